Source: an optimization exercise on an open RTL-to-GDS flow (aim: small area). Production flows keep margins and buffers that such runs may drop.
At most, simulation tests tie the RTL to the original design; equivalence was not proved.
The runs stand in the order in which they began. Some may have run side by side, so a run need not build on the results above it, and the first need not be the original design.
The series may have gaps, and a smaller design here may also do less where the tests do not look.
Function not checked in run 1: the RTL went through the layout flow alone.
Power and IR drop assume default switching activity.

File: flow/config.mk
export PLATFORM = sky130hd
export DESIGN_NAME = race_controller
export DESIGN_NICKNAME = race_controller
export VERILOG_FILES = /design/flow/design.v
export SDC_FILE = /design/flow/constraint.sdc
export NUM_CORES = 4
export LEC_CHECK = 0
export CAP_MARGIN = 20
export CORE_MARGIN = 2
export CORE_UTILIZATION = 40
export PLACE_DENSITY = 0.6
export SLEW_MARGIN = 20
File: flow/constraint.sdc
create_clock -name core_clock -period 12.0 [get_ports {clk}]
set_input_delay 2.4000 -clock core_clock [delete_from_list [all_inputs] [get_ports {clk}]]
set_output_delay 2.4000 -clock core_clock [all_outputs]
set_load 0.01 [all_outputs]
File: flow/design.v
`timescale 1ns / 1ps
module collision_detect #(parameter WIDTH = 20, parameter HEIGHT = 20)
    (input [20:0] object, input active, input [9:0] car_x, input [8:0] car_y,
    output collided);
  wire object_present = object[20];
  wire [9:0] obj_x = object[19:10];
  wire [8:0] obj_y = object[8:0];
  wire [9:0] ul_x = car_x - 10;
  wire [8:0] ul_y = car_y - 10;
  wire ul_in = (ul_x >= obj_x) && (ul_x < obj_x + WIDTH) &&
               (ul_y >= obj_y) && (ul_y < obj_y + HEIGHT);
  wire [9:0] ur_x = car_x + 10;
  wire [8:0] ur_y = car_y - 10;
  wire ur_in = (ur_x >= obj_x) && (ur_x < obj_x + WIDTH) &&
               (ur_y >= obj_y) && (ur_y < obj_y + HEIGHT);
  wire [9:0] bl_x = car_x - 10;
  wire [8:0] bl_y = car_y + 10;
  wire bl_in = (bl_x >= obj_x) && (bl_x < obj_x + WIDTH) &&
               (bl_y >= obj_y) && (bl_y < obj_y + HEIGHT);
  wire [9:0] br_x = car_x + 10;
  wire [8:0] br_y = car_y + 10;
  wire br_in = (br_x >= obj_x) && (br_x < obj_x + WIDTH) &&
               (br_y >= obj_y) && (br_y < obj_y + HEIGHT);
  assign collided = active && object_present && (ul_in || ur_in || bl_in || br_in);
endmodule
`timescale 1ns / 1ps
module buff_item_manager(input clk_100mhz, input rst,
    input item_box_hit,
    input banana_hit,
    input lightning_hit,
    input Z,
    output reg [1:0] owned_item,
    output reg picking_item,
    output has_banana_buff,
    output has_lightning_buff,
    output has_mushroom_buff,
    output reg place_banana,
    output reg use_lightning,
    output reg use_mushroom
    );
  reg [2:0] item_pick_counter;
  reg [14-1:0] item_pick_clk_counter;
  reg [14-1:0] item_rotation_clk_counter;
  reg [2:0] mushroom_counter;
  reg [14-1:0] mushroom_clk_counter;
  reg [2:0] banana_counter;
  reg [14-1:0] banana_clk_counter;
  reg [2:0] lightning_counter;
  reg [14-1:0] lightning_clk_counter;
  assign has_banana_buff = banana_counter > 0;
  assign has_mushroom_buff = mushroom_counter > 0;
  assign has_lightning_buff = lightning_counter > 0;
  always @(posedge clk_100mhz) begin
    if(rst == 1) begin
      owned_item <= 0;
      picking_item <= 0;
      item_pick_counter <= 0;
      item_pick_clk_counter <= 0;
      item_rotation_clk_counter <= 0;
      place_banana <= 0;
      use_lightning <= 0;
      use_mushroom <= 0;
      mushroom_counter <= 0;
      mushroom_clk_counter <= 0;
      banana_counter <= 0;
      banana_clk_counter <= 0;
      lightning_counter <= 0;
      lightning_clk_counter <= 0;
    end
    else begin
      if(item_box_hit) begin
        picking_item <= 1;
      end
      if(lightning_hit) begin
        lightning_counter <= 3;
      end
      if(banana_hit) begin
        banana_counter <= 1;
      end
      if(picking_item == 1) begin
        if(item_pick_clk_counter < 10000) begin
          item_pick_clk_counter <= item_pick_clk_counter + 1;
        end
        else begin
          item_pick_clk_counter <= 0;
          if(item_pick_counter < 2) begin
            item_pick_counter <= item_pick_counter + 1;
          end
          else begin
            picking_item <= 0;
            item_pick_counter <= 0;
          end
        end
        if(item_rotation_clk_counter < 1200) begin
          item_rotation_clk_counter <= item_rotation_clk_counter + 1;
        end
        else begin
          item_rotation_clk_counter <= 0;
          if(owned_item == 3) begin
            owned_item <= 1;
          end
          else begin
            owned_item <= owned_item + 1;
          end
        end
      end
      else if(owned_item != 0) begin
        if(Z == 1) begin
          case(owned_item)
            1: begin
              place_banana <= 1;
              owned_item <= 0;
            end
            2: begin
              mushroom_counter <= 1;
              use_mushroom <= 1;
              owned_item <= 0;
            end
            3: begin
              use_lightning <= 1;
              owned_item <= 0;
            end
          endcase
        end
      end
      else begin
        place_banana <= 0;
        use_lightning <= 0;
        use_mushroom <= 0;
      end
      if(has_banana_buff) begin
        if(banana_clk_counter < 10000) begin
          banana_clk_counter <= banana_clk_counter + 1;
        end
        else begin
          banana_clk_counter <= 0;
          banana_counter <= banana_counter - 1;
        end
      end
      if(has_mushroom_buff) begin
        if(mushroom_clk_counter < 10000) begin
          mushroom_clk_counter <= mushroom_clk_counter + 1;
        end
        else begin
          mushroom_clk_counter <= 0;
          mushroom_counter <= mushroom_counter - 1;
        end
      end
      if(has_lightning_buff) begin
        if(lightning_clk_counter < 10000) begin
          lightning_clk_counter <= lightning_clk_counter + 1;
        end
        else begin
          lightning_clk_counter <= 0;
          lightning_counter <= lightning_counter - 1;
        end
      end
    end
  end
endmodule
`timescale 1ns / 1ps
module physics_logic (input clk_100mhz, input rst,
    input [2:0] phase,
    input [2:0] selected_character1, input [2:0] selected_character2,
    input race_begin,
    input [9:0] car1_x,
    input [8:0] car1_y,
    output reg lap_completed1,
    output reg correct_direction1,
    input [9:0] car2_x,
    input [8:0] car2_y,
    output reg lap_completed2,
    output reg correct_direction2,
    input car1_banana_buff,
    input car1_mushroom_buff,
    input car1_lightning_buff,
    input car2_banana_buff,
    input car2_mushroom_buff,
    input car2_lightning_buff,
    input A1,
    input B1,
    input stickLeft1,
    input stickRight1,
    input A2,
    input B2,
    input stickLeft2,
    input stickRight2,
    input [1:0] map_type,
    output reg [9:0] imap_x,
    output reg [8:0] imap_y,
    input [20:0] item_box1,
    input [20:0] item_box2,
    input [20:0] item_box3,
    input [20:0] item_box4,
    input [20:0] item_box5,
    input [20:0] item_box6,
    input [20:0] item_box7,
    input [20:0] item_box8,
    input [20:0] banana1,
    input [20:0] banana2,
    input [20:0] banana3,
    input [20:0] banana4,
    input [20:0] banana5,
    input [20:0] banana6,
    input [20:0] banana7,
    input [20:0] banana8,
    output item_box_hit1,
    output item_box_hit2,
    output item_box1_hit,
    output item_box2_hit,
    output item_box3_hit,
    output item_box4_hit,
    output item_box5_hit,
    output item_box6_hit,
    output item_box7_hit,
    output item_box8_hit,
    output banana_hit1,
    output banana_hit2,
    output banana1_hit,
    output banana2_hit,
    output banana3_hit,
    output banana4_hit,
    output banana5_hit,
    output banana6_hit,
    output banana7_hit,
    output banana8_hit,
    input banana1_active,
    input banana2_active,
    input banana3_active,
    input banana4_active,
    input banana5_active,
    input banana6_active,
    input banana7_active,
    input banana8_active,
    output forward1,
    output backward1,
    output turn_left1,
    output turn_right1, 
    output [1:0] speed1,
    output forward2,
    output backward2,
    output turn_left2,
    output turn_right2, 
    output [1:0] speed2
    );
    reg [6-1:0] counter_deltas;
    reg clk_update_deltas;
    always @(posedge clk_100mhz) begin
        if(rst == 1) begin
            counter_deltas <= 0;
            clk_update_deltas <= 1;
        end
        else if(counter_deltas == 50) begin
            counter_deltas <= 0;
            clk_update_deltas <= ~clk_update_deltas;
        end
        else begin
            counter_deltas <= counter_deltas + 1;
        end
    end
    wire update_deltas = (counter_deltas == 50) && (clk_update_deltas == 0);
    reg [9:0] car1_previous_x;
    reg [9:0] car1_previous_y;
    wire signed [10:0] car1_delta_x = $signed({1'b0, car1_x}) - $signed({1'b0, car1_previous_x});
    wire signed [9:0] car1_delta_y = $signed({1'b0, car1_y}) - $signed({1'b0, car1_previous_y});
    reg signed [10:0] car1_forward_delta_x;
    reg signed [9:0] car1_forward_delta_y;
    reg signed [10:0] car1_backward_delta_x;
    reg signed [9:0] car1_backward_delta_y;
    reg signed [10:0] car1_turn_left_delta_x;
    reg signed [9:0] car1_turn_left_delta_y;
    reg signed [10:0] car1_turn_right_delta_x;
    reg signed [9:0] car1_turn_right_delta_y;
    always @(posedge clk_100mhz) begin
        if(rst == 1) begin
            car1_previous_x <= car1_x;
            car1_previous_y <= car1_y;
            car1_forward_delta_x <= 0;
            car1_forward_delta_y <= 0;
            car1_backward_delta_x <= 0;
            car1_backward_delta_y <= 0;
            car1_turn_left_delta_x <= 0;
            car1_turn_left_delta_y <= 0;
            car1_turn_right_delta_x <= 0;
            car1_turn_right_delta_y <= 0;
        end
        else if(update_deltas) begin
            car1_previous_x <= car1_x;
            car1_previous_y <= car1_y;
            if(forward1 == 1) begin
                if(car1_delta_x != 0) begin
                    car1_forward_delta_x <= car1_delta_x;
                end
                if(car1_delta_y != 0) begin
                    car1_forward_delta_y <= car1_delta_y;
                end
            end
            if(backward1 == 1) begin
                if(car1_delta_x != 0) begin
                    car1_backward_delta_x <= car1_delta_x;
                end
                if(car1_delta_y != 0) begin
                    car1_backward_delta_y <= car1_delta_y;
                end
            end
            if(turn_left1 == 1) begin
                if(car1_delta_x != 0) begin
                    car1_turn_left_delta_x <= car1_delta_x;
                end
                if(car1_delta_y != 0) begin
                    car1_turn_left_delta_y <= car1_delta_y;
                end
            end
            if(turn_right1 == 1) begin
                if(car1_delta_x != 0) begin
                    car1_turn_right_delta_x <= car1_delta_x;
                end
                if(car1_delta_y != 0) begin
                    car1_turn_right_delta_y <= car1_delta_y;
                end
            end
        end
    end
    reg [9:0] car2_previous_x;
    reg [9:0] car2_previous_y;
    wire signed [10:0] car2_delta_x = $signed({1'b0, car2_x}) - $signed({1'b0, car2_previous_x});
    wire signed [9:0] car2_delta_y = $signed({1'b0, car2_y}) - $signed({1'b0, car2_previous_y});
    reg signed [10:0] car2_forward_delta_x;
    reg signed [9:0] car2_forward_delta_y;
    reg signed [10:0] car2_backward_delta_x;
    reg signed [9:0] car2_backward_delta_y;
    reg signed [10:0] car2_turn_left_delta_x;
    reg signed [9:0] car2_turn_left_delta_y;
    reg signed [10:0] car2_turn_right_delta_x;
    reg signed [9:0] car2_turn_right_delta_y;
    always @(posedge clk_100mhz) begin
        if(rst == 1) begin
            car2_previous_x <= car2_x;
            car2_previous_y <= car2_y;
            car2_forward_delta_x <= 0;
            car2_forward_delta_y <= 0;
            car2_backward_delta_x <= 0;
            car2_backward_delta_y <= 0;
            car2_turn_left_delta_x <= 0;
            car2_turn_left_delta_y <= 0;
            car2_turn_right_delta_x <= 0;
            car2_turn_right_delta_y <= 0;
        end
        else if(update_deltas) begin
            car2_previous_x <= car2_x;
            car2_previous_y <= car2_y;
            if(forward2 == 1) begin
                if(car2_delta_x != 0) begin
                    car2_forward_delta_x <= car2_delta_x;
                end
                if(car2_delta_y != 0) begin
                    car2_forward_delta_y <= car2_delta_y;
                end
            end
            if(backward2 == 1) begin
                if(car2_delta_x != 0) begin
                    car2_backward_delta_x <= car2_delta_x;
                end
                if(car2_delta_y != 0) begin
                    car2_backward_delta_y <= car2_delta_y;
                end
            end
            if(turn_left2 == 1) begin
                if(car2_delta_x != 0) begin
                    car2_turn_left_delta_x <= car2_delta_x;
                end
                if(car2_delta_y != 0) begin
                    car2_turn_left_delta_y <= car2_delta_y;
                end
            end
            if(turn_right2 == 1) begin
                if(car2_delta_x != 0) begin
                    car2_turn_right_delta_x <= car2_delta_x;
                end
                if(car2_delta_y != 0) begin
                    car2_turn_right_delta_y <= car2_delta_y;
                end
            end
        end
    end
    reg [1:0] car1_previous_map_type;
    reg [1:0] car1_current_map_type;
    wire signed [10:0] scar1_forward_x = $signed({1'b0, car1_x}) + car1_forward_delta_x;
    wire signed [9:0] scar1_forward_y = $signed({1'b0, car1_y}) + car1_forward_delta_y;
    wire [9:0] car1_forward_x = scar1_forward_x;
    wire [8:0] car1_forward_y = scar1_forward_y;
    reg [1:0] car1_forward_map_type;
    wire signed [10:0] scar1_backward_x = $signed({1'b0, car1_x}) + car1_backward_delta_x;
    wire signed [9:0] scar1_backward_y = $signed({1'b0, car1_y}) + car1_backward_delta_y;
    wire [9:0] car1_backward_x = scar1_backward_x;
    wire [8:0] car1_backward_y = scar1_backward_y;
    reg [1:0] car1_backward_map_type;
    wire signed [10:0] scar1_turn_left_x = $signed({1'b0, car1_x}) + car1_turn_left_delta_x;
    wire signed [9:0] scar1_turn_left_y = $signed({1'b0, car1_y}) + car1_turn_left_delta_y;
    wire [9:0] car1_turn_left_x = scar1_turn_left_x;
    wire [8:0] car1_turn_left_y = scar1_turn_left_y;
    reg [1:0] car1_turn_left_map_type;
    wire signed [10:0] scar1_turn_right_x = $signed({1'b0, car1_x}) + car1_turn_right_delta_x;
    wire signed [9:0] scar1_turn_right_y = $signed({1'b0, car1_y}) + car1_turn_right_delta_y;
    wire [9:0] car1_turn_right_x = scar1_turn_right_x;
    wire [8:0] car1_turn_right_y = scar1_turn_right_y;
    reg [1:0] car1_turn_right_map_type;
    reg [1:0] car2_previous_map_type;
    reg [1:0] car2_current_map_type;
    wire signed [10:0] scar2_forward_x = $signed({1'b0, car2_x}) + car2_forward_delta_x;
    wire signed [9:0] scar2_forward_y = $signed({1'b0, car2_y}) + car2_forward_delta_y;
    wire [9:0] car2_forward_x = scar2_forward_x;
    wire [8:0] car2_forward_y = scar2_forward_y;
    reg [1:0] car2_forward_map_type;
    wire signed [10:0] scar2_backward_x = $signed({1'b0, car2_x}) + car2_backward_delta_x;
    wire signed [9:0] scar2_backward_y = $signed({1'b0, car2_y}) + car2_backward_delta_y;
    wire [9:0] car2_backward_x = scar2_backward_x;
    wire [8:0] car2_backward_y = scar2_backward_y;
    reg [1:0] car2_backward_map_type;
    wire signed [10:0] scar2_turn_left_x = $signed({1'b0, car2_x}) + car2_turn_left_delta_x;
    wire signed [9:0] scar2_turn_left_y = $signed({1'b0, car2_y}) + car2_turn_left_delta_y;
    wire [9:0] car2_turn_left_x = scar2_turn_left_x;
    wire [8:0] car2_turn_left_y = scar2_turn_left_y;
    reg [1:0] car2_turn_left_map_type;
    wire signed [10:0] scar2_turn_right_x = $signed({1'b0, car2_x}) + car2_turn_right_delta_x;
    wire signed [9:0] scar2_turn_right_y = $signed({1'b0, car2_y}) + car2_turn_right_delta_y;
    wire [9:0] car2_turn_right_x = scar2_turn_right_x;
    wire [8:0] car2_turn_right_y = scar2_turn_right_y;
    reg [1:0] car2_turn_right_map_type;
    reg [4:0] imap_counter;
    always @(posedge clk_100mhz) begin
        if(rst == 1) begin
            imap_counter <= 0;
            imap_x <= 0;
            imap_y <= 0;
            car1_previous_map_type <= 0;
            car1_current_map_type <= 0;
            car1_current_map_type <= 0;
            car1_forward_map_type <= 0;
            car1_backward_map_type <= 0;
            car1_turn_left_map_type <= 0;
            car1_turn_right_map_type <= 0;
            car2_previous_map_type <= 0;
            car2_current_map_type <= 0;
            car2_current_map_type <= 0;
            car2_forward_map_type <= 0;
            car2_backward_map_type <= 0;
            car2_turn_left_map_type <= 0;
            car2_turn_right_map_type <= 0;
        end
        else begin
            imap_counter <= imap_counter + 1;
            case(imap_counter)
                0: begin
                    imap_x <= car1_x;
                    imap_y <= car1_y;
                end
                2: begin
                    car1_previous_map_type <= car1_current_map_type;
                    car1_current_map_type <= map_type;
                    imap_x <= car1_forward_x;
                    imap_y <= car1_forward_y;
                end
                4: begin
                    car1_forward_map_type <= map_type;
                    imap_x <= car1_backward_x;
                    imap_y <= car1_backward_y;
                end
                6: begin
                    car1_backward_map_type <= map_type;
                    imap_x <= car1_turn_left_x;
                    imap_y <= car1_turn_left_y;
                end
                8: begin
                    car1_turn_left_map_type <= map_type;
                    imap_x <= car1_turn_right_x;
                    imap_y <= car1_turn_right_y;
                end
                10: begin
                    car1_turn_right_map_type <= map_type;
                    imap_x <= car2_x;
                    imap_y <= car2_y;
                end
                12: begin
                    car2_previous_map_type <= car2_current_map_type;
                    car2_current_map_type <= map_type;
                    imap_x <= car2_forward_x;
                    imap_y <= car2_forward_y;
                end
                14: begin
                    car2_forward_map_type <= map_type;
                    imap_x <= car2_backward_x;
                    imap_y <= car2_backward_y;
                end
                16: begin
                    car2_backward_map_type <= map_type;
                    imap_x <= car2_turn_left_x;
                    imap_y <= car2_turn_left_y;
                end
                18: begin
                    car2_turn_left_map_type <= map_type;
                    imap_x <= car2_turn_right_x;
                    imap_y <= car2_turn_right_y;
                end
                20: begin
                    car2_turn_right_map_type <= map_type;
                end
            endcase
        end
    end
    wire finish_entered1 = (car1_previous_map_type != 3) &&
            (car1_current_map_type == 3);
    wire finish_exited1 = (car1_previous_map_type == 3) &&
            (car1_current_map_type != 3);
    always @(posedge clk_100mhz) begin
        if(rst == 1) begin
            correct_direction1 <= 1;
            lap_completed1 <= 0;
        end
        else begin
            if(finish_entered1) begin
                if(car1_delta_x > 0) begin
                    if(correct_direction1 == 1) begin
                        lap_completed1 <= 1;
                    end
                end
            end
            if(finish_exited1) begin
                if(car1_delta_x >= 0) begin
                    lap_completed1 <= 0;
                    correct_direction1 <= 1;
                end
                else begin
                    correct_direction1 <= 0;
                end
            end
        end
    end
    wire finish_entered2 = (car2_previous_map_type != 3) &&
            (car2_current_map_type == 3);
    wire finish_exited2 = (car2_previous_map_type == 3) &&
            (car2_current_map_type != 3);
    always @(posedge clk_100mhz) begin
        if(rst == 1) begin
            correct_direction2 <= 1;
            lap_completed2 <= 0;
        end
        else begin
            if(finish_entered2) begin
                if(car2_delta_x > 0) begin
                    if(correct_direction2 == 1) begin
                        lap_completed2 <= 1;
                    end
                end
            end
            if(finish_exited2) begin
                if(car2_delta_x >= 0) begin
                    lap_completed2 <= 0;
                    correct_direction2 <= 1;
                end
                else begin
                    correct_direction2 <= 0;
                end
            end
        end
    end
    wire [1:0] road_speed1 = (car1_mushroom_buff ? 3 :
            (car1_lightning_buff ? 1 : 2));
    wire [1:0] wall_speed1 = 1;
    wire [1:0] grass_speed1 = (car1_mushroom_buff ? 2 : 1);
    wire [1:0] finish_speed1 = road_speed1;
    assign speed1 = (car1_current_map_type == 0 ? road_speed1 : 
      (car1_current_map_type == 3 ? finish_speed1 :
      (car1_current_map_type == 1 ? grass_speed1 :
      (car1_current_map_type == 2 ? wall_speed1 : 0))));
    wire [1:0] road_speed2 = (car2_mushroom_buff ? 3 :
            (car2_lightning_buff ? 1 : 2));
    wire [1:0] wall_speed2 = 1;
    wire [1:0] grass_speed2 = (car2_mushroom_buff ? 2 : 1);
    wire [1:0] finish_speed2 = road_speed2;
    assign speed2 = (car2_current_map_type == 0 ? road_speed2 : 
      (car2_current_map_type == 3 ? finish_speed2 :
      (car2_current_map_type == 1 ? grass_speed2 :
      (car2_current_map_type == 2 ? wall_speed2 : 0))));
    wire wall_forward1 = (car1_forward_map_type == 2) ||
            (car1_forward_x >= 640 || car1_forward_y >= 480 || car1_forward_y == 0);
    wire wall_backward1 = (car1_backward_map_type == 2) ||
            (car1_backward_x >= 640 || car1_backward_y >= 480 || car1_backward_y == 0);
    wire wall_turn_left1 = (car1_turn_left_map_type == 2) ||
            (car1_turn_left_x >= 640 || car1_turn_left_y >= 480 || car1_turn_left_y == 0);
    wire wall_turn_right1 = (car1_turn_right_map_type == 2) ||
            (car1_turn_right_x >= 640 || car1_turn_right_y >= 480 || car1_turn_right_y == 0);
    assign forward1 = A1 && (~wall_forward1 || (wall_forward1 && wall_backward1)) && race_begin;
    assign backward1 = B1 && (~wall_backward1 || (wall_forward1 && wall_backward1)) && race_begin;
    assign turn_left1 = (car1_banana_buff || car1_lightning_buff ? stickRight1 : stickLeft1) && (~wall_turn_left1 || (wall_turn_left1 && wall_turn_right1)) && race_begin;
    assign turn_right1 = (car1_banana_buff || car1_lightning_buff ? stickLeft1 : stickRight1) && (~wall_turn_right1 || (wall_turn_left1 && wall_turn_right1)) && race_begin;
    wire wall_forward2 = (car2_forward_map_type == 2) ||
            (car2_forward_x >= 640 || car2_forward_y >= 480 || car2_forward_y == 0);
    wire wall_backward2 = (car2_backward_map_type == 2) ||
            (car2_backward_x >= 640 || car2_backward_y >= 480 || car2_backward_y == 0);
    wire wall_turn_left2 = (car2_turn_left_map_type == 2) ||
            (car2_turn_left_x >= 640 || car2_turn_left_y >= 480 || car2_turn_left_y == 0);
    wire wall_turn_right2 = (car2_turn_right_map_type == 2) ||
            (car2_turn_right_x >= 640 || car2_turn_right_y >= 480 || car2_turn_right_y == 0);
    assign forward2 = A2 && (~wall_forward2 || (wall_forward2 && wall_backward2)) && race_begin;
    assign backward2 = B2 && (~wall_backward2 || (wall_forward2 && wall_backward2)) && race_begin;
    assign turn_left2 = (car2_banana_buff || car2_lightning_buff ? stickRight2 : stickLeft2) && (~wall_turn_left2 || (wall_turn_left2 && wall_turn_right2)) && race_begin;
    assign turn_right2 = (car2_banana_buff || car2_lightning_buff ? stickLeft2 : stickRight2) && (~wall_turn_right2 || (wall_turn_left2 && wall_turn_right2)) && race_begin;
    wire car1_item_box1;
    wire car1_item_box2;
    wire car1_item_box3;
    wire car1_item_box4;
    wire car1_item_box5;
    wire car1_item_box6;
    wire car1_item_box7;
    wire car1_item_box8;
    collision_detect c1ib1(.object(item_box1), .active(1), .collided(car1_item_box1), .car_x(car1_x), .car_y(car1_y));
    collision_detect c1ib2(.object(item_box2), .active(1), .collided(car1_item_box2), .car_x(car1_x), .car_y(car1_y));
    collision_detect c1ib3(.object(item_box3), .active(1), .collided(car1_item_box3), .car_x(car1_x), .car_y(car1_y));
    collision_detect c1ib4(.object(item_box4), .active(1), .collided(car1_item_box4), .car_x(car1_x), .car_y(car1_y));
    collision_detect c1ib5(.object(item_box5), .active(1), .collided(car1_item_box5), .car_x(car1_x), .car_y(car1_y));
    collision_detect c1ib6(.object(item_box6), .active(1), .collided(car1_item_box6), .car_x(car1_x), .car_y(car1_y));
    collision_detect c1ib7(.object(item_box7), .active(1), .collided(car1_item_box7), .car_x(car1_x), .car_y(car1_y));
    collision_detect c1ib8(.object(item_box8), .active(1), .collided(car1_item_box8), .car_x(car1_x), .car_y(car1_y));
    wire car2_item_box1;
    wire car2_item_box2;
    wire car2_item_box3;
    wire car2_item_box4;
    wire car2_item_box5;
    wire car2_item_box6;
    wire car2_item_box7;
    wire car2_item_box8;
    collision_detect c2ib1(.object(item_box1), .active(1), .collided(car2_item_box1), .car_x(car2_x), .car_y(car2_y));
    collision_detect c2ib2(.object(item_box2), .active(1), .collided(car2_item_box2), .car_x(car2_x), .car_y(car2_y));
    collision_detect c2ib3(.object(item_box3), .active(1), .collided(car2_item_box3), .car_x(car2_x), .car_y(car2_y));
    collision_detect c2ib4(.object(item_box4), .active(1), .collided(car2_item_box4), .car_x(car2_x), .car_y(car2_y));
    collision_detect c2ib5(.object(item_box5), .active(1), .collided(car2_item_box5), .car_x(car2_x), .car_y(car2_y));
    collision_detect c2ib6(.object(item_box6), .active(1), .collided(car2_item_box6), .car_x(car2_x), .car_y(car2_y));
    collision_detect c2ib7(.object(item_box7), .active(1), .collided(car2_item_box7), .car_x(car2_x), .car_y(car2_y));
    collision_detect c2ib8(.object(item_box8), .active(1), .collided(car2_item_box8), .car_x(car2_x), .car_y(car2_y));
    assign item_box_hit1 = car1_item_box1 || car1_item_box2 ||
                          car1_item_box3 || car1_item_box4 ||
                          car1_item_box5 || car1_item_box6 ||
                          car1_item_box7 || car1_item_box8;
    assign item_box_hit2 = car2_item_box1 || car2_item_box2 ||
                          car2_item_box3 || car2_item_box4 ||
                          car2_item_box5 || car2_item_box6 ||
                          car2_item_box7 || car2_item_box8;
    assign item_box1_hit = car1_item_box1 || car2_item_box1;
    assign item_box2_hit = car1_item_box2 || car2_item_box2;
    assign item_box3_hit = car1_item_box3 || car2_item_box3;
    assign item_box4_hit = car1_item_box4 || car2_item_box4;
    assign item_box5_hit = car1_item_box5 || car2_item_box5;
    assign item_box6_hit = car1_item_box6 || car2_item_box6;
    assign item_box7_hit = car1_item_box7 || car2_item_box7;
    assign item_box8_hit = car1_item_box8 || car2_item_box8;
    wire car1_banana1;
    wire car1_banana2;
    wire car1_banana3;
    wire car1_banana4;
    wire car1_banana5;
    wire car1_banana6;
    wire car1_banana7;
    wire car1_banana8;
    collision_detect c1ban1(.object(banana1), .active(banana1_active), .collided(car1_banana1), .car_x(car1_x), .car_y(car1_y));
    collision_detect c1ban2(.object(banana2), .active(banana2_active), .collided(car1_banana2), .car_x(car1_x), .car_y(car1_y));
    collision_detect c1ban3(.object(banana3), .active(banana3_active), .collided(car1_banana3), .car_x(car1_x), .car_y(car1_y));
    collision_detect c1ban4(.object(banana4), .active(banana4_active), .collided(car1_banana4), .car_x(car1_x), .car_y(car1_y));
    collision_detect c1ban5(.object(banana5), .active(banana5_active), .collided(car1_banana5), .car_x(car1_x), .car_y(car1_y));
    collision_detect c1ban6(.object(banana6), .active(banana6_active), .collided(car1_banana6), .car_x(car1_x), .car_y(car1_y));
    collision_detect c1ban7(.object(banana7), .active(banana7_active), .collided(car1_banana7), .car_x(car1_x), .car_y(car1_y));
    collision_detect c1ban8(.object(banana8), .active(banana8_active), .collided(car1_banana8), .car_x(car1_x), .car_y(car1_y));
    wire car2_banana1;
    wire car2_banana2;
    wire car2_banana3;
    wire car2_banana4;
    wire car2_banana5;
    wire car2_banana6;
    wire car2_banana7;
    wire car2_banana8;
    collision_detect c2ban1(.object(banana1), .active(banana1_active), .collided(car2_banana1), .car_x(car2_x), .car_y(car2_y));
    collision_detect c2ban2(.object(banana2), .active(banana2_active), .collided(car2_banana2), .car_x(car2_x), .car_y(car2_y));
    collision_detect c2ban3(.object(banana3), .active(banana3_active), .collided(car2_banana3), .car_x(car2_x), .car_y(car2_y));
    collision_detect c2ban4(.object(banana4), .active(banana4_active), .collided(car2_banana4), .car_x(car2_x), .car_y(car2_y));
    collision_detect c2ban5(.object(banana5), .active(banana5_active), .collided(car2_banana5), .car_x(car2_x), .car_y(car2_y));
    collision_detect c2ban6(.object(banana6), .active(banana6_active), .collided(car2_banana6), .car_x(car2_x), .car_y(car2_y));
    collision_detect c2ban7(.object(banana7), .active(banana7_active), .collided(car2_banana7), .car_x(car2_x), .car_y(car2_y));
    collision_detect c2ban8(.object(banana8), .active(banana8_active), .collided(car2_banana8), .car_x(car2_x), .car_y(car2_y));
    assign banana_hit1 = car1_banana1 || car1_banana2 ||
                          car1_banana3 || car1_banana4 ||
                          car1_banana5 || car1_banana6 ||
                          car1_banana7 || car1_banana8;
    assign banana_hit2 = car2_banana1 || car2_banana2 ||
                          car2_banana3 || car2_banana4 ||
                          car2_banana5 || car2_banana6 ||
                          car2_banana7 || car2_banana8;
    assign banana1_hit = car1_banana1 || car2_banana1;
    assign banana2_hit = car1_banana2 || car2_banana2;
    assign banana3_hit = car1_banana3 || car2_banana3;
    assign banana4_hit = car1_banana4 || car2_banana4;
    assign banana5_hit = car1_banana5 || car2_banana5;
    assign banana6_hit = car1_banana6 || car2_banana6;
    assign banana7_hit = car1_banana7 || car2_banana7;
    assign banana8_hit = car1_banana8 || car2_banana8;
endmodule    
`timescale 1ns / 1ps
module game_logic(input clk_100mhz, input rst,
		input A1, B1, start1, Z1, R1, L1, dU1, dD1, dL1, dR1, cU1, cD1, cL1, cR1,
		input stickUp1, stickDown1, stickLeft1, stickRight1,
		input [7:0] stickX1, input [7:0] stickY1,
		input A2, B2, start2, Z2, R2, L2, dU2, dD2, dL2, dR2, cU2, cD2, cL2, cR2,
		input stickUp2, stickDown2, stickLeft2, stickRight2,
		input [7:0] stickX2, input [7:0] stickY2,
		input phase_loaded,
		output in_loading_phase,
		output reg [2:0] phase,
		output reg [2:0] selected_character1,
		output reg [2:0] selected_character2,
		output reg character_selected1,
		output reg character_selected2,
		output reg ready_for_race,
		output reg [1:0] laps_completed1,
		output reg [1:0] laps_completed2,
		input lap_completed1,
		input lap_completed2,
		output reg race_begin,
		output reg [1:0] oym_counter,
		output reg [1:0] finish_place1,
		output reg [1:0] finish_place2,
		output reg [3:0] fmin_tens1,
		output reg [3:0] fmin_ones1,
		output reg [3:0] fsec_tens1,
		output reg [3:0] fsec_ones1,
		output reg [3:0] fms_tens1,
		output reg [3:0] fms_ones1,
		output reg [3:0] fmin_tens2,
		output reg [3:0] fmin_ones2,
		output reg [3:0] fsec_tens2,
		output reg [3:0] fsec_ones2,
		output reg [3:0] fms_tens2,
		output reg [3:0] fms_ones2,
		input [3:0] min_tens,
		input [3:0] min_ones,
		input [3:0] sec_tens,
		input [3:0] sec_ones,
		input [3:0] ms_tens,
		input [3:0] ms_ones,
		output [1:0] owned_item1,
		output [1:0] owned_item2,
		output picking_item1,
		output picking_item2,
		output car1_banana_buff,
		output car1_mushroom_buff,
		output car1_lightning_buff,
		output car2_banana_buff,
		output car2_mushroom_buff,
		output car2_lightning_buff,
	    input [20:0] imap_item_box1,
	    input [20:0] imap_item_box2,
	    input [20:0] imap_item_box3,
	    input [20:0] imap_item_box4,
	    input [20:0] imap_item_box5,
	    input [20:0] imap_item_box6,
	    input [20:0] imap_item_box7,
	    input [20:0] imap_item_box8,
		output [20:0] item_box1,
		output [20:0] item_box2,
		output [20:0] item_box3,
		output [20:0] item_box4,
		output [20:0] item_box5,
		output [20:0] item_box6,
		output [20:0] item_box7,
		output [20:0] item_box8,
		input item_box_hit1,
		input item_box_hit2,
	    input item_box1_hit,
	    input item_box2_hit,
	    input item_box3_hit,
	    input item_box4_hit,
	    input item_box5_hit,
	    input item_box6_hit,
	    input item_box7_hit,
	    input item_box8_hit,
		input banana_hit1,
		input banana_hit2,
	    input banana1_hit,
	    input banana2_hit,
	    input banana3_hit,
	    input banana4_hit,
	    input banana5_hit,
	    input banana6_hit,
	    input banana7_hit,
	    input banana8_hit,
	    input [9:0] car1_x, input [8:0] car1_y,
	    input [9:0] car2_x, input [8:0] car2_y,
	    output reg [20:0] banana1,
	    output reg [20:0] banana2,
	    output reg [20:0] banana3,
	    output reg [20:0] banana4,
	    output reg [20:0] banana5,
	    output reg [20:0] banana6,
	    output reg [20:0] banana7,
	    output reg [20:0] banana8,
	    output banana1_active,
	    output banana2_active,
	    output banana3_active,
	    output banana4_active,
	    output banana5_active,
	    output banana6_active,
	    output banana7_active,
	    output banana8_active,
	    output lightning_used,
	    output banana_placed,
	    output mushroom_used
	);
	assign in_loading_phase = (phase == 3 ||
		                    phase == 4 ||
		                    phase == 5 ||
		                    phase == 6);
	reg prev_lap_completed1;
	reg prev_lap_completed2;
	reg [19:0] item_box1_pos;
	assign item_box1[19:0] = item_box1_pos;
	reg [19:0] item_box2_pos;
	assign item_box2[19:0] = item_box2_pos;
	reg [19:0] item_box3_pos;
	assign item_box3[19:0] = item_box3_pos;
	reg [19:0] item_box4_pos;
	assign item_box4[19:0] = item_box4_pos;
	reg [19:0] item_box5_pos;
	assign item_box5[19:0] = item_box5_pos;
	reg [19:0] item_box6_pos;
	assign item_box6[19:0] = item_box6_pos;
	reg [19:0] item_box7_pos;
	assign item_box7[19:0] = item_box7_pos;
	reg [19:0] item_box8_pos;
	assign item_box8[19:0] = item_box8_pos;
	always @(posedge clk_100mhz) begin
		if(rst == 1) begin
			phase <= 3;
			selected_character1 <= 0;
			selected_character2 <= 1;
			character_selected1 <= 0;
			character_selected2 <= 0;
			ready_for_race <= 0;
			laps_completed1 <= 0;
			laps_completed2 <= 0;
			finish_place1 <= 0;
			finish_place2 <= 0;
      item_box1_pos <= 0;
      item_box2_pos <= 0;
      item_box3_pos <= 0;
      item_box4_pos <= 0;
      item_box5_pos <= 0;
      item_box6_pos <= 0;
      item_box7_pos <= 0;
      item_box8_pos <= 0;
      fmin_tens1 <= 0;
      fmin_ones1 <= 0;
      fsec_tens1 <= 0;
      fsec_ones1 <= 0;
      fms_tens1 <= 0;
      fms_ones1 <= 0;
      fmin_tens2 <= 0;
      fmin_ones2 <= 0;
      fsec_tens2 <= 0;
      fsec_ones2 <= 0;
      fms_tens2 <= 0;
      fms_ones2 <= 0;
      prev_lap_completed1 <= 0;
      prev_lap_completed2 <= 0;
		end
		else begin
			prev_lap_completed1 <= lap_completed1;
			prev_lap_completed2 <= lap_completed2;
			case(phase)
				3: begin
					if(phase_loaded == 1) begin
						phase <= 0;
					end
				end
				0: begin
					if(A1 == 1 || start1 == 1 || A2 == 1 || start2 == 1) begin
						phase <= 4;
					end
				end
				4: begin
					if(phase_loaded == 1) begin
						phase <= 1;
					end
					selected_character1 <= 0;
					selected_character2 <= 1;
					ready_for_race <= 0;
					character_selected1 <= 0;
					character_selected2 <= 0;
				end
				1: begin
					if(character_selected1 == 1 && character_selected2 == 1) begin
						ready_for_race <= 1;
					end 
					else begin
						ready_for_race <= 0;
					end
					if(ready_for_race && (start1 || start2)) begin
						phase <= 5;
						item_box1_pos <= imap_item_box1;
						item_box2_pos <= imap_item_box2;
						item_box3_pos <= imap_item_box3;
						item_box4_pos <= imap_item_box4;
						item_box5_pos <= imap_item_box5;
						item_box6_pos <= imap_item_box6;
						item_box7_pos <= imap_item_box7;
						item_box8_pos <= imap_item_box8;
					end
					if(~character_selected1) begin
						if(stickLeft1 == 1) begin
							if(selected_character1[1:0] != 2'b00 && 
								selected_character1 - 1 != selected_character2) begin
								selected_character1 <= selected_character1 - 1;
							end
						end
						if(stickRight1 == 1) begin
							if(selected_character1[1:0] != 2'b11 && 
								selected_character1 + 1 != selected_character2) begin
								selected_character1 <= selected_character1 + 1;
							end
						end
						if(stickDown1 == 1) begin
							if(selected_character1[2] != 1'b1 && 
								selected_character1 + 3'b100 != selected_character2) begin
								selected_character1 <= selected_character1 + 3'b100;
							end
						end
						if(stickUp1 == 1) begin
							if(selected_character1[2] != 1'b0 && 
								selected_character1 - 3'b100 != selected_character2) begin
								selected_character1 <= selected_character1 - 3'b100;
							end
						end
						if(A1 == 1) begin
							character_selected1 <= 1;
						end
					end
					else begin
						if(B1 == 1) begin
							character_selected1 <= 0;
						end
					end
					if(~character_selected2) begin
						if(stickLeft2 == 1) begin
							if(selected_character2[1:0] != 2'b00 && 
								selected_character2 - 1 != selected_character1) begin
								selected_character2 <= selected_character2 - 1;
							end
						end
						if(stickRight2 == 1) begin
							if(selected_character2[1:0] != 2'b11 && 
								selected_character2 + 1 != selected_character1) begin
								selected_character2 <= selected_character2 + 1;
							end
						end
						if(stickDown2 == 1) begin
							if(selected_character2[2] != 1'b1 && 
								selected_character2 + 3'b100 != selected_character1) begin
								selected_character2 <= selected_character2 + 3'b100;
							end
						end
						if(stickUp2 == 1) begin
							if(selected_character2[2] != 1'b0 && 
								selected_character2 - 3'b100 != selected_character1) begin
								selected_character2 <= selected_character2 - 3'b100;
							end
						end
						if(A2 == 1) begin
							character_selected2 <= 1;
						end
					end
					else begin
						if(B2 == 1) begin
							character_selected2 <= 0;
						end
					end
				end
				5: begin
					if(phase_loaded == 1) begin
						phase <= 2;
					end
					laps_completed1 <= 0;
					laps_completed2 <= 0;
					finish_place1 <= 0;
					finish_place2 <= 0;
					fmin_tens1 <= 0;
					fmin_ones1 <= 0;
					fsec_tens1 <= 0;
					fsec_ones1 <= 0;
					fms_tens1 <= 0;
					fms_ones1 <= 0;
					fmin_tens2 <= 0;
					fmin_ones2 <= 0;
					fsec_tens2 <= 0;
					fsec_ones2 <= 0;
					fms_tens2 <= 0;
					fms_ones2 <= 0;
				end
				2: begin
					if(prev_lap_completed1 == 0 && lap_completed1 == 1) begin
						if(laps_completed1 == 2) begin
							finish_place1 <= finish_place2 == 0 ? 1 : 2;
							laps_completed1 <= 3;
							if(finish_place2 == 0) begin
								fmin_tens1 <= min_tens;
								fmin_ones1 <= min_ones;
								fsec_tens1 <= sec_tens;
								fsec_ones1 <= sec_ones;
								fms_tens1 <= ms_tens;
								fms_ones1 <= ms_ones;
							end
							else begin
								fmin_tens2 <= min_tens;
								fmin_ones2 <= min_ones;
								fsec_tens2 <= sec_tens;
								fsec_ones2 <= sec_ones;
								fms_tens2 <= ms_tens;
								fms_ones2 <= ms_ones;
							end
						end
						else if(laps_completed1 < 2) begin
							laps_completed1 <= laps_completed1 + 1;
						end
					end
					if(prev_lap_completed2 == 0 && lap_completed2 == 1) begin
						if(laps_completed2 == 2) begin
							finish_place2 <= finish_place1 == 0 ? 1 : 2;
							laps_completed2 <= 3;
							if(finish_place1 == 0) begin
								fmin_tens1 <= min_tens;
								fmin_ones1 <= min_ones;
								fsec_tens1 <= sec_tens;
								fsec_ones1 <= sec_ones;
								fms_tens1 <= ms_tens;
								fms_ones1 <= ms_ones;
							end
							else begin
								fmin_tens2 <= min_tens;
								fmin_ones2 <= min_ones;
								fsec_tens2 <= sec_tens;
								fsec_ones2 <= sec_ones;
								fms_tens2 <= ms_tens;
								fms_ones2 <= ms_ones;
							end
						end
						else if(laps_completed2 < 2) begin
							laps_completed2 <= laps_completed2 + 1;
						end
					end
					if(finish_place1 != 0 && finish_place2 != 0) begin
						phase <= 6;
					end
				end
				6: begin
					if(phase_loaded == 1) begin
						phase <= 7;
					end
				end
				7: begin
					if(start1 || start2) begin
						phase <= 4;
					end
				end
				default: begin
					phase <= 0;
				end
			endcase
		end
	end
	reg [14-1:0] counter;
	always @(posedge clk_100mhz) begin
		if(rst == 1 || phase == 5) begin
			race_begin <= 0;
			oym_counter <= 0;
			counter <= 0;
		end
		else begin
			if(phase == 2) begin
				if(race_begin == 0) begin
					if(counter == 10000) begin
						counter <= 0;
						if(oym_counter == 2) begin
							race_begin <= 1;
						end
						else begin
							oym_counter <= oym_counter + 1;
						end
					end
					else begin
						counter <= counter + 1;
					end
				end
			end
		end
	end
	reg [3:0] item_box1_timer;
	reg [3:0] item_box2_timer;
	reg [3:0] item_box3_timer;
	reg [3:0] item_box4_timer;
	reg [3:0] item_box5_timer;
	reg [3:0] item_box6_timer;
	reg [3:0] item_box7_timer;
	reg [3:0] item_box8_timer;
	reg [14-1:0] second_counter;
	always @(posedge clk_100mhz) begin
		if(rst == 1) begin
			second_counter <= 0;
			item_box1_timer <= 5;
			item_box2_timer <= 5;
			item_box3_timer <= 5;
			item_box4_timer <= 5;
			item_box5_timer <= 5;
			item_box6_timer <= 5;
			item_box7_timer <= 5;
			item_box8_timer <= 5;
		end
		else begin
			if(second_counter == 10000) begin
				second_counter <= 0;
				item_box1_timer <= item_box1_timer + ((item_box1_timer == 5) ? 0 : 1);
				item_box2_timer <= item_box2_timer + ((item_box2_timer == 5) ? 0 : 1);
				item_box3_timer <= item_box3_timer + ((item_box3_timer == 5) ? 0 : 1);
				item_box4_timer <= item_box4_timer + ((item_box4_timer == 5) ? 0 : 1);
				item_box5_timer <= item_box5_timer + ((item_box5_timer == 5) ? 0 : 1);
				item_box6_timer <= item_box6_timer + ((item_box6_timer == 5) ? 0 : 1);
				item_box7_timer <= item_box7_timer + ((item_box7_timer == 5) ? 0 : 1);
				item_box8_timer <= item_box8_timer + ((item_box8_timer == 5) ? 0 : 1);
			end
			else begin
				second_counter <= second_counter + 1;
			end
			if(item_box1_hit) item_box1_timer <= 0;
			if(item_box2_hit) item_box2_timer <= 0;
			if(item_box3_hit) item_box3_timer <= 0;
			if(item_box4_hit) item_box4_timer <= 0;
			if(item_box5_hit) item_box5_timer <= 0;
			if(item_box6_hit) item_box6_timer <= 0;
			if(item_box7_hit) item_box7_timer <= 0;
			if(item_box8_hit) item_box8_timer <= 0;
		end
	end
	assign item_box1[20] = (item_box1_timer == 5) && imap_item_box1[20];
	assign item_box2[20] = (item_box2_timer == 5) && imap_item_box2[20];
	assign item_box3[20] = (item_box3_timer == 5) && imap_item_box3[20];
	assign item_box4[20] = (item_box4_timer == 5) && imap_item_box4[20];
	assign item_box5[20] = (item_box5_timer == 5) && imap_item_box5[20];
	assign item_box6[20] = (item_box6_timer == 5) && imap_item_box6[20];
	assign item_box7[20] = (item_box7_timer == 5) && imap_item_box7[20];
	assign item_box8[20] = (item_box8_timer == 5) && imap_item_box8[20];
	wire car1_place_banana;
	wire car2_place_banana;
	wire car1_use_lightning;
	wire car2_use_lightning;
	wire car1_use_mushroom;
	wire car2_use_mushroom;
	assign lightning_used = car1_use_lightning || car2_use_lightning;
	assign banana_placed = car1_place_banana || car2_place_banana;
	assign mushroom_used = car1_use_mushroom || car2_use_mushroom;
	buff_item_manager car1_buffs(.clk_100mhz(clk_100mhz), .rst(rst || phase == 5),
			.item_box_hit(item_box_hit1), 
			.banana_hit(banana_hit1),
			.lightning_hit(car2_use_lightning),
			.Z(Z1), .owned_item(owned_item1),
			.picking_item(picking_item1), 
			.has_banana_buff(car1_banana_buff),
			.has_mushroom_buff(car1_mushroom_buff),
			.has_lightning_buff(car1_lightning_buff),
			.place_banana(car1_place_banana),
			.use_lightning(car1_use_lightning),
			.use_mushroom(car1_use_mushroom));
	buff_item_manager car2_buffs(.clk_100mhz(clk_100mhz), .rst(rst || phase == 5),
			.item_box_hit(item_box_hit2), 
			.banana_hit(banana_hit2),
			.lightning_hit(car1_use_lightning),
			.Z(Z2), .owned_item(owned_item2),
			.picking_item(picking_item2), 
			.has_banana_buff(car2_banana_buff),
			.has_mushroom_buff(car2_mushroom_buff),
			.has_lightning_buff(car2_lightning_buff),
			.place_banana(car2_place_banana),
			.use_lightning(car2_use_lightning),
			.use_mushroom(car2_use_mushroom));
	wire [4:0] next_free_banana_slot = 
			(banana1[20] == 0 ? 1 :
			(banana2[20] == 0 ? 2 :
			(banana3[20] == 0 ? 3 :
			(banana4[20] == 0 ? 4 :
			(banana5[20] == 0 ? 5 :
			(banana6[20] == 0 ? 6 :
			(banana7[20] == 0 ? 7 :
			(banana8[20] == 0 ? 8 : 1))))))));
	reg [13-1:0] banana1_clock;
	reg [13-1:0] banana2_clock;
	reg [13-1:0] banana3_clock;
	reg [13-1:0] banana4_clock;
	reg [13-1:0] banana5_clock;
	reg [13-1:0] banana6_clock;
	reg [13-1:0] banana7_clock;
	reg [13-1:0] banana8_clock;
	assign banana1_active = banana1_clock == 0;
	assign banana2_active = banana2_clock == 0;
	assign banana3_active = banana3_clock == 0;
	assign banana4_active = banana4_clock == 0;
	assign banana5_active = banana5_clock == 0;
	assign banana6_active = banana6_clock == 0;
	assign banana7_active = banana7_clock == 0;
	assign banana8_active = banana8_clock == 0;
	always @(posedge clk_100mhz) begin
		if(rst == 1) begin
			banana1 <= 0;
			banana2 <= 0;
			banana3 <= 0;
			banana4 <= 0;
			banana5 <= 0;
			banana6 <= 0;
			banana7 <= 0;
			banana8 <= 0;
			banana1_clock <= 0;
			banana2_clock <= 0;
			banana3_clock <= 0;
			banana4_clock <= 0;
			banana5_clock <= 0;
			banana6_clock <= 0;
			banana7_clock <= 0;
			banana8_clock <= 0;
		end
		else begin
			if(car1_place_banana) begin
				case(next_free_banana_slot)
					1: banana1 <= {1'b1, car1_x, 1'b0, car1_y};
					2: banana2 <= {1'b1, car1_x, 1'b0, car1_y};
					3: banana3 <= {1'b1, car1_x, 1'b0, car1_y};
					4: banana4 <= {1'b1, car1_x, 1'b0, car1_y};
					5: banana5 <= {1'b1, car1_x, 1'b0, car1_y};
					6: banana6 <= {1'b1, car1_x, 1'b0, car1_y};
					7: banana7 <= {1'b1, car1_x, 1'b0, car1_y};
					8: banana8 <= {1'b1, car1_x, 1'b0, car1_y};
				endcase
				case(next_free_banana_slot)
					1: banana1_clock <= 5000;
					2: banana2_clock <= 5000;
					3: banana3_clock <= 5000;
					4: banana4_clock <= 5000;
					5: banana5_clock <= 5000;
					6: banana6_clock <= 5000;
					7: banana7_clock <= 5000;
					8: banana8_clock <= 5000;
				endcase
			end
			if(car2_place_banana) begin
				case(next_free_banana_slot)
					1: banana1 <= {1'b1, car2_x, 1'b0, car2_y};
					2: banana2 <= {1'b1, car2_x, 1'b0, car2_y};
					3: banana3 <= {1'b1, car2_x, 1'b0, car2_y};
					4: banana4 <= {1'b1, car2_x, 1'b0, car2_y};
					5: banana5 <= {1'b1, car2_x, 1'b0, car2_y};
					6: banana6 <= {1'b1, car2_x, 1'b0, car2_y};
					7: banana7 <= {1'b1, car2_x, 1'b0, car2_y};
					8: banana8 <= {1'b1, car2_x, 1'b0, car2_y};
				endcase
				case(next_free_banana_slot)
					1: banana1_clock <= 5000;
					2: banana2_clock <= 5000;
					3: banana3_clock <= 5000;
					4: banana4_clock <= 5000;
					5: banana5_clock <= 5000;
					6: banana6_clock <= 5000;
					7: banana7_clock <= 5000;
					8: banana8_clock <= 5000;
				endcase
			end
			if(banana1_hit && banana1_clock == 0) banana1 <= 0;
			if(banana2_hit && banana2_clock == 0) banana2 <= 0;
			if(banana3_hit && banana3_clock == 0) banana3 <= 0;
			if(banana4_hit && banana4_clock == 0) banana4 <= 0;
			if(banana5_hit && banana5_clock == 0) banana5 <= 0;
			if(banana6_hit && banana6_clock == 0) banana6 <= 0;
			if(banana7_hit && banana7_clock == 0) banana7 <= 0;
			if(banana8_hit && banana8_clock == 0) banana8 <= 0;
			if(banana1_clock > 0) banana1_clock <= banana1_clock - 1;
			if(banana2_clock > 0) banana2_clock <= banana2_clock - 1;
			if(banana3_clock > 0) banana3_clock <= banana3_clock - 1;
			if(banana4_clock > 0) banana4_clock <= banana4_clock - 1;
			if(banana5_clock > 0) banana5_clock <= banana5_clock - 1;
			if(banana6_clock > 0) banana6_clock <= banana6_clock - 1;
			if(banana7_clock > 0) banana7_clock <= banana7_clock - 1;
			if(banana8_clock > 0) banana8_clock <= banana8_clock - 1;
		end
	end
endmodule
`timescale 1ns / 1ps
module race_controller (
    input clk,
    input rst,
    input A1, B1, start1, Z1, up1, down1, left1, right1, steer_left1, steer_right1,
    input A2, B2, start2, Z2, up2, down2, left2, right2, steer_left2, steer_right2,
    input phase_loaded,
    input [20:0] imap_item_box1,
    input [20:0] imap_item_box2,
    input [20:0] imap_item_box3,
    input [20:0] imap_item_box4,
    input [20:0] imap_item_box5,
    input [20:0] imap_item_box6,
    input [20:0] imap_item_box7,
    input [20:0] imap_item_box8,
    input [1:0] map_type,
    input [3:0] min_tens, input [3:0] min_ones,
    input [3:0] sec_tens, input [3:0] sec_ones,
    input [3:0] ms_tens, input [3:0] ms_ones,
    input [9:0] car1_x, input [8:0] car1_y,
    input [9:0] car2_x, input [8:0] car2_y,
    output [2:0] phase,
    output in_loading_phase,
    output [2:0] selected_character1, output [2:0] selected_character2,
    output character_selected1, output character_selected2,
    output ready_for_race,
    output [1:0] laps_completed1, output [1:0] laps_completed2,
    output race_begin,
    output [1:0] oym_counter,
    output [1:0] finish_place1, output [1:0] finish_place2,
    output [3:0] fmin_tens1, output [3:0] fmin_ones1, output [3:0] fsec_tens1,
    output [3:0] fsec_ones1, output [3:0] fms_tens1, output [3:0] fms_ones1,
    output [3:0] fmin_tens2, output [3:0] fmin_ones2, output [3:0] fsec_tens2,
    output [3:0] fsec_ones2, output [3:0] fms_tens2, output [3:0] fms_ones2,
    output [1:0] owned_item1, output [1:0] owned_item2,
    output picking_item1, output picking_item2,
    output car1_banana_buff, output car1_mushroom_buff, output car1_lightning_buff,
    output car2_banana_buff, output car2_mushroom_buff, output car2_lightning_buff,
    output lightning_used, output banana_placed, output mushroom_used,
    output [20:0] item_box1,
    output [20:0] item_box2,
    output [20:0] item_box3,
    output [20:0] item_box4,
    output [20:0] item_box5,
    output [20:0] item_box6,
    output [20:0] item_box7,
    output [20:0] item_box8,
    output [20:0] banana1,
    output [20:0] banana2,
    output [20:0] banana3,
    output [20:0] banana4,
    output [20:0] banana5,
    output [20:0] banana6,
    output [20:0] banana7,
    output [20:0] banana8,
    output lap_completed1, output correct_direction1,
    output lap_completed2, output correct_direction2,
    output [9:0] imap_x, output [8:0] imap_y,
    output forward1, output backward1, output turn_left1, output turn_right1,
    output [1:0] speed1,
    output forward2, output backward2, output turn_left2, output turn_right2,
    output [1:0] speed2
    );
  wire item_box_hit1;
  wire item_box_hit2;
  wire banana_hit1;
  wire banana_hit2;
  wire item_box1_hit;
  wire item_box2_hit;
  wire item_box3_hit;
  wire item_box4_hit;
  wire item_box5_hit;
  wire item_box6_hit;
  wire item_box7_hit;
  wire item_box8_hit;
  wire banana1_hit;
  wire banana2_hit;
  wire banana3_hit;
  wire banana4_hit;
  wire banana5_hit;
  wire banana6_hit;
  wire banana7_hit;
  wire banana8_hit;
  wire banana1_active;
  wire banana2_active;
  wire banana3_active;
  wire banana4_active;
  wire banana5_active;
  wire banana6_active;
  wire banana7_active;
  wire banana8_active;
  game_logic gl(.clk_100mhz(clk), .rst(rst),
      .A1(A1), .B1(B1), .start1(start1), .Z1(Z1), .R1(1'b0), .L1(1'b0),
      .dU1(1'b0), .dD1(1'b0), .dL1(1'b0), .dR1(1'b0), .cU1(1'b0), .cD1(1'b0), .cL1(1'b0), .cR1(1'b0),
      .stickUp1(up1), .stickDown1(down1), .stickLeft1(left1), .stickRight1(right1),
      .stickX1(8'd0), .stickY1(8'd0),
      .A2(A2), .B2(B2), .start2(start2), .Z2(Z2), .R2(1'b0), .L2(1'b0),
      .dU2(1'b0), .dD2(1'b0), .dL2(1'b0), .dR2(1'b0), .cU2(1'b0), .cD2(1'b0), .cL2(1'b0), .cR2(1'b0),
      .stickUp2(up2), .stickDown2(down2), .stickLeft2(left2), .stickRight2(right2),
      .stickX2(8'd0), .stickY2(8'd0),
      .phase_loaded(phase_loaded),
      .in_loading_phase(in_loading_phase),
      .phase(phase),
      .selected_character1(selected_character1),
      .selected_character2(selected_character2),
      .character_selected1(character_selected1),
      .character_selected2(character_selected2),
      .ready_for_race(ready_for_race),
      .laps_completed1(laps_completed1),
      .laps_completed2(laps_completed2),
      .lap_completed1(lap_completed1),
      .lap_completed2(lap_completed2),
      .race_begin(race_begin),
      .oym_counter(oym_counter),
      .finish_place1(finish_place1),
      .finish_place2(finish_place2),
      .fmin_tens1(fmin_tens1),
      .fmin_ones1(fmin_ones1),
      .fsec_tens1(fsec_tens1),
      .fsec_ones1(fsec_ones1),
      .fms_tens1(fms_tens1),
      .fms_ones1(fms_ones1),
      .fmin_tens2(fmin_tens2),
      .fmin_ones2(fmin_ones2),
      .fsec_tens2(fsec_tens2),
      .fsec_ones2(fsec_ones2),
      .fms_tens2(fms_tens2),
      .fms_ones2(fms_ones2),
      .min_tens(min_tens),
      .min_ones(min_ones),
      .sec_tens(sec_tens),
      .sec_ones(sec_ones),
      .ms_tens(ms_tens),
      .ms_ones(ms_ones),
      .owned_item1(owned_item1),
      .owned_item2(owned_item2),
      .picking_item1(picking_item1),
      .picking_item2(picking_item2),
      .car1_banana_buff(car1_banana_buff),
      .car1_mushroom_buff(car1_mushroom_buff),
      .car1_lightning_buff(car1_lightning_buff),
      .car2_banana_buff(car2_banana_buff),
      .car2_mushroom_buff(car2_mushroom_buff),
      .car2_lightning_buff(car2_lightning_buff),
      .imap_item_box1(imap_item_box1),
      .imap_item_box2(imap_item_box2),
      .imap_item_box3(imap_item_box3),
      .imap_item_box4(imap_item_box4),
      .imap_item_box5(imap_item_box5),
      .imap_item_box6(imap_item_box6),
      .imap_item_box7(imap_item_box7),
      .imap_item_box8(imap_item_box8),
      .item_box1(item_box1),
      .item_box2(item_box2),
      .item_box3(item_box3),
      .item_box4(item_box4),
      .item_box5(item_box5),
      .item_box6(item_box6),
      .item_box7(item_box7),
      .item_box8(item_box8),
      .item_box_hit1(item_box_hit1),
      .item_box_hit2(item_box_hit2),
      .item_box1_hit(item_box1_hit),
      .item_box2_hit(item_box2_hit),
      .item_box3_hit(item_box3_hit),
      .item_box4_hit(item_box4_hit),
      .item_box5_hit(item_box5_hit),
      .item_box6_hit(item_box6_hit),
      .item_box7_hit(item_box7_hit),
      .item_box8_hit(item_box8_hit),
      .banana_hit1(banana_hit1),
      .banana_hit2(banana_hit2),
      .banana1_hit(banana1_hit),
      .banana2_hit(banana2_hit),
      .banana3_hit(banana3_hit),
      .banana4_hit(banana4_hit),
      .banana5_hit(banana5_hit),
      .banana6_hit(banana6_hit),
      .banana7_hit(banana7_hit),
      .banana8_hit(banana8_hit),
      .car1_x(car1_x),
      .car1_y(car1_y),
      .car2_x(car2_x),
      .car2_y(car2_y),
      .banana1(banana1),
      .banana2(banana2),
      .banana3(banana3),
      .banana4(banana4),
      .banana5(banana5),
      .banana6(banana6),
      .banana7(banana7),
      .banana8(banana8),
      .banana1_active(banana1_active),
      .banana2_active(banana2_active),
      .banana3_active(banana3_active),
      .banana4_active(banana4_active),
      .banana5_active(banana5_active),
      .banana6_active(banana6_active),
      .banana7_active(banana7_active),
      .banana8_active(banana8_active),
      .lightning_used(lightning_used),
      .banana_placed(banana_placed),
      .mushroom_used(mushroom_used));
  physics_logic pl(.clk_100mhz(clk), .rst(rst),
      .A1(A1), .B1(B1), .stickLeft1(steer_left1), .stickRight1(steer_right1),
      .A2(A2), .B2(B2), .stickLeft2(steer_left2), .stickRight2(steer_right2),
      .phase(phase),
      .selected_character1(selected_character1),
      .selected_character2(selected_character2),
      .race_begin(race_begin),
      .car1_x(car1_x),
      .car1_y(car1_y),
      .lap_completed1(lap_completed1),
      .correct_direction1(correct_direction1),
      .car2_x(car2_x),
      .car2_y(car2_y),
      .lap_completed2(lap_completed2),
      .correct_direction2(correct_direction2),
      .car1_banana_buff(car1_banana_buff),
      .car1_mushroom_buff(car1_mushroom_buff),
      .car1_lightning_buff(car1_lightning_buff),
      .car2_banana_buff(car2_banana_buff),
      .car2_mushroom_buff(car2_mushroom_buff),
      .car2_lightning_buff(car2_lightning_buff),
      .map_type(map_type),
      .imap_x(imap_x),
      .imap_y(imap_y),
      .item_box1(item_box1),
      .item_box2(item_box2),
      .item_box3(item_box3),
      .item_box4(item_box4),
      .item_box5(item_box5),
      .item_box6(item_box6),
      .item_box7(item_box7),
      .item_box8(item_box8),
      .banana1(banana1),
      .banana2(banana2),
      .banana3(banana3),
      .banana4(banana4),
      .banana5(banana5),
      .banana6(banana6),
      .banana7(banana7),
      .banana8(banana8),
      .item_box_hit1(item_box_hit1),
      .item_box_hit2(item_box_hit2),
      .item_box1_hit(item_box1_hit),
      .item_box2_hit(item_box2_hit),
      .item_box3_hit(item_box3_hit),
      .item_box4_hit(item_box4_hit),
      .item_box5_hit(item_box5_hit),
      .item_box6_hit(item_box6_hit),
      .item_box7_hit(item_box7_hit),
      .item_box8_hit(item_box8_hit),
      .banana_hit1(banana_hit1),
      .banana_hit2(banana_hit2),
      .banana1_hit(banana1_hit),
      .banana2_hit(banana2_hit),
      .banana3_hit(banana3_hit),
      .banana4_hit(banana4_hit),
      .banana5_hit(banana5_hit),
      .banana6_hit(banana6_hit),
      .banana7_hit(banana7_hit),
      .banana8_hit(banana8_hit),
      .banana1_active(banana1_active),
      .banana2_active(banana2_active),
      .banana3_active(banana3_active),
      .banana4_active(banana4_active),
      .banana5_active(banana5_active),
      .banana6_active(banana6_active),
      .banana7_active(banana7_active),
      .banana8_active(banana8_active),
      .forward1(forward1),
      .backward1(backward1),
      .turn_left1(turn_left1),
      .turn_right1(turn_right1),
      .speed1(speed1),
      .forward2(forward2),
      .backward2(backward2),
      .turn_left2(turn_left2),
      .turn_right2(turn_right2),
      .speed2(speed2));
endmodule
File: flow/run.sh
#!/bin/bash
# synth_recipe.tcl (not shown) runs the flow's synth.tcl, then flattens the netlist and writes it again
# the make line also repeats each setting of config.mk as NAME=value (left out here)
make -C /OpenROAD-flow-scripts/flow DESIGN_CONFIG=/design/flow/config.mk WORK_HOME=/design/flow/orfs CLKGATE_MAP_FILE= SYNTH_SCRIPT=/design/flow/synth_recipe.tcl finish
==> results of run 1 <==
[through the flow]
stage                     cells  worst slack (ns)
final                     15670             2.432
after global routing      15660             2.310
after floorplan           11650             4.598
after CTS                 15660             2.535
after detailed placement  15440             2.562
after global placement    15440             2.518
[metal layers]
layer  up-vias  global-route usage  routed length (um)
li1      44690                   -                   -
met1     45850              0.4025              170100
met2      3814              0.5036              179600
met3       953             0.05838               33470
met4        12              0.1624               24510
met5         -                   0                  75
[state kept, by name (all words and copies together), names as in the netlist, 21 cells and up]
register,cells
gl.banana1,21
gl.banana2,21
gl.banana3,21
gl.banana4,21
gl.banana5,21
gl.banana6,21
gl.banana7,21
gl.banana8,21
[area by class of cell]
| type | instances | area share |
|---|---|---|
| Antenna cell | 5 | 0.0001102 |
| Clock buffer | 157 | 0.02815 |
| Clock inverter | 58 | 0.006580 |
| Inverter | 602 | 0.01993 |
| Multi-Input combinational cell | 9744 | 0.6572 |
| Sequential cell | 990 | 0.1779 |
| Tap cell | 3202 | 0.03529 |
| Timing Repair Buffer | 907 | 0.07486 |
[cells by family (layout without fill, tap and decap cells)]
| family | after synthesis | after routing | synth area share |
|---|---|---|---|
| XOR/XNOR | 577 | 577 | 0.05181 |
| AND/OR/NAND/NOR | 3271 | 3271 | 0.1576 |
| multiplexers | 238 | 238 | 0.02445 |
| buffers and inverters | 918 | 1724 | 0.03593 |
| flip-flops | 990 | 990 | 0.2071 |
| AO/OA/AOI/OAI | 3284 | 3284 | 0.2173 |
| other | 0 | 5 | 0 |
| adder cells (fa/ha/maj) | 2374 | 2374 | 0.3059 |
[cell usage after synthesis, types with 156 or more instances]
cell type  number
ha_1         2348
a21oi_1       984
nand2_1       959
dfxtp_1       952
nor2_1        944
o21ai_0       683
inv_1         596
xnor2_1       353
a211oi_1      313
clkbuf_1      277
nand3_1       271
nor3_1        259
mux2i_1       236
xor2_1        224
a21o_1        178
o21a_1        167
nand2b_1      156
[worst paths after layout]
| check | from | endpoint |
|---|---|---|
| hold reg to reg | gl.banana8[9] | gl.banana8[9] |
| hold / removal | gl.banana8[9] | gl.banana8[9] |
| setup / recovery | car1_x[0] | turn_right1 |
| setup reg to reg | gl.banana7[12] | gl.banana7[16] |
[cell usage in the layout, fill, tap and decap left out, types with 76 or more instances in the layout]
| cell | Yosys | final |
|---|---|---|
| nor3_1 | 259 | 256 |
| clkdlybuf4s50_1 | 0 | 690 |
| nor2b_1 | 135 | 135 |
| and3_1 | 76 | 76 |
| nand3_1 | 271 | 267 |
| or3_1 | 86 | 86 |
| clkbuf_16 | 0 | 115 |
| nand2_1 | 959 | 953 |
| inv_1 | 596 | 591 |
| xor2_1 | 224 | 200 |
| a21o_1 | 178 | 178 |
| nand2b_1 | 156 | 156 |
| o21ai_0 | 683 | 681 |
| buf_4 | 7 | 193 |
| a21oi_1 | 984 | 983 |
| a22oi_1 | 80 | 80 |
| xnor2_1 | 353 | 323 |
| nor2_1 | 944 | 936 |
| a211oi_1 | 313 | 313 |
| nor4_1 | 80 | 80 |
| mux2i_1 | 236 | 236 |
| o21a_1 | 167 | 167 |
| o211ai_1 | 112 | 112 |
| ha_1 | 2348 | 2344 |
| dfxtp_1 | 952 | 952 |
[power by group]
group / switching, mW / internal [mW]
sequential: 0.215 / 3.51
combinational: 2.48 / 1.54
clock: 1.60 / 2.11
total: 4.30 / 7.17
[worst register-to-register path, stage by stage (launching register included)]
cell and delay [ns]:
dfxtp_1 0.71, a21oi_1 0.21, nor3_1 0.28, xnor2_1 0.30, ha_1 0.34, a211o_1 0.32, nor2_1 0.11, o311ai_0 0.21
a221oi_1 0.37, o22ai_1 0.37, a221oi_1 0.59, a21oi_1 0.11, nand2_1 0.80, a211oi_1 0.12
==> results.yml, run 1 <==
timing:
  fin_crit_ns: 9.568
  fin_setup_tns_ns: 0
  finClkSkew_ns: 0.1209
  fin_crit_sh: 0.7973
  hold_slack_ns: 0.4308
  fmax_mhz: 104.5
  hold_violations: 0
  rsz0062_at_grt: "no"
  finalSetupViolations: 0
  slew_headroom: 0.1487
  worstMarginPinSlew_ns: 1.273
  drv_slew: 0
grt:
  grtUsageTotal: 0.3149
  grt_pass1_wl_mm: 596.2
  grt_max_degree: 93
  antenna_found_initial: 24
  grt-ovfl-total: 0
  grt_pass1_vias: 92250
clock_network:
  hold_buffers: 0
  h-tree-depth: 3
  cts_buffer_depth: 3
  root_buffer: "clkbuf_16"
  cts.sinks: 990
  cts.clk_slew.worst_paths_ns: 0.06
  cts_buffers: 115
  post_cts_buffers: 0
  cts_tree: "yes"
  clk_latency_ns: 0.85
  cts_resized: 0
logic_synthesis:
  synth_ff_type: "dfxtp_1"
  postSynthCellCount: 11650
  synth-seq-cells: 990
  synth_edf_count: 38
  yosysTopAreaCell: "ha_1"
  synth_area_sq_mm: 0.09755
  synthArstFlopShare: 0
  synth_top_area_frac: 0.3012
  synth_cell_type_count: 100
  yosysSeqAreaShare: 0.2071
  synth_area_leaders: "ha_1 30%, dfxtp_1 20%, a21oi_1 5.0%, nand2_1 3.7%, nor2_1 3.6%"
  avgSynthCellArea_sq_um: 8.372
  yosysWarnings: 19
critical_path:
  arrival_ns: 7.17
  cpMaxStageDelayCell: "clkdlybuf4s50_1"
  path_delay_family: "compound AO/OA/AOI/OAI gates"
  r2r_slack_ns: 6.97
  worstPathRequired_ns: 9.60
  critPathBufInv: 2
  crit_type: "in -> out"
  cp-end-kind: "output port"
  crit_fanout: 11
  critPathLaunchType: "primary input"
  r2r_cells: 13
  cp.depth: 12
  max_stage_delay_ns: 0.82
  worstPathCellList: "clkdlybuf4s50_1, ha_1, fa_1, a21o_1, a21oi_1, o211ai_1, a21o_1, xor2_1, or2_2, a2111o_1, a21boi_1, clkdlybuf4s50_1"
detailed_routing:
  first_pass_iters: 8
  post_drt_via_cell_ratio: 6.085
  drt_wl_total_mm: 407.8
  first_iter_violations: 8298
  drc: 0
  routed-via-count: 95320
  avgRoutedWirePerCell_um: 26.03
  drtAntennaViolNets: 0
min_path:
  hold_depth: 2
  hold_class: "reg -> reg"
run:
  drv_cap: 0
placement:
  io_buffers: 712
  place_congestion: 0.9763
  postPlaceCellArea_sq_mm: 0.1095
  dp_hpwl_mm: 300.4
pwr:
  ir_drop_v: 0.0001220
  p_per_area_mw_per_mm2: 101.0
  power.total_mw: 11.46
  power_leakage_nw: 45.85
die:
  dieHeight_um: 497.8
  pin_count: 713
  core_area_sq_mm: 0.2428
  dieArea_sq_mm: 0.2478
  start_util: 0.4018
  die_width_um: 497.8
  num_rows: 181
final_layout:
  fill_cells: 23340
  drive_gt1_frac: 0.04640
  stdcell_area_sq_mm: 0.1135
  fin_util: 0.4676
  final_nets: 14980
  multiInputGateArea_sq_mm: 0.07461
  area.growth.synth_to_final_pct: 16.38
  area.sequential_sq_mm: 0.02020
outcome:
  outcome: "no timing/DRC/antenna violations"
==> run 2: changes to the inputs <==
==> flow/design.v (replaced) <==
`timescale 1ns / 1ps
module axis_hit #(parameter W = 10)
    (input [W-1:0] pr, input pr_lt20, input [W-1:0] o, output hit);
  wire [W:0] u = {1'b0, pr} - {1'b0, o};
  wire low40 = (u[5:0] < 6'd40);
  wire low20 = (u[5:0] >= 6'd20);
  assign hit = (u[W-1:6] == 0) && low40 && (!u[W] || (pr_lt20 && low20));
endmodule
module collision_detect (input [20:0] object, input active,
    input [9:0] prx, input prx_lt20, input [8:0] pry, input pry_lt20,
    output collided);
  wire hx, hy;
  axis_hit #(10) ax(.pr(prx), .pr_lt20(prx_lt20), .o(object[19:10]), .hit(hx));
  axis_hit #(9) ay(.pr(pry), .pr_lt20(pry_lt20), .o(object[8:0]), .hit(hy));
  assign collided = active && object[20] && hx && hy;
endmodule
`timescale 1ns / 1ps
`timescale 1ns / 1ps
`timescale 1ns / 1ps
`timescale 1ns / 1ps
module race_controller (
    input clk,
    input rst,
    input A1, B1, start1, Z1, up1, down1, left1, right1, steer_left1, steer_right1,
    input A2, B2, start2, Z2, up2, down2, left2, right2, steer_left2, steer_right2,
    input phase_loaded,
    input [20:0] imap_item_box1,
    input [20:0] imap_item_box2,
    input [20:0] imap_item_box3,
    input [20:0] imap_item_box4,
    input [20:0] imap_item_box5,
    input [20:0] imap_item_box6,
    input [20:0] imap_item_box7,
    input [20:0] imap_item_box8,
    input [1:0] map_type,
    input [3:0] min_tens, input [3:0] min_ones,
    input [3:0] sec_tens, input [3:0] sec_ones,
    input [3:0] ms_tens, input [3:0] ms_ones,
    input [9:0] car1_x, input [8:0] car1_y,
    input [9:0] car2_x, input [8:0] car2_y,
    output reg [2:0] phase,
    output in_loading_phase,
    output reg [2:0] selected_character1, output reg [2:0] selected_character2,
    output reg character_selected1, output reg character_selected2,
    output reg ready_for_race,
    output reg [1:0] laps_completed1, output reg [1:0] laps_completed2,
    output reg race_begin,
    output reg [1:0] oym_counter,
    output reg [1:0] finish_place1, output reg [1:0] finish_place2,
    output reg [3:0] fmin_tens1, output reg [3:0] fmin_ones1, output reg [3:0] fsec_tens1,
    output reg [3:0] fsec_ones1, output reg [3:0] fms_tens1, output reg [3:0] fms_ones1,
    output reg [3:0] fmin_tens2, output reg [3:0] fmin_ones2, output reg [3:0] fsec_tens2,
    output reg [3:0] fsec_ones2, output reg [3:0] fms_tens2, output reg [3:0] fms_ones2,
    output [1:0] owned_item1, output [1:0] owned_item2,
    output picking_item1, output picking_item2,
    output car1_banana_buff, output car1_mushroom_buff, output car1_lightning_buff,
    output car2_banana_buff, output car2_mushroom_buff, output car2_lightning_buff,
    output lightning_used, output banana_placed, output mushroom_used,
    output [20:0] item_box1,
    output [20:0] item_box2,
    output [20:0] item_box3,
    output [20:0] item_box4,
    output [20:0] item_box5,
    output [20:0] item_box6,
    output [20:0] item_box7,
    output [20:0] item_box8,
    output [20:0] banana1,
    output [20:0] banana2,
    output [20:0] banana3,
    output [20:0] banana4,
    output [20:0] banana5,
    output [20:0] banana6,
    output [20:0] banana7,
    output [20:0] banana8,
    output reg lap_completed1, output reg correct_direction1,
    output reg lap_completed2, output reg correct_direction2,
    output reg [9:0] imap_x, output reg [8:0] imap_y,
    output forward1, output backward1, output turn_left1, output turn_right1,
    output [1:0] speed1,
    output forward2, output backward2, output turn_left2, output turn_right2,
    output [1:0] speed2
    );
  localparam [14-1:0] SEC_END = 10000;
  wire ph_start   = phase == 0;
  wire ph_csel    = phase == 1;
  wire ph_racing  = phase == 2;
  wire ph_ld_race = phase == 5;
  assign in_loading_phase = phase[2] ^ (phase[1] & phase[0]);   
  wire [9:0] c1_prx = car1_x + 10'd10;
  wire [8:0] c1_pry = car1_y + 9'd10;
  wire [9:0] c2_prx = car2_x + 10'd10;
  wire [8:0] c2_pry = car2_y + 9'd10;
  wire c1_prx_lt20 = c1_prx < 10'd20;
  wire c1_pry_lt20 = c1_pry < 9'd20;
  wire c2_prx_lt20 = c2_prx < 10'd20;
  wire c2_pry_lt20 = c2_pry < 9'd20;
  wire [20:0] obj [0:15];
  wire [15:0] obj_active;
  wire [15:0] hit1, hit2;
  genvar gi;
  generate
    for (gi = 0; gi < 16; gi = gi + 1) begin : coll
      collision_detect cd1(.object(obj[gi]), .active(obj_active[gi]),
          .prx(c1_prx), .prx_lt20(c1_prx_lt20), .pry(c1_pry), .pry_lt20(c1_pry_lt20),
          .collided(hit1[gi]));
      collision_detect cd2(.object(obj[gi]), .active(obj_active[gi]),
          .prx(c2_prx), .prx_lt20(c2_prx_lt20), .pry(c2_pry), .pry_lt20(c2_pry_lt20),
          .collided(hit2[gi]));
    end
  endgenerate
  wire item_box_hit1 = |hit1[7:0];
  wire item_box_hit2 = |hit2[7:0];
  wire banana_hit1 = |hit1[15:8];
  wire banana_hit2 = |hit2[15:8];
  wire [7:0] box_hit = hit1[7:0] | hit2[7:0];
  wire [7:0] ban_hit = hit1[15:8] | hit2[15:8];
  reg prev_lap_completed1, prev_lap_completed2;
  reg [19:0] box_pos [0:7];
  wire [20:0] imap_box [0:7];
  assign imap_box[0] = imap_item_box1;
  assign imap_box[1] = imap_item_box2;
  assign imap_box[2] = imap_item_box3;
  assign imap_box[3] = imap_item_box4;
  assign imap_box[4] = imap_item_box5;
  assign imap_box[5] = imap_item_box6;
  assign imap_box[6] = imap_item_box7;
  assign imap_box[7] = imap_item_box8;
  wire go_race = ph_csel && ready_for_race && (start1 || start2);
  wire lap_ev1 = ph_racing && !prev_lap_completed1 && lap_completed1;
  wire lap_ev2 = ph_racing && !prev_lap_completed2 && lap_completed2;
  wire fin1 = lap_ev1 && laps_completed1 == 2'd2;
  wire fin2 = lap_ev2 && laps_completed2 == 2'd2;
  wire fp1_zero = finish_place1 == 2'd0;
  wire fp2_zero = finish_place2 == 2'd0;
  wire set_ft1 = (fin1 && fp2_zero) || (fin2 && fp1_zero);
  wire set_ft2 = (fin1 && !fp2_zero) || (fin2 && !fp1_zero);
  function [2:0] move_sel(input [2:0] s, input [2:0] o, input l, input r, input d, input u);
    begin
      move_sel = s;
      if (l && s[1:0] != 2'b00 && s - 3'd1 != o) move_sel = s - 3'd1;
      if (r && s[1:0] != 2'b11 && s + 3'd1 != o) move_sel = s + 3'd1;
      if (d && !s[2] && s + 3'd4 != o) move_sel = s + 3'd4;
      if (u && s[2] && s - 3'd4 != o) move_sel = s - 3'd4;
    end
  endfunction
  integer k;
  always @(posedge clk) begin
    if (rst) begin
      phase <= 3;
      selected_character1 <= 0;
      selected_character2 <= 1;
      character_selected1 <= 0;
      character_selected2 <= 0;
      ready_for_race <= 0;
      laps_completed1 <= 0;
      laps_completed2 <= 0;
      finish_place1 <= 0;
      finish_place2 <= 0;
      prev_lap_completed1 <= 0;
      prev_lap_completed2 <= 0;
    end
    else begin
      prev_lap_completed1 <= lap_completed1;
      prev_lap_completed2 <= lap_completed2;
      case (phase)
        3: if (phase_loaded) phase <= 0;
        0: if (A1 || start1 || A2 || start2) phase <= 4;
        4: if (phase_loaded) phase <= 1;
        1: if (go_race) phase <= 5;
        5: if (phase_loaded) phase <= 2;
        2: if (!fp1_zero && !fp2_zero) phase <= 6;
        6: if (phase_loaded) phase <= 7;
        default: if (start1 || start2) phase <= 4;
      endcase
      if (phase == 4) begin
        selected_character1 <= 0;
        selected_character2 <= 1;
        ready_for_race <= 0;
        character_selected1 <= 0;
        character_selected2 <= 0;
      end
      if (ph_csel) begin
        ready_for_race <= character_selected1 && character_selected2;
        if (!character_selected1) begin
          selected_character1 <= move_sel(selected_character1, selected_character2, left1, right1, down1, up1);
          if (A1) character_selected1 <= 1;
        end
        else if (B1) character_selected1 <= 0;
        if (!character_selected2) begin
          selected_character2 <= move_sel(selected_character2, selected_character1, left2, right2, down2, up2);
          if (A2) character_selected2 <= 1;
        end
        else if (B2) character_selected2 <= 0;
      end
      if (ph_ld_race) begin
        laps_completed1 <= 0;
        laps_completed2 <= 0;
        finish_place1 <= 0;
        finish_place2 <= 0;
      end
      if (lap_ev1) begin
        if (fin1) begin
          finish_place1 <= fp2_zero ? 2'd1 : 2'd2;
          laps_completed1 <= 2'd3;
        end
        else if (laps_completed1 < 2) laps_completed1 <= laps_completed1 + 2'd1;
      end
      if (lap_ev2) begin
        if (fin2) begin
          finish_place2 <= fp1_zero ? 2'd1 : 2'd2;
          laps_completed2 <= 2'd3;
        end
        else if (laps_completed2 < 2) laps_completed2 <= laps_completed2 + 2'd1;
      end
    end
  end
  always @(posedge clk) begin
    if (rst) begin
      for (k = 0; k < 8; k = k + 1) box_pos[k] <= 0;
    end
    else if (go_race) begin
      for (k = 0; k < 8; k = k + 1) box_pos[k] <= imap_box[k][19:0];
    end
  end
  always @(posedge clk) begin
    if (rst || ph_ld_race) begin
      {fmin_tens1, fmin_ones1, fsec_tens1, fsec_ones1, fms_tens1, fms_ones1} <= 0;
      {fmin_tens2, fmin_ones2, fsec_tens2, fsec_ones2, fms_tens2, fms_ones2} <= 0;
    end
    else begin
      if (set_ft1)
        {fmin_tens1, fmin_ones1, fsec_tens1, fsec_ones1, fms_tens1, fms_ones1} <=
            {min_tens, min_ones, sec_tens, sec_ones, ms_tens, ms_ones};
      if (set_ft2)
        {fmin_tens2, fmin_ones2, fsec_tens2, fsec_ones2, fms_tens2, fms_ones2} <=
            {min_tens, min_ones, sec_tens, sec_ones, ms_tens, ms_ones};
    end
  end
  reg [14-1:0] oym_clk;
  always @(posedge clk) begin
    if (rst || ph_ld_race) begin
      race_begin <= 0;
      oym_counter <= 0;
      oym_clk <= 0;
    end
    else if (ph_racing && !race_begin) begin
      if (oym_clk == SEC_END) begin
        oym_clk <= 0;
        if (oym_counter == 2) race_begin <= 1;
        else oym_counter <= oym_counter + 2'd1;
      end
      else oym_clk <= oym_clk + 1'b1;
    end
  end
  reg [14-1:0] second_counter;
  reg [2:0] box_timer [0:7];
  wire second_tick = second_counter == SEC_END;
  always @(posedge clk) begin
    if (rst) begin
      second_counter <= 0;
      for (k = 0; k < 8; k = k + 1) box_timer[k] <= 5;
    end
    else begin
      second_counter <= second_tick ? {14{1'b0}} : second_counter + 1'b1;
      for (k = 0; k < 8; k = k + 1) begin
        if (box_hit[k]) box_timer[k] <= 0;
        else if (second_tick && box_timer[k] != 5)
          box_timer[k] <= box_timer[k] + 3'd1;
      end
    end
  end
  wire [20:0] box_out [0:7];
  generate
    for (gi = 0; gi < 8; gi = gi + 1) begin : boxo
      assign box_out[gi] = {box_timer[gi] == 5 && imap_box[gi][20], box_pos[gi]};
      assign obj[gi] = box_out[gi];
      assign obj_active[gi] = 1'b1;
    end
  endgenerate
  assign item_box1 = box_out[0];
  assign item_box2 = box_out[1];
  assign item_box3 = box_out[2];
  assign item_box4 = box_out[3];
  assign item_box5 = box_out[4];
  assign item_box6 = box_out[5];
  assign item_box7 = box_out[6];
  assign item_box8 = box_out[7];
  wire brst = rst || ph_ld_race;
  reg [1:0] owned [0:1];
  reg picking [0:1];
  reg [1:0] pick_cnt [0:1];
  reg [14-1:0] pick_clk [0:1];
  reg [10:0] rot_clk [0:1];
  reg place_banana [0:1];
  reg use_lightning [0:1];
  reg use_mushroom [0:1];
  reg ban_buff [0:1];
  reg mush_buff [0:1];
  reg [1:0] light_cnt [0:1];
  reg [14-1:0] ban_clk [0:1];
  reg [14-1:0] mush_clk [0:1];
  reg [14-1:0] light_clk [0:1];
  wire [1:0] bm_box_hit = {item_box_hit2, item_box_hit1};
  wire [1:0] bm_ban_hit = {banana_hit2, banana_hit1};
  wire [1:0] bm_Z = {Z2, Z1};
  wire [1:0] bm_light_hit = {use_lightning[0], use_lightning[1]};
  integer c;
  always @(posedge clk) begin
    for (c = 0; c < 2; c = c + 1) begin
      if (brst) begin
        owned[c] <= 0;
        picking[c] <= 0;
        pick_cnt[c] <= 0;
        pick_clk[c] <= 0;
        rot_clk[c] <= 0;
        place_banana[c] <= 0;
        use_lightning[c] <= 0;
        use_mushroom[c] <= 0;
        ban_buff[c] <= 0;
        mush_buff[c] <= 0;
        light_cnt[c] <= 0;
        ban_clk[c] <= 0;
        mush_clk[c] <= 0;
        light_clk[c] <= 0;
      end
      else begin
        if (bm_box_hit[c]) picking[c] <= 1;
        if (bm_light_hit[c]) light_cnt[c] <= 3;
        if (bm_ban_hit[c]) ban_buff[c] <= 1;
        if (picking[c]) begin
          if (pick_clk[c] != SEC_END) pick_clk[c] <= pick_clk[c] + 1'b1;
          else begin
            pick_clk[c] <= 0;
            if (pick_cnt[c] != 2) pick_cnt[c] <= pick_cnt[c] + 2'd1;
            else begin
              picking[c] <= 0;
              pick_cnt[c] <= 0;
            end
          end
          if (rot_clk[c] != 1200) rot_clk[c] <= rot_clk[c] + 1'b1;
          else begin
            rot_clk[c] <= 0;
            owned[c] <= (owned[c] == 2'd3) ? 2'd1 : owned[c] + 2'd1;
          end
        end
        else if (owned[c] != 0) begin
          if (bm_Z[c]) begin
            owned[c] <= 0;
            case (owned[c])
              1: place_banana[c] <= 1;
              2: begin mush_buff[c] <= 1; use_mushroom[c] <= 1; end
              default: use_lightning[c] <= 1;
            endcase
          end
        end
        else begin
          place_banana[c] <= 0;
          use_lightning[c] <= 0;
          use_mushroom[c] <= 0;
        end
        if (ban_buff[c]) begin
          if (ban_clk[c] != SEC_END) ban_clk[c] <= ban_clk[c] + 1'b1;
          else begin ban_clk[c] <= 0; ban_buff[c] <= 0; end
        end
        if (mush_buff[c]) begin
          if (mush_clk[c] != SEC_END) mush_clk[c] <= mush_clk[c] + 1'b1;
          else begin mush_clk[c] <= 0; mush_buff[c] <= 0; end
        end
        if (light_cnt[c] != 0) begin
          if (light_clk[c] != SEC_END) light_clk[c] <= light_clk[c] + 1'b1;
          else begin light_clk[c] <= 0; light_cnt[c] <= light_cnt[c] - 2'd1; end
        end
      end
    end
  end
  assign owned_item1 = owned[0];
  assign owned_item2 = owned[1];
  assign picking_item1 = picking[0];
  assign picking_item2 = picking[1];
  assign car1_banana_buff = ban_buff[0];
  assign car2_banana_buff = ban_buff[1];
  assign car1_mushroom_buff = mush_buff[0];
  assign car2_mushroom_buff = mush_buff[1];
  assign car1_lightning_buff = light_cnt[0] != 0;
  assign car2_lightning_buff = light_cnt[1] != 0;
  assign lightning_used = use_lightning[0] || use_lightning[1];
  assign banana_placed = place_banana[0] || place_banana[1];
  assign mushroom_used = use_mushroom[0] || use_mushroom[1];
  reg [19:0] ban [0:7];      
  reg [13-1:0] ban_grace [0:7];
  wire [7:0] ban_present;
  wire [7:0] ban_active;
  generate
    for (gi = 0; gi < 8; gi = gi + 1) begin : bano
      assign ban_present[gi] = ban[gi][19];
      assign ban_active[gi] = ban_grace[gi] == 0;
      assign obj[8 + gi] = {ban[gi][19:9], 1'b0, ban[gi][8:0]};
      assign obj_active[8 + gi] = ban_active[gi];
    end
  endgenerate
  assign banana1 = obj[8];
  assign banana2 = obj[9];
  assign banana3 = obj[10];
  assign banana4 = obj[11];
  assign banana5 = obj[12];
  assign banana6 = obj[13];
  assign banana7 = obj[14];
  assign banana8 = obj[15];
  wire [7:0] free_slot;
  assign free_slot[0] = !ban_present[0] || (&ban_present);
  generate
    for (gi = 1; gi < 8; gi = gi + 1) begin : fslot
      assign free_slot[gi] = !ban_present[gi] && (&ban_present[gi-1:0]);
    end
  endgenerate
  wire any_place = place_banana[0] || place_banana[1];
  wire [18:0] place_pos = place_banana[1] ? {car2_x, car2_y} : {car1_x, car1_y};
  always @(posedge clk) begin
    for (k = 0; k < 8; k = k + 1) begin
      if (rst) begin
        ban[k] <= 0;
        ban_grace[k] <= 0;
      end
      else begin
        if (ban_hit[k] && ban_active[k]) ban[k] <= 0;
        else if (any_place && free_slot[k]) ban[k] <= {1'b1, place_pos};
        if (!ban_active[k]) ban_grace[k] <= ban_grace[k] - 1'b1;
        else if (any_place && free_slot[k]) ban_grace[k] <= 5000;
      end
    end
  end
  reg [6:0] delta_cnt;    
  wire update_deltas = delta_cnt == 7'd101;
  always @(posedge clk) begin
    if (rst || update_deltas) delta_cnt <= 0;
    else delta_cnt <= delta_cnt + 1'b1;
  end
  reg [9:0] prev_x [0:1];
  reg [8:0] prev_y [0:1];
  reg [9:0] dlx [0:1][0:3];
  reg [8:0] dly [0:1][0:3];
  wire [9:0] cx [0:1];
  wire [8:0] cy [0:1];
  assign cx[0] = car1_x; assign cy[0] = car1_y;
  assign cx[1] = car2_x; assign cy[1] = car2_y;
  wire [10:0] ddx [0:1];
  wire [9:0] ddy [0:1];
  assign ddx[0] = {1'b0, car1_x} - {1'b0, prev_x[0]};
  assign ddx[1] = {1'b0, car2_x} - {1'b0, prev_x[1]};
  assign ddy[0] = {1'b0, car1_y} - {1'b0, prev_y[0]};
  assign ddy[1] = {1'b0, car2_y} - {1'b0, prev_y[1]};
  wire [1:0] dx_nz = {ddx[1][9:0] != 0, ddx[0][9:0] != 0};
  wire [1:0] dy_nz = {ddy[1][8:0] != 0, ddy[0][8:0] != 0};
  wire [3:0] dir [0:1];
  assign dir[0] = {turn_right1, turn_left1, backward1, forward1};
  assign dir[1] = {turn_right2, turn_left2, backward2, forward2};
  integer d;
  always @(posedge clk) begin
    for (c = 0; c < 2; c = c + 1) begin
      if (rst) begin
        prev_x[c] <= cx[c];
        prev_y[c] <= cy[c];
        for (d = 0; d < 4; d = d + 1) begin
          dlx[c][d] <= 0;
          dly[c][d] <= 0;
        end
      end
      else if (update_deltas) begin
        prev_x[c] <= cx[c];
        prev_y[c] <= cy[c];
        for (d = 0; d < 4; d = d + 1) begin
          if (dir[c][d] && dx_nz[c]) dlx[c][d] <= ddx[c][9:0];
          if (dir[c][d] && dy_nz[c]) dly[c][d] <= ddy[c][8:0];
        end
      end
    end
  end
  wire [9:0] px [0:1][0:3];
  wire [8:0] py [0:1][0:3];
  wire wall_pos [0:1][0:3];
  genvar gc, gd;
  generate
    for (gc = 0; gc < 2; gc = gc + 1) begin : probe_c
      for (gd = 0; gd < 4; gd = gd + 1) begin : probe_d
        assign px[gc][gd] = cx[gc] + dlx[gc][gd];
        assign py[gc][gd] = cy[gc] + dly[gc][gd];
        assign wall_pos[gc][gd] = px[gc][gd] >= 10'd640 || py[gc][gd] >= 9'd480 || py[gc][gd] == 9'd0;
      end
    end
  endgenerate
  reg [4:0] imap_counter;
  reg [1:0] cur_mt [0:1];
  reg prev_fin [0:1];
  reg wall_mt [0:1][0:3];
  always @(posedge clk) begin
    if (rst) begin
      imap_counter <= 0;
      imap_x <= 0;
      imap_y <= 0;
      for (c = 0; c < 2; c = c + 1) begin
        cur_mt[c] <= 0;
        prev_fin[c] <= 0;
        for (d = 0; d < 4; d = d + 1) wall_mt[c][d] <= 0;
      end
    end
    else begin
      imap_counter <= imap_counter + 1'b1;
      case (imap_counter)
        5'd0:  begin imap_x <= car1_x; imap_y <= car1_y; end
        5'd2:  begin prev_fin[0] <= cur_mt[0] == 3; cur_mt[0] <= map_type;
                     imap_x <= px[0][0]; imap_y <= py[0][0]; end
        5'd4:  begin wall_mt[0][0] <= map_type == 2; imap_x <= px[0][1]; imap_y <= py[0][1]; end
        5'd6:  begin wall_mt[0][1] <= map_type == 2; imap_x <= px[0][2]; imap_y <= py[0][2]; end
        5'd8:  begin wall_mt[0][2] <= map_type == 2; imap_x <= px[0][3]; imap_y <= py[0][3]; end
        5'd10: begin wall_mt[0][3] <= map_type == 2; imap_x <= car2_x; imap_y <= car2_y; end
        5'd12: begin prev_fin[1] <= cur_mt[1] == 3; cur_mt[1] <= map_type;
                     imap_x <= px[1][0]; imap_y <= py[1][0]; end
        5'd14: begin wall_mt[1][0] <= map_type == 2; imap_x <= px[1][1]; imap_y <= py[1][1]; end
        5'd16: begin wall_mt[1][1] <= map_type == 2; imap_x <= px[1][2]; imap_y <= py[1][2]; end
        5'd18: begin wall_mt[1][2] <= map_type == 2; imap_x <= px[1][3]; imap_y <= py[1][3]; end
        5'd20: begin wall_mt[1][3] <= map_type == 2; end
        default: ;
      endcase
    end
  end
  wire wall [0:1][0:3];
  generate
    for (gc = 0; gc < 2; gc = gc + 1) begin : wall_c
      for (gd = 0; gd < 4; gd = gd + 1) begin : wall_d
        assign wall[gc][gd] = wall_mt[gc][gd] || wall_pos[gc][gd];
      end
    end
  endgenerate
  wire [1:0] fin_in = {cur_mt[1] == 3, cur_mt[0] == 3};
  wire [1:0] dx_neg = {ddx[1][10], ddx[0][10]};
  always @(posedge clk) begin
    if (rst) begin
      correct_direction1 <= 1;
      lap_completed1 <= 0;
      correct_direction2 <= 1;
      lap_completed2 <= 0;
    end
    else begin
      if (!prev_fin[0] && fin_in[0] && !dx_neg[0] && dx_nz[0] && correct_direction1) lap_completed1 <= 1;
      if (prev_fin[0] && !fin_in[0]) begin
        if (!dx_neg[0]) begin lap_completed1 <= 0; correct_direction1 <= 1; end
        else correct_direction1 <= 0;
      end
      if (!prev_fin[1] && fin_in[1] && !dx_neg[1] && dx_nz[1] && correct_direction2) lap_completed2 <= 1;
      if (prev_fin[1] && !fin_in[1]) begin
        if (!dx_neg[1]) begin lap_completed2 <= 0; correct_direction2 <= 1; end
        else correct_direction2 <= 0;
      end
    end
  end
  function [1:0] speed_of(input [1:0] mt, input mush, input light);
    begin
      case (mt)
        1: speed_of = mush ? 2 : 1;
        2: speed_of = 1;
        default: speed_of = mush ? 3 : (light ? 1 : 2);
      endcase
    end
  endfunction
  assign speed1 = speed_of(cur_mt[0], car1_mushroom_buff, car1_lightning_buff);
  assign speed2 = speed_of(cur_mt[1], car2_mushroom_buff, car2_lightning_buff);
  wire inv1 = car1_banana_buff || car1_lightning_buff;
  wire inv2 = car2_banana_buff || car2_lightning_buff;
  assign forward1 = A1 && (!wall[0][0] || wall[0][1]) && race_begin;
  assign backward1 = B1 && (!wall[0][1] || wall[0][0]) && race_begin;
  assign turn_left1 = (inv1 ? steer_right1 : steer_left1) && (!wall[0][2] || wall[0][3]) && race_begin;
  assign turn_right1 = (inv1 ? steer_left1 : steer_right1) && (!wall[0][3] || wall[0][2]) && race_begin;
  assign forward2 = A2 && (!wall[1][0] || wall[1][1]) && race_begin;
  assign backward2 = B2 && (!wall[1][1] || wall[1][0]) && race_begin;
  assign turn_left2 = (inv2 ? steer_right2 : steer_left2) && (!wall[1][2] || wall[1][3]) && race_begin;
  assign turn_right2 = (inv2 ? steer_left2 : steer_right2) && (!wall[1][3] || wall[1][2]) && race_begin;
endmodule
==> results.yml, run 2 <==
critical_path:
  path_delay_family: "buffers and inverters"
  critPathLaunchType: "primary input"
  cp-end-kind: "output port"
  worstPathCellList: "clkdlybuf4s50_1, ha_1, a21o_1, a21o_1, a2111oi_0, nor3_1, nor3_1, nor3_1, a211o_1, nor2_1, nor2_1, clkdlybuf4s50_1"
  cpMaxStageDelayCell: "clkdlybuf4s50_1"
  crit_type: "in -> out"
  r2r_slack_ns: 7.44
  arrival_ns: 7.24
  worstPathRequired_ns: 9.60
  critPathBufInv: 2
  path_common_cell: "nor3_1"
  crit_fanout: 17
  max_stage_delay_ns: 1.06
timing:
  worstMarginPinSlew_ns: 1.198
  fmax_mhz: 103.7
  fin_crit_sh: 0.8036
  hold_violations: 0
  hold_slack_ns: 0.4513
  finClkSkew_ns: 0.05880
  drv_slew: 0
  fin_crit_ns: 9.643
  slew_headroom: 0.1984
  fin_setup_tns_ns: 0
  finalSetupViolations: 0
  rsz0062_at_grt: "no"
pwr:
  power_switching_share: 0.3493
  power_leakage_nw: 33.07
  power_switching_mw: 3.594
  clkPwrFrac: 0.347
  p_comb_frac: 0.316
  power_frac_seq: 0.337
  p_per_area_mw_per_mm2: 116.1
  ir_drop_v: 0.0001141
  internal_power_mw: 6.696
logic_synthesis:
  yosysTopAreaCell: "dfxtp_1"
  synth_top_area_frac: 0.2446
  synthArstFlopShare: 0
  avgSynthCellArea_sq_um: 7.884
  yosysWarnings: 51
  synth_edf_count: 38
  synth.most_common_cell: "nor2_1"
  synth_common_cells: "1078 x nor2_1, 908 x dfxtp_1, 894 x nand2_1, 859 x ha_1, 804 x a21oi_1"
  synth_cell_type_count: 89
  postSynthCellCount: 9427
  synth_area_leaders: "dfxtp_1 24%, ha_1 14%, nor2_1 5.4%, a21oi_1 5.4%, nand2_1 4.5%"
  yosysSeqAreaShare: 0.2599
  synth_area_sq_mm: 0.07432
  synth-seq-cells: 946
  synth_ff_type: "dfxtp_1"
placement:
  io_buffers: 704
  dp_hpwl_mm: 213.6
  place_congestion: 0.9571
die:
  core_area_sq_mm: 0.1850
  die_width_um: 435.1
  dieHeight_um: 435.1
  num_rows: 158
  start_util: 0.4017
  dieArea_sq_mm: 0.1893
  pin_count: 713
min_path:
  hold_class: "reg -> reg"
clock_network:
  cts.clk_slew.worst_paths_ns: 0.06
  root_buffer: "clkbuf_16"
  cts_buffers: 112
  cts.sinks: 946
  h-tree-depth: 3
  cts_buffer_depth: 3
  hold_buffers: 0
  cts_resized: 0
  clk_latency_ns: 0.80
  post_cts_buffers: 0
  cts_tree: "yes"
grt:
  grt-ovfl-total: 0
  grt_max_degree: 161
  grtUsageTotal: 0.2893
  antenna_found_initial: 34
  grt_pass1_wl_mm: 421.4
  grt_pass1_vias: 68490
outcome:
  outcome: "no timing/DRC/antenna violations"
detailed_routing:
  first_pass_iters: 6
  avgRoutedWirePerCell_um: 22.74
  post_drt_via_cell_ratio: 5.753
  drt_wl_total_mm: 287.7
  drtAntennaViolNets: 0
  drc: 0
  first_iter_violations: 5238
  routed-via-count: 72780
final_layout:
  reg_top3: "ban: 160 flops, box_pos: 160 flops, ban_grace: 104 flops"
  layout_common_cells: "1073 x nor2_1, 907 x dfxtp_1, 892 x nand2_1"
  final_nets: 11270
  area.growth.synth_to_final_pct: 19.27
  final_common_cell: "nor2_1"
  fill_cells: 18030
  drive_gt1_frac: 0.05028
run:
  drv_cap: 0
## run 2: path summary, 6_finish.rpt
path / start / to / cells past startpoint
setup / recovery: car2_x[1] / backward2 / 12
hold / removal: fsec_ones2[3] / fsec_ones2[3] / 2
setup reg to reg: dly[5][0] / dlx[5][3] / 12
hold reg to reg: fsec_ones2[3] / fsec_ones2[3] / 2
## run 2: through the flow
step / std cells / instance area (sq um) / util / power (mW) / setup slack [ns]
after detailed placement: 12440 / 84750 / 0.4580 / 6.711 / 2.560
after floorplan: 9434 / 74350 / - / 5.769 / 4.698
after global placement: 12440 / 84740 / 0.4580 / 6.639 / 2.519
final: 12650 / 88640 / 0.4791 / 10.29 / 2.357
after global routing: 12650 / 88640 / 0.4790 / 10.84 / 2.181
after CTS: 12640 / 88620 / 0.4789 / 10.31 / 2.531
## run 2: kinds of logic after synthesis
family	after synthesis	share of synthesized area
other	1	0.00005045
adder cells (fa/ha/maj)	943	0.1672
AO/OA/AOI/OAI	2609	0.2258
multiplexers	167	0.02266
flip-flops	946	0.2599
AND/OR/NAND/NOR	3220	0.2034
buffers and inverters	910	0.04655
XOR/XNOR	631	0.07436
## run 2: cell type report
cell class | instances | area [sq um] | area share
multi-input cells | 7578 | 52060 | 0.5873
flip-flops and latches | 946 | 19320 | 0.2179
repair buffers | 822 | 7959 | 0.08978
clock buffers | 167 | 3353 | 0.03783
well taps | 2480 | 3103 | 0.03501
inverters | 613 | 2306 | 0.02601
clock inverters | 37 | 515.5 | 0.005815
diodes | 9 | 22.52 | 0.0002541
## run 2: power by group through the flow
stage / Sequential (mW) / Combinational (mW) / Clock [mW]
after floorplan: 3.50 / 2.27 / 0
after global placement: 3.53 / 3.11 / 0
after detailed placement: 3.53 / 3.18 / 0
after CTS: 3.47 / 3.20 / 3.65
after global routing: 3.49 / 3.58 / 3.77
final: 3.47 / 3.25 / 3.57
## run 2: routing by layer
metal | global-route usage | routed length, um
met1 | 0.3471 | 116500
met3 | 0.04077 | 18020
met4 | 0.1896 | 20980
met5 | 0 | 80
met2 | 0.4826 | 132100
## run 2: worst min-delay path: cells and delay by family (launching register included)
family / cells / cell delay [ns]
AOI/OAI and AO/OA: 1 / 0.05
and+or+nand+nor: 1 / 0.05
DFF: 1 / 0.31
==> run 3: changes to the inputs <==
--- a/flow/design.v
+++ b/flow/design.v
@@ -1,18 +1,58 @@
 `timescale 1ns / 1ps
+module cmaj(input a, input b, input c, output y);
+  assign y = (a & b) | (a & c) | (b & c);
+endmodule
+module cblk2(input [1:0] a, input [1:0] b, input c, output y);
+  wire m = (a[0] & b[0]) | (a[0] & c) | (b[0] & c);
+  assign y = (a[1] & b[1]) | (a[1] & m) | (b[1] & m);
+endmodule
+module cchain #(parameter W = 10, parameter GE = 1)
+    (input [W-1:0] o, input [W-1:0] nt, output y);
+  wire [W:0] c;
+  assign c[1] = GE ? (o[0] | nt[0]) : (o[0] & nt[0]);
+  genvar k;
+  generate
+    for (k = 1; k + 1 < W; k = k + 2) begin : b2
+      cblk2 s(.a(o[k+1:k]), .b(nt[k+1:k]), .c(c[k]), .y(c[k+2]));
+    end
+    if ((W - 1) % 2 == 1) begin : b1
+      cmaj s(.a(o[W-1]), .b(nt[W-1]), .c(c[W-1]), .y(c[W]));
+    end
+  endgenerate
+  assign y = c[W];
+endmodule
 module axis_hit #(parameter W = 10)
-    (input [W-1:0] pr, input pr_lt20, input [W-1:0] o, output hit);
-  wire [W:0] u = {1'b0, pr} - {1'b0, o};
-  wire low40 = (u[5:0] < 6'd40);
-  wire low20 = (u[5:0] >= 6'd20);
-  assign hit = (u[W-1:6] == 0) && low40 && (!u[W] || (pr_lt20 && low20));
+    (input [W-1:0] o, input ohz, input [W-1:0] nt1, input [W-1:0] nt2,
+     input [4:0] npr5, input wrap, output hit);
+  wire ge1, gt2, gtp;
+  cchain #(W, 1) c1(.o(o), .nt(nt1), .y(ge1));
+  cchain #(W, 0) c2(.o(o), .nt(nt2), .y(gt2));
+  cchain #(5, 0) c3(.o(o[4:0]), .nt(npr5), .y(gtp));
+  assign hit = (ge1 & ~gt2) | (wrap & ohz & ~gtp);
+endmodule
+module axis_car #(parameter W = 10)
+    (input [W-1:0] c, output [W-1:0] nt1, output [W-1:0] nt2, output [4:0] npr5,
+     output wrap);
+  wire [W-1:0] pr = c + 10;
+  wire [W-1:0] pl = c - 10;
+  wire [W-1:0] prm39 = c - 29;
+  assign wrap = pr < 20;
+  wire clamp = !wrap && pr < 39;
+  assign nt1 = clamp ? {W{1'b1}} : ~prm39;
+  assign nt2 = wrap ? ~pl : ~pr;
+  assign npr5 = ~pr[4:0];
 endmodule
 module collision_detect (input [20:0] object, input active,
-    input [9:0] prx, input prx_lt20, input [8:0] pry, input pry_lt20,
+    input [1:0] ohz,           
+    input [9:0] xnt1, input [9:0] xnt2, input [4:0] xnpr5, input xwrap,
+    input [8:0] ynt1, input [8:0] ynt2, input [4:0] ynpr5, input ywrap,
     output collided);
   wire hx, hy;
-  axis_hit #(10) ax(.pr(prx), .pr_lt20(prx_lt20), .o(object[19:10]), .hit(hx));
-  axis_hit #(9) ay(.pr(pry), .pr_lt20(pry_lt20), .o(object[8:0]), .hit(hy));
-  assign collided = active && object[20] && hx && hy;
+  axis_hit #(10) ax(.o(object[19:10]), .ohz(ohz[0]), .nt1(xnt1), .nt2(xnt2),
+      .npr5(xnpr5), .wrap(xwrap), .hit(hx));
+  axis_hit #(9) ay(.o(object[8:0]), .ohz(ohz[1]), .nt1(ynt1), .nt2(ynt2),
+      .npr5(ynpr5), .wrap(ywrap), .hit(hy));
+  assign collided = active & hx & hy;
 endmodule
 `timescale 1ns / 1ps
 `timescale 1ns / 1ps
@@ -80,31 +120,52 @@
     output forward2, output backward2, output turn_left2, output turn_right2,
     output [1:0] speed2
     );
-  localparam [14-1:0] SEC_END = 10000;
-  wire ph_start   = phase == 0;
+  localparam [13:0] SEC_END   = 14'd6219;    
+  localparam [14:0] PICK_END  = 15'd5426;    
+  localparam [10:0] ROT_END   = 11'd158;     
+  localparam [12:0] GRACE_START = 13'd7972;  
+  localparam [6:0]  DELTA_END = 7'd45;       
+  function [13:0] sec_next(input [13:0] s);
+    sec_next = {s[12:0], ~(s[13] ^ s[12])};
+  endfunction
+  function [14:0] pick_next(input [14:0] s);
+    pick_next = {s[13:0], ~(s[14] ^ s[13])};
+  endfunction
+  function [10:0] rot_next(input [10:0] s);
+    rot_next = {s[9:0], ~(s[10] ^ s[8])};
+  endfunction
+  function [12:0] grace_next(input [12:0] s);
+    grace_next = {s[11:0], ~(s[12] ^ s[3])};
+  endfunction
+  function [6:0] delta_next(input [6:0] s);
+    delta_next = {s[5:0], ~(s[6] ^ s[5])};
+  endfunction
   wire ph_csel    = phase == 1;
   wire ph_racing  = phase == 2;
   wire ph_ld_race = phase == 5;
   assign in_loading_phase = phase[2] ^ (phase[1] & phase[0]);   
-  wire [9:0] c1_prx = car1_x + 10'd10;
-  wire [8:0] c1_pry = car1_y + 9'd10;
-  wire [9:0] c2_prx = car2_x + 10'd10;
-  wire [8:0] c2_pry = car2_y + 9'd10;
-  wire c1_prx_lt20 = c1_prx < 10'd20;
-  wire c1_pry_lt20 = c1_pry < 9'd20;
-  wire c2_prx_lt20 = c2_prx < 10'd20;
-  wire c2_pry_lt20 = c2_pry < 9'd20;
+  wire [9:0] c1_xnt1, c1_xnt2, c2_xnt1, c2_xnt2;
+  wire [8:0] c1_ynt1, c1_ynt2, c2_ynt1, c2_ynt2;
+  wire [4:0] c1_xnpr5, c1_ynpr5, c2_xnpr5, c2_ynpr5;
+  wire c1_xwrap, c1_ywrap, c2_xwrap, c2_ywrap;
+  axis_car #(10) c1x(.c(car1_x), .nt1(c1_xnt1), .nt2(c1_xnt2), .npr5(c1_xnpr5), .wrap(c1_xwrap));
+  axis_car #(9)  c1y(.c(car1_y), .nt1(c1_ynt1), .nt2(c1_ynt2), .npr5(c1_ynpr5), .wrap(c1_ywrap));
+  axis_car #(10) c2x(.c(car2_x), .nt1(c2_xnt1), .nt2(c2_xnt2), .npr5(c2_xnpr5), .wrap(c2_xwrap));
+  axis_car #(9)  c2y(.c(car2_y), .nt1(c2_ynt1), .nt2(c2_ynt2), .npr5(c2_ynpr5), .wrap(c2_ywrap));
   wire [20:0] obj [0:15];
-  wire [15:0] obj_active;
+  wire [15:0] obj_active;       
   wire [15:0] hit1, hit2;
   genvar gi;
   generate
     for (gi = 0; gi < 16; gi = gi + 1) begin : coll
-      collision_detect cd1(.object(obj[gi]), .active(obj_active[gi]),
-          .prx(c1_prx), .prx_lt20(c1_prx_lt20), .pry(c1_pry), .pry_lt20(c1_pry_lt20),
+      wire [1:0] ohz = {obj[gi][8:5] == 4'd0, obj[gi][19:15] == 5'd0};
+      collision_detect cd1(.object(obj[gi]), .active(obj_active[gi]), .ohz(ohz),
+          .xnt1(c1_xnt1), .xnt2(c1_xnt2), .xnpr5(c1_xnpr5), .xwrap(c1_xwrap),
+          .ynt1(c1_ynt1), .ynt2(c1_ynt2), .ynpr5(c1_ynpr5), .ywrap(c1_ywrap),
           .collided(hit1[gi]));
-      collision_detect cd2(.object(obj[gi]), .active(obj_active[gi]),
-          .prx(c2_prx), .prx_lt20(c2_prx_lt20), .pry(c2_pry), .pry_lt20(c2_pry_lt20),
+      collision_detect cd2(.object(obj[gi]), .active(obj_active[gi]), .ohz(ohz),
+          .xnt1(c2_xnt1), .xnt2(c2_xnt2), .xnpr5(c2_xnpr5), .xwrap(c2_xwrap),
+          .ynt1(c2_ynt1), .ynt2(c2_ynt2), .ynpr5(c2_ynpr5), .ywrap(c2_ywrap),
           .collided(hit2[gi]));
     end
   endgenerate
@@ -236,45 +297,38 @@
             {min_tens, min_ones, sec_tens, sec_ones, ms_tens, ms_ones};
     end
   end
-  reg [14-1:0] oym_clk;
+  reg [13:0] oym_clk;
+  wire oym_tick = oym_clk == SEC_END;
+  wire oym_run = ph_racing && !race_begin;
   always @(posedge clk) begin
+    oym_clk <= (oym_run && !oym_tick) ? sec_next(oym_clk) : 14'd0;
     if (rst || ph_ld_race) begin
       race_begin <= 0;
       oym_counter <= 0;
-      oym_clk <= 0;
     end
-    else if (ph_racing && !race_begin) begin
-      if (oym_clk == SEC_END) begin
-        oym_clk <= 0;
-        if (oym_counter == 2) race_begin <= 1;
-        else oym_counter <= oym_counter + 2'd1;
-      end
-      else oym_clk <= oym_clk + 1'b1;
+    else if (oym_run && oym_tick) begin
+      if (oym_counter == 2) race_begin <= 1;
+      else oym_counter <= oym_counter + 2'd1;
     end
   end
-  reg [14-1:0] second_counter;
+  reg [13:0] second_counter;
   reg [2:0] box_timer [0:7];
   wire second_tick = second_counter == SEC_END;
   always @(posedge clk) begin
-    if (rst) begin
-      second_counter <= 0;
-      for (k = 0; k < 8; k = k + 1) box_timer[k] <= 5;
-    end
-    else begin
-      second_counter <= second_tick ? {14{1'b0}} : second_counter + 1'b1;
-      for (k = 0; k < 8; k = k + 1) begin
-        if (box_hit[k]) box_timer[k] <= 0;
-        else if (second_tick && box_timer[k] != 5)
-          box_timer[k] <= box_timer[k] + 3'd1;
-      end
+    second_counter <= (rst || second_tick) ? 14'd0 : sec_next(second_counter);
+    for (k = 0; k < 8; k = k + 1) begin
+      if (rst) box_timer[k] <= 3'b100;
+      else if (box_hit[k]) box_timer[k] <= 3'b000;
+      else if (second_tick && !(box_timer[k][2] && !box_timer[k][1]))
+        box_timer[k] <= {box_timer[k][1:0], ~box_timer[k][2]};
     end
   end
   wire [20:0] box_out [0:7];
   generate
     for (gi = 0; gi < 8; gi = gi + 1) begin : boxo
-      assign box_out[gi] = {box_timer[gi] == 5 && imap_box[gi][20], box_pos[gi]};
+      assign box_out[gi] = {box_timer[gi][2] && !box_timer[gi][1] && imap_box[gi][20], box_pos[gi]};
       assign obj[gi] = box_out[gi];
-      assign obj_active[gi] = 1'b1;
+      assign obj_active[gi] = box_out[gi][20];
     end
   endgenerate
   assign item_box1 = box_out[0];
@@ -288,8 +342,7 @@
   wire brst = rst || ph_ld_race;
   reg [1:0] owned [0:1];
   reg picking [0:1];
-  reg [1:0] pick_cnt [0:1];
-  reg [14-1:0] pick_clk [0:1];
+  reg [14:0] pick_clk [0:1];
   reg [10:0] rot_clk [0:1];
   reg place_banana [0:1];
   reg use_lightning [0:1];
@@ -297,9 +350,9 @@
   reg ban_buff [0:1];
   reg mush_buff [0:1];
   reg [1:0] light_cnt [0:1];
-  reg [14-1:0] ban_clk [0:1];
-  reg [14-1:0] mush_clk [0:1];
-  reg [14-1:0] light_clk [0:1];
+  reg [13:0] ban_clk [0:1];
+  reg [13:0] mush_clk [0:1];
+  reg [13:0] light_clk [0:1];
   wire [1:0] bm_box_hit = {item_box_hit2, item_box_hit1};
   wire [1:0] bm_ban_hit = {banana_hit2, banana_hit1};
   wire [1:0] bm_Z = {Z2, Z1};
@@ -307,11 +360,13 @@
   integer c;
   always @(posedge clk) begin
     for (c = 0; c < 2; c = c + 1) begin
+      pick_clk[c] <= (!brst && picking[c] && pick_clk[c] != PICK_END) ? pick_next(pick_clk[c]) : 15'd0;
+      ban_clk[c] <= (!brst && ban_buff[c] && ban_clk[c] != SEC_END) ? sec_next(ban_clk[c]) : 14'd0;
+      mush_clk[c] <= (!brst && mush_buff[c] && mush_clk[c] != SEC_END) ? sec_next(mush_clk[c]) : 14'd0;
+      light_clk[c] <= (!brst && light_cnt[c] != 0 && light_clk[c] != SEC_END) ? sec_next(light_clk[c]) : 14'd0;
       if (brst) begin
         owned[c] <= 0;
         picking[c] <= 0;
-        pick_cnt[c] <= 0;
-        pick_clk[c] <= 0;
         rot_clk[c] <= 0;
         place_banana[c] <= 0;
         use_lightning[c] <= 0;
@@ -319,25 +374,14 @@
         ban_buff[c] <= 0;
         mush_buff[c] <= 0;
         light_cnt[c] <= 0;
-        ban_clk[c] <= 0;
-        mush_clk[c] <= 0;
-        light_clk[c] <= 0;
       end
       else begin
         if (bm_box_hit[c]) picking[c] <= 1;
         if (bm_light_hit[c]) light_cnt[c] <= 3;
         if (bm_ban_hit[c]) ban_buff[c] <= 1;
         if (picking[c]) begin
-          if (pick_clk[c] != SEC_END) pick_clk[c] <= pick_clk[c] + 1'b1;
-          else begin
-            pick_clk[c] <= 0;
-            if (pick_cnt[c] != 2) pick_cnt[c] <= pick_cnt[c] + 2'd1;
-            else begin
-              picking[c] <= 0;
-              pick_cnt[c] <= 0;
-            end
-          end
-          if (rot_clk[c] != 1200) rot_clk[c] <= rot_clk[c] + 1'b1;
+          if (pick_clk[c] == PICK_END) picking[c] <= 0;
+          if (rot_clk[c] != ROT_END) rot_clk[c] <= rot_next(rot_clk[c]);
           else begin
             rot_clk[c] <= 0;
             owned[c] <= (owned[c] == 2'd3) ? 2'd1 : owned[c] + 2'd1;
@@ -358,18 +402,9 @@
           use_lightning[c] <= 0;
           use_mushroom[c] <= 0;
         end
-        if (ban_buff[c]) begin
-          if (ban_clk[c] != SEC_END) ban_clk[c] <= ban_clk[c] + 1'b1;
-          else begin ban_clk[c] <= 0; ban_buff[c] <= 0; end
-        end
-        if (mush_buff[c]) begin
-          if (mush_clk[c] != SEC_END) mush_clk[c] <= mush_clk[c] + 1'b1;
-          else begin mush_clk[c] <= 0; mush_buff[c] <= 0; end
-        end
-        if (light_cnt[c] != 0) begin
-          if (light_clk[c] != SEC_END) light_clk[c] <= light_clk[c] + 1'b1;
-          else begin light_clk[c] <= 0; light_cnt[c] <= light_cnt[c] - 2'd1; end
-        end
+        if (ban_buff[c] && ban_clk[c] == SEC_END) ban_buff[c] <= 0;
+        if (mush_buff[c] && mush_clk[c] == SEC_END) mush_buff[c] <= 0;
+        if (light_cnt[c] != 0 && light_clk[c] == SEC_END) light_cnt[c] <= light_cnt[c] - 2'd1;
       end
     end
   end
@@ -387,13 +422,15 @@
   assign banana_placed = place_banana[0] || place_banana[1];
   assign mushroom_used = use_mushroom[0] || use_mushroom[1];
   reg [19:0] ban [0:7];      
-  reg [13-1:0] ban_grace [0:7];
+  reg [12:0] ban_grace [0:7];
   wire [7:0] ban_present;
+  wire [7:0] grace_end;
   wire [7:0] ban_active;
   generate
     for (gi = 0; gi < 8; gi = gi + 1) begin : bano
       assign ban_present[gi] = ban[gi][19];
-      assign ban_active[gi] = ban_grace[gi] == 0;
+      assign grace_end[gi] = ban_grace[gi] == 13'd0;
+      assign ban_active[gi] = ban_present[gi] && grace_end[gi];
       assign obj[8 + gi] = {ban[gi][19:9], 1'b0, ban[gi][8:0]};
       assign obj_active[8 + gi] = ban_active[gi];
     end
@@ -417,23 +454,17 @@
   wire [18:0] place_pos = place_banana[1] ? {car2_x, car2_y} : {car1_x, car1_y};
   always @(posedge clk) begin
     for (k = 0; k < 8; k = k + 1) begin
-      if (rst) begin
-        ban[k] <= 0;
-        ban_grace[k] <= 0;
-      end
-      else begin
-        if (ban_hit[k] && ban_active[k]) ban[k] <= 0;
-        else if (any_place && free_slot[k]) ban[k] <= {1'b1, place_pos};
-        if (!ban_active[k]) ban_grace[k] <= ban_grace[k] - 1'b1;
-        else if (any_place && free_slot[k]) ban_grace[k] <= 5000;
-      end
+      if (rst || (ban_hit[k] && ban_active[k])) ban[k] <= 0;
+      else if (any_place && free_slot[k]) ban[k] <= {1'b1, place_pos};
+      if (rst) ban_grace[k] <= 13'd0;
+      else if (!grace_end[k]) ban_grace[k] <= grace_next(ban_grace[k]);
+      else if (any_place && free_slot[k]) ban_grace[k] <= GRACE_START;
     end
   end
-  reg [6:0] delta_cnt;    
-  wire update_deltas = delta_cnt == 7'd101;
+  reg [6:0] delta_cnt;
+  wire update_deltas = delta_cnt == DELTA_END;
   always @(posedge clk) begin
-    if (rst || update_deltas) delta_cnt <= 0;
-    else delta_cnt <= delta_cnt + 1'b1;
+    delta_cnt <= (rst || update_deltas) ? 7'd0 : delta_next(delta_cnt);
   end
   reg [9:0] prev_x [0:1];
   reg [8:0] prev_y [0:1];
--- a/flow/config.mk
+++ b/flow/config.mk
@@ -10,3 +10,5 @@
 export CORE_UTILIZATION = 40
 export PLACE_DENSITY = 0.6
 export SLEW_MARGIN = 20
+export SYNTH_HIERARCHICAL = 1
+export SYNTH_MINIMUM_KEEP_SIZE = 0
==> results.yml, run 3 <==
outcome:
  outcome: "no timing/DRC/antenna violations"
final_layout:
  fill_cells: 15090
  drive_gt1_frac: 0.07093
  final_common_cell: "nand2_1"
  stdcell_area_sq_mm: 0.07574
  final_nets: 9487
  layout_common_cells: "1478 x nand2_1, 1102 x a21oi_1, 905 x dfxtp_1"
  reg_top3: "ban: 160 flops, box_pos: 160 flops, ban_grace: 104 flops"
  area.growth.synth_to_final_pct: 22.03
pwr:
  p_per_area_mw_per_mm2: 108.6
  power.total_mw: 8.222
  ir_drop_v: 0.0001152
  power_leakage_nw: 26.93
clock_network:
  cts.clk_slew.worst_paths_ns: 0.06
  cts_buffers: 109
  cts_tree: "yes"
  cts_buffer_depth: 3
  post_cts_buffers: 0
  cts.sinks: 944
  cts_resized: 0
  hold_buffers: 0
  h-tree-depth: 3
  clk_latency_ns: 0.75
  root_buffer: "clkbuf_16"
detailed_routing:
  avgRoutedWirePerCell_um: 23.95
  first_iter_violations: 6616
  first_pass_iters: 18
  post_drt_via_cell_ratio: 6.100
  drtAntennaViolNets: 0
  routed-via-count: 67910
  drc: 0
  drt_wl_total_mm: 266.6
critical_path:
  cpMaxStageDelayCell: "clkdlybuf4s50_1"
  max_stage_delay_ns: 0.84
  worstPathCellList: "clkdlybuf4s50_1, ha_1, fa_1, a211o_1, a2111oi_2, nor3_1, or4_1, o221ai_1, a31oi_1, o31ai_1, nor3b_1, clkdlybuf4s50_1"
  crit_fanout: 12
  worstPathRequired_ns: 9.60
  path_common_cell: "clkdlybuf4s50_1"
  arrival_ns: 7.27
  critPathLaunchType: "primary input"
  cp-end-kind: "output port"
  crit_type: "in -> out"
logic_synthesis:
  synth_edf_count: 38
  synth_area_sq_mm: 0.06207
  synth_cell_type_count: 121
  postSynthCellCount: 8284
  synthArstFlopShare: 0
  avgSynthCellArea_sq_um: 7.492
  synth-seq-cells: 944
  yosysSeqAreaShare: 0.3106
  synth_area_leaders: "dfxtp_1 29%, nand2_1 9.0%, a21oi_1 8.9%, o22ai_1 6.6%, o21ai_1 5.2%"
  synth_top_area_frac: 0.2922
  yosysTopAreaCell: "dfxtp_1"
  synth.most_common_cell: "nand2_1"
  synth_ff_type: "dfxtp_1"
  synth_common_cells: "1480 x nand2_1, 1109 x a21oi_1, 906 x dfxtp_1, 656 x o22ai_1, 644 x o21ai_1"
  yosysWarnings: 55
timing:
  hold_slack_ns: 0.4056
  rsz0062_at_grt: "no"
  fmax_mhz: 103.4
  worstMarginPinSlew_ns: 1.211
  finalSetupViolations: 0
  fin_crit_sh: 0.8056
  timing.final.ws_setup_ns: 2.332
  hold_violations: 0
  finClkSkew_ns: 0.06093
  slew_headroom: 0.1907
  fin_setup_tns_ns: 0
  drv_slew: 0
  fin_crit_ns: 9.668
grt:
  grt_max_degree: 162
  grtUsageTotal: 0.3204
  antenna_found_initial: 18
  grt_pass1_wl_mm: 390.2
  grt-ovfl-total: 0
  grt_pass1_vias: 61340
die:
  die_width_um: 397.9
  dieArea_sq_mm: 0.1583
  start_util: 0.4029
  core_area_sq_mm: 0.1540
  pin_count: 713
  dieHeight_um: 397.9
  num_rows: 144
min_path:
  hold_class: "reg -> reg"
placement:
  place_ws_ns: 2.472
  dp_hpwl_mm: 192.6
  place_congestion: 0.9529
  postPlaceCellArea_sq_mm: 0.07203
  io_buffers: 704
run:
  drv_cap: 0
-- run 3: changes by cell type after synthesis, moves of 193 or more --
| cell | previous run | this run |
|---|---|---|
| ha_1 | 859 | 223 |
| nand2_1 | 894 | 1480 |
| nor2_1 | 1078 | 424 |
| o21ai_0 | 513 | 115 |
| and2_1 | 25 | 268 |
| o22ai_1 | 44 | 656 |
| a21oi_1 | 804 | 1109 |
| xor2_1 | 331 | 100 |
| inv_1 | 612 | 257 |
| xnor2_1 | 300 | 107 |
| o21ai_1 | 4 | 644 |
-- run 3: path summary, 6_finish.rpt --
check	from	to	cells after the start	slack, ns
setup / recovery	car2_y[0]	turn_right2	12	2.33
hold / removal	pick_clk[0][4]	pick_clk[0][5]	1	0.41
setup reg to reg	prev_y[1][0]	dly[4][7]	11	7.64
hold reg to reg	pick_clk[0][4]	pick_clk[0][5]	1	0.41
-- run 3: through the flow --
stage / util / cells
6_report: 0.4917 / 11130
5_1_grt: 0.4916 / 11130
3_5_place_dp: 0.4676 / 10920
2_1_floorplan: - / 8291
4_1_cts: 0.4914 / 11120
3_3_place_gp: 0.4674 / 10920
-- run 3: per-module statistics from Yosys, one instance, submodules excluded, a selection --
| module | flip-flops and latches | cells | cell area [sq um] | times used |
|---|---|---|---|---|
| cmaj | 0 | 1 | 11.26 | 64 |
| race_controller | 944 | 4842 | 43010 | 1 |
| cblk2 | 0 | 4 | 20.02 | 640 |
| collision_detect | 0 | 1 | 6.256 | 32 |
-- run 3: cell type report --
class                      count  area (sq um)  share of cell area
antenna                        9         22.52           0.0002974
clock buffer                 160          3182             0.04201
clock inverter                41         484.2            0.006393
inverter                     259         977.2             0.01290
multi-input combinational   6815         41000              0.5413
sequential                   944         19280              0.2546
tap                         2044          2557             0.03377
timing repair buffer         860          8235              0.1087
-- run 3: layer usage --
metal / global-route usage / wire [um] / share of wire
met1: 0.4137 / 108900 / 0.41
met2: 0.5107 / 118700 / 0.45
met3: 0.05911 / 24040 / 0.090
met4: 0.1606 / 14810 / 0.056
met5: 0 / 85 / 0.00032
-- run 3: power breakdown --
part           switching [mW]  total (mW)  internal (mW)  leakage, nW
sequential             0.0469        3.25           3.21         7.68
clock                    1.46        3.44           1.97         1.79
combinational            1.03        1.53          0.503         17.5
total                    2.54        8.22           5.69         26.9
-- run 3: cell families after synthesis --
logic type               after synthesis  share of synthesized area
AO/OA/AOI/OAI                       3209                     0.3128
AND/OR/NAND/NOR                     2904                     0.2194
flip-flops                           944                     0.3106
buffers and inverters                532                    0.03530
adder cells (fa/ha/maj)              307                    0.06302
XOR/XNOR                             211                    0.03026
multiplexers                         176                    0.02859
other                                  1                 0.00006042
-- run 3: worst max-delay path, delay by kind of cell --
kind / cells / cell delay, ns
buffers and inverters: 2 / 1.49
AO/OA/AOI/OAI: 5 / 1.24
AND/OR/NAND/NOR: 3 / 1.19
adder cells (fa/ha/maj): 2 / 0.93
==> run 4: changes to the inputs <==
==> flow/flow/run.sh (new file) <==
#!/bin/bash
# The standard layout, with two changes:
#  - the port buffers are sky130_fd_sc_hd__buf_1 (one buffer on every port, as
#    in the standard flow, but the smallest buffer cell);
#  - clock tree synthesis clusters the flip-flops under clkbuf_4 leaf buffers
#    and inserts no dummy loads.
set -euo pipefail
export BUFFER_PORTS_ARGS="-buffer_cell sky130_fd_sc_hd__buf_1"
export CTS_ARGS="-sink_clustering_enable -repair_clock_nets -dont_use_dummy_load -buf_list {sky130_fd_sc_hd__clkbuf_4} -sink_clustering_size 10 -sink_clustering_max_diameter 40"
bash standard.sh > standard_flow.log 2>&1
==> flow/standard.sh (new file) <==
#!/bin/bash
# synth_recipe.tcl (not shown) runs the flow's synth.tcl, then flattens the netlist and writes it again
# the make line also repeats each setting of config.mk as NAME=value (left out here)
make -C /OpenROAD-flow-scripts/flow DESIGN_CONFIG=/design/flow/config.mk WORK_HOME=/design/flow/orfs CLKGATE_MAP_FILE= SYNTH_SCRIPT=/design/flow/synth_recipe.tcl "${@:-finish}"
--- a/flow/config.mk
+++ b/flow/config.mk
@@ -7,8 +7,8 @@
 export LEC_CHECK = 0
 export CAP_MARGIN = 20
 export CORE_MARGIN = 2
-export CORE_UTILIZATION = 40
-export PLACE_DENSITY = 0.6
+export CORE_UTILIZATION = 55
+export PLACE_DENSITY = 0.7
 export SLEW_MARGIN = 20
 export SYNTH_HIERARCHICAL = 1
 export SYNTH_MINIMUM_KEEP_SIZE = 0
removed: flow/run.sh
==> results.yml, run 4 <==
pwr:
  ir_drop_v: 0.00007655
  p_per_area_mw_per_mm2: 92.98
  power_leakage_nw: 24.02
logic_synthesis:
  synth_area_leaders: "dfxtp_1 29%, nand2_1 9.0%, a21oi_1 8.9%, o22ai_1 6.6%, o21ai_1 5.2%"
  yosysTopAreaCell: "dfxtp_1"
  yosysSeqAreaShare: 0.3106
  synthArstFlopShare: 0
  synth_area_sq_mm: 0.06207
  yosysWarnings: 55
  synth_top_area_frac: 0.2922
  avgSynthCellArea_sq_um: 7.492
  synth.most_common_cell: "nand2_1"
  synth_cell_type_count: 121
  synth_common_cells: "1480 x nand2_1, 1109 x a21oi_1, 906 x dfxtp_1, 656 x o22ai_1, 644 x o21ai_1"
  synth_ff_type: "dfxtp_1"
  postSynthCellCount: 8284
  synth_edf_count: 38
  synth-seq-cells: 944
final_layout:
  drive_gt1_frac: 0.06620
  fin_cells: 10520
  reg_top3: "ban: 160 flops, box_pos: 160 flops, ban_grace: 104 flops"
  fill_cells: 10510
  layout_common_cells: "1471 x nand2_1, 1102 x a21oi_1, 906 x dfxtp_1"
  final_nets: 9503
  final_common_cell: "nand2_1"
  area.sequential_sq_mm: 0.01928
  area.growth.synth_to_final_pct: 9.575
  multiInputGateArea_sq_mm: 0.04102
run:
  drv_cap: 0
detailed_routing:
  first_iter_violations: 8317
  drtAntennaViolNets: 0
  routed-via-count: 69000
  drc: 0
  post_drt_via_cell_ratio: 6.560
  first_pass_iters: 15
  avgRoutedWirePerCell_um: 23.72
  drt_wl_total_mm: 249.4
die:
  num_rows: 123
  pin_count: 713
  core_area_sq_mm: 0.1122
  die_width_um: 339.9
  start_util: 0.5532
  dieHeight_um: 339.9
  dieArea_sq_mm: 0.1156
critical_path:
  crit_fanout: 15
  worstPathRequired_ns: 9.60
  crit_type: "in -> out"
  cpMaxStageDelayCell: "or4_1"
  max_stage_delay_ns: 0.55
  arrival_ns: 6.30
  critPathLaunchType: "primary input"
  path_common_cell: "buf_1"
  path_delay_family: "compound AO/OA/AOI/OAI gates"
  worstPathCellList: "buf_1, ha_1, fa_1, a21o_1, a221oi_2, xnor2_1, or4_1, a2111oi_0, or4_4, a41oi_4, and2_2, buf_1"
  critPathBufInv: 2
  cp-end-kind: "output port"
outcome:
  outcome: "no timing/DRC/antenna violations"
placement:
  place_ws_ns: 2.764
  dp_hpwl_mm: 178.9
  io_buffers: 704
  place_congestion: 0.9890
  dp_cells: 10350
timing:
  fin_setup_tns_ns: 0
  worstMarginPinSlew_ns: 1.299
  timing.final.ws_setup_ns: 3.304
  fin_crit_ns: 8.696
  finalSetupViolations: 0
  hold_violations: 0
  slew_headroom: 0.1316
  fmax_mhz: 115.0
  drv_slew: 0
  finClkSkew_ns: 0.1077
  rsz0062_at_grt: "no"
  fin_crit_sh: 0.7247
clock_network:
  post_cts_buffers: 0
  cts.sinks: 944
  cts_buffer_depth: 3
  clk_latency_ns: 1.10
  cts_resized: 0
  cts_buffers: 147
  root_buffer: "clkbuf_4"
  cts.clk_slew.worst_paths_ns: 0.11
  hold_buffers: 0
  h-tree-depth: 4
  cts_tree: "yes"
grt:
  grt_pass1_wl_mm: 369.7
  antenna_found_initial: 11
  grtUsageTotal: 0.4099
  grt_max_degree: 201
  grt_pass1_vias: 61410
  grt-ovfl-total: 0
min_path:
  hold_class: "reg -> reg"
run 4: per-module statistics from Yosys (local to each module, per instance), excerpt:
| module | copies in the design | flip-flops and latches | cells |
|---|---|---|---|
| collision_detect | 32 | 0 | 1 |
| race_controller | 1 | 944 | 4842 |
| cblk2 | 640 | 0 | 4 |
| cmaj | 64 | 0 | 1 |
run 4: cell type report:
class	instances	area share
inverters	259	0.01437
clock buffers	147	0.01623
flip-flops and latches	944	0.2835
well taps	1500	0.02760
multi-input cells	6815	0.6031
repair buffers	838	0.05473
diodes	14	0.0005151
run 4: metal layers:
layer	vias to the layer above	routed length [um]	global-route usage
met5	-	78	0
met4	14	18550	0.2719
met3	1057	30600	0.1185
met2	4002	107400	0.6253
met1	32080	92800	0.5026
li1	31840	-	-
run 4: logic make-up (layout without fill, tap and decap cells):
logic type / after synthesis / after routing / synth area share
compound gates: 3209 / 3209 / 0.3128
simple gates: 2904 / 2904 / 0.2194
other cells: 1 / 22 / 0.00006042
xor+xnor: 211 / 211 / 0.03026
fa+ha+maj: 307 / 307 / 0.06302
mux: 176 / 176 / 0.02859
flops: 944 / 944 / 0.3106
buf+inv: 532 / 1244 / 0.03530
run 4: power breakdown:
part           total [mW]  switching, mW  internal [mW]
Clock                1.66           1.10          0.560
Combinational        1.42          0.999          0.417
Sequential           3.25         0.0460           3.20
run 4: worst paths after layout:
kind                    from            end  slack (ns)  cells past startpoint
setup reg to reg    phase[0]  box_pos[1][0]        7.57                      8
hold / removal    oym_clk[7]     oym_clk[8]        0.41                      1
setup / recovery   car1_y[0]      backward1        3.30                     12
hold reg to reg   oym_clk[7]     oym_clk[8]        0.41                      1
run 4: per-stage QoR:
step / utilization / total power, mW / area [sq um] / hold slack (ns)
final: 0.6062 / 6.324 / 68010 / 0.4120
after floorplan: - / 4.155 / 62090 / 0.4202
after global routing: 0.6061 / 6.568 / 68000 / 0.4352
after detailed placement: 0.5954 / 4.666 / 66800 / 0.4341
after global placement: 0.5949 / 4.637 / 66740 / 0.4301
after CTS: 0.6052 / 6.291 / 67900 / 0.4158
==> run 5: changes to the inputs <==
--- a/flow/design.v
+++ b/flow/design.v
@@ -1,61 +1,151 @@
 `timescale 1ns / 1ps
-module cmaj(input a, input b, input c, output y);
-  assign y = (a & b) | (a & c) | (b & c);
+module carry2(input [1:0] a, input [1:0] b, output y);
+  wire c1 = a[0] | b[0];
+  assign y = (a[1] & b[1]) | (a[1] & c1) | (b[1] & c1);
 endmodule
-module cblk2(input [1:0] a, input [1:0] b, input c, output y);
-  wire m = (a[0] & b[0]) | (a[0] & c) | (b[0] & c);
-  assign y = (a[1] & b[1]) | (a[1] & m) | (b[1] & m);
-endmodule
-module cchain #(parameter W = 10, parameter GE = 1)
-    (input [W-1:0] o, input [W-1:0] nt, output y);
+module axis_hit #(parameter W = 10)
+    (input [W-1:0] o, input [W-1:0] nt1, input wrap, input clamp, output hit);
   wire [W:0] c;
-  assign c[1] = GE ? (o[0] | nt[0]) : (o[0] & nt[0]);
+  wire [W-1:0] d;
+  carry2 c01(.a(o[1:0]), .b(nt1[1:0]), .y(c[2]));
   genvar k;
   generate
-    for (k = 1; k + 1 < W; k = k + 2) begin : b2
-      cblk2 s(.a(o[k+1:k]), .b(nt[k+1:k]), .c(c[k]), .y(c[k+2]));
-    end
-    if ((W - 1) % 2 == 1) begin : b1
-      cmaj s(.a(o[W-1]), .b(nt[W-1]), .c(c[W-1]), .y(c[W]));
+    for (k = 2; k < W; k = k + 1) begin : f
+      fadd u(.a(o[k]), .b(nt1[k]), .c(c[k]), .s(d[k]), .co(c[k+1]));
     end
   endgenerate
-  assign y = c[W];
-endmodule
-module axis_hit #(parameter W = 10)
-    (input [W-1:0] o, input ohz, input [W-1:0] nt1, input [W-1:0] nt2,
-     input [4:0] npr5, input wrap, output hit);
-  wire ge1, gt2, gtp;
-  cchain #(W, 1) c1(.o(o), .nt(nt1), .y(ge1));
-  cchain #(W, 0) c2(.o(o), .nt(nt2), .y(gt2));
-  cchain #(5, 0) c3(.o(o[4:0]), .nt(npr5), .y(gtp));
-  assign hit = (ge1 & ~gt2) | (wrap & ohz & ~gtp);
+  wire lt40 = (d[W-1:6] == 0) && !(d[5] && (d[4] || d[3]));
+  wire ge20 = d[5] || (d[4] && (d[3] || d[2]));
+  assign hit = lt40 && !(o[W-1] && (clamp || (wrap && ge20)));
 endmodule
 module axis_car #(parameter W = 10)
-    (input [W-1:0] c, output [W-1:0] nt1, output [W-1:0] nt2, output [4:0] npr5,
-     output wrap);
-  wire [W-1:0] pr = c + 10;
-  wire [W-1:0] pl = c - 10;
-  wire [W-1:0] prm39 = c - 29;
-  assign wrap = pr < 20;
-  wire clamp = !wrap && pr < 39;
-  assign nt1 = clamp ? {W{1'b1}} : ~prm39;
-  assign nt2 = wrap ? ~pl : ~pr;
-  assign npr5 = ~pr[4:0];
+    (input [W-1:0] c, output [W-1:0] nt1, output wrap, output clamp);
+  localparam [W-1:0] M29 = -29;
+  localparam [W-1:0] TOP10 = -10;
+  wire [W-1:0] t1;
+  add_const #(W, M29) am(.a(c), .s(t1));
+  assign nt1 = ~t1;
+  assign wrap = c >= TOP10 || c < 10;
+  assign clamp = c >= 10 && c < 29;
 endmodule
 module collision_detect (input [20:0] object, input active,
-    input [1:0] ohz,           
-    input [9:0] xnt1, input [9:0] xnt2, input [4:0] xnpr5, input xwrap,
-    input [8:0] ynt1, input [8:0] ynt2, input [4:0] ynpr5, input ywrap,
+    input [9:0] xnt1, input xwrap, input xclamp,
+    input [8:0] ynt1, input ywrap, input yclamp,
     output collided);
   wire hx, hy;
-  axis_hit #(10) ax(.o(object[19:10]), .ohz(ohz[0]), .nt1(xnt1), .nt2(xnt2),
-      .npr5(xnpr5), .wrap(xwrap), .hit(hx));
-  axis_hit #(9) ay(.o(object[8:0]), .ohz(ohz[1]), .nt1(ynt1), .nt2(ynt2),
-      .npr5(ynpr5), .wrap(ywrap), .hit(hy));
+  axis_hit #(10) ax(.o(object[19:10]), .nt1(xnt1), .wrap(xwrap), .clamp(xclamp), .hit(hx));
+  axis_hit #(9) ay(.o(object[8:0]), .nt1(ynt1), .wrap(ywrap), .clamp(yclamp), .hit(hy));
   assign collided = active & hx & hy;
 endmodule
 `timescale 1ns / 1ps
 `timescale 1ns / 1ps
+module fadd(input a, input b, input c, output s, output co);
+  assign {co, s} = a + b + c;
+endmodule
+module hadd(input a, input b, output s, output co);
+  assign {co, s} = a + b;
+endmodule
+module xnor2m(input a, input b, output y);
+  assign y = ~(a ^ b);
+endmodule
+module rca_add #(parameter W = 10) (input [W-1:0] a, input [W-1:0] b, output [W-1:0] s, output co);
+  wire [W:0] c;
+  hadd h0(.a(a[0]), .b(b[0]), .s(s[0]), .co(c[1]));
+  genvar k;
+  generate
+    for (k = 1; k < W; k = k + 1) begin : f
+      fadd u(.a(a[k]), .b(b[k]), .c(c[k]), .s(s[k]), .co(c[k+1]));
+    end
+  endgenerate
+  assign co = c[W];
+endmodule
+module rca_sub #(parameter W = 10) (input [W-1:0] a, input [W-1:0] b, output [W-1:0] d, output borrow);
+  wire [W:0] c;
+  wire [W-1:0] nb = ~b;
+  assign c[0] = 1'b1;
+  genvar k;
+  generate
+    for (k = 0; k < W; k = k + 1) begin : f
+      fadd u(.a(a[k]), .b(nb[k]), .c(c[k]), .s(d[k]), .co(c[k+1]));
+    end
+  endgenerate
+  assign borrow = ~c[W];
+endmodule
+module add_const #(parameter W = 10, parameter [W-1:0] K = 1) (input [W-1:0] a, output [W-1:0] s);
+  function integer lowest_one(input [W-1:0] v);
+    integer i;
+    begin
+      lowest_one = W;
+      for (i = W - 1; i >= 0; i = i - 1) if (v[i]) lowest_one = i;
+    end
+  endfunction
+  localparam integer F = lowest_one(K);
+  wire [W:0] c;
+  genvar k;
+  generate
+    for (k = 0; k < W; k = k + 1) begin : b
+      if (k < F) begin : low
+        assign s[k] = a[k];
+      end
+      else if (k == F) begin : first
+        assign s[k] = ~a[k];
+        assign c[k+1] = a[k];
+      end
+      else if (k == W - 1) begin : top
+        assign s[k] = K[k] ? ~(a[k] ^ c[k]) : (a[k] ^ c[k]);
+      end
+      else if (K[k]) begin : one
+        xnor2m x(.a(a[k]), .b(c[k]), .y(s[k]));
+        assign c[k+1] = a[k] | c[k];
+      end
+      else begin : zero
+        hadd h(.a(a[k]), .b(c[k]), .s(s[k]), .co(c[k+1]));
+      end
+    end
+  endgenerate
+endmodule
+module ldbit(input en, input d, input hold, input q, output y);
+  assign y = (en & d) | (hold & q);
+endmodule
+module ldmux #(parameter W = 1) (input en, input [W-1:0] d, input hold, input [W-1:0] q, output [W-1:0] y);
+  genvar k;
+  generate
+    for (k = 0; k < W; k = k + 1) begin : b
+      ldbit u(.en(en), .d(d[k]), .hold(hold), .q(q[k]), .y(y[k]));
+    end
+  endgenerate
+endmodule
+module ao222n(input [2:0] s, input [2:0] d, output y);
+  assign y = ~|(s & d);
+endmodule
+module nand4m(input [3:0] a, output y);
+  assign y = ~&a;
+endmodule
+module aosel11(input [10:0] s, input [10:0] d, output y);
+  wire [3:0] t;
+  ao222n g0(.s(s[2:0]), .d(d[2:0]), .y(t[0]));
+  ao222n g1(.s(s[5:3]), .d(d[5:3]), .y(t[1]));
+  ao222n g2(.s(s[8:6]), .d(d[8:6]), .y(t[2]));
+  ao222n g3(.s({s[10:9], s[10]}), .d({d[10:9], d[10]}), .y(t[3]));
+  nand4m g4(.a(t), .y(y));
+endmodule
+module lfsr_alt #(parameter N = 14, parameter TAP = 13) (input [N-1:0] p, input cond, output [N-1:0] pn);
+  wire ncond = ~cond;
+  wire top = (N % 2 == 0) ? ~p[N-1] : p[N-1];      
+  wire tap = (TAP % 2 == 0) ? ~p[TAP-1] : p[TAP-1];  
+  assign pn[0] = cond & ~(top ^ tap);
+  genvar k;
+  generate
+    for (k = 1; k < N; k = k + 1) begin : b
+      if (k % 2 == 1) begin : odd
+        assign pn[k] = ~(cond & p[k-1]);
+      end
+      else begin : even
+        assign pn[k] = ~(ncond | p[k-1]);
+      end
+    end
+  endgenerate
+endmodule
 `timescale 1ns / 1ps
 `timescale 1ns / 1ps
 module race_controller (
@@ -125,47 +215,43 @@
   localparam [10:0] ROT_END   = 11'd158;     
   localparam [12:0] GRACE_START = 13'd7972;  
   localparam [6:0]  DELTA_END = 7'd45;       
-  function [13:0] sec_next(input [13:0] s);
-    sec_next = {s[12:0], ~(s[13] ^ s[12])};
-  endfunction
-  function [14:0] pick_next(input [14:0] s);
-    pick_next = {s[13:0], ~(s[14] ^ s[13])};
-  endfunction
+  localparam [13:0] ALT14 = 14'h2AAA;
+  localparam [14:0] ALT15 = 15'h2AAA;
+  localparam [6:0]  ALT7  = 7'h2A;
+  localparam [13:0] SEC_P   = SEC_END ^ ALT14;
+  localparam [14:0] PICK_P  = PICK_END ^ ALT15;
+  localparam [6:0]  DELTA_P = DELTA_END ^ ALT7;
   function [10:0] rot_next(input [10:0] s);
     rot_next = {s[9:0], ~(s[10] ^ s[8])};
   endfunction
   function [12:0] grace_next(input [12:0] s);
     grace_next = {s[11:0], ~(s[12] ^ s[3])};
   endfunction
-  function [6:0] delta_next(input [6:0] s);
-    delta_next = {s[5:0], ~(s[6] ^ s[5])};
-  endfunction
   wire ph_csel    = phase == 1;
   wire ph_racing  = phase == 2;
   wire ph_ld_race = phase == 5;
   assign in_loading_phase = phase[2] ^ (phase[1] & phase[0]);   
-  wire [9:0] c1_xnt1, c1_xnt2, c2_xnt1, c2_xnt2;
-  wire [8:0] c1_ynt1, c1_ynt2, c2_ynt1, c2_ynt2;
-  wire [4:0] c1_xnpr5, c1_ynpr5, c2_xnpr5, c2_ynpr5;
+  wire [9:0] c1_xnt1, c2_xnt1;
+  wire [8:0] c1_ynt1, c2_ynt1;
   wire c1_xwrap, c1_ywrap, c2_xwrap, c2_ywrap;
-  axis_car #(10) c1x(.c(car1_x), .nt1(c1_xnt1), .nt2(c1_xnt2), .npr5(c1_xnpr5), .wrap(c1_xwrap));
-  axis_car #(9)  c1y(.c(car1_y), .nt1(c1_ynt1), .nt2(c1_ynt2), .npr5(c1_ynpr5), .wrap(c1_ywrap));
-  axis_car #(10) c2x(.c(car2_x), .nt1(c2_xnt1), .nt2(c2_xnt2), .npr5(c2_xnpr5), .wrap(c2_xwrap));
-  axis_car #(9)  c2y(.c(car2_y), .nt1(c2_ynt1), .nt2(c2_ynt2), .npr5(c2_ynpr5), .wrap(c2_ywrap));
+  wire c1_xclamp, c1_yclamp, c2_xclamp, c2_yclamp;
+  axis_car #(10) c1x(.c(car1_x), .nt1(c1_xnt1), .wrap(c1_xwrap), .clamp(c1_xclamp));
+  axis_car #(9)  c1y(.c(car1_y), .nt1(c1_ynt1), .wrap(c1_ywrap), .clamp(c1_yclamp));
+  axis_car #(10) c2x(.c(car2_x), .nt1(c2_xnt1), .wrap(c2_xwrap), .clamp(c2_xclamp));
+  axis_car #(9)  c2y(.c(car2_y), .nt1(c2_ynt1), .wrap(c2_ywrap), .clamp(c2_yclamp));
   wire [20:0] obj [0:15];
   wire [15:0] obj_active;       
   wire [15:0] hit1, hit2;
   genvar gi;
   generate
     for (gi = 0; gi < 16; gi = gi + 1) begin : coll
-      wire [1:0] ohz = {obj[gi][8:5] == 4'd0, obj[gi][19:15] == 5'd0};
-      collision_detect cd1(.object(obj[gi]), .active(obj_active[gi]), .ohz(ohz),
-          .xnt1(c1_xnt1), .xnt2(c1_xnt2), .xnpr5(c1_xnpr5), .xwrap(c1_xwrap),
-          .ynt1(c1_ynt1), .ynt2(c1_ynt2), .ynpr5(c1_ynpr5), .ywrap(c1_ywrap),
+      collision_detect cd1(.object(obj[gi]), .active(obj_active[gi]),
+          .xnt1(c1_xnt1), .xwrap(c1_xwrap), .xclamp(c1_xclamp),
+          .ynt1(c1_ynt1), .ywrap(c1_ywrap), .yclamp(c1_yclamp),
           .collided(hit1[gi]));
-      collision_detect cd2(.object(obj[gi]), .active(obj_active[gi]), .ohz(ohz),
-          .xnt1(c2_xnt1), .xnt2(c2_xnt2), .xnpr5(c2_xnpr5), .xwrap(c2_xwrap),
-          .ynt1(c2_ynt1), .ynt2(c2_ynt2), .ynpr5(c2_ynpr5), .ywrap(c2_ywrap),
+      collision_detect cd2(.object(obj[gi]), .active(obj_active[gi]),
+          .xnt1(c2_xnt1), .xwrap(c2_xwrap), .xclamp(c2_xclamp),
+          .ynt1(c2_ynt1), .ywrap(c2_ywrap), .yclamp(c2_yclamp),
           .collided(hit2[gi]));
     end
   endgenerate
@@ -275,33 +361,36 @@
       end
     end
   end
-  always @(posedge clk) begin
-    if (rst) begin
-      for (k = 0; k < 8; k = k + 1) box_pos[k] <= 0;
-    end
-    else if (go_race) begin
-      for (k = 0; k < 8; k = k + 1) box_pos[k] <= imap_box[k][19:0];
+  wire [159:0] box_pos_q, box_pos_d, box_pos_in;
+  generate
+    for (gi = 0; gi < 8; gi = gi + 1) begin : bpos
+      assign box_pos_q[gi*20 +: 20] = box_pos[gi];
+      assign box_pos_in[gi*20 +: 20] = imap_box[gi][19:0];
     end
+  endgenerate
+  ldmux #(160) box_pos_mux(.en(!rst && go_race), .d(box_pos_in), .hold(!rst && !go_race),
+      .q(box_pos_q), .y(box_pos_d));
+  always @(posedge clk) begin
+    for (k = 0; k < 8; k = k + 1) box_pos[k] <= box_pos_d[k*20 +: 20];
   end
+  wire ft_clr = rst || ph_ld_race;
+  wire [23:0] ft_now = {min_tens, min_ones, sec_tens, sec_ones, ms_tens, ms_ones};
+  wire [23:0] ft1_q = {fmin_tens1, fmin_ones1, fsec_tens1, fsec_ones1, fms_tens1, fms_ones1};
+  wire [23:0] ft2_q = {fmin_tens2, fmin_ones2, fsec_tens2, fsec_ones2, fms_tens2, fms_ones2};
+  wire [23:0] ft1_d, ft2_d;
+  ldmux #(24) ft1_mux(.en(!ft_clr && set_ft1), .d(ft_now), .hold(!ft_clr && !set_ft1), .q(ft1_q), .y(ft1_d));
+  ldmux #(24) ft2_mux(.en(!ft_clr && set_ft2), .d(ft_now), .hold(!ft_clr && !set_ft2), .q(ft2_q), .y(ft2_d));
   always @(posedge clk) begin
-    if (rst || ph_ld_race) begin
-      {fmin_tens1, fmin_ones1, fsec_tens1, fsec_ones1, fms_tens1, fms_ones1} <= 0;
-      {fmin_tens2, fmin_ones2, fsec_tens2, fsec_ones2, fms_tens2, fms_ones2} <= 0;
-    end
-    else begin
-      if (set_ft1)
-        {fmin_tens1, fmin_ones1, fsec_tens1, fsec_ones1, fms_tens1, fms_ones1} <=
-            {min_tens, min_ones, sec_tens, sec_ones, ms_tens, ms_ones};
-      if (set_ft2)
-        {fmin_tens2, fmin_ones2, fsec_tens2, fsec_ones2, fms_tens2, fms_ones2} <=
-            {min_tens, min_ones, sec_tens, sec_ones, ms_tens, ms_ones};
-    end
+    {fmin_tens1, fmin_ones1, fsec_tens1, fsec_ones1, fms_tens1, fms_ones1} <= ft1_d;
+    {fmin_tens2, fmin_ones2, fsec_tens2, fsec_ones2, fms_tens2, fms_ones2} <= ft2_d;
   end
   reg [13:0] oym_clk;
-  wire oym_tick = oym_clk == SEC_END;
+  wire oym_tick = oym_clk == SEC_P;
   wire oym_run = ph_racing && !race_begin;
+  wire [13:0] oym_clk_d;
+  lfsr_alt #(14, 13) oym_step(.p(oym_clk), .cond(oym_run && !oym_tick), .pn(oym_clk_d));
   always @(posedge clk) begin
-    oym_clk <= (oym_run && !oym_tick) ? sec_next(oym_clk) : 14'd0;
+    oym_clk <= oym_clk_d;
     if (rst || ph_ld_race) begin
       race_begin <= 0;
       oym_counter <= 0;
@@ -313,9 +402,11 @@
   end
   reg [13:0] second_counter;
   reg [2:0] box_timer [0:7];
-  wire second_tick = second_counter == SEC_END;
+  wire second_tick = second_counter == SEC_P;
+  wire [13:0] second_counter_d;
+  lfsr_alt #(14, 13) sec_step(.p(second_counter), .cond(!rst && !second_tick), .pn(second_counter_d));
   always @(posedge clk) begin
-    second_counter <= (rst || second_tick) ? 14'd0 : sec_next(second_counter);
+    second_counter <= second_counter_d;
     for (k = 0; k < 8; k = k + 1) begin
       if (rst) box_timer[k] <= 3'b100;
       else if (box_hit[k]) box_timer[k] <= 3'b000;
@@ -357,13 +448,30 @@
   wire [1:0] bm_ban_hit = {banana_hit2, banana_hit1};
   wire [1:0] bm_Z = {Z2, Z1};
   wire [1:0] bm_light_hit = {use_lightning[0], use_lightning[1]};
+  wire [1:0] pick_end, ban_end, mush_end, light_end;
+  wire [14:0] pick_clk_d [0:1];
+  wire [13:0] ban_clk_d [0:1];
+  wire [13:0] mush_clk_d [0:1];
+  wire [13:0] light_clk_d [0:1];
+  generate
+    for (gi = 0; gi < 2; gi = gi + 1) begin : bclk
+      assign pick_end[gi] = pick_clk[gi] == PICK_P;
+      assign ban_end[gi] = ban_clk[gi] == SEC_P;
+      assign mush_end[gi] = mush_clk[gi] == SEC_P;
+      assign light_end[gi] = light_clk[gi] == SEC_P;
+      lfsr_alt #(15, 14) ps(.p(pick_clk[gi]), .cond(!brst && picking[gi] && !pick_end[gi]), .pn(pick_clk_d[gi]));
+      lfsr_alt #(14, 13) bs(.p(ban_clk[gi]), .cond(!brst && ban_buff[gi] && !ban_end[gi]), .pn(ban_clk_d[gi]));
+      lfsr_alt #(14, 13) ms(.p(mush_clk[gi]), .cond(!brst && mush_buff[gi] && !mush_end[gi]), .pn(mush_clk_d[gi]));
+      lfsr_alt #(14, 13) ls(.p(light_clk[gi]), .cond(!brst && light_cnt[gi] != 0 && !light_end[gi]), .pn(light_clk_d[gi]));
+    end
+  endgenerate
   integer c;
   always @(posedge clk) begin
     for (c = 0; c < 2; c = c + 1) begin
-      pick_clk[c] <= (!brst && picking[c] && pick_clk[c] != PICK_END) ? pick_next(pick_clk[c]) : 15'd0;
-      ban_clk[c] <= (!brst && ban_buff[c] && ban_clk[c] != SEC_END) ? sec_next(ban_clk[c]) : 14'd0;
-      mush_clk[c] <= (!brst && mush_buff[c] && mush_clk[c] != SEC_END) ? sec_next(mush_clk[c]) : 14'd0;
-      light_clk[c] <= (!brst && light_cnt[c] != 0 && light_clk[c] != SEC_END) ? sec_next(light_clk[c]) : 14'd0;
+      pick_clk[c] <= pick_clk_d[c];
+      ban_clk[c] <= ban_clk_d[c];
+      mush_clk[c] <= mush_clk_d[c];
+      light_clk[c] <= light_clk_d[c];
       if (brst) begin
         owned[c] <= 0;
         picking[c] <= 0;
@@ -380,7 +488,7 @@
         if (bm_light_hit[c]) light_cnt[c] <= 3;
         if (bm_ban_hit[c]) ban_buff[c] <= 1;
         if (picking[c]) begin
-          if (pick_clk[c] == PICK_END) picking[c] <= 0;
+          if (pick_end[c]) picking[c] <= 0;
           if (rot_clk[c] != ROT_END) rot_clk[c] <= rot_next(rot_clk[c]);
           else begin
             rot_clk[c] <= 0;
@@ -402,9 +510,9 @@
           use_lightning[c] <= 0;
           use_mushroom[c] <= 0;
         end
-        if (ban_buff[c] && ban_clk[c] == SEC_END) ban_buff[c] <= 0;
-        if (mush_buff[c] && mush_clk[c] == SEC_END) mush_buff[c] <= 0;
-        if (light_cnt[c] != 0 && light_clk[c] == SEC_END) light_cnt[c] <= light_cnt[c] - 2'd1;
+        if (ban_buff[c] && ban_end[c]) ban_buff[c] <= 0;
+        if (mush_buff[c] && mush_end[c]) mush_buff[c] <= 0;
+        if (light_cnt[c] != 0 && light_end[c]) light_cnt[c] <= light_cnt[c] - 2'd1;
       end
     end
   end
@@ -452,19 +560,28 @@
   endgenerate
   wire any_place = place_banana[0] || place_banana[1];
   wire [18:0] place_pos = place_banana[1] ? {car2_x, car2_y} : {car1_x, car1_y};
+  wire [19:0] ban_d [0:7];
+  generate
+    for (gi = 0; gi < 8; gi = gi + 1) begin : banmux
+      wire clr = rst || (ban_hit[gi] && ban_active[gi]);
+      wire ld = any_place && free_slot[gi];
+      ldmux #(20) m(.en(!clr && ld), .d({1'b1, place_pos}), .hold(!clr && !ld), .q(ban[gi]), .y(ban_d[gi]));
+    end
+  endgenerate
   always @(posedge clk) begin
     for (k = 0; k < 8; k = k + 1) begin
-      if (rst || (ban_hit[k] && ban_active[k])) ban[k] <= 0;
-      else if (any_place && free_slot[k]) ban[k] <= {1'b1, place_pos};
+      ban[k] <= ban_d[k];
       if (rst) ban_grace[k] <= 13'd0;
       else if (!grace_end[k]) ban_grace[k] <= grace_next(ban_grace[k]);
       else if (any_place && free_slot[k]) ban_grace[k] <= GRACE_START;
     end
   end
   reg [6:0] delta_cnt;
-  wire update_deltas = delta_cnt == DELTA_END;
+  wire update_deltas = delta_cnt == DELTA_P;
+  wire [6:0] delta_cnt_d;
+  lfsr_alt #(7, 6) dstep(.p(delta_cnt), .cond(!rst && !update_deltas), .pn(delta_cnt_d));
   always @(posedge clk) begin
-    delta_cnt <= (rst || update_deltas) ? 7'd0 : delta_next(delta_cnt);
+    delta_cnt <= delta_cnt_d;
   end
   reg [9:0] prev_x [0:1];
   reg [8:0] prev_y [0:1];
@@ -476,49 +593,86 @@
   assign cx[1] = car2_x; assign cy[1] = car2_y;
   wire [10:0] ddx [0:1];
   wire [9:0] ddy [0:1];
-  assign ddx[0] = {1'b0, car1_x} - {1'b0, prev_x[0]};
-  assign ddx[1] = {1'b0, car2_x} - {1'b0, prev_x[1]};
-  assign ddy[0] = {1'b0, car1_y} - {1'b0, prev_y[0]};
-  assign ddy[1] = {1'b0, car2_y} - {1'b0, prev_y[1]};
+  rca_sub #(10) sx0(.a(car1_x), .b(prev_x[0]), .d(ddx[0][9:0]), .borrow(ddx[0][10]));
+  rca_sub #(10) sx1(.a(car2_x), .b(prev_x[1]), .d(ddx[1][9:0]), .borrow(ddx[1][10]));
+  rca_sub #(9) sy0(.a(car1_y), .b(prev_y[0]), .d(ddy[0][8:0]), .borrow(ddy[0][9]));
+  rca_sub #(9) sy1(.a(car2_y), .b(prev_y[1]), .d(ddy[1][8:0]), .borrow(ddy[1][9]));
   wire [1:0] dx_nz = {ddx[1][9:0] != 0, ddx[0][9:0] != 0};
   wire [1:0] dy_nz = {ddy[1][8:0] != 0, ddy[0][8:0] != 0};
   wire [3:0] dir [0:1];
   assign dir[0] = {turn_right1, turn_left1, backward1, forward1};
   assign dir[1] = {turn_right2, turn_left2, backward2, forward2};
+  wire prev_ld = rst || update_deltas;
+  wire [18:0] prev_d [0:1];
+  wire [9:0] dlx_d [0:1][0:3];
+  wire [8:0] dly_d [0:1][0:3];
+  genvar gc, gd;
+  generate
+    for (gc = 0; gc < 2; gc = gc + 1) begin : dmux_c
+      ldmux #(19) pm(.en(prev_ld), .d({cx[gc], cy[gc]}), .hold(!prev_ld), .q({prev_x[gc], prev_y[gc]}), .y(prev_d[gc]));
+      for (gd = 0; gd < 4; gd = gd + 1) begin : dmux_d
+        wire ldx = update_deltas && dir[gc][gd] && dx_nz[gc];
+        wire ldy = update_deltas && dir[gc][gd] && dy_nz[gc];
+        ldmux #(10) mx(.en(!rst && ldx), .d(ddx[gc][9:0]), .hold(!rst && !ldx), .q(dlx[gc][gd]), .y(dlx_d[gc][gd]));
+        ldmux #(9) my(.en(!rst && ldy), .d(ddy[gc][8:0]), .hold(!rst && !ldy), .q(dly[gc][gd]), .y(dly_d[gc][gd]));
+      end
+    end
+  endgenerate
   integer d;
   always @(posedge clk) begin
     for (c = 0; c < 2; c = c + 1) begin
-      if (rst) begin
-        prev_x[c] <= cx[c];
-        prev_y[c] <= cy[c];
-        for (d = 0; d < 4; d = d + 1) begin
-          dlx[c][d] <= 0;
-          dly[c][d] <= 0;
-        end
-      end
-      else if (update_deltas) begin
-        prev_x[c] <= cx[c];
-        prev_y[c] <= cy[c];
-        for (d = 0; d < 4; d = d + 1) begin
-          if (dir[c][d] && dx_nz[c]) dlx[c][d] <= ddx[c][9:0];
-          if (dir[c][d] && dy_nz[c]) dly[c][d] <= ddy[c][8:0];
-        end
+      {prev_x[c], prev_y[c]} <= prev_d[c];
+      for (d = 0; d < 4; d = d + 1) begin
+        dlx[c][d] <= dlx_d[c][d];
+        dly[c][d] <= dly_d[c][d];
       end
     end
   end
   wire [9:0] px [0:1][0:3];
   wire [8:0] py [0:1][0:3];
   wire wall_pos [0:1][0:3];
-  genvar gc, gd;
   generate
     for (gc = 0; gc < 2; gc = gc + 1) begin : probe_c
       for (gd = 0; gd < 4; gd = gd + 1) begin : probe_d
-        assign px[gc][gd] = cx[gc] + dlx[gc][gd];
-        assign py[gc][gd] = cy[gc] + dly[gc][gd];
+        wire cox, coy;
+        rca_add #(10) ax(.a(cx[gc]), .b(dlx[gc][gd]), .s(px[gc][gd]), .co(cox));
+        rca_add #(9) ay(.a(cy[gc]), .b(dly[gc][gd]), .s(py[gc][gd]), .co(coy));
         assign wall_pos[gc][gd] = px[gc][gd] >= 10'd640 || py[gc][gd] >= 9'd480 || py[gc][gd] == 9'd0;
       end
     end
   endgenerate
+  wire [10:0] imap_sel;
+  wire imap_ld = !rst && !imap_counter[0] && imap_counter <= 5'd18;
+  generate
+    for (gi = 0; gi < 10; gi = gi + 1) begin : isel
+      assign imap_sel[gi] = imap_ld && imap_counter[4:1] == gi;
+    end
+  endgenerate
+  assign imap_sel[10] = !rst && !imap_ld;
+  wire [18:0] imap_src [0:10];
+  assign imap_src[0] = {car1_x, car1_y};
+  assign imap_src[1] = {px[0][0], py[0][0]};
+  assign imap_src[2] = {px[0][1], py[0][1]};
+  assign imap_src[3] = {px[0][2], py[0][2]};
+  assign imap_src[4] = {px[0][3], py[0][3]};
+  assign imap_src[5] = {car2_x, car2_y};
+  assign imap_src[6] = {px[1][0], py[1][0]};
+  assign imap_src[7] = {px[1][1], py[1][1]};
+  assign imap_src[8] = {px[1][2], py[1][2]};
+  assign imap_src[9] = {px[1][3], py[1][3]};
+  assign imap_src[10] = {imap_x, imap_y};
+  wire [18:0] imap_d;
+  generate
+    for (gi = 0; gi < 19; gi = gi + 1) begin : imux
+      wire [10:0] col;
+      genvar gj;
+      for (gj = 0; gj < 11; gj = gj + 1) begin : src
+        assign col[gj] = imap_src[gj][gi];
+      end
+      aosel11 m(.s(imap_sel), .d(col), .y(imap_d[gi]));
+    end
+  endgenerate
+  always @(posedge clk) {imap_x, imap_y} <= imap_d;
   reg [4:0] imap_counter;
   reg [1:0] cur_mt [0:1];
   reg prev_fin [0:1];
@@ -526,8 +680,6 @@
   always @(posedge clk) begin
     if (rst) begin
       imap_counter <= 0;
-      imap_x <= 0;
-      imap_y <= 0;
       for (c = 0; c < 2; c = c + 1) begin
         cur_mt[c] <= 0;
         prev_fin[c] <= 0;
@@ -537,18 +689,15 @@
     else begin
       imap_counter <= imap_counter + 1'b1;
       case (imap_counter)
-        5'd0:  begin imap_x <= car1_x; imap_y <= car1_y; end
-        5'd2:  begin prev_fin[0] <= cur_mt[0] == 3; cur_mt[0] <= map_type;
-                     imap_x <= px[0][0]; imap_y <= py[0][0]; end
-        5'd4:  begin wall_mt[0][0] <= map_type == 2; imap_x <= px[0][1]; imap_y <= py[0][1]; end
-        5'd6:  begin wall_mt[0][1] <= map_type == 2; imap_x <= px[0][2]; imap_y <= py[0][2]; end
-        5'd8:  begin wall_mt[0][2] <= map_type == 2; imap_x <= px[0][3]; imap_y <= py[0][3]; end
-        5'd10: begin wall_mt[0][3] <= map_type == 2; imap_x <= car2_x; imap_y <= car2_y; end
-        5'd12: begin prev_fin[1] <= cur_mt[1] == 3; cur_mt[1] <= map_type;
-                     imap_x <= px[1][0]; imap_y <= py[1][0]; end
-        5'd14: begin wall_mt[1][0] <= map_type == 2; imap_x <= px[1][1]; imap_y <= py[1][1]; end
-        5'd16: begin wall_mt[1][1] <= map_type == 2; imap_x <= px[1][2]; imap_y <= py[1][2]; end
-        5'd18: begin wall_mt[1][2] <= map_type == 2; imap_x <= px[1][3]; imap_y <= py[1][3]; end
+        5'd2:  begin prev_fin[0] <= cur_mt[0] == 3; cur_mt[0] <= map_type;end
+        5'd4:  begin wall_mt[0][0] <= map_type == 2; end
+        5'd6:  begin wall_mt[0][1] <= map_type == 2; end
+        5'd8:  begin wall_mt[0][2] <= map_type == 2; end
+        5'd10: begin wall_mt[0][3] <= map_type == 2; end
+        5'd12: begin prev_fin[1] <= cur_mt[1] == 3; cur_mt[1] <= map_type;end
+        5'd14: begin wall_mt[1][0] <= map_type == 2; end
+        5'd16: begin wall_mt[1][1] <= map_type == 2; end
+        5'd18: begin wall_mt[1][2] <= map_type == 2; end
         5'd20: begin wall_mt[1][3] <= map_type == 2; end
         default: ;
       endcase
--- a/flow/flow/run.sh
+++ b/flow/flow/run.sh
@@ -6,5 +6,5 @@
 #    and inserts no dummy loads.
 set -euo pipefail
 export BUFFER_PORTS_ARGS="-buffer_cell sky130_fd_sc_hd__buf_1"
-export CTS_ARGS="-sink_clustering_enable -repair_clock_nets -dont_use_dummy_load -buf_list {sky130_fd_sc_hd__clkbuf_4} -sink_clustering_size 10 -sink_clustering_max_diameter 40"
+export CTS_ARGS="-sink_clustering_enable -repair_clock_nets -dont_use_dummy_load -buf_list {sky130_fd_sc_hd__clkbuf_4} -sink_clustering_size 8 -sink_clustering_max_diameter 35"
 bash standard.sh > standard_flow.log 2>&1
--- a/flow/config.mk
+++ b/flow/config.mk
@@ -7,8 +7,8 @@
 export LEC_CHECK = 0
 export CAP_MARGIN = 20
 export CORE_MARGIN = 2
-export CORE_UTILIZATION = 55
-export PLACE_DENSITY = 0.7
+export CORE_UTILIZATION = 60
+export PLACE_DENSITY = 0.72
 export SLEW_MARGIN = 20
 export SYNTH_HIERARCHICAL = 1
 export SYNTH_MINIMUM_KEEP_SIZE = 0
==> results.yml, run 5 <==
critical_path:
  cp-end-kind: "output port"
  critPathLaunchType: "primary input"
  worstPathRequired_ns: 9.60
  arrival_ns: 7.80
  crit_type: "in -> out"
  crit_fanout: 12
  r2r_end: "dlx[3][1]"
  r2r_slack_ns: 5.44
  reg2reg_from: "prev_x[0][0]"
  r2r_cells: 16
timing:
  fin_crit_sh: 0.8498
  hold_violations: 0
  timing.final.ws_setup_ns: 1.802
  fin_crit_ns: 10.20
  slew_headroom: 0.2696
  drv_slew: 0
  worstMarginPinSlew_ns: 1.091
  rsz0062_at_grt: "no"
  finalSetupViolations: 0
  fmax_mhz: 98.06
  finClkSkew_ns: 0.09834
  fin_setup_tns_ns: 0
final_layout:
  layout_common_cells: "944 x dfxtp_1, 702 x buf_1, 654 x fa_1"
  final_common_cell: "dfxtp_1"
  final_nets: 6279
  area.growth.synth_to_final_pct: 11.50
  reg_top3: "ban: 160 flops, box_pos: 160 flops, ban_grace: 104 flops"
  drive_gt1_frac: 0.08354
clock_network:
  cts_buffer_depth: 3
  cts_resized: 0
  clk_latency_ns: 1.11
  cts.clk_slew.worst_paths_ns: 0.08
  post_cts_buffers: 0
  cts_buffers: 167
  cts_tree: "yes"
  h-tree-depth: 4
  hold_buffers: 0
  cts.sinks: 944
  root_buffer: "clkbuf_4"
grt:
  grt_pass1_wl_mm: 241.7
  grtUsageTotal: 0.3729
  grt_pass1_vias: 39680
  antenna_found_initial: 15
  grt_max_degree: 89
  grt-ovfl-total: 0
detailed_routing:
  first_iter_violations: 4398
  routed-via-count: 40560
  first_pass_iters: 9
  drtAntennaViolNets: 0
  drc: 0
  drt_wl_total_mm: 161.6
  post_drt_via_cell_ratio: 6.334
  avgRoutedWirePerCell_um: 25.24
placement:
  dp_hpwl_mm: 118.1
  place_ws_ns: 1.978
  io_buffers: 704
  place_congestion: 0.9213
logic_synthesis:
  avgSynthCellArea_sq_um: 11.46
  yosysWarnings: 55
  synth_area_sq_mm: 0.05050
  postSynthCellCount: 4408
die:
  die_width_um: 294.1
  dieArea_sq_mm: 0.08651
  num_rows: 106
  start_util: 0.6044
  pin_count: 713
  core_area_sq_mm: 0.08356
  dieHeight_um: 294.1
run:
  drv_cap: 0
outcome:
  outcome: "no timing/DRC/antenna violations"
pwr:
  ir_drop_v: 0.0001070
  power_leakage_nw: 22.64
  p_per_area_mw_per_mm2: 108.6
  power.total_mw: 6.115
min_path:
  hold_class: "reg -> reg"
  whs_endpoint: "second_counter[8]"
  min_from: "second_counter[7]"
  hold_depth: 1
[run 5: how the worst max path moves through the flow]
| stage | slack (ns) | start | end |
|---|---|---|---|
| after floorplan | 0.06 | rst | box_pos[0][0] |
| after global placement | 2.08 | car1_x[0] | forward1 |
| after detailed placement | 1.98 | car1_x[0] | forward1 |
| after CTS | 1.93 | car1_x[0] | forward1 |
| after global routing | 1.68 | car2_x[0] | forward2 |
| final | 1.80 | car1_x[0] | forward1 |
[run 5: layout make-up]
| class | count | area [sq um] |
|---|---|---|
| Antenna cell | 9 | 22.52 |
| Clock buffer | 167 | 1254 |
| Tap cell | 1080 | 1351 |
| Fill cell | 6743 | 27240 |
| Multi-Input combinational cell | 3253 | 30860 |
| Timing Repair Buffer | 797 | 3346 |
| Inverter | 154 | 578.1 |
| Sequential cell | 944 | 18900 |
[run 5: per-stage QoR]
| step | cell area, sq um | utilization | hold slack [ns] | cells |
|---|---|---|---|---|
| final | 56310 | 0.6739 | 0.3370 | 6404 |
| after CTS | 56270 | 0.6735 | 0.3265 | 6395 |
| after detailed placement | 55020 | 0.6585 | 0.3660 | 6228 |
| after floorplan | 50560 | - | 0.3530 | 4422 |
| after global routing | 56310 | 0.6739 | 0.3313 | 6402 |
| after global placement | 55000 | 0.6583 | 0.3631 | 6227 |
[run 5: report_power, final]
| part | total, mW | switching [mW] | internal, mW |
|---|---|---|---|
| Sequential | 3.24 | 0.0575 | 3.19 |
| Clock | 1.72 | 1.09 | 0.633 |
| Combinational | 1.15 | 0.751 | 0.398 |
| Total | 6.11 | 1.90 | 4.22 |
[run 5: worst max-delay path, stage by stage]
cell and delay [ns]:
buf_1 0.29, ha_1 0.33, fa_1 0.38, fa_1 0.40, fa_1 0.42, fa_1 0.42
fa_1 0.41, fa_1 0.41, fa_1 0.41, fa_1 0.39, fa_1 0.47, o21ai_0 0.14
nand2_1 0.08, a31oi_1 0.23, o211ai_1 0.16, inv_1 0.16, buf_1 0.29
[run 5: per-layer routing]
| metal | vias to the layer above | share of wire | track usage |
|---|---|---|---|
| met5 | - | 0.00028 | 0 |
| met4 | 8 | 0.042 | 0.1542 |
| met3 | 434 | 0.12 | 0.1158 |
| met2 | 2155 | 0.45 | 0.5611 |
| met1 | 20100 | 0.39 | 0.5018 |
| li1 | 17860 | - | - |
==> run 6: changes to the inputs <==
--- a/flow/design.v
+++ b/flow/design.v
@@ -3,10 +3,9 @@
   wire c1 = a[0] | b[0];
   assign y = (a[1] & b[1]) | (a[1] & c1) | (b[1] & c1);
 endmodule
-module axis_hit #(parameter W = 10)
-    (input [W-1:0] o, input [W-1:0] nt1, input wrap, input clamp, output hit);
+module axis_diff #(parameter W = 10)
+    (input [W-1:0] o, input [W-1:0] nt1, output [W-1:2] d);
   wire [W:0] c;
-  wire [W-1:0] d;
   carry2 c01(.a(o[1:0]), .b(nt1[1:0]), .y(c[2]));
   genvar k;
   generate
@@ -14,9 +13,6 @@
       fadd u(.a(o[k]), .b(nt1[k]), .c(c[k]), .s(d[k]), .co(c[k+1]));
     end
   endgenerate
-  wire lt40 = (d[W-1:6] == 0) && !(d[5] && (d[4] || d[3]));
-  wire ge20 = d[5] || (d[4] && (d[3] || d[2]));
-  assign hit = lt40 && !(o[W-1] && (clamp || (wrap && ge20)));
 endmodule
 module axis_car #(parameter W = 10)
     (input [W-1:0] c, output [W-1:0] nt1, output wrap, output clamp);
@@ -28,15 +24,6 @@
   assign wrap = c >= TOP10 || c < 10;
   assign clamp = c >= 10 && c < 29;
 endmodule
-module collision_detect (input [20:0] object, input active,
-    input [9:0] xnt1, input xwrap, input xclamp,
-    input [8:0] ynt1, input ywrap, input yclamp,
-    output collided);
-  wire hx, hy;
-  axis_hit #(10) ax(.o(object[19:10]), .nt1(xnt1), .wrap(xwrap), .clamp(xclamp), .hit(hx));
-  axis_hit #(9) ay(.o(object[8:0]), .nt1(ynt1), .wrap(ywrap), .clamp(yclamp), .hit(hy));
-  assign collided = active & hx & hy;
-endmodule
 `timescale 1ns / 1ps
 `timescale 1ns / 1ps
 module fadd(input a, input b, input c, output s, output co);
@@ -129,23 +116,6 @@
   ao222n g3(.s({s[10:9], s[10]}), .d({d[10:9], d[10]}), .y(t[3]));
   nand4m g4(.a(t), .y(y));
 endmodule
-module lfsr_alt #(parameter N = 14, parameter TAP = 13) (input [N-1:0] p, input cond, output [N-1:0] pn);
-  wire ncond = ~cond;
-  wire top = (N % 2 == 0) ? ~p[N-1] : p[N-1];      
-  wire tap = (TAP % 2 == 0) ? ~p[TAP-1] : p[TAP-1];  
-  assign pn[0] = cond & ~(top ^ tap);
-  genvar k;
-  generate
-    for (k = 1; k < N; k = k + 1) begin : b
-      if (k % 2 == 1) begin : odd
-        assign pn[k] = ~(cond & p[k-1]);
-      end
-      else begin : even
-        assign pn[k] = ~(ncond | p[k-1]);
-      end
-    end
-  endgenerate
-endmodule
 `timescale 1ns / 1ps
 `timescale 1ns / 1ps
 module race_controller (
@@ -176,7 +146,7 @@
     output reg [1:0] laps_completed1, output reg [1:0] laps_completed2,
     output reg race_begin,
     output reg [1:0] oym_counter,
-    output reg [1:0] finish_place1, output reg [1:0] finish_place2,
+    output [1:0] finish_place1, output [1:0] finish_place2,
     output reg [3:0] fmin_tens1, output reg [3:0] fmin_ones1, output reg [3:0] fsec_tens1,
     output reg [3:0] fsec_ones1, output reg [3:0] fms_tens1, output reg [3:0] fms_ones1,
     output reg [3:0] fmin_tens2, output reg [3:0] fmin_ones2, output reg [3:0] fsec_tens2,
@@ -221,12 +191,39 @@
   localparam [13:0] SEC_P   = SEC_END ^ ALT14;
   localparam [14:0] PICK_P  = PICK_END ^ ALT15;
   localparam [6:0]  DELTA_P = DELTA_END ^ ALT7;
+  localparam [12:0] GRACE_ALT = 13'h0AAA;
+  function [12:0] grace_step(input [12:0] p, input step, input ldz);
+    reg [12:0] s, n;
+    begin
+      s = p ^ GRACE_ALT;
+      n = ({13{step}} & {s[11:0], ~(s[12] ^ s[3])}) | ({13{ldz}} & GRACE_START);
+      grace_step = n ^ GRACE_ALT;
+    end
+  endfunction
+  function [13:0] lfsr14_alt(input [13:0] p, input cond);
+    reg [13:0] s;
+    begin
+      s = p ^ ALT14;
+      lfsr14_alt = ({14{cond}} & {s[12:0], ~(s[13] ^ s[12])}) ^ ALT14;
+    end
+  endfunction
+  function [14:0] lfsr15_alt(input [14:0] p, input cond);
+    reg [14:0] s;
+    begin
+      s = p ^ ALT15;
+      lfsr15_alt = ({15{cond}} & {s[13:0], ~(s[14] ^ s[13])}) ^ ALT15;
+    end
+  endfunction
+  function [6:0] lfsr7_alt(input [6:0] p, input cond);
+    reg [6:0] s;
+    begin
+      s = p ^ ALT7;
+      lfsr7_alt = ({7{cond}} & {s[5:0], ~(s[6] ^ s[5])}) ^ ALT7;
+    end
+  endfunction
   function [10:0] rot_next(input [10:0] s);
     rot_next = {s[9:0], ~(s[10] ^ s[8])};
   endfunction
-  function [12:0] grace_next(input [12:0] s);
-    grace_next = {s[11:0], ~(s[12] ^ s[3])};
-  endfunction
   wire ph_csel    = phase == 1;
   wire ph_racing  = phase == 2;
   wire ph_ld_race = phase == 5;
@@ -239,20 +236,26 @@
   axis_car #(9)  c1y(.c(car1_y), .nt1(c1_ynt1), .wrap(c1_ywrap), .clamp(c1_yclamp));
   axis_car #(10) c2x(.c(car2_x), .nt1(c2_xnt1), .wrap(c2_xwrap), .clamp(c2_xclamp));
   axis_car #(9)  c2y(.c(car2_y), .nt1(c2_ynt1), .wrap(c2_ywrap), .clamp(c2_yclamp));
+  function axis_in(input [9:2] d, input msb, input wrap, input clamp);
+    axis_in = (d[9:6] == 0) && !(d[5] && (d[4] || d[3])) &&
+              !(msb && (clamp || (wrap && (d[5] || (d[4] && (d[3] || d[2]))))));
+  endfunction
   wire [20:0] obj [0:15];
   wire [15:0] obj_active;       
   wire [15:0] hit1, hit2;
   genvar gi;
   generate
     for (gi = 0; gi < 16; gi = gi + 1) begin : coll
-      collision_detect cd1(.object(obj[gi]), .active(obj_active[gi]),
-          .xnt1(c1_xnt1), .xwrap(c1_xwrap), .xclamp(c1_xclamp),
-          .ynt1(c1_ynt1), .ywrap(c1_ywrap), .yclamp(c1_yclamp),
-          .collided(hit1[gi]));
-      collision_detect cd2(.object(obj[gi]), .active(obj_active[gi]),
-          .xnt1(c2_xnt1), .xwrap(c2_xwrap), .xclamp(c2_xclamp),
-          .ynt1(c2_ynt1), .ywrap(c2_ywrap), .yclamp(c2_yclamp),
-          .collided(hit2[gi]));
+      wire [9:2] dx1, dx2;
+      wire [8:2] dy1, dy2;
+      axis_diff #(10) ax1(.o(obj[gi][19:10]), .nt1(c1_xnt1), .d(dx1));
+      axis_diff #(9)  ay1(.o(obj[gi][8:0]), .nt1(c1_ynt1), .d(dy1));
+      axis_diff #(10) ax2(.o(obj[gi][19:10]), .nt1(c2_xnt1), .d(dx2));
+      axis_diff #(9)  ay2(.o(obj[gi][8:0]), .nt1(c2_ynt1), .d(dy2));
+      assign hit1[gi] = obj_active[gi] && axis_in(dx1, obj[gi][19], c1_xwrap, c1_xclamp) &&
+                        axis_in({1'b0, dy1}, obj[gi][8], c1_ywrap, c1_yclamp);
+      assign hit2[gi] = obj_active[gi] && axis_in(dx2, obj[gi][19], c2_xwrap, c2_xclamp) &&
+                        axis_in({1'b0, dy2}, obj[gi][8], c2_ywrap, c2_yclamp);
     end
   endgenerate
   wire item_box_hit1 = |hit1[7:0];
@@ -277,8 +280,11 @@
   wire lap_ev2 = ph_racing && !prev_lap_completed2 && lap_completed2;
   wire fin1 = lap_ev1 && laps_completed1 == 2'd2;
   wire fin2 = lap_ev2 && laps_completed2 == 2'd2;
-  wire fp1_zero = finish_place1 == 2'd0;
-  wire fp2_zero = finish_place2 == 2'd0;
+  reg fsec1, fsec2;
+  wire fp1_zero = laps_completed1 != 2'd3;
+  wire fp2_zero = laps_completed2 != 2'd3;
+  assign finish_place1 = fp1_zero ? 2'd0 : (fsec1 ? 2'd2 : 2'd1);
+  assign finish_place2 = fp2_zero ? 2'd0 : (fsec2 ? 2'd2 : 2'd1);
   wire set_ft1 = (fin1 && fp2_zero) || (fin2 && fp1_zero);
   wire set_ft2 = (fin1 && !fp2_zero) || (fin2 && !fp1_zero);
   function [2:0] move_sel(input [2:0] s, input [2:0] o, input l, input r, input d, input u);
@@ -301,8 +307,6 @@
       ready_for_race <= 0;
       laps_completed1 <= 0;
       laps_completed2 <= 0;
-      finish_place1 <= 0;
-      finish_place2 <= 0;
       prev_lap_completed1 <= 0;
       prev_lap_completed2 <= 0;
     end
@@ -342,19 +346,17 @@
       if (ph_ld_race) begin
         laps_completed1 <= 0;
         laps_completed2 <= 0;
-        finish_place1 <= 0;
-        finish_place2 <= 0;
       end
       if (lap_ev1) begin
         if (fin1) begin
-          finish_place1 <= fp2_zero ? 2'd1 : 2'd2;
+          fsec1 <= !fp2_zero;
           laps_completed1 <= 2'd3;
         end
         else if (laps_completed1 < 2) laps_completed1 <= laps_completed1 + 2'd1;
       end
       if (lap_ev2) begin
         if (fin2) begin
-          finish_place2 <= fp1_zero ? 2'd1 : 2'd2;
+          fsec2 <= !fp1_zero;
           laps_completed2 <= 2'd3;
         end
         else if (laps_completed2 < 2) laps_completed2 <= laps_completed2 + 2'd1;
@@ -388,7 +390,7 @@
   wire oym_tick = oym_clk == SEC_P;
   wire oym_run = ph_racing && !race_begin;
   wire [13:0] oym_clk_d;
-  lfsr_alt #(14, 13) oym_step(.p(oym_clk), .cond(oym_run && !oym_tick), .pn(oym_clk_d));
+  assign oym_clk_d = lfsr14_alt(oym_clk, oym_run && !oym_tick);
   always @(posedge clk) begin
     oym_clk <= oym_clk_d;
     if (rst || ph_ld_race) begin
@@ -404,7 +406,7 @@
   reg [2:0] box_timer [0:7];
   wire second_tick = second_counter == SEC_P;
   wire [13:0] second_counter_d;
-  lfsr_alt #(14, 13) sec_step(.p(second_counter), .cond(!rst && !second_tick), .pn(second_counter_d));
+  assign second_counter_d = lfsr14_alt(second_counter, !rst && !second_tick);
   always @(posedge clk) begin
     second_counter <= second_counter_d;
     for (k = 0; k < 8; k = k + 1) begin
@@ -450,32 +452,37 @@
   wire [1:0] bm_light_hit = {use_lightning[0], use_lightning[1]};
   wire [1:0] pick_end, ban_end, mush_end, light_end;
   wire [14:0] pick_clk_d [0:1];
+  wire [1:0] rot_end;
+  wire [10:0] rot_clk_d [0:1];
   wire [13:0] ban_clk_d [0:1];
   wire [13:0] mush_clk_d [0:1];
   wire [13:0] light_clk_d [0:1];
   generate
     for (gi = 0; gi < 2; gi = gi + 1) begin : bclk
       assign pick_end[gi] = pick_clk[gi] == PICK_P;
+      assign rot_end[gi] = rot_clk[gi] == ROT_END;
+      ldmux #(11) rs(.en(!brst && picking[gi] && !rot_end[gi]), .d(rot_next(rot_clk[gi])),
+          .hold(!brst && !picking[gi]), .q(rot_clk[gi]), .y(rot_clk_d[gi]));
       assign ban_end[gi] = ban_clk[gi] == SEC_P;
       assign mush_end[gi] = mush_clk[gi] == SEC_P;
       assign light_end[gi] = light_clk[gi] == SEC_P;
-      lfsr_alt #(15, 14) ps(.p(pick_clk[gi]), .cond(!brst && picking[gi] && !pick_end[gi]), .pn(pick_clk_d[gi]));
-      lfsr_alt #(14, 13) bs(.p(ban_clk[gi]), .cond(!brst && ban_buff[gi] && !ban_end[gi]), .pn(ban_clk_d[gi]));
-      lfsr_alt #(14, 13) ms(.p(mush_clk[gi]), .cond(!brst && mush_buff[gi] && !mush_end[gi]), .pn(mush_clk_d[gi]));
-      lfsr_alt #(14, 13) ls(.p(light_clk[gi]), .cond(!brst && light_cnt[gi] != 0 && !light_end[gi]), .pn(light_clk_d[gi]));
+      assign pick_clk_d[gi] = lfsr15_alt(pick_clk[gi], !brst && picking[gi] && !pick_end[gi]);
+      assign ban_clk_d[gi] = lfsr14_alt(ban_clk[gi], !brst && ban_buff[gi] && !ban_end[gi]);
+      assign mush_clk_d[gi] = lfsr14_alt(mush_clk[gi], !brst && mush_buff[gi] && !mush_end[gi]);
+      assign light_clk_d[gi] = lfsr14_alt(light_clk[gi], !brst && light_cnt[gi] != 0 && !light_end[gi]);
     end
   endgenerate
   integer c;
   always @(posedge clk) begin
     for (c = 0; c < 2; c = c + 1) begin
       pick_clk[c] <= pick_clk_d[c];
+      rot_clk[c] <= rot_clk_d[c];
       ban_clk[c] <= ban_clk_d[c];
       mush_clk[c] <= mush_clk_d[c];
       light_clk[c] <= light_clk_d[c];
       if (brst) begin
         owned[c] <= 0;
         picking[c] <= 0;
-        rot_clk[c] <= 0;
         place_banana[c] <= 0;
         use_lightning[c] <= 0;
         use_mushroom[c] <= 0;
@@ -489,11 +496,7 @@
         if (bm_ban_hit[c]) ban_buff[c] <= 1;
         if (picking[c]) begin
           if (pick_end[c]) picking[c] <= 0;
-          if (rot_clk[c] != ROT_END) rot_clk[c] <= rot_next(rot_clk[c]);
-          else begin
-            rot_clk[c] <= 0;
-            owned[c] <= (owned[c] == 2'd3) ? 2'd1 : owned[c] + 2'd1;
-          end
+          if (rot_end[c]) owned[c] <= (owned[c] == 2'd3) ? 2'd1 : owned[c] + 2'd1;
         end
         else if (owned[c] != 0) begin
           if (bm_Z[c]) begin
@@ -530,14 +533,17 @@
   assign banana_placed = place_banana[0] || place_banana[1];
   assign mushroom_used = use_mushroom[0] || use_mushroom[1];
   reg [19:0] ban [0:7];      
-  reg [12:0] ban_grace [0:7];
+  reg [12:0] ban_grace [0:7];   
+  wire [12:0] ban_grace_d [0:7];
   wire [7:0] ban_present;
   wire [7:0] grace_end;
   wire [7:0] ban_active;
   generate
     for (gi = 0; gi < 8; gi = gi + 1) begin : bano
       assign ban_present[gi] = ban[gi][19];
-      assign grace_end[gi] = ban_grace[gi] == 13'd0;
+      assign grace_end[gi] = ban_grace[gi] == GRACE_ALT;
+      assign ban_grace_d[gi] = grace_step(ban_grace[gi], !rst && !grace_end[gi],
+          !rst && grace_end[gi] && any_place && free_slot[gi]);
       assign ban_active[gi] = ban_present[gi] && grace_end[gi];
       assign obj[8 + gi] = {ban[gi][19:9], 1'b0, ban[gi][8:0]};
       assign obj_active[8 + gi] = ban_active[gi];
@@ -571,15 +577,13 @@
   always @(posedge clk) begin
     for (k = 0; k < 8; k = k + 1) begin
       ban[k] <= ban_d[k];
-      if (rst) ban_grace[k] <= 13'd0;
-      else if (!grace_end[k]) ban_grace[k] <= grace_next(ban_grace[k]);
-      else if (any_place && free_slot[k]) ban_grace[k] <= GRACE_START;
+      ban_grace[k] <= ban_grace_d[k];
     end
   end
   reg [6:0] delta_cnt;
   wire update_deltas = delta_cnt == DELTA_P;
   wire [6:0] delta_cnt_d;
-  lfsr_alt #(7, 6) dstep(.p(delta_cnt), .cond(!rst && !update_deltas), .pn(delta_cnt_d));
+  assign delta_cnt_d = lfsr7_alt(delta_cnt, !rst && !update_deltas);
   always @(posedge clk) begin
     delta_cnt <= delta_cnt_d;
   end
==> results.yml, run 6 <==
outcome:
  outcome: "no timing/DRC/antenna violations"
timing:
  fmax_mhz: 95.85
  fin_crit_ns: 10.43
  hold_slack_ns: 0.3020
  finClkSkew_ns: 0.1282
  hold_violations: 0
  finalSetupViolations: 0
  fin_crit_sh: 0.8695
  fin_setup_tns_ns: 0
  drv_slew: 0
  worstMarginPinSlew_ns: 1.162
  slew_headroom: 0.2198
  rsz0062_at_grt: "no"
grt:
  grt_max_degree: 90
  grt-ovfl-total: 0
  grt_pass1_vias: 40270
  grtUsageTotal: 0.4158
  grt_pass1_wl_mm: 258.8
  antenna_found_initial: 7
clock_network:
  post_cts_buffers: 0
  hold_buffers: 0
  cts_tree: "yes"
  cts.clk_slew.worst_paths_ns: 0.09
  cts.sinks: 942
  cts_buffer_depth: 3
  cts_resized: 0
  clk_latency_ns: 1.08
  h-tree-depth: 4
  cts_buffers: 168
  root_buffer: "clkbuf_4"
detailed_routing:
  first_pass_iters: 16
  drtAntennaViolNets: 0
  avgRoutedWirePerCell_um: 28.59
  first_iter_violations: 5119
  post_drt_via_cell_ratio: 6.641
  drt_wl_total_mm: 177.9
  routed-via-count: 41320
  drc: 0
final_layout:
  layout_common_cells: "940 x dfxtp_1, 703 x buf_1, 654 x fa_1"
  drive_gt1_frac: 0.07365
  area.growth.synth_to_final_pct: 12.09
  fill_cells: 6543
  final_common_cell: "dfxtp_1"
  final_nets: 6116
  reg_top3: "ban: 160 flops, box_pos: 160 flops, ban_grace: 104 flops"
die:
  core_area_sq_mm: 0.08172
  dieArea_sq_mm: 0.08435
  num_rows: 105
  pin_count: 713
  die_width_um: 290.4
  start_util: 0.6024
  dieHeight_um: 290.4
run:
  drv_cap: 0
logic_synthesis:
  postSynthCellCount: 4226
  avgSynthCellArea_sq_um: 11.65
  synth_area_sq_mm: 0.04923
  yosysWarnings: 55
critical_path:
  worstPathRequired_ns: 9.60
  crit_fanout: 12
  critPathLaunchType: "primary input"
  arrival_ns: 8.03
  cp-end-kind: "output port"
  crit_type: "in -> out"
placement:
  dp_hpwl_mm: 129.7
  io_buffers: 704
  place_congestion: 1.011
pwr:
  power_leakage_nw: 22.45
  ir_drop_v: 0.00009443
  p_per_area_mw_per_mm2: 110.8
min_path:
  hold_class: "reg -> reg"
[run 6: cell count changes in the layout (fill, tap and decap cells not counted), sizes merged, moves of 15 or more]
cell,delta
o21ai,-71
nand2,+37
nor2,-45
o21a,+22
a22o,+23
and3,-27
nor2b,-101
nand4,+15
a21oi,-78
xor2,-20
inv,-20
o311a,+34
nand3,+16
[run 6: per-stage QoR]
step                setup WS [ns]  cells    util  total power [mW]  instance area [sq um]
finish                      1.567   6223  0.6753             6.113                  55180
CTS                         1.670   6215  0.6746             6.096                  55120
global placement            1.778   6046  0.6591             4.382                  53860
detailed placement          1.671   6047  0.6591             4.404                  53860
global route                1.372   6218  0.6751             6.351                  55170
floorplan                   2.272   4240       -             3.942                  49280
[run 6: area by class of cell]
type	instances	area, sq um	area share
Multi-Input combinational cell	3091	29730	0.5388
Antenna cell	7	17.52	0.0003174
Inverter	134	503.0	0.009115
Tap cell	1070	1339	0.02426
Clock buffer	168	1261	0.02286
Timing Repair Buffer	811	3450	0.06251
Sequential cell	942	18880	0.3421
[run 6: final timing paths]
check / cells after the start / start / to / slack, ns
setup / recovery: 17 / car1_x[0] / turn_left1 / 1.57
hold / removal: 1 / ban_grace[6][0] / ban_grace[6][1] / 0.30
setup reg to reg: 16 / prev_x[1][0] / dlx[5][5] / 5.30
hold reg to reg: 1 / ban_grace[6][0] / ban_grace[6][1] / 0.30
[run 6: worst max-delay path, stage by stage]
cell	delay (ns)
buf_1	0.28
ha_1	0.33
fa_1	0.38
fa_1	0.39
fa_1	0.39
fa_1	0.39
fa_1	0.39
fa_1	0.40
fa_1	0.39
fa_1	0.40
fa_1	0.47
o21ai_0	0.27
nand2_1	0.12
a31oi_1	0.20
nor2_1	0.06
nor3b_1	0.55
buf_1	0.23
[run 6: layer usage]
metal | share of wire | track usage | vias up
li1 | - | - | 17430
met1 | 0.37 | 0.5387 | 20380
met2 | 0.43 | 0.6162 | 2836
met3 | 0.13 | 0.1318 | 670
met4 | 0.069 | 0.2444 | 6
met5 | 0.00019 | 0 | -
[run 6: power by group]
| part | internal (mW) | total [mW] | switching, mW |
|---|---|---|---|
| Clock | 0.637 | 1.73 | 1.10 |
| Combinational | 0.381 | 1.17 | 0.785 |
| Sequential | 3.17 | 3.21 | 0.0448 |
==> run 7: changes to the inputs <==
--- a/flow/design.v
+++ b/flow/design.v
@@ -15,14 +15,13 @@
   endgenerate
 endmodule
 module axis_car #(parameter W = 10)
-    (input [W-1:0] c, output [W-1:0] nt1, output wrap, output clamp);
-  localparam [W-1:0] M29 = -29;
+    (input [W-1:0] nc, output [W-1:0] nt1, output wrap, output clamp);
+  localparam [W-1:0] K29 = 29;
   localparam [W-1:0] TOP10 = -10;
-  wire [W-1:0] t1;
-  add_const #(W, M29) am(.a(c), .s(t1));
-  assign nt1 = ~t1;
-  assign wrap = c >= TOP10 || c < 10;
-  assign clamp = c >= 10 && c < 29;
+  localparam [W-1:0] TOP29 = -29;
+  add_const #(W, K29) am(.a(nc), .s(nt1));
+  assign wrap = nc >= TOP10 || nc < 10;               
+  assign clamp = nc >= TOP29 && nc < TOP10;           
 endmodule
 `timescale 1ns / 1ps
 `timescale 1ns / 1ps
@@ -46,13 +45,16 @@
   endgenerate
   assign co = c[W];
 endmodule
-module rca_sub #(parameter W = 10) (input [W-1:0] a, input [W-1:0] b, output [W-1:0] d, output borrow);
+module or2m(input a, input b, output y);
+  assign y = a | b;
+endmodule
+module rca_sub #(parameter W = 10) (input [W-1:0] a, input [W-1:0] nb, output [W-1:0] d, output borrow);
   wire [W:0] c;
-  wire [W-1:0] nb = ~b;
-  assign c[0] = 1'b1;
+  xnor2m x0(.a(a[0]), .b(nb[0]), .y(d[0]));
+  or2m o0(.a(a[0]), .b(nb[0]), .y(c[1]));
   genvar k;
   generate
-    for (k = 0; k < W; k = k + 1) begin : f
+    for (k = 1; k < W; k = k + 1) begin : f
       fadd u(.a(a[k]), .b(nb[k]), .c(c[k]), .s(d[k]), .co(c[k+1]));
     end
   endgenerate
@@ -232,10 +234,10 @@
   wire [8:0] c1_ynt1, c2_ynt1;
   wire c1_xwrap, c1_ywrap, c2_xwrap, c2_ywrap;
   wire c1_xclamp, c1_yclamp, c2_xclamp, c2_yclamp;
-  axis_car #(10) c1x(.c(car1_x), .nt1(c1_xnt1), .wrap(c1_xwrap), .clamp(c1_xclamp));
-  axis_car #(9)  c1y(.c(car1_y), .nt1(c1_ynt1), .wrap(c1_ywrap), .clamp(c1_yclamp));
-  axis_car #(10) c2x(.c(car2_x), .nt1(c2_xnt1), .wrap(c2_xwrap), .clamp(c2_xclamp));
-  axis_car #(9)  c2y(.c(car2_y), .nt1(c2_ynt1), .wrap(c2_ywrap), .clamp(c2_yclamp));
+  axis_car #(10) c1x(.nc(~car1_x), .nt1(c1_xnt1), .wrap(c1_xwrap), .clamp(c1_xclamp));
+  axis_car #(9)  c1y(.nc(~car1_y), .nt1(c1_ynt1), .wrap(c1_ywrap), .clamp(c1_yclamp));
+  axis_car #(10) c2x(.nc(~car2_x), .nt1(c2_xnt1), .wrap(c2_xwrap), .clamp(c2_xclamp));
+  axis_car #(9)  c2y(.nc(~car2_y), .nt1(c2_ynt1), .wrap(c2_ywrap), .clamp(c2_yclamp));
   function axis_in(input [9:2] d, input msb, input wrap, input clamp);
     axis_in = (d[9:6] == 0) && !(d[5] && (d[4] || d[3])) &&
               !(msb && (clamp || (wrap && (d[5] || (d[4] && (d[3] || d[2]))))));
@@ -290,10 +292,10 @@
   function [2:0] move_sel(input [2:0] s, input [2:0] o, input l, input r, input d, input u);
     begin
       move_sel = s;
-      if (l && s[1:0] != 2'b00 && s - 3'd1 != o) move_sel = s - 3'd1;
-      if (r && s[1:0] != 2'b11 && s + 3'd1 != o) move_sel = s + 3'd1;
-      if (d && !s[2] && s + 3'd4 != o) move_sel = s + 3'd4;
-      if (u && s[2] && s - 3'd4 != o) move_sel = s - 3'd4;
+      if (l && s[1:0] != 2'b00 && {s[2], s[1:0] - 2'd1} != o) move_sel = {s[2], s[1:0] - 2'd1};
+      if (r && s[1:0] != 2'b11 && {s[2], s[1:0] + 2'd1} != o) move_sel = {s[2], s[1:0] + 2'd1};
+      if (d && !s[2] && {1'b1, s[1:0]} != o) move_sel = {1'b1, s[1:0]};
+      if (u && s[2] && {1'b0, s[1:0]} != o) move_sel = {1'b0, s[1:0]};
     end
   endfunction
   integer k;
@@ -587,8 +589,8 @@
   always @(posedge clk) begin
     delta_cnt <= delta_cnt_d;
   end
-  reg [9:0] prev_x [0:1];
-  reg [8:0] prev_y [0:1];
+  reg [9:0] prev_x [0:1];    
+  reg [8:0] prev_y [0:1];    
   reg [9:0] dlx [0:1][0:3];
   reg [8:0] dly [0:1][0:3];
   wire [9:0] cx [0:1];
@@ -597,10 +599,10 @@
   assign cx[1] = car2_x; assign cy[1] = car2_y;
   wire [10:0] ddx [0:1];
   wire [9:0] ddy [0:1];
-  rca_sub #(10) sx0(.a(car1_x), .b(prev_x[0]), .d(ddx[0][9:0]), .borrow(ddx[0][10]));
-  rca_sub #(10) sx1(.a(car2_x), .b(prev_x[1]), .d(ddx[1][9:0]), .borrow(ddx[1][10]));
-  rca_sub #(9) sy0(.a(car1_y), .b(prev_y[0]), .d(ddy[0][8:0]), .borrow(ddy[0][9]));
-  rca_sub #(9) sy1(.a(car2_y), .b(prev_y[1]), .d(ddy[1][8:0]), .borrow(ddy[1][9]));
+  rca_sub #(10) sx0(.a(car1_x), .nb(prev_x[0]), .d(ddx[0][9:0]), .borrow(ddx[0][10]));
+  rca_sub #(10) sx1(.a(car2_x), .nb(prev_x[1]), .d(ddx[1][9:0]), .borrow(ddx[1][10]));
+  rca_sub #(9) sy0(.a(car1_y), .nb(prev_y[0]), .d(ddy[0][8:0]), .borrow(ddy[0][9]));
+  rca_sub #(9) sy1(.a(car2_y), .nb(prev_y[1]), .d(ddy[1][8:0]), .borrow(ddy[1][9]));
   wire [1:0] dx_nz = {ddx[1][9:0] != 0, ddx[0][9:0] != 0};
   wire [1:0] dy_nz = {ddy[1][8:0] != 0, ddy[0][8:0] != 0};
   wire [3:0] dir [0:1];
@@ -613,7 +615,7 @@
   genvar gc, gd;
   generate
     for (gc = 0; gc < 2; gc = gc + 1) begin : dmux_c
-      ldmux #(19) pm(.en(prev_ld), .d({cx[gc], cy[gc]}), .hold(!prev_ld), .q({prev_x[gc], prev_y[gc]}), .y(prev_d[gc]));
+      ldmux #(19) pm(.en(prev_ld), .d(~{cx[gc], cy[gc]}), .hold(!prev_ld), .q({prev_x[gc], prev_y[gc]}), .y(prev_d[gc]));
       for (gd = 0; gd < 4; gd = gd + 1) begin : dmux_d
         wire ldx = update_deltas && dir[gc][gd] && dx_nz[gc];
         wire ldy = update_deltas && dir[gc][gd] && dy_nz[gc];
==> results.yml, run 7 <==
timing:
  fin_setup_tns_ns: 0
  rsz0062_at_grt: "no"
  slew_headroom: 0.2319
  hold_violations: 0
  finalSetupViolations: 0
  fin_crit_sh: 0.8635
  worstMarginPinSlew_ns: 1.152
  hold_slack_ns: 0.3267
  fin_crit_ns: 10.36
  fmax_mhz: 96.50
  drv_slew: 0
  finClkSkew_ns: 0.1643
grt:
  grt_max_degree: 93
  grt_pass1_wl_mm: 259.3
  grt_pass1_vias: 40250
  antenna_found_initial: 4
  grt-ovfl-total: 0
  grtUsageTotal: 0.4160
clock_network:
  cts.sinks: 942
  clk_latency_ns: 1.12
  cts_buffer_depth: 3
  post_cts_buffers: 0
  cts.clk_slew.worst_paths_ns: 0.09
  hold_buffers: 0
  cts_resized: 0
  root_buffer: "clkbuf_4"
  cts_tree: "yes"
  h-tree-depth: 4
  cts_buffers: 160
critical_path:
  crit_start: "car2_x[0]"
  r2r_end: "dlx[5][2]"
  endpoint: "turn_left2"
  reg2reg_from: "prev_x[1][0]"
  worstPathRequired_ns: 9.60
  r2r_cells: 15
  crit_type: "in -> out"
  critPathLaunchType: "primary input"
  crit_fanout: 9
  cp-end-kind: "output port"
  r2r_slack_ns: 5.55
  arrival_ns: 7.96
die:
  dieHeight_um: 289.8
  num_rows: 104
  die_width_um: 289.8
  pin_count: 713
  dieArea_sq_mm: 0.08400
  core_area_sq_mm: 0.08068
  start_util: 0.6076
min_path:
  hold_class: "reg -> reg"
placement:
  place_congestion: 1.005
  io_buffers: 704
  dp_hpwl_mm: 136.7
pwr:
  ir_drop_v: 0.00007958
  power_leakage_nw: 22.13
  p_per_area_mw_per_mm2: 108.6
final_layout:
  multiInputGateArea_sq_mm: 0.02980
  fill_cells: 6413
  area.sequential_sq_mm: 0.01888
  drive_gt1_frac: 0.06939
  final_common_cell: "dfxtp_1"
  reg_top3: "ban: 160 flops, box_pos: 160 flops, ban_grace: 104 flops"
  final_nets: 6060
  area.growth.synth_to_final_pct: 12.15
  layout_common_cells: "940 x dfxtp_1, 703 x buf_1, 650 x fa_1"
detailed_routing:
  first_iter_violations: 4116
  first_pass_iters: 9
  avgRoutedWirePerCell_um: 28.47
  drc: 0
  drt_wl_total_mm: 175.2
  drtAntennaViolNets: 0
  routed-via-count: 40280
  post_drt_via_cell_ratio: 6.545
logic_synthesis:
  postSynthCellCount: 4191
  synth_area_sq_mm: 0.04902
  avgSynthCellArea_sq_um: 11.70
  yosysWarnings: 55
outcome:
  outcome: "no timing/DRC/antenna violations"
run:
  drv_cap: 0
==> run 7: worst max-delay path, cell delays in order <==
cell     delay [ns]
buf_1          0.26
ha_1           0.31
fa_1           0.38
fa_1           0.41
fa_1           0.42
fa_1           0.40
fa_1           0.42
fa_1           0.42
fa_1           0.40
fa_1           0.41
fa_1           0.47
o21ai_0        0.13
nand2_1        0.08
a31oi_1        0.25
nor2_1         0.07
nor3b_1        0.43
buf_1          0.29
==> run 7: cell type report <==
class / count / area share
multi-input cells: 3090 / 0.5421
flip-flops and latches: 942 / 0.3434
repair buffers: 802 / 0.06188
well taps: 1060 / 0.02412
clock buffers: 160 / 0.02185
inverters: 93 / 0.006350
diodes: 7 / 0.0003186
==> run 7: layer usage <==
layer  vias up  track usage  part of all wire
met2      2273       0.6650              0.46
met1     20080       0.4869              0.35
met5         -            0                 0
met3       580       0.1271              0.11
met4         0       0.2748             0.079
li1      17350            -                 -
==> run 7: through the flow <==
stage          cells  instance area (sq um)  worst slack [ns]    util  power [mW]
2_1_floorplan   4205                  49070             2.243       -       3.906
3_3_place_gp    5986                  53700             1.893  0.6656       4.318
3_5_place_dp    5986                  53700             1.809  0.6656       4.334
4_1_cts         6146                  54900             1.748  0.6805       5.963
5_1_grt         6151                  54970             1.484  0.6813       6.216
6_report        6154                  54980             1.638  0.6814       5.969
==> run 7: report_power, final <==
group	switching, mW	leakage, nW	internal, mW	total [mW]
combinational	0.719	13.8	0.360	1.08
clock	1.07	0.736	0.608	1.68
sequential	0.0479	7.62	3.17	3.21
total	1.83	22.1	4.13	5.97
==> run 7: how the worst min path moves through the flow <==
stage / start / endpoint / slack (ns) / cells after the start
after global routing: ban_clk[0][0] / ban_clk[0][1] / 0.34 / 1
final: ban_grace[4][0] / ban_grace[4][1] / 0.33 / 1
after floorplan: ban_clk[0][10] / ban_clk[0][11] / 0.35 / 1
after detailed placement: pick_clk[1][4] / pick_clk[1][5] / 0.36 / 1
after CTS: ban_grace[0][5] / ban_grace[0][6] / 0.32 / 1
after global placement: pick_clk[1][4] / pick_clk[1][5] / 0.36 / 1
==> run 8: changes to the inputs <==
--- a/flow/design.v
+++ b/flow/design.v
@@ -14,15 +14,6 @@
     end
   endgenerate
 endmodule
-module axis_car #(parameter W = 10)
-    (input [W-1:0] nc, output [W-1:0] nt1, output wrap, output clamp);
-  localparam [W-1:0] K29 = 29;
-  localparam [W-1:0] TOP10 = -10;
-  localparam [W-1:0] TOP29 = -29;
-  add_const #(W, K29) am(.a(nc), .s(nt1));
-  assign wrap = nc >= TOP10 || nc < 10;               
-  assign clamp = nc >= TOP29 && nc < TOP10;           
-endmodule
 `timescale 1ns / 1ps
 `timescale 1ns / 1ps
 module fadd(input a, input b, input c, output s, output co);
@@ -234,10 +225,18 @@
   wire [8:0] c1_ynt1, c2_ynt1;
   wire c1_xwrap, c1_ywrap, c2_xwrap, c2_ywrap;
   wire c1_xclamp, c1_yclamp, c2_xclamp, c2_yclamp;
-  axis_car #(10) c1x(.nc(~car1_x), .nt1(c1_xnt1), .wrap(c1_xwrap), .clamp(c1_xclamp));
-  axis_car #(9)  c1y(.nc(~car1_y), .nt1(c1_ynt1), .wrap(c1_ywrap), .clamp(c1_yclamp));
-  axis_car #(10) c2x(.nc(~car2_x), .nt1(c2_xnt1), .wrap(c2_xwrap), .clamp(c2_xclamp));
-  axis_car #(9)  c2y(.nc(~car2_y), .nt1(c2_ynt1), .wrap(c2_ywrap), .clamp(c2_yclamp));
+  add_const #(10, 10'd29) c1x(.a(~car1_x), .s(c1_xnt1));
+  add_const #(9, 9'd29)   c1y(.a(~car1_y), .s(c1_ynt1));
+  add_const #(10, 10'd29) c2x(.a(~car2_x), .s(c2_xnt1));
+  add_const #(9, 9'd29)   c2y(.a(~car2_y), .s(c2_ynt1));
+  assign c1_xwrap = car1_x >= 10'd1014 || car1_x < 10'd10;
+  assign c1_ywrap = car1_y >= 9'd502 || car1_y < 9'd10;
+  assign c2_xwrap = car2_x >= 10'd1014 || car2_x < 10'd10;
+  assign c2_ywrap = car2_y >= 9'd502 || car2_y < 9'd10;
+  assign c1_xclamp = car1_x >= 10'd10 && car1_x < 10'd29;
+  assign c1_yclamp = car1_y >= 9'd10 && car1_y < 9'd29;
+  assign c2_xclamp = car2_x >= 10'd10 && car2_x < 10'd29;
+  assign c2_yclamp = car2_y >= 9'd10 && car2_y < 9'd29;
   function axis_in(input [9:2] d, input msb, input wrap, input clamp);
     axis_in = (d[9:6] == 0) && !(d[5] && (d[4] || d[3])) &&
               !(msb && (clamp || (wrap && (d[5] || (d[4] && (d[3] || d[2]))))));
==> results.yml, run 8 <==
outcome:
  outcome: "no timing/DRC/antenna violations"
timing:
  fin_crit_ns: 10.04
  worstMarginPinSlew_ns: 1.146
  rsz0062_at_grt: "no"
  drv_slew: 0
  fin_crit_sh: 0.8369
  hold_violations: 0
  fmax_mhz: 99.57
  finalSetupViolations: 0
  fin_setup_tns_ns: 0
  hold_slack_ns: 0.3002
  slew_headroom: 0.2165
  finClkSkew_ns: 0.1319
final_layout:
  fill_cells: 6525
  area.growth.synth_to_final_pct: 12.11
  drive_gt1_frac: 0.06489
  final_nets: 6104
  final_common_cell: "dfxtp_1"
  reg_top3: "ban: 160 flops, box_pos: 160 flops, ban_grace: 104 flops"
  layout_common_cells: "940 x dfxtp_1, 703 x buf_1, 650 x fa_1"
clock_network:
  cts_buffer_depth: 3
  hold_buffers: 0
  cts_buffers: 162
  cts.clk_slew.worst_paths_ns: 0.08
  h-tree-depth: 4
  cts.sinks: 942
  post_cts_buffers: 0
  root_buffer: "clkbuf_4"
  cts_resized: 0
  clk_latency_ns: 1.14
  cts_tree: "yes"
critical_path:
  cp-end-kind: "output port"
  worstPathCellList: "buf_1, ha_1, fa_1, fa_1, fa_1, fa_1, fa_1, fa_1, fa_1, fa_1, fa_1, o21ai_0, nand2_1, a31oi_1, nand2_1, o2111a_1, buf_1"
  critPathLaunchType: "primary input"
  path_delay_family: "adder cells"
  arrival_ns: 7.64
  critPathBufInv: 2
  path_common_cell: "fa_1"
  max_stage_delay_ns: 0.53
  cpMaxStageDelayCell: "fa_1"
  worstPathRequired_ns: 9.60
  crit_type: "in -> out"
  crit_fanout: 10
pwr:
  ir_drop_v: 0.00008712
  p_comb_frac: 0.177
  power_frac_seq: 0.538
  power_switching_mw: 1.824
  clkPwrFrac: 0.285
  internal_power_mw: 4.148
  power_leakage_nw: 21.99
  power_switching_share: 0.3055
  p_per_area_mw_per_mm2: 108.8
detailed_routing:
  drc: 0
  first_iter_violations: 3262
  avgRoutedWirePerCell_um: 26.46
  first_pass_iters: 7
  routed-via-count: 39770
  drt_wl_total_mm: 164.2
  drtAntennaViolNets: 0
  post_drt_via_cell_ratio: 6.412
logic_synthesis:
  synth_area_sq_mm: 0.04896
  yosysWarnings: 55
  avgSynthCellArea_sq_um: 11.56
  postSynthCellCount: 4235
grt:
  grt-ovfl-total: 0
  grt_pass1_vias: 39830
  grtUsageTotal: 0.3904
  grt_max_degree: 127
  antenna_found_initial: 3
  grt_pass1_wl_mm: 242.7
die:
  core_area_sq_mm: 0.08068
  start_util: 0.6069
  die_width_um: 289.7
  dieHeight_um: 289.7
  dieArea_sq_mm: 0.08391
  num_rows: 104
  pin_count: 713
min_path:
  hold_class: "reg -> reg"
placement:
  place_congestion: 0.9822
  dp_hpwl_mm: 130.8
  io_buffers: 704
run:
  drv_cap: 0
[run 8: path summary, 6_finish.rpt]
check	startpoint	endpoint	slack, ns	depth (start not counted)
min reg2reg	ban_grace[6][2]	ban_grace[6][3]	0.30	1
max	car2_x[0]	turn_right2	1.96	17
min	ban_grace[6][2]	ban_grace[6][3]	0.30	1
max reg2reg	prev_x[1][0]	dlx[4][1]	5.69	15
[run 8: metal layers]
| metal | vias up | part of all wire | track usage |
|---|---|---|---|
| li1 | 17500 | - | - |
| met1 | 19940 | 0.36 | 0.4543 |
| met2 | 1769 | 0.48 | 0.6410 |
| met3 | 562 | 0.077 | 0.09474 |
| met4 | 0 | 0.077 | 0.2659 |
| met5 | - | 0 | 0 |
[run 8: layout make-up]
cell class | instances | area, sq um | area share
Multi-Input combinational cell | 3135 | 29730 | 0.5416
Antenna cell | 11 | 27.53 | 0.0005015
Tap cell | 1060 | 1326 | 0.02416
Sequential cell | 942 | 18880 | 0.3439
Timing Repair Buffer | 791 | 3329 | 0.06065
Inverter | 102 | 382.9 | 0.006975
Clock buffer | 162 | 1216 | 0.02216
[run 8: power groups by stage]
stage	Combinational [mW]	Clock (mW)	Sequential, mW
after detailed placement	1.03	0	3.28
after CTS	1.04	1.72	3.21
after floorplan	0.637	0	3.28
after global placement	1.02	0	3.28
after global routing	1.16	1.85	3.22
final	1.06	1.70	3.21
[run 8: metrics by stage]
step	instance area (sq um)	utilization	cells	total power, mW	worst slack [ns]
detailed placement	53620	0.6646	6029	4.318	2.063
global route	54890	0.6803	6200	6.231	1.793
CTS	54830	0.6796	6191	5.974	2.064
finish	54890	0.6804	6203	5.973	1.957
global placement	53610	0.6645	6028	4.298	2.178
floorplan	49020	-	4249	3.913	2.970

afterwards: timing with drivers on the ports:
The flow's constraints put no driver on any port. The routed layouts listed below were extracted and timed again, unchanged, in two steps. Step 1 assumes that a clkbuf_16 drives the clock port and a buf_2 every other input. Step 2, shift: input delay + t, output delay - t, t = (earliest + latest rising clock arrival at the registers) / 2. This alone moves slack from input paths to output paths. Three values: no drivers, after step 1, after step 2; two values: the first two.
| run | t, ns | setup WS [ns] | slew at the worst register clock pin (ns) | worst data-port slew with drivers (ns) | cell pins on the clock port's net |
|---|---|---|---|---|---|
| run 1 | 0.886 | 2.432 / 2.359 / 2.359 | 0.07 / 0.07 | 0.11 | 1 |
| run 2 | 0.854 | 2.357 / 2.269 / 2.269 | 0.07 / 0.07 | 0.17 | 1 |
| run 3 | 0.801 | 2.332 / 2.309 / 2.309 | 0.07 / 0.07 | 0.18 | 1 |
| run 4 | 1.135 | 3.304 / 3.281 / 2.419 | 0.11 / 0.11 | 0.13 | 1 |
| run 5 | 1.135 | 1.802 / 1.783 / 1.783 | 0.09 / 0.09 | 0.11 | 1 |
| run 6 | 1.095 | 1.567 / 1.519 / 1.519 | 0.09 / 0.09 | 0.10 | 1 |
| run 7 | 1.111 | 1.638 / 1.616 / 1.616 | 0.09 / 0.09 | 0.08 | 1 |
| run 8 | 1.144 | 1.957 / 1.936 / 1.936 | 0.10 / 0.10 | 0.09 | 1 |
After both steps setup and hold are still met in every run listed. The setup slack of run 4, which loses most, moves by -0.023 ns with the drivers and by -0.885 ns with both steps.
